This design comes from an exercise in tuning for small area, a short achievable clock period and few clock cycles per item on the open sky130 flow, not from production work.
RTL that was checked went through simulation tests only; none was proved equivalent to the original.
Order is by start time. A run may have started before the one above it ended, and the first run may already hold edits.
The series may have gaps, and a smaller design here may also do less where the tests do not look.
For runs 2, 8, 10 and 11, only the layout was checked, not whether the RTL still works.

===== flow/design.v =====
`timescale 1ns/1ps
module linear_equation_solver_3x3 #(
    parameter DATA_WIDTH = 16,
    parameter MAX_ITER = 40,
    parameter FRAC_BITS = 8             
)(
    input wire clk,
    input wire rst,
    input wire start,
    input wire [DATA_WIDTH-1:0] a_data,
    input wire [3:0] a_addr,
    input wire a_wen,
    input wire [DATA_WIDTH-1:0] b_data,
    input wire [1:0] b_addr,
    input wire b_wen,
    output reg [DATA_WIDTH-1:0] x0, x1, x2,
    output reg done
);
    reg [DATA_WIDTH-1:0] A [0:8];
    reg [DATA_WIDTH-1:0] b [0:2];
    reg [DATA_WIDTH-1:0] x [0:2];
    reg [5:0] iter;  
    reg [1:0] state;
    localparam S_IDLE=0, S_UPDATE=1, S_OUTPUT=2;
    integer i, j;
    reg signed [2*DATA_WIDTH-1:0] prod;
    reg signed [2*DATA_WIDTH-1:0] sum;    
    reg signed [2*DATA_WIDTH-1:0] num;    
    reg signed [DATA_WIDTH-1:0] denom;    
    always @(posedge clk or posedge rst) begin
        if (rst) begin
            state <= S_IDLE;
            iter <= 0; done <= 0;
            x0 <= 0; x1 <= 0; x2 <= 0;
            x[0] <= 0; x[1] <= 0; x[2] <= 0;
        end else begin
            case (state)
                S_IDLE: begin
                    if (start) begin
                        done <= 0;
                        x[0] <= 0; x[1] <= 0; x[2] <= 0;
                        iter <= 0;
                        state <= S_UPDATE;
                    end
                end
                S_UPDATE: begin
                    for (i = 0; i < 3; i = i + 1) begin
                        sum = 0;
                        for (j = 0; j < 3; j = j + 1) begin
                            if (j != i) begin
                                prod = $signed(A[i*3 + j]) * $signed(x[j]);
                                sum = sum + (prod >>> FRAC_BITS);
                            end
                        end
                        num = $signed(b[i]) - sum;       
                        denom = $signed(A[i*3 + i]);     
                        if (denom != 0)
                            x[i] <= ($signed(num) * (1 << FRAC_BITS)) / $signed(denom);
                        else
                            x[i] <= 0;
                    end
                    iter <= iter + 1;
                    if (iter == MAX_ITER - 1)
                        state <= S_OUTPUT;
                end
                S_OUTPUT: begin
                    x0 <= x[0];
                    x1 <= x[1];
                    x2 <= x[2];
                    done <= 1;
                    state <= S_IDLE;
                end
                default: state <= S_IDLE;
            endcase
        end
    end
    always @(posedge clk) begin
        if (a_wen)
            A[a_addr] <= a_data;
        if (b_wen)
            b[b_addr] <= b_data;
    end
endmodule

===== flow/constraint.sdc =====
create_clock -name core_clock -period 110.0 [get_ports {clk}]
set_input_delay 22.0000 -clock core_clock [delete_from_list [all_inputs] [get_ports {clk}]]
set_output_delay 22.0000 -clock core_clock [all_outputs]
set_load 0.01 [all_outputs]

===== flow/config.mk =====
export PLATFORM = sky130hd
export DESIGN_NAME = linear_equation_solver_3x3
export DESIGN_NICKNAME = linear_equation_solver_3x3
export VERILOG_FILES = /design/flow/design.v
export SDC_FILE = /design/flow/constraint.sdc
export NUM_CORES = 4
export LEC_CHECK = 0
export CAP_MARGIN = 20
export CORE_MARGIN = 2
export CORE_UTILIZATION = 45
export PLACE_DENSITY = 0.6
export SETUP_SLACK_MARGIN = 5
export SLEW_MARGIN = 20

===== flow/run.sh =====
#!/bin/bash
# synth_recipe.tcl (not shown) runs the flow's synth.tcl, then flattens the netlist and writes it again
# the make line also repeats each setting of config.mk as NAME=value (left out here)
make -C /OpenROAD-flow-scripts/flow DESIGN_CONFIG=/design/flow/config.mk WORK_HOME=/design/flow/orfs CLKGATE_MAP_FILE= SYNTH_SCRIPT=/design/flow/synth_recipe.tcl finish

==> impl_metrics.sql, run 1 <==
INSERT INTO impl_metrics (metric_group, metric, value, unit) VALUES
('sta', 'max_freq', '0.0101', 'GHz'),
('global_routing', 'first_global_vias', '143000', ''),
('worst_setup_path', 'critical_path.slowest_cell', 'sky130_fd_sc_hd__dfrtp_1', ''),
('cts', 'clk_path_buf_depth', '3', ''),
('worst_setup_path', 'cp_common_cell', 'sky130_fd_sc_hd__o21a_1', ''),
('sta', 'worst-slew-pin-transition', '1240', 'ps'),
('worst_setup_path', 'worst_setup_path_startpoint', 'x[2][13]$_DFFE_PP0P_', ''),
('sta', 'timing.final.crit_period', '98950', 'ps'),
('placed_design', 'dpl.hpwl', '442000', 'um'),
('global_routing', 'grtUsageMet1', '41.7', '%'),
('sta', 'setup-violations-final', '0', ''),
('yosys', 'post_synth.cell_area_avg', '7.81', 'um^2'),
('floorplan', 'die-area', '357000', 'um^2'),
('global_routing', 'grt_first_pass_wirelength', '849000', 'um'),
('global_routing', 'grt.met2_usage', '49.0', '%'),
('final_layout', 'fin_nets', '24400', ''),
('yosys', 'synth-edff-count', '192', ''),
('routing', 'average_routed_wire_per_standard_cell', '21.8', 'um'),
('global_routing', 'grt_start_max_net_pins', '50', ''),
('worst_setup_path', 'setup.worst_path.end', 'x[0][1]$_DFFE_PP0P_', ''),
('worst_setup_path', 'timing.critical_path.depth', '411', ''),
('sta', 'finalCritPeriodShare', '90.0', '%'),
('yosys', 'portion_of_the_post_synthesis_area_used_by_sequential_elements', '5.29', '%'),
('global_routing', 'busiest_layer', 'met2', ''),
('worst_setup_path', 'critPathMaxFanout', '36', ''),
('routing', 'vias_per_cell', '5.81', ''),
('floorplan', 'pin_count', '92', ''),
('worst_setup_path', 'startpoint_type', 'register', ''),
('floorplan', 'standard_cell_row_count', '217', ''),
('yosys', 'yosys_warnings', '2', ''),
('cts', 'cts_buffers', '43', ''),
('cts', 'htree_num_levels', '2', ''),
('yosys', 'post_synth_num_cell_types', '115', ''),
('worst_setup_path', 'crit-reg2reg-launch', 'x[2][13]$_DFFE_PP0P_', ''),
('cts', 'tritoncts', 'yes', ''),
('sta', 'hold_viol_final', '0', ''),
('floorplan', 'die_w', '598', 'um'),
('routing', 'vias', '147000', ''),
('placed_design', 'io_buffers', '91', ''),
('placed_design', 'routabilityCongestion', '0.971', ''),
('yosys', 'synthArstFlopShare', '35.4', '%'),
('cts', 'clock-root-buffer', 'sky130_fd_sc_hd__clkbuf_16', ''),
('worst_setup_path', 'timing.rr.end', 'x[0][1]$_DFFE_PP0P_', ''),
('worst_setup_path', 'critical-path-max-stage-delay', '810', 'ps'),
('sta', 'final-max-slew-violation-count', '0', ''),
('worst_setup_path', 'category_of_cells_accounting_for_the_largest_share_of_critical_path_delay', 'compound AO/OA/AOI/OAI gates', ''),
('final_layout', 'mostFrequentLayoutCell', 'sky130_fd_sc_hd__inv_1', ''),
('worst_setup_path', 'critical_path_arrival', '99410', 'ps'),
('sta', 'timing.max_slew.rel_slack', '14.7', '%'),
('worst_setup_path', 'worst-setup-path-type', 'register to register', ''),
('final_layout', 'flow.area_growth_from_synthesis', '7.08', '%'),
('sta', 'setup_skew_after_layout', '77.9', 'ps'),
('global_routing', 'globalRouteMet3Util', '3.39', '%'),
('routing', 'drc_violations', '0', ''),
('sta', 'totalNegativeSetupSlack', '0', 'ps'),
('worst_setup_path', 'ff2ff_setup_slack', '11050', 'ps'),
('cts', 'clock_sinks', '297', ''),
('worst_setup_path', 'cp.buffers_inverters', '25', ''),
('routing', 'first_iter_violations', '11800', ''),
('outcome', 'outcome', 'finished clean', ''),
('global_routing', 'track_usage', '30.4', '%'),
('cts', 'clk_latency', '700', 'ps'),
('global_routing', 'grt_remaining_overflow', '0', ''),
('yosys', 'ys_dominant_reg_cell', 'sky130_fd_sc_hd__edfxtp_1', ''),
('routing', 'total_iterations_of_the_first_detailed_routing_run', '6', ''),
('routing', 'totalWireLength', '551000', 'um'),
('routing', 'ant_nets', '0', ''),
('worst_setup_path', 'required', '110460', 'ps'),
('final_layout', 'layout-drive-gt1-share', '5.87', '%'),
('cts', 'clk_transition_reported_paths', '90', 'ps'),
('yosys', 'post_synth_inst_count', '20300', '');
## how the worst min path moves through the flow
| stage | startpoint | slack [ps] | cells past startpoint | endpoint |
|---|---|---|---|---|
| 4_1_cts | x[0][10]$_DFFE_PP0P_ | 490 | 2 | x[0][10]$_DFFE_PP0P_ |
| 6_report | x[1][4]$_DFFE_PP0P_ | 500 | 2 | x[1][4]$_DFFE_PP0P_ |
| 3_3_place_gp | x[0][0]$_DFFE_PP0P_ | 460 | 2 | x[0][0]$_DFFE_PP0P_ |
| 5_1_grt | x1[13]$_DFFE_PP0P_ | 520 | 1 | x1[13]$_DFFE_PP0P_ |
| 2_1_floorplan | iter[5]$_DFFE_PP0P_ | 470 | 1 | iter[5]$_DFFE_PP0P_ |
| 3_5_place_dp | x[0][10]$_DFFE_PP0P_ | 480 | 2 | x[0][10]$_DFFE_PP0P_ |
## Yosys cell counts, types with 88 or more instances
cell	n	area, um^2
sky130_fd_sc_hd__a211oi_1	127	953
sky130_fd_sc_hd__a21boi_0	88	661
sky130_fd_sc_hd__a21o_1	608	4560
sky130_fd_sc_hd__a21oi_1	1251	6260
sky130_fd_sc_hd__a31oi_1	182	1140
sky130_fd_sc_hd__and2_1	783	4900
sky130_fd_sc_hd__and3_1	112	701
sky130_fd_sc_hd__clkbuf_1	552	2070
sky130_fd_sc_hd__dfrtp_1	105	2630
sky130_fd_sc_hd__edfxtp_1	192	5770
sky130_fd_sc_hd__fa_1	1575	31500
sky130_fd_sc_hd__ha_1	2191	27400
sky130_fd_sc_hd__inv_1	2382	8940
sky130_fd_sc_hd__mux2_2	350	3940
sky130_fd_sc_hd__mux2i_1	101	1010
sky130_fd_sc_hd__nand2_1	2100	7880
sky130_fd_sc_hd__nand2b_1	279	1750
sky130_fd_sc_hd__nand3_1	265	1330
sky130_fd_sc_hd__nand4_1	174	1090
sky130_fd_sc_hd__nor2_1	1484	5570
sky130_fd_sc_hd__nor2b_1	248	1550
sky130_fd_sc_hd__nor3_1	571	2860
sky130_fd_sc_hd__o211ai_1	99	743
sky130_fd_sc_hd__o21a_1	604	4530
sky130_fd_sc_hd__o21ai_0	1017	5090
sky130_fd_sc_hd__o21bai_1	139	1040
sky130_fd_sc_hd__o31ai_1	123	923
sky130_fd_sc_hd__or2_2	104	651
sky130_fd_sc_hd__or3_1	184	1150
sky130_fd_sc_hd__xnor2_1	857	7510
sky130_fd_sc_hd__xor2_1	436	3820
## state kept, by name, summed over array words and instances (netlist names)
name and flops:
iter 6, x1 16, x 48, b 48, done 1, x2 16
x0 16, state 2, A 144
## layer usage
| metal | wire length (um) | up-vias |
|---|---|---|
| met5 | 87 | - |
| met4 | 22600 | 12 |
| met3 | 37000 | 848 |
| met2 | 247000 | 4814 |
| met1 | 244000 | 70900 |
| li1 | - | 70100 |
## worst register-to-register path: cells and delay by family, from the launching register on
kind / cells / cell delay, ps
simple gates: 88 / 18180
buf+inv: 25 / 5150
fa+ha+maj: 42 / 14630
mux: 6 / 1990
flops: 1 / 810
compound gates: 246 / 56760
xor+xnor: 4 / 1250
## cells by family (layout without fill, tap and decap cells)
group                      after synthesis  after routing  synth area share, %
AOI/OAI and AO/OA                     4956           4957                 20.4
xor gates and xnor gates              1297           1297                 7.19
adders and majority gates             3766           3766                 37.2
buffers and inverters                 2997           2878                 7.11
DFF                                    297            297                 5.29
muxes                                  451            451                 3.12
other                                    1            454              0.00236
and+or+nand+nor                       6530           6530                 19.7
## through the flow
| step | setup WS, ps | std cells | area, um^2 | util [%] | hold slack, ps |
|---|---|---|---|---|---|
| 6_report | 11050 | 25200 | 170000 | 48.5 | 498 |
| 3_5_place_dp | 3780 | 25100 | 168000 | 47.9 | 479 |
| 5_1_grt | 4960 | 25200 | 170000 | 48.5 | 516 |
| 4_1_cts | 5030 | 25200 | 169000 | 48.3 | 492 |
| 2_1_floorplan | 22680 | 20700 | 160000 | - | 472 |
| 3_3_place_gp | 3270 | 25100 | 168000 | 47.9 | 465 |
## cell type report
cell class / count / area (um^2)
Timing Repair inverter: 2 / 10.0
Sequential cell: 297 / 8400
Tap cell: 4599 / 5750
Fill cell: 35000 / 180000
Inverter: 2385 / 8970
Multi-Input combinational cell: 17400 / 142000
Timing Repair Buffer: 413 / 3320
Antenna cell: 46 / 115
Clock inverter: 29 / 288
Clock buffer: 49 / 1140
## repair_timing
action,in CTS,in global routing
resized for setup,6,133
hold buffers,0,0
gates cloned,0,3
setup buffers,0,24
endpoints found under the setup margin,15,48
pin swaps,0,5
hold endpoints to repair,0,0
Testbench counts, summed over its fixed seeds: cycles 61,200, solves 1,200.
Power of run 1 is left out: the tool's default activity adds up to more than one toggle a clock period on the data nets, which glitch-free logic cannot reach.
==> run 2: changes to the inputs <==
==> flow/design.v (replaced) <==
`timescale 1ns/1ps
module linear_equation_solver_3x3 #(
    parameter DATA_WIDTH = 16,
    parameter MAX_ITER = 40,
    parameter FRAC_BITS = 8
)(
    input wire clk,
    input wire rst,
    input wire start,
    input wire [DATA_WIDTH-1:0] a_data,
    input wire [3:0] a_addr,
    input wire a_wen,
    input wire [DATA_WIDTH-1:0] b_data,
    input wire [1:0] b_addr,
    input wire b_wen,
    output reg [DATA_WIDTH-1:0] x0, x1, x2,
    output reg done
);
    reg [15:0] A [0:8];
    reg [15:0] b [0:2];
    reg [15:0] xo0, xo1, xo2;           
    always @(posedge clk) begin
        if (a_wen)
            A[a_addr] <= a_data;
        if (b_wen)
            b[b_addr] <= b_data;
    end
    function [15:0] abs16;
        input [15:0] v;
        abs16 = v[15] ? (~v + 16'd1) : v;
    endfunction
    function [3:0] lzc16;
        input [15:0] v;
        integer n;
        begin
            lzc16 = 4'd0;
            for (n = 0; n < 16; n = n + 1)
                if (v[n]) lzc16 = 4'd15 - n[3:0];
        end
    endfunction
    reg  [2:0]  rvalid;
    reg  [17:0] rr0, rr1, rr2;
    reg  [3:0]  sr0, sr1, sr2;
    reg         eng_busy;
    reg  [1:0]  eng_row;
    reg  [1:0]  eng_cnt;
    reg  [15:0] eng_dn;
    reg  [15:0] eng_r;
    reg  [17:0] eng_q;
    wire [1:0] pick = !rvalid[0] ? 2'd0 : !rvalid[1] ? 2'd1 : 2'd2;
    wire       need = ~&rvalid;
    wire [15:0] pick_d = abs16(pick == 2'd0 ? A[0] : pick == 2'd1 ? A[4] : A[8]);
    wire [3:0]  pick_s = lzc16(pick_d);
    wire diag_wr  = a_wen && (a_addr == 4'd0 || a_addr == 4'd4 || a_addr == 4'd8);
    wire [1:0] diag_row = (a_addr == 4'd0) ? 2'd0 : (a_addr == 4'd4) ? 2'd1 : 2'd2;
    wire hit_busy = diag_wr && diag_row == eng_row;
    wire hit_pick = diag_wr && diag_row == pick;
    reg [15:0] st_r;
    reg [17:0] st_q;
    reg [16:0] st_t;
    integer k;
    always @* begin
        st_r = eng_r;
        st_q = eng_q;
        for (k = 0; k < 6; k = k + 1) begin
            st_t = {st_r, 1'b1};
            if (st_t >= {1'b0, eng_dn}) begin
                st_r = st_t[15:0] - eng_dn;
                st_q = {st_q[16:0], 1'b1};
            end else begin
                st_r = st_t[15:0];
                st_q = {st_q[16:0], 1'b0};
            end
        end
    end
    wire eng_fin = eng_busy && eng_cnt == 2'd2;
    always @(posedge clk or posedge rst) begin
        if (rst) begin
            rvalid <= 3'b000;
            eng_busy <= 1'b0;
        end else begin
            if (eng_busy) begin
                eng_r <= st_r;
                eng_q <= st_q;
                eng_cnt <= eng_cnt + 2'd1;
                if (hit_busy) begin
                    eng_busy <= 1'b0;
                end else if (eng_fin) begin
                    eng_busy <= 1'b0;
                    rvalid[eng_row] <= 1'b1;
                    case (eng_row)
                        2'd0: rr0 <= st_q;
                        2'd1: rr1 <= st_q;
                        default: rr2 <= st_q;
                    endcase
                end
            end else if (need && !hit_pick) begin
                eng_busy <= 1'b1;
                eng_row <= pick;
                eng_cnt <= 2'd0;
                eng_dn <= pick_d << pick_s;
                eng_r <= 16'h7fff;
                eng_q <= 18'd0;
                case (pick)
                    2'd0: sr0 <= pick_s;
                    2'd1: sr1 <= pick_s;
                    default: sr2 <= pick_s;
                endcase
            end
            if (diag_wr)
                rvalid[diag_row] <= 1'b0;
        end
    end
    reg        running;
    reg [5:0]  it;         
    reg [1:0]  pos;        
    reg [1:0]  row1;       
    reg        replay;     
    reg        v2, slow2, sgn2, zero2, par2, end2, last2, first2;
    reg [1:0]  row2, pos2;
    reg [18:0] t2;
    reg [16:0] ylo2;
    reg [7:0]  mlo2;
    reg [15:0] rhi;
    reg        acc1, acc2;
    wire rd_even = it[0];    
    wire [15:0] xr0 = rd_even ? x0 : xo0;
    wire [15:0] xr1 = rd_even ? x1 : xo1;
    wire [15:0] xr2 = rd_even ? x2 : xo2;
    wire [1:0]  r1 = replay ? row2 : row1;
    wire [15:0] opa1 = (row1 == 2'd0) ? A[1] : (row1 == 2'd1) ? A[3] : A[6];
    wire [15:0] opx1 = (row1 == 2'd0) ? xr1 : xr0;
    wire [15:0] opa2 = (row1 == 2'd0) ? A[2] : (row1 == 2'd1) ? A[5] : A[7];
    wire [15:0] opx2 = (row1 == 2'd2) ? xr1 : xr2;
    wire [15:0] bi   = (row1 == 2'd0) ? b[0] : (row1 == 2'd1) ? b[1] : b[2];
    wire [15:0] di   = (row1 == 2'd0) ? A[0] : (row1 == 2'd1) ? A[4] : A[8];
    wire signed [31:0] p1 = $signed(opa1) * $signed(opx1);
    wire signed [31:0] p2 = $signed(opa2) * $signed(opx2);
    wire [23:0] num = {{8{bi[15]}}, bi} - p1[31:8] - p2[31:8];
    wire        sgn_n = num[23];
    wire [23:0] mag = sgn_n ? (~num + 24'd1) : num;
    wire [15:0] dabs1 = abs16(di);
    wire        zero1 = (di == 16'd0);
    wire        fast1 = zero1 || (mag[23:8] < dabs1);
    wire [3:0]  s1 = (r1 == 2'd0) ? sr0 : (r1 == 2'd1) ? sr1 : sr2;
    wire [31:0] y1 = replay ? {rhi, mlo2, 8'd0} :
                     fast1  ? {mag, 8'd0} : {16'd0, mag[23:8]};
    wire [31:0] ys1 = y1 << s1;
    wire [18:0] t1 = ys1[31:13];
    wire rready = (row1 == 2'd0 ? rvalid[0] : row1 == 2'd1 ? rvalid[1] : rvalid[2]) ||
                  (eng_fin && eng_row == row1);
    wire [17:0] rc2 = (row2 == 2'd0) ? rr0 : (row2 == 2'd1) ? rr1 : rr2;
    wire [15:0] d2  = abs16((row2 == 2'd0) ? A[0] : (row2 == 2'd1) ? A[4] : A[8]);
    wire [36:0] prod2 = t2 * rc2;
    wire [16:0] q0 = prod2[36:20];
    wire [33:0] qd_full = q0 * d2;
    wire [16:0] r0 = ylo2 - qd_full[16:0];
    wire        ge = (r0 >= {1'b0, d2});
    wire [15:0] q  = q0[15:0] + {15'd0, ge};
    wire [16:0] rem = ge ? (r0 - {1'b0, d2}) : r0;
    wire [15:0] xn = zero2 ? 16'd0 : sgn2 ? (~q + 16'd1) : q;
    wire [15:0] x_same  = (row2 == 2'd0) ? (par2 ? xo0 : x0) :
                          (row2 == 2'd1) ? (par2 ? xo1 : x1) : (par2 ? xo2 : x2);
    wire [15:0] x_other = (row2 == 2'd0) ? (par2 ? x0 : xo0) :
                          (row2 == 2'd1) ? (par2 ? x1 : xo1) : (par2 ? x2 : xo2);
    wire eq1 = (xn == x_other);
    wire eq2 = (xn == x_same) && !first2;
    wire wb  = v2 && !slow2;
    wire fin = wb && end2 && ((acc1 && eq1) || (acc2 && eq2) || last2);
    wire issue = running && !replay && !(v2 && slow2) && rready && !fin;
    always @(posedge clk or posedge rst) begin
        if (rst) begin
            running <= 1'b0;
            done <= 1'b0;
            v2 <= 1'b0;
            replay <= 1'b0;
            x0 <= 16'd0; x1 <= 16'd0; x2 <= 16'd0;
            it <= 6'd1; pos <= 2'd0; row1 <= 2'd0;
        end else begin
            if (wb) begin
                if (par2) begin
                    case (row2)
                        2'd0: xo0 <= xn;
                        2'd1: xo1 <= xn;
                        default: xo2 <= xn;
                    endcase
                end else begin
                    case (row2)
                        2'd0: x0 <= xn;
                        2'd1: x1 <= xn;
                        default: x2 <= xn;
                    endcase
                end
                if (pos2 == 2'd0) begin
                    acc1 <= eq1; acc2 <= eq2;
                end else begin
                    acc1 <= acc1 & eq1; acc2 <= acc2 & eq2;
                end
            end
            if (replay) begin
                replay <= 1'b0;
                v2 <= 1'b1;
                slow2 <= 1'b0;
                t2 <= t1;
                ylo2 <= y1[16:0];
            end else if (v2 && slow2) begin
                replay <= 1'b1;
                v2 <= 1'b0;
                rhi <= rem[15:0];
            end else if (issue) begin
                v2 <= 1'b1;
                slow2 <= !fast1;
                row2 <= row1;
                pos2 <= pos;
                par2 <= it[0];
                end2 <= (pos == 2'd2);
                last2 <= (it == MAX_ITER);
                first2 <= (it == 6'd1);
                sgn2 <= sgn_n ^ di[15];
                zero2 <= zero1;
                t2 <= t1;
                ylo2 <= y1[16:0];
                mlo2 <= mag[7:0];
                if (pos == 2'd2) begin
                    pos <= 2'd0;
                    it <= it + 6'd1;
                end else begin
                    pos <= pos + 2'd1;
                    row1 <= (row1 == 2'd2) ? 2'd0 : row1 + 2'd1;
                end
            end else begin
                v2 <= 1'b0;
            end
            if (fin) begin
                running <= 1'b0;
                done <= 1'b1;
                v2 <= 1'b0;
            end
            if (!running && start) begin
                running <= 1'b1;
                done <= 1'b0;
                v2 <= 1'b0;
                replay <= 1'b0;
                it <= 6'd1;
                pos <= 2'd0;
                row1 <= 2'd0;
                x0 <= 16'd0; x1 <= 16'd0; x2 <= 16'd0;
            end
        end
    end
endmodule
==> impl_metrics.sql, run 2 <==
INSERT INTO impl_metrics (metric_group, metric, value, unit) VALUES
('yosys', 'synthArstFlopShare', '13.4', '%'),
('final_layout', 'layout_common_cells', 'sky130_fd_sc_hd__inv_1 (1,226), sky130_fd_sc_hd__nand2_1 (1,047), sky130_fd_sc_hd__fa_1 (933)', ''),
('job', 'max_cap_viol_count', '0', ''),
('worst_setup_path', 'critPathMaxFanout', '26', ''),
('yosys', 'synth.largest_area_cell', 'sky130_fd_sc_hd__fa_1', ''),
('final_layout', 'nFillCells', '14400', ''),
('sta', 'setup_repair_after_global_routing_missed_its_margin', 'no', ''),
('yosys', 'synth_xor_xnor_area_share', '3.68', '%'),
('cts', 'post-cts-setup-buffers', '0', ''),
('cts', 'clk_latency', '730', 'ps'),
('yosys', 'synthDominantCellAreaShare', '27.1', '%'),
('routing', 'vias_per_cell', '5.71', ''),
('sta', 'totalNegativeSetupSlack', '0', 'ps'),
('floorplan', 'core-area', '152000', 'um^2'),
('sta', 'max_freq', '0.0411', 'GHz'),
('global_routing', 'number_of_antenna_violations_at_the_first_check_in_global_routing', '7', ''),
('routing', 'totalWireLength', '221000', 'um'),
('cts', 'cts_repair_resize_count', '0', ''),
('cts', 'cts_hold_repair.buffers', '0', ''),
('routing', 'average_routed_wire_per_standard_cell', '23.0', 'um'),
('floorplan', 'standard_cell_row_count', '143', ''),
('final_layout', 'flow.area_growth_from_synthesis', '8.20', '%'),
('sta', 'setup-violations-final', '0', ''),
('worst_setup_path', 'timing.critical_path.to_type', 'register', ''),
('final_layout', 'largest_reg_flops', '144', ''),
('yosys', 'most_frequent_cell_after_synthesis', 'sky130_fd_sc_hd__inv_1', ''),
('cts', 'clk_transition_reported_paths', '60', 'ps'),
('cts', 'htree_num_levels', '2', ''),
('placed_design', 'dpl.hpwl', '178000', 'um'),
('routing', 'drc_violations', '0', ''),
('yosys', 'synth_commonest_cells', 'sky130_fd_sc_hd__inv_1 (1,227), sky130_fd_sc_hd__nand2_1 (1,047), sky130_fd_sc_hd__fa_1 (933)', ''),
('global_routing', 'grt_start_max_net_pins', '77', ''),
('yosys', 'yosys.area_share.simple', '15.3', '%'),
('final_layout', 'biggest_registers_after_layout', 'A: 144 flops, b: 48 flops, t2: 19 flops', ''),
('yosys', 'ys_dominant_reg_cell', 'sky130_fd_sc_hd__edfxtp_1', ''),
('cts', 'clk_path_buf_depth', '3', ''),
('worst_setup_path', 'worst-setup-path-type', 'input pin to register', ''),
('yosys', 'post_synth_inst_count', '7518', ''),
('routing', 'first_iter_violations', '4988', ''),
('yosys', 'synth-edff-count', '427', ''),
('floorplan', 'pin_count', '92', ''),
('outcome', 'outcome', 'finished clean', ''),
('sta', 'final-max-slew-violation-count', '0', ''),
('floorplan', 'height_of_the_die', '396', 'um'),
('sta', 'setup_skew_after_layout', '94.9', 'ps'),
('routing', 'vias', '54800', ''),
('sta', 'hold_viol_final', '0', ''),
('cts', 'tritoncts', 'yes', ''),
('final_layout', 'fin_nets', '8982', ''),
('worst_setup_path', 'critical-path-max-stage-delay', '1080', 'ps'),
('yosys', 'synth_compound_area_share', '10.4', '%'),
('yosys', 'synth_fa_ha_area_share', '35.7', '%'),
('floorplan', 'start_util', '45.4', '%'),
('yosys', 'yosys_warnings', '1', ''),
('final_layout', 'largest_register', 'A', ''),
('yosys', 'post_synth.cell_area_avg', '9.18', 'um^2'),
('yosys', 'multiplexer_fraction_of_the_synthesized_cell_area', '5.75', '%'),
('global_routing', 'first_global_vias', '54700', ''),
('final_layout', 'mostFrequentLayoutCell', 'sky130_fd_sc_hd__inv_1', ''),
('worst_setup_path', 'startpoint_type', 'input pin', ''),
('sta', 'finalCritPeriodShare', '22.1', '%'),
('hold_path', 'min_path_type', 'register to register', ''),
('yosys', 'mappedNetlistArea', '69000', 'um^2'),
('placed_design', 'io_buffers', '91', ''),
('floorplan', 'die_w', '396', 'um'),
('sta', 'timing.max_slew.rel_slack', '22.7', '%'),
('floorplan', 'die-area', '157000', 'um^2'),
('worst_setup_path', 'critical_path.cell_chain', 'clkdlybuf4s50_1 -> clkinv_2 -> and3_1', ''),
('final_layout', 'layout-drive-gt1-share', '5.38', '%'),
('global_routing', 'grt_remaining_overflow', '0', ''),
('placed_design', 'placed_area', '72700', 'um^2'),
('yosys', 'post_synth_num_cell_types', '91', ''),
('global_routing', 'grt_first_pass_wirelength', '338000', 'um'),
('final_layout', 'postLayoutCellArea', '74700', 'um^2'),
('cts', 'clock_sinks', '493', ''),
('worst_setup_path', 'critical_path.slowest_cell', 'sky130_fd_sc_hd__clkdlybuf4s50_1', ''),
('worst_setup_path', 'required', '110270', 'ps'),
('sta', 'worst-slew-pin-transition', '1150', 'ps'),
('cts', 'clock-root-buffer', 'sky130_fd_sc_hd__clkbuf_16', ''),
('cts', 'cts_buffers', '57', ''),
('routing', 'total_iterations_of_the_first_detailed_routing_run', '8', ''),
('yosys', 'postSynthRegisterBits', '493', ''),
('worst_setup_path', 'category_of_cells_accounting_for_the_largest_share_of_critical_path_delay', 'buffers and inverters', ''),
('yosys', 'portion_of_the_post_synthesis_area_used_by_sequential_elements', '21.0', '%'),
('yosys', 'synth_top_family_by_area', 'adder cells', ''),
('placed_design', 'routabilityCongestion', '0.970', ''),
('routing', 'ant_nets', '0', ''),
('sta', 'timing.final.crit_period', '24320', 'ps'),
('global_routing', 'track_usage', '28.4', '%'),
('worst_setup_path', 'cp.buffers_inverters', '2', ''),
('yosys', 'synth_top_cells_by_area', 'sky130_fd_sc_hd__fa_1 (27%), sky130_fd_sc_hd__edfxtp_1 (19%), sky130_fd_sc_hd__ha_1 (8.6%)', ''),
('worst_setup_path', 'critical_path_arrival', '24590', 'ps');
==> run 2: cell types whose count changed after synthesis, sizes merged, moves of 481 or more <==
cell,before,now
a21oi,1252,274
and2,784,233
nand2,2100,1047
inv,2382,1227
o21ai,1056,320
o21a,605,82
nor2,1487,583
fa,1575,933
ha,2191,475
xnor2,858,192
a21o,608,78
nor3,571,90
==> run 2: metal layers <==
metal / wire (um) / up-vias / global-route usage (%)
li1: - / 24600 / -
met1: 94100 / 27600 / 40.1
met2: 96800 / 2299 / 43.3
met3: 22700 / 325 / 6.71
met4: 7620 / 4 / 8.28
met5: 62 / - / 0.216
==> run 2: metrics by stage <==
step	utilization, %	instances	setup WS, ps	hold slack, ps
2_1_floorplan	-	7518	84910	423
3_3_place_gp	47.8	9497	84990	449
3_5_place_dp	47.8	9498	84970	462
4_1_cts	49.1	9603	85660	480
5_1_grt	49.1	9608	85560	486
6_report	49.1	9608	85680	484
==> run 2: layout make-up <==
class                           instances  area (um^2)  share of cell area (%)
Inverter                             1231         4620                    6.19
Clock buffer                           71         1500                    2.01
Timing Repair Buffer                  241         2080                    2.79
Antenna cell                            1         2.50                 0.00335
Sequential cell                       493        14500                    19.4
Tap cell                             2030         2540                    3.40
Clock inverter                         34          440                   0.590
Multi-Input combinational cell       5507        49000                    65.6
==> run 2: kinds of logic (layout without fill, tap and decap cells) <==
kind of cell,Yosys count,count (layout)
AND/OR/NAND/NOR,2353,2353
buffers and inverters,1518,1577
XOR/XNOR,290,290
multiplexers,335,335
AO/OA/AOI/OAI,1120,1120
adder cells (fa/ha/maj),1408,1408
other,1,2
flip-flops,493,493
==> run 2: final timing paths <==
path	start	endpoint	slack, ps	cells past startpoint
max	rst	rr1[9]$_DFFE_PP_	85680	3
min	eng_q[6]$_SDFFCE_PN0P_	rr1[12]$_DFFE_PP_	480	0
max reg2reg	row2[1]$_DFFE_PP_	row2[0]$_DFFE_PP_	88530	61
min reg2reg	eng_q[6]$_SDFFCE_PN0P_	rr1[12]$_DFFE_PP_	480	0
max in group asynchronous	rst	row1[0]$_DFFE_PP0P_	86370	3
min in group asynchronous	rst	x1[11]$_DFFE_PP0P_	22440	2
Power of run 2 is left out for the same reason.
==> run 3: changes to the inputs <==
--- a/flow/design.v
+++ b/flow/design.v
@@ -48,12 +48,15 @@
     reg  [15:0] eng_r;
     reg  [17:0] eng_q;
-    wire [1:0] pick = !rvalid[0] ? 2'd0 : !rvalid[1] ? 2'd1 : 2'd2;
-    wire       need = ~&rvalid;
+    reg       dw_q;
+    reg [1:0] dw_row;
+    always @(posedge clk) begin
+        dw_q   <= a_wen && (a_addr == 4'd0 || a_addr == 4'd4 || a_addr == 4'd8);
+        dw_row <= (a_addr == 4'd0) ? 2'd0 : (a_addr == 4'd4) ? 2'd1 : 2'd2;
+    end
+    wire [1:0] pick = dw_q ? dw_row : !rvalid[0] ? 2'd0 : !rvalid[1] ? 2'd1 : 2'd2;
+    wire       need = dw_q || ~&rvalid;
     wire [15:0] pick_d = abs16(pick == 2'd0 ? A[0] : pick == 2'd1 ? A[4] : A[8]);
     wire [3:0]  pick_s = lzc16(pick_d);
-    wire diag_wr  = a_wen && (a_addr == 4'd0 || a_addr == 4'd4 || a_addr == 4'd8);
-    wire [1:0] diag_row = (a_addr == 4'd0) ? 2'd0 : (a_addr == 4'd4) ? 2'd1 : 2'd2;
-    wire hit_busy = diag_wr && diag_row == eng_row;
-    wire hit_pick = diag_wr && diag_row == pick;
+    wire dw_hit = dw_q && dw_row == eng_row;
     reg [15:0] st_r;
     reg [17:0] st_q;
@@ -74,5 +77,6 @@
         end
     end
-    wire eng_fin = eng_busy && eng_cnt == 2'd2;
+    wire eng_fin  = eng_busy && eng_cnt == 2'd2;
+    wire eng_load = !eng_busy && need;
     always @(posedge clk or posedge rst) begin
         if (rst) begin
@@ -81,25 +85,34 @@
         end else begin
             if (eng_busy) begin
-                eng_r <= st_r;
-                eng_q <= st_q;
-                eng_cnt <= eng_cnt + 2'd1;
-                if (hit_busy) begin
+                if (dw_hit || eng_fin)
                     eng_busy <= 1'b0;
-                end else if (eng_fin) begin
-                    eng_busy <= 1'b0;
+                if (eng_fin && !dw_hit)
                     rvalid[eng_row] <= 1'b1;
-                    case (eng_row)
-                        2'd0: rr0 <= st_q;
-                        2'd1: rr1 <= st_q;
-                        default: rr2 <= st_q;
-                    endcase
-                end
-            end else if (need && !hit_pick) begin
+            end else if (need) begin
                 eng_busy <= 1'b1;
-                eng_row <= pick;
-                eng_cnt <= 2'd0;
-                eng_dn <= pick_d << pick_s;
-                eng_r <= 16'h7fff;
-                eng_q <= 18'd0;
+            end
+            if (dw_q)
+                rvalid[dw_row] <= 1'b0;
+        end
+    end
+    always @(posedge clk) begin
+        if (eng_busy) begin
+            eng_r <= st_r;
+            eng_q <= st_q;
+            eng_cnt <= eng_cnt + 2'd1;
+            if (eng_fin) begin
+                case (eng_row)
+                    2'd0: rr0 <= st_q;
+                    2'd1: rr1 <= st_q;
+                    default: rr2 <= st_q;
+                endcase
+            end
+        end else begin
+            eng_row <= pick;
+            eng_cnt <= 2'd0;
+            eng_dn <= pick_d << pick_s;
+            eng_r <= 16'h7fff;
+            eng_q <= 18'd0;
+            if (need) begin
                 case (pick)
                     2'd0: sr0 <= pick_s;
@@ -108,6 +121,4 @@
                 endcase
             end
-            if (diag_wr)
-                rvalid[diag_row] <= 1'b0;
         end
     end
@@ -152,5 +163,11 @@
     wire [17:0] rc2 = (row2 == 2'd0) ? rr0 : (row2 == 2'd1) ? rr1 : rr2;
     wire [15:0] d2  = abs16((row2 == 2'd0) ? A[0] : (row2 == 2'd1) ? A[4] : A[8]);
-    wire [36:0] prod2 = t2 * rc2;
+    reg [36:0] prod2;
+    integer pi;
+    always @* begin
+        prod2 = 37'd0;
+        for (pi = 0; pi < 19; pi = pi + 1)
+            prod2 = prod2 + ((t2[pi] ? ({19'd0, rc2} << pi) : 37'd0) & ~37'h3fff);
+    end
     wire [16:0] q0 = prod2[36:20];
     wire [33:0] qd_full = q0 * d2;
@@ -168,5 +185,5 @@
     wire wb  = v2 && !slow2;
     wire fin = wb && end2 && ((acc1 && eq1) || (acc2 && eq2) || last2);
-    wire issue = running && !replay && !(v2 && slow2) && rready && !fin;
+    wire issue = running && !replay && !(v2 && slow2) && rready;
     always @(posedge clk or posedge rst) begin
         if (rst) begin
@@ -176,60 +193,22 @@
             replay <= 1'b0;
             x0 <= 16'd0; x1 <= 16'd0; x2 <= 16'd0;
-            it <= 6'd1; pos <= 2'd0; row1 <= 2'd0;
         end else begin
-            if (wb) begin
-                if (par2) begin
-                    case (row2)
-                        2'd0: xo0 <= xn;
-                        2'd1: xo1 <= xn;
-                        default: xo2 <= xn;
-                    endcase
-                end else begin
-                    case (row2)
-                        2'd0: x0 <= xn;
-                        2'd1: x1 <= xn;
-                        default: x2 <= xn;
-                    endcase
-                end
-                if (pos2 == 2'd0) begin
-                    acc1 <= eq1; acc2 <= eq2;
-                end else begin
-                    acc1 <= acc1 & eq1; acc2 <= acc2 & eq2;
-                end
-            end
-            if (replay) begin
+            if (wb && !par2) begin
+                case (row2)
+                    2'd0: x0 <= xn;
+                    2'd1: x1 <= xn;
+                    default: x2 <= xn;
+                endcase
+            end
+            if (replay)
                 replay <= 1'b0;
+            else if (v2 && slow2)
+                replay <= 1'b1;
+            if (replay)
                 v2 <= 1'b1;
-                slow2 <= 1'b0;
-                t2 <= t1;
-                ylo2 <= y1[16:0];
-            end else if (v2 && slow2) begin
-                replay <= 1'b1;
+            else if (v2 && slow2)
                 v2 <= 1'b0;
-                rhi <= rem[15:0];
-            end else if (issue) begin
-                v2 <= 1'b1;
-                slow2 <= !fast1;
-                row2 <= row1;
-                pos2 <= pos;
-                par2 <= it[0];
-                end2 <= (pos == 2'd2);
-                last2 <= (it == MAX_ITER);
-                first2 <= (it == 6'd1);
-                sgn2 <= sgn_n ^ di[15];
-                zero2 <= zero1;
-                t2 <= t1;
-                ylo2 <= y1[16:0];
-                mlo2 <= mag[7:0];
-                if (pos == 2'd2) begin
-                    pos <= 2'd0;
-                    it <= it + 6'd1;
-                end else begin
-                    pos <= pos + 2'd1;
-                    row1 <= (row1 == 2'd2) ? 2'd0 : row1 + 2'd1;
-                end
-            end else begin
-                v2 <= 1'b0;
-            end
+            else
+                v2 <= issue;
             if (fin) begin
                 running <= 1'b0;
@@ -242,9 +221,54 @@
                 v2 <= 1'b0;
                 replay <= 1'b0;
-                it <= 6'd1;
+                x0 <= 16'd0; x1 <= 16'd0; x2 <= 16'd0;
+            end
+        end
+    end
+    always @(posedge clk) begin
+        if (wb && par2) begin
+            case (row2)
+                2'd0: xo0 <= xn;
+                2'd1: xo1 <= xn;
+                default: xo2 <= xn;
+            endcase
+        end
+        if (wb) begin
+            if (pos2 == 2'd0) begin
+                acc1 <= eq1; acc2 <= eq2;
+            end else begin
+                acc1 <= acc1 & eq1; acc2 <= acc2 & eq2;
+            end
+        end
+        if (replay) begin
+            slow2 <= 1'b0;
+            t2 <= t1;
+            ylo2 <= y1[16:0];
+        end else if (v2 && slow2) begin
+            rhi <= rem[15:0];
+        end else if (issue) begin
+            slow2 <= !fast1;
+            row2 <= row1;
+            pos2 <= pos;
+            par2 <= it[0];
+            end2 <= (pos == 2'd2);
+            last2 <= (it == MAX_ITER);
+            first2 <= (it == 6'd1);
+            sgn2 <= sgn_n ^ di[15];
+            zero2 <= zero1;
+            t2 <= t1;
+            ylo2 <= y1[16:0];
+            mlo2 <= mag[7:0];
+            if (pos == 2'd2) begin
                 pos <= 2'd0;
-                row1 <= 2'd0;
-                x0 <= 16'd0; x1 <= 16'd0; x2 <= 16'd0;
-            end
+                it <= it + 6'd1;
+            end else begin
+                pos <= pos + 2'd1;
+                row1 <= (row1 == 2'd2) ? 2'd0 : row1 + 2'd1;
+            end
+        end
+        if (!running && start) begin
+            it <= 6'd1;
+            pos <= 2'd0;
+            row1 <= 2'd0;
         end
     end
==> impl_metrics.sql, run 3 <==
INSERT INTO impl_metrics (metric_group, metric, value, unit) VALUES
('final_layout', 'flow.area_growth_from_synthesis', '7.85', '%'),
('global_routing', 'first_global_vias', '51000', ''),
('global_routing', 'track_usage', '27.0', '%'),
('yosys', 'yosys_warnings', '1', ''),
('worst_setup_path', 'critical_path_arrival', '1770', 'ps'),
('final_layout', 'fin_nets', '8376', ''),
('worst_setup_path', 'worst-setup-path-type', 'register to output pin', ''),
('global_routing', 'grt_start_max_net_pins', '74', ''),
('yosys', 'post_synth_inst_count', '7044', ''),
('routing', 'average_routed_wire_per_standard_cell', '22.0', 'um'),
('cts', 'clk_path_buf_depth', '3', ''),
('yosys', 'portion_of_the_post_synthesis_area_used_by_sequential_elements', '21.7', '%'),
('sta', 'worst-slew-pin-transition', '1180', 'ps'),
('cts', 'htree_num_levels', '2', ''),
('final_layout', 'largest_reg_flops', '144', ''),
('sta', 'max_freq', '0.0421', 'GHz'),
('sta', 'setup-violations-final', '0', ''),
('global_routing', 'grt_first_pass_wirelength', '305000', 'um'),
('sta', 'timing.max_slew.rel_slack', '20.5', '%'),
('floorplan', 'pin_count', '92', ''),
('worst_setup_path', 'cp.buffers_inverters', '1', ''),
('cts', 'cts_buffers', '54', ''),
('floorplan', 'core-area', '144000', 'um^2'),
('worst_setup_path', 'ff2ff_setup_slack', '88260', 'ps'),
('floorplan', 'start_util', '45.4', '%'),
('cts', 'post-cts-setup-buffers', '0', ''),
('routing', 'total_iterations_of_the_first_detailed_routing_run', '8', ''),
('yosys', 'postSynthRegisterBits', '496', ''),
('yosys', 'synthArstFlopShare', '11.3', '%'),
('worst_setup_path', 'critical-path-max-stage-delay', '680', 'ps'),
('yosys', 'synth-edff-count', '396', ''),
('cts', 'cts_hold_repair.buffers', '0', ''),
('routing', 'drc_violations', '0', ''),
('global_routing', 'grt_remaining_overflow', '0', ''),
('placed_design', 'io_buffers', '91', ''),
('cts', 'clock_sinks', '496', ''),
('yosys', 'synth.largest_area_cell', 'sky130_fd_sc_hd__fa_1', ''),
('worst_setup_path', 'startpoint_type', 'register', ''),
('cts', 'clock-root-buffer', 'sky130_fd_sc_hd__clkbuf_16', ''),
('sta', 'timing.final.crit_period', '23770', 'ps'),
('floorplan', 'standard_cell_row_count', '139', ''),
('sta', 'setup_repair_after_global_routing_missed_its_margin', 'no', ''),
('placed_design', 'dpl.hpwl', '159000', 'um'),
('sta', 'totalNegativeSetupSlack', '0', 'ps'),
('routing', 'totalWireLength', '197000', 'um'),
('placed_design', 'routabilityCongestion', '0.949', ''),
('yosys', 'synth_top_cells_by_area', 'sky130_fd_sc_hd__fa_1 (26%), sky130_fd_sc_hd__edfxtp_1 (18%), sky130_fd_sc_hd__ha_1 (8.3%)', ''),
('worst_setup_path', 'critical_path.cell_chain', 'clkdlybuf4s50_1', ''),
('yosys', 'post_synth_num_cell_types', '114', ''),
('floorplan', 'die_w', '385', 'um'),
('worst_setup_path', 'critPathMaxFanout', '6', ''),
('job', 'max_cap_viol_count', '0', ''),
('worst_setup_path', 'required', '88000', 'ps'),
('final_layout', 'antenna-diode-count', '0', ''),
('cts', 'tritoncts', 'yes', ''),
('sta', 'setup_skew_after_layout', '39.7', 'ps'),
('sta', 'final-max-slew-violation-count', '0', ''),
('floorplan', 'height_of_the_die', '385', 'um'),
('routing', 'ant_nets', '0', ''),
('yosys', 'most_frequent_cell_after_synthesis', 'sky130_fd_sc_hd__inv_1', ''),
('sta', 'hold_viol_final', '0', ''),
('final_layout', 'largest_register', 'A', ''),
('worst_setup_path', 'category_of_cells_accounting_for_the_largest_share_of_critical_path_delay', 'buffers and inverters', ''),
('cts', 'clk_latency', '680', 'ps'),
('routing', 'vias_per_cell', '5.69', ''),
('hold_path', 'min_path_type', 'register to register', ''),
('yosys', 'post_synth.cell_area_avg', '9.26', 'um^2'),
('final_layout', 'layout_common_cells', 'sky130_fd_sc_hd__inv_1 (1,054), sky130_fd_sc_hd__nand2_1 (957), sky130_fd_sc_hd__fa_1 (854)', ''),
('worst_setup_path', 'timing.critical_path.to_type', 'output pin', ''),
('final_layout', 'multi_input_area', '46200', 'um^2'),
('global_routing', 'number_of_antenna_violations_at_the_first_check_in_global_routing', '2', ''),
('cts', 'clk_transition_reported_paths', '60', 'ps'),
('yosys', 'synthDominantCellAreaShare', '26.2', '%'),
('final_layout', 'mostFrequentLayoutCell', 'sky130_fd_sc_hd__inv_1', ''),
('outcome', 'outcome', 'finished clean', ''),
('cts', 'cts_repair_resize_count', '0', ''),
('yosys', 'mappedNetlistArea', '65200', 'um^2'),
('final_layout', 'layout-drive-gt1-share', '5.94', '%'),
('final_layout', 'ff_latch_area', '14200', 'um^2'),
('final_layout', 'biggest_registers_after_layout', 'A: 144 flops, b: 48 flops, t2: 19 flops', ''),
('yosys', 'synth_commonest_cells', 'sky130_fd_sc_hd__inv_1 (1,056), sky130_fd_sc_hd__nand2_1 (957), sky130_fd_sc_hd__fa_1 (854)', ''),
('routing', 'vias', '51200', ''),
('worst_setup_path', 'critical_path.slowest_cell', 'sky130_fd_sc_hd__clkdlybuf4s50_1', ''),
('final_layout', 'nFillCells', '13600', ''),
('yosys', 'ys_dominant_reg_cell', 'sky130_fd_sc_hd__edfxtp_1', ''),
('routing', 'first_iter_violations', '4440', ''),
('floorplan', 'die-area', '148000', 'um^2'),
('sta', 'finalCritPeriodShare', '21.6', '%');
-- run 3: cell count changes after synthesis, sizes merged, moves of 31 or more --
cell	previous run	this run
inv	1227	1060
dfxtp	0	44
a21oi	274	307
and2	233	166
clkbuf	241	203
o21ai	320	287
edfxtp	427	396
fa	933	854
ha	475	432
nand2	1047	959
-- run 3: routing by layer --
metal	track usage, %	part of all wire [%]	vias up
met5	0	0.0066	-
met4	8.04	3.3	2
met3	4.00	7.4	321
met2	42.5	45	1920
met1	38.4	44	25800
li1	-	-	23200
-- run 3: cells by family after synthesis --
group                      after synthesis  share of synthesized area (%)
and+or+nand+nor                       2241                           15.5
buffers and inverters                 1325                           7.74
adders and majority gates             1286                           34.5
AOI/OAI and AO/OA                     1069                           10.4
DFF                                    496                           21.7
xor gates and xnor gates               313                           4.35
muxes                                  313                           5.72
other                                    1                        0.00575
-- run 3: per-stage QoR --
| stage | hold slack (ps) | instances | util (%) | cell area, um^2 | worst slack (ps) |
|---|---|---|---|---|---|
| after floorplan | 393 | 7044 | - | 65200 | 86190 |
| after global placement | 401 | 8893 | 47.7 | 68500 | 86180 |
| after detailed placement | 403 | 8893 | 47.7 | 68500 | 86170 |
| after CTS | 411 | 8994 | 49.0 | 70300 | 86200 |
| after global routing | 434 | 8995 | 49.0 | 70300 | 86170 |
| final | 410 | 8995 | 49.0 | 70300 | 86230 |
-- run 3: layout make-up --
class / count / share of cell area [%]
timing repair buffer: 208 / 2.54
inverter: 1064 / 5.68
clock inverter: 28 / 0.448
clock buffer: 73 / 2.15
multi-input combinational: 5223 / 65.6
sequential: 496 / 20.2
tap: 1903 / 3.39
-- run 3: path summary, 6_finish.rpt --
| path | from | end | cells after the start |
|---|---|---|---|
| max | x1[3]$_DFFE_PP0P_ | x1[3] | 1 |
| min | eng_cnt[0]$_SDFF_PN0_ | eng_cnt[0]$_SDFF_PN0_ | 1 |
| max reg2reg | eng_dn[2]$_SDFFCE_PP0N_ | eng_r[1]$_SDFF_PN1_ | 84 |
| min reg2reg | eng_cnt[0]$_SDFF_PN0_ | eng_cnt[0]$_SDFF_PN0_ | 1 |
| max in group asynchronous | rst | x1[8]$_DFFE_PP0P_ | 3 |
| min in group asynchronous | rst | rvalid[0]$_DFF_PP0_ | 3 |
Testbench counts for the RTL of run 3, summed over its fixed seeds: cycles 35,813, solves 1,200.
Power of run 3 is left out for the same reason.
==> run 4: changes to the inputs <==
--- a/flow/config.mk
+++ b/flow/config.mk
@@ -6,4 +6,5 @@
 export NUM_CORES = 4
 export LEC_CHECK = 0
+export ABC_AREA = 1
 export CAP_MARGIN = 20
 export CORE_MARGIN = 2
==> impl_metrics.sql, run 4 <==
INSERT INTO impl_metrics (metric_group, metric, value, unit) VALUES
('worst_setup_path', 'timing.critical_path.to_type', 'register', ''),
('global_routing', 'number_of_antenna_violations_at_the_first_check_in_global_routing', '9', ''),
('cts', 'clk_latency', '670', 'ps'),
('yosys', 'post_synth.cell_area_avg', '8.24', 'um^2'),
('worst_setup_path', 'required', '110520', 'ps'),
('worst_setup_path', 'crit-reg2reg-launch', 'eng_dn[2]$_SDFFCE_PP0N_', ''),
('sta', 'setup_repair_after_global_routing_missed_its_margin', 'no', ''),
('sta', 'hold_viol_final', '0', ''),
('worst_setup_path', 'ff2ff_setup_slack', '91820', 'ps'),
('worst_setup_path', 'ff2ff_path_depth', '89', ''),
('routing', 'total_iterations_of_the_first_detailed_routing_run', '7', ''),
('sta', 'totalNegativeSetupSlack', '0', 'ps'),
('cts', 'clock_sinks', '496', ''),
('floorplan', 'height_of_the_die', '382', 'um'),
('routing', 'average_routed_wire_per_standard_cell', '20.8', 'um'),
('final_layout', 'layout_common_cells', 'sky130_fd_sc_hd__nand2_1 (1,583), sky130_fd_sc_hd__inv_1 (1,568), sky130_fd_sc_hd__fa_1 (854)', ''),
('worst_setup_path', 'critPathMaxFanout', '27', ''),
('final_layout', 'nFillCells', '13700', ''),
('floorplan', 'start_util', '45.4', '%'),
('yosys', 'post_synth_inst_count', '7802', ''),
('placed_design', 'io_buffers', '91', ''),
('floorplan', 'pin_count', '92', ''),
('yosys', 'yosys_warnings', '1', ''),
('cts', 'post-cts-setup-buffers', '0', ''),
('yosys', 'synth.largest_area_cell', 'sky130_fd_sc_hd__fa_1', ''),
('final_layout', 'largest_reg_flops', '144', ''),
('yosys', 'synthDominantCellAreaShare', '26.6', '%'),
('sta', 'worst-slew-pin-transition', '1140', 'ps'),
('outcome', 'outcome', 'finished clean', ''),
('worst_setup_path', 'worst-setup-path-type', 'input pin to register', ''),
('cts', 'cts_repair_resize_count', '0', ''),
('cts', 'clk_path_buf_depth', '3', ''),
('cts', 'tritoncts', 'yes', ''),
('hold_path', 'hold_path.startpoint', 'eng_cnt[0]$_SDFF_PN0_', ''),
('yosys', 'most_frequent_cell_after_synthesis', 'sky130_fd_sc_hd__nand2_1', ''),
('sta', 'final-max-slew-violation-count', '0', ''),
('global_routing', 'grt_first_pass_wirelength', '313000', 'um'),
('yosys', 'ys_dominant_reg_cell', 'sky130_fd_sc_hd__edfxtp_1', ''),
('yosys', 'synth_top_cells_by_area', 'sky130_fd_sc_hd__fa_1 (27%), sky130_fd_sc_hd__edfxtp_1 (18%), sky130_fd_sc_hd__nand2_1 (9.2%)', ''),
('final_layout', 'postLayoutCellArea', '69300', 'um^2'),
('routing', 'drc_violations', '0', ''),
('worst_setup_path', 'critical_path_arrival', '24600', 'ps'),
('placed_design', 'placed_area', '67500', 'um^2'),
('final_layout', 'biggest_registers_after_layout', 'A: 144 flops, b: 48 flops, t2: 19 flops', ''),
('placed_design', 'routabilityCongestion', '0.957', ''),
('worst_setup_path', 'timing.rr.end', 'eng_r[5]$_SDFF_PN1_', ''),
('global_routing', 'track_usage', '28.0', '%'),
('floorplan', 'die_w', '382', 'um'),
('sta', 'setup-violations-final', '0', ''),
('hold_path', 'whs_endpoint', 'eng_cnt[0]$_SDFF_PN0_', ''),
('cts', 'clock-root-buffer', 'sky130_fd_sc_hd__clkbuf_16', ''),
('sta', 'timing.max_slew.rel_slack', '24.2', '%'),
('cts', 'cts_buffers', '54', ''),
('yosys', 'portion_of_the_post_synthesis_area_used_by_sequential_elements', '22.0', '%'),
('floorplan', 'die-area', '146000', 'um^2'),
('routing', 'ant_nets', '0', ''),
('global_routing', 'first_global_vias', '53000', ''),
('sta', 'max_freq', '0.0415', 'GHz'),
('yosys', 'postSynthRegisterBits', '496', ''),
('worst_setup_path', 'startpoint_type', 'input pin', ''),
('yosys', 'mappedNetlistArea', '64300', 'um^2'),
('sta', 'setup_skew_after_layout', '38.4', 'ps'),
('global_routing', 'grt_remaining_overflow', '0', ''),
('routing', 'totalWireLength', '203000', 'um'),
('routing', 'first_iter_violations', '4937', ''),
('cts', 'cts_hold_repair.buffers', '0', ''),
('final_layout', 'fin_nets', '9159', ''),
('cts', 'clk_transition_reported_paths', '60', 'ps'),
('hold_path', 'timing.hold.worst_path_depth', '1', ''),
('sta', 'timing.final.crit_period', '24080', 'ps'),
('placed_design', 'dpl.hpwl', '163000', 'um'),
('final_layout', 'flow.area_growth_from_synthesis', '7.80', '%'),
('yosys', 'post_synth_num_cell_types', '80', ''),
('global_routing', 'grt_start_max_net_pins', '68', ''),
('floorplan', 'core-area', '142000', 'um^2'),
('job', 'max_cap_viol_count', '0', ''),
('yosys', 'synth_commonest_cells', 'sky130_fd_sc_hd__nand2_1 (1,584), sky130_fd_sc_hd__inv_1 (1,569), sky130_fd_sc_hd__fa_1 (854)', ''),
('yosys', 'synthArstFlopShare', '11.3', '%'),
('final_layout', 'mostFrequentLayoutCell', 'sky130_fd_sc_hd__nand2_1', ''),
('final_layout', 'layout-drive-gt1-share', '5.01', '%'),
('yosys', 'synth-edff-count', '396', ''),
('sta', 'finalCritPeriodShare', '21.9', '%'),
('final_layout', 'largest_register', 'A', ''),
('floorplan', 'standard_cell_row_count', '138', ''),
('routing', 'vias', '52900', ''),
('hold_path', 'min_path_type', 'register to register', ''),
('cts', 'htree_num_levels', '2', ''),
('routing', 'vias_per_cell', '5.41', '');
## run 4: logic make-up (layout without fill, tap and decap cells)
family,after synthesis,after routing,synth area share (%)
and+or+nand+nor,2913,2913,19.0
buffers and inverters,1839,1908,10.9
adders and majority gates,1286,1286,35.0
AOI/OAI and AO/OA,983,983,9.08
DFF,496,496,22.0
xor gates and xnor gates,281,281,3.92
muxes,3,3,0.0506
other,1,8,0.00583
## run 4: metrics by stage
stage	cells	worst slack [ps]	util, %	hold WS (ps)
floorplan	7802	85800	-	393
global placement	9663	85310	47.6	405
detailed placement	9663	85360	47.6	406
CTS	9760	86020	48.9	414
global route	9767	85790	48.9	431
finish	9768	85920	48.9	417
## run 4: cell type report
| type | count | area [um^2] | area share [%] |
|---|---|---|---|
| Inverter | 1606 | 6030 | 8.70 |
| Multi-Input combinational cell | 5467 | 43200 | 62.3 |
| Tap cell | 1890 | 2360 | 3.41 |
| Timing Repair Buffer | 205 | 1770 | 2.56 |
| Antenna cell | 7 | 17.5 | 0.0253 |
| Clock buffer | 70 | 1440 | 2.08 |
| Clock inverter | 27 | 325 | 0.469 |
| Sequential cell | 496 | 14200 | 20.4 |
## run 4: routing by layer
metal  routed length [um]  vias to the layer above  track usage (%)
li1                     -                    24600                -
met1                82900                    25700             36.9
met2                95400                     2165             46.4
met3                14400                      446             3.56
met4                10600                        6             12.4
met5                   40                        -                0
## run 4: worst max-delay path by stage
stage / from / end / slack (ps) / depth (start not counted)
global placement: start / x1[2]$_DFFE_PP0P_ / 85310 / 9
detailed placement: start / x1[1]$_DFFE_PP0P_ / 85360 / 9
CTS: start / x1[1]$_DFFE_PP0P_ / 86020 / 9
global route: start / x1[1]$_DFFE_PP0P_ / 85790 / 9
finish: start / x1[1]$_DFFE_PP0P_ / 85920 / 9
floorplan: a_addr[1] / A[8][0]$_DFFE_PP_ / 85800 / 3
## run 4: critical path: stages
cell	delay, ps
sky130_fd_sc_hd__clkdlybuf4s50_1	460
sky130_fd_sc_hd__inv_1	40
sky130_fd_sc_hd__nor2_1	70
sky130_fd_sc_hd__buf_4	320
sky130_fd_sc_hd__inv_1	290
sky130_fd_sc_hd__nand2_1	790
sky130_fd_sc_hd__inv_1	370
sky130_fd_sc_hd__nand2_1	150
sky130_fd_sc_hd__nand2_1	70
Power of run 4 is left out for the same reason.
==> run 5: changes to the inputs <==
--- a/flow/design.v
+++ b/flow/design.v
@@ -47,5 +47,4 @@
     reg  [15:0] eng_dn;
     reg  [15:0] eng_r;
-    reg  [17:0] eng_q;
     reg       dw_q;
     reg [1:0] dw_row;
@@ -59,4 +58,5 @@
     wire [3:0]  pick_s = lzc16(pick_d);
     wire dw_hit = dw_q && dw_row == eng_row;
+    wire [17:0] eng_q = (eng_row == 2'd0) ? rr0 : (eng_row == 2'd1) ? rr1 : rr2;
     reg [15:0] st_r;
     reg [17:0] st_q;
@@ -99,13 +99,10 @@
         if (eng_busy) begin
             eng_r <= st_r;
-            eng_q <= st_q;
             eng_cnt <= eng_cnt + 2'd1;
-            if (eng_fin) begin
-                case (eng_row)
-                    2'd0: rr0 <= st_q;
-                    2'd1: rr1 <= st_q;
-                    default: rr2 <= st_q;
-                endcase
-            end
+            case (eng_row)
+                2'd0: rr0 <= st_q;
+                2'd1: rr1 <= st_q;
+                default: rr2 <= st_q;
+            endcase
         end else begin
             eng_row <= pick;
@@ -113,5 +110,4 @@
             eng_dn <= pick_d << pick_s;
             eng_r <= 16'h7fff;
-            eng_q <= 18'd0;
             if (need) begin
                 case (pick)
@@ -128,4 +124,6 @@
     reg [1:0]  row1;       
     reg        replay;     
+    reg        first1;     
+    reg        zero_x;     
     reg        v2, slow2, sgn2, zero2, par2, end2, last2, first2;
     reg [1:0]  row2, pos2;
@@ -141,7 +139,7 @@
     wire [1:0]  r1 = replay ? row2 : row1;
     wire [15:0] opa1 = (row1 == 2'd0) ? A[1] : (row1 == 2'd1) ? A[3] : A[6];
-    wire [15:0] opx1 = (row1 == 2'd0) ? xr1 : xr0;
+    wire [15:0] opx1 = first1 ? 16'd0 : (row1 == 2'd0) ? xr1 : xr0;
     wire [15:0] opa2 = (row1 == 2'd0) ? A[2] : (row1 == 2'd1) ? A[5] : A[7];
-    wire [15:0] opx2 = (row1 == 2'd2) ? xr1 : xr2;
+    wire [15:0] opx2 = first1 ? 16'd0 : (row1 == 2'd2) ? xr1 : xr2;
     wire [15:0] bi   = (row1 == 2'd0) ? b[0] : (row1 == 2'd1) ? b[1] : b[2];
     wire [15:0] di   = (row1 == 2'd0) ? A[0] : (row1 == 2'd1) ? A[4] : A[8];
@@ -216,4 +214,7 @@
                 v2 <= 1'b0;
             end
+            if (zero_x) begin
+                x0 <= 16'd0; x1 <= 16'd0; x2 <= 16'd0;
+            end
             if (!running && start) begin
                 running <= 1'b1;
@@ -221,5 +222,4 @@
                 v2 <= 1'b0;
                 replay <= 1'b0;
-                x0 <= 16'd0; x1 <= 16'd0; x2 <= 16'd0;
             end
         end
@@ -267,8 +267,12 @@
             end
         end
+        zero_x <= !running && start;
+        if (issue && pos == 2'd2)
+            first1 <= 1'b0;
         if (!running && start) begin
             it <= 6'd1;
             pos <= 2'd0;
             row1 <= 2'd0;
+            first1 <= 1'b1;
         end
     end
--- a/flow/config.mk
+++ b/flow/config.mk
@@ -6,5 +6,4 @@
 export NUM_CORES = 4
 export LEC_CHECK = 0
-export ABC_AREA = 1
 export CAP_MARGIN = 20
 export CORE_MARGIN = 2
==> impl_metrics.sql, run 5 <==
INSERT INTO impl_metrics (metric_group, metric, value, unit) VALUES
('worst_setup_path', 'critical_path.cell_chain', 'clkdlybuf4s50_1', ''),
('final_layout', 'final_core_util', '49.2', '%'),
('yosys', 'synth_commonest_cells', 'sky130_fd_sc_hd__inv_1 (1,073), sky130_fd_sc_hd__nand2_1 (908), sky130_fd_sc_hd__fa_1 (856)', ''),
('yosys', 'post_synth.cell_area_avg', '9.28', 'um^2'),
('cts', 'clk_latency', '690', 'ps'),
('placed_design', 'io_buffers', '91', ''),
('sta', 'setup_skew_after_layout', '41.7', 'ps'),
('yosys', 'ys_dominant_reg_cell', 'sky130_fd_sc_hd__edfxtp_1', ''),
('sta', 'timing.final.crit_period', '23850', 'ps'),
('routing', 'total_iterations_of_the_first_detailed_routing_run', '6', ''),
('final_layout', 'layout-drive-gt1-share', '6.45', '%'),
('cts', 'clk_path_buf_depth', '3', ''),
('sta', 'finalCritPeriodShare', '21.7', '%'),
('yosys', 'mappedNetlistArea', '65400', 'um^2'),
('yosys', 'synth_top_family_by_area', 'adder cells', ''),
('final_layout', 'layout_common_cells', 'sky130_fd_sc_hd__inv_1 (1,072), sky130_fd_sc_hd__nand2_1 (908), sky130_fd_sc_hd__fa_1 (856)', ''),
('cts', 'tritoncts', 'yes', ''),
('routing', 'totalWireLength', '212000', 'um'),
('worst_setup_path', 'critPathMaxFanout', '5', ''),
('cts', 'clock-root-buffer', 'sky130_fd_sc_hd__clkbuf_16', ''),
('yosys', 'synthDominantCellAreaShare', '26.2', '%'),
('worst_setup_path', 'startpoint_type', 'register', ''),
('routing', 'average_routed_wire_per_standard_cell', '23.5', 'um'),
('yosys', 'synth.largest_area_cell', 'sky130_fd_sc_hd__fa_1', ''),
('global_routing', 'first_global_vias', '51500', ''),
('yosys', 'synth_compound_area_share', '10.6', '%'),
('final_layout', 'mostFrequentLayoutCell', 'sky130_fd_sc_hd__inv_1', ''),
('floorplan', 'die_w', '385', 'um'),
('yosys', 'post_synth_inst_count', '7046', ''),
('placed_design', 'dpl.hpwl', '171000', 'um'),
('global_routing', 'grt_remaining_overflow', '0', ''),
('global_routing', 'grt_first_pass_wirelength', '318000', 'um'),
('routing', 'drc_violations', '0', ''),
('worst_setup_path', 'worst-setup-path-type', 'register to output pin', ''),
('floorplan', 'start_util', '45.4', '%'),
('floorplan', 'core-area', '144000', 'um^2'),
('worst_setup_path', 'critical-path-max-stage-delay', '750', 'ps'),
('yosys', 'post_synth_num_cell_types', '110', ''),
('worst_setup_path', 'required', '88000', 'ps'),
('final_layout', 'biggest_registers_after_layout', 'A: 144 flops, b: 48 flops, t2: 19 flops', ''),
('cts', 'htree_num_levels', '2', ''),
('job', 'max_cap_viol_count', '0', ''),
('routing', 'ant_nets', '0', ''),
('cts', 'clock_sinks', '486', ''),
('routing', 'first_iter_violations', '4779', ''),
('yosys', 'synthArstFlopShare', '11.5', '%'),
('floorplan', 'die-area', '148000', 'um^2'),
('yosys', 'yosys.area_share.simple', '14.7', '%'),
('yosys', 'yosys_warnings', '1', ''),
('sta', 'totalNegativeSetupSlack', '0', 'ps'),
('outcome', 'outcome', 'finished clean', ''),
('sta', 'timing.max_slew.rel_slack', '18.3', '%'),
('final_layout', 'largest_reg_flops', '144', ''),
('routing', 'vias_per_cell', '5.72', ''),
('final_layout', 'largest_register', 'A', ''),
('worst_setup_path', 'critical_path.slowest_cell', 'sky130_fd_sc_hd__clkdlybuf4s50_1', ''),
('global_routing', 'number_of_antenna_violations_at_the_first_check_in_global_routing', '20', ''),
('yosys', 'synth_fa_ha_area_share', '34.4', '%'),
('yosys', 'postSynthRegisterBits', '486', ''),
('sta', 'final-max-slew-violation-count', '0', ''),
('sta', 'hold_viol_final', '0', ''),
('global_routing', 'track_usage', '28.6', '%'),
('worst_setup_path', 'timing.critical_path.to_type', 'output pin', ''),
('hold_path', 'min_path_type', 'register to register', ''),
('cts', 'cts_buffers', '59', ''),
('floorplan', 'standard_cell_row_count', '139', ''),
('placed_design', 'routabilityCongestion', '0.988', ''),
('worst_setup_path', 'category_of_cells_accounting_for_the_largest_share_of_critical_path_delay', 'buffers and inverters', ''),
('cts', 'cts_hold_repair.buffers', '0', ''),
('cts', 'clk_transition_reported_paths', '60', 'ps'),
('final_layout', 'fin_nets', '8405', ''),
('sta', 'setup_repair_after_global_routing_missed_its_margin', 'no', ''),
('sta', 'setup-violations-final', '0', ''),
('floorplan', 'pin_count', '92', ''),
('worst_setup_path', 'critical_path_arrival', '1850', 'ps'),
('worst_setup_path', 'cp.buffers_inverters', '1', ''),
('global_routing', 'grt_start_max_net_pins', '94', ''),
('sta', 'max_freq', '0.0419', 'GHz'),
('cts', 'cts_repair_resize_count', '0', ''),
('yosys', 'portion_of_the_post_synthesis_area_used_by_sequential_elements', '21.4', '%'),
('yosys', 'most_frequent_cell_after_synthesis', 'sky130_fd_sc_hd__inv_1', ''),
('routing', 'vias', '51700', ''),
('sta', 'worst-slew-pin-transition', '1220', 'ps'),
('yosys', 'synth_xor_xnor_area_share', '4.38', '%'),
('cts', 'post-cts-setup-buffers', '0', ''),
('sta', 'whs', '412', 'ps'),
('floorplan', 'height_of_the_die', '385', 'um'),
('yosys', 'synth_top_cells_by_area', 'sky130_fd_sc_hd__fa_1 (26%), sky130_fd_sc_hd__edfxtp_1 (18%), sky130_fd_sc_hd__ha_1 (8.2%)', ''),
('yosys', 'synth-edff-count', '396', ''),
('yosys', 'multiplexer_fraction_of_the_synthesized_cell_area', '6.73', '%'),
('final_layout', 'flow.area_growth_from_synthesis', '8.46', '%');
[run 5: cell types whose count changed after synthesis, moves of 63 or more]
cell                       before   now
sky130_fd_sc_hd__xnor2_1       82   206
sky130_fd_sc_hd__nand2b_1       0    63
sky130_fd_sc_hd__nor2_1       682   617
sky130_fd_sc_hd__inv_1       1569  1073
sky130_fd_sc_hd__mux2i_1        1   260
sky130_fd_sc_hd__mux2_2         2    76
sky130_fd_sc_hd__and2_1         5   154
sky130_fd_sc_hd__nand2_1     1584   908
sky130_fd_sc_hd__o21a_1         4    87
sky130_fd_sc_hd__xor2_1       191   105
sky130_fd_sc_hd__nand3_1      373    64
sky130_fd_sc_hd__o21ai_0      319   238
[run 5: final cells by class]
type	instances	area (um^2)
Clock inverter	38	358
Clock buffer	74	1600
Timing Repair Buffer	234	2010
Sequential cell	486	14000
Fill cell	13500	73100
Multi-Input combinational cell	5214	46500
Antenna cell	3	7.51
Inverter	1081	4060
Tap cell	1903	2380
[run 5: routing by layer]
layer	global-route usage, %	share of wire (%)	vias up
li1	-	-	23300
met1	38.9	42	26000
met2	43.9	44	1968
met3	7.09	9.4	419
met4	11.0	4.4	14
met5	0	0.15	-
[run 5: metrics by stage]
step           setup slack, ps  cells  area (um^2)
2_1_floorplan            86190   7046        65400
3_3_place_gp             86380   8918        68900
3_5_place_dp             86360   8918        68900
4_1_cts                  85970   9030        70900
5_1_grt                  85960   9030        70900
6_report                 86150   9033        70900
[run 5: cells by family (layout without fill, tap and decap cells)]
family,after synthesis,count (layout)
fa+ha+maj,1286,1286
compound gates,1070,1070
flops,486,486
mux,383,383
simple gates,2156,2156
other cells,1,4
xor+xnor,318,318
buf+inv,1346,1427
[run 5: final timing paths]
kind	start	to	slack (ps)	cells after the start
max in group asynchronous	rst	replay$_DFF_PP0_	87270	3
setup / recovery	x1[4]$_DFFE_PP0P_	x1[4]	86150	1
setup reg to reg	eng_dn[2]$_SDFFCE_PP0N_	eng_r[13]$_SDFF_PN1_	89000	79
min in group asynchronous	rst	eng_busy$_DFF_PP0_	22000	3
hold / removal	eng_cnt[0]$_SDFF_PN0_	eng_cnt[0]$_SDFF_PN0_	410	1
hold reg to reg	eng_cnt[0]$_SDFF_PN0_	eng_cnt[0]$_SDFF_PN0_	410	1
Testbench counts for the RTL of run 5, summed over its fixed seeds: cycles 35,813, solves 1,200.
Power of run 5 is left out for the same reason.
==> run 6: changes to the inputs <==
--- a/flow/config.mk
+++ b/flow/config.mk
@@ -6,8 +6,9 @@
 export NUM_CORES = 4
 export LEC_CHECK = 0
+export ABC_AREA = 1
 export CAP_MARGIN = 20
 export CORE_MARGIN = 2
-export CORE_UTILIZATION = 45
-export PLACE_DENSITY = 0.6
+export CORE_UTILIZATION = 60
+export PLACE_DENSITY = 0.7
 export SETUP_SLACK_MARGIN = 5
 export SLEW_MARGIN = 20
==> impl_metrics.sql, run 6 <==
INSERT INTO impl_metrics (metric_group, metric, value, unit) VALUES
('outcome', 'outcome', 'finished clean', ''),
('routing', 'totalWireLength', '199000', 'um'),
('yosys', 'synth_commonest_cells', 'sky130_fd_sc_hd__inv_1 (1,568), sky130_fd_sc_hd__nand2_1 (1,550), sky130_fd_sc_hd__fa_1 (856)', ''),
('routing', 'topmost_layer_with_routed_signal_wires', 'met5', ''),
('job', 'max_cap_viol_count', '0', ''),
('placed_design', 'dpl_worst_slack', '85990', 'ps'),
('routing', 'route.met3.wl', '20100', 'um'),
('sta', 'fin_ws', '86310', 'ps'),
('floorplan', 'die_w', '332', 'um'),
('hold_path', 'min_path_type', 'register to register', ''),
('routing', 'total_iterations_of_the_first_detailed_routing_run', '7', ''),
('sta', 'finalCritPeriodShare', '21.5', '%'),
('worst_setup_path', 'worst-setup-path-type', 'register to output pin', ''),
('global_routing', 'grt_first_pass_wirelength', '307000', 'um'),
('global_routing', 'number_of_antenna_violations_at_the_first_check_in_global_routing', '2', ''),
('sta', 'timing.max_slew.rel_slack', '15.9', '%'),
('yosys', 'synth-edff-count', '396', ''),
('sta', 'hold_viol_final', '0', ''),
('worst_setup_path', 'cp.buffers_inverters', '1', ''),
('routing', 'vias', '53900', ''),
('final_layout', 'biggest_registers_after_layout', 'A: 144 flops, b: 48 flops, t2: 19 flops', ''),
('final_layout', 'layout-drive-gt1-share', '4.66', '%'),
('yosys', 'post_synth_num_cell_types', '81', ''),
('worst_setup_path', 'ff2ff_path_depth', '92', ''),
('worst_setup_path', 'category_of_cells_accounting_for_the_largest_share_of_critical_path_delay', 'buffers and inverters', ''),
('cts', 'cts_hold_repair.buffers', '0', ''),
('final_layout', 'nFillCells', '9287', ''),
('floorplan', 'pin_count', '92', ''),
('cts', 'clock-root-buffer', 'sky130_fd_sc_hd__clkbuf_16', ''),
('worst_setup_path', 'critical_path_arrival', '1690', 'ps'),
('yosys', 'synth.largest_area_cell', 'sky130_fd_sc_hd__fa_1', ''),
('yosys', 'ys_dominant_reg_cell', 'sky130_fd_sc_hd__edfxtp_1', ''),
('yosys', 'post_synth.cell_area_avg', '8.21', 'um^2'),
('hold_path', 'timing.hold.worst_path_depth', '1', ''),
('worst_setup_path', 'critPathMaxFanout', '5', ''),
('cts', 'post-cts-setup-buffers', '0', ''),
('floorplan', 'core-area', '107000', 'um^2'),
('routing', 'drc_violations', '0', ''),
('routing', 'ant_nets', '0', ''),
('placed_design', 'dpl.hpwl', '160000', 'um'),
('cts', 'clk_transition_reported_paths', '70', 'ps'),
('routing', 'wl_met2', '89900', 'um'),
('cts', 'tritoncts', 'yes', ''),
('routing', 'first_iter_violations', '5947', ''),
('worst_setup_path', 'required', '88000', 'ps'),
('hold_path', 'hold_path.startpoint', 'eng_cnt[0]$_SDFF_PN0_', ''),
('cts', 'htree_num_levels', '2', ''),
('cts', 'clock_sinks', '486', ''),
('sta', 'final-max-slew-violation-count', '0', ''),
('floorplan', 'die-area', '110000', 'um^2'),
('sta', 'totalNegativeSetupSlack', '0', 'ps'),
('routing', 'average_routed_wire_per_standard_cell', '21.5', 'um'),
('sta', 'setup_repair_after_global_routing_missed_its_margin', 'no', ''),
('sta', 'worst-slew-pin-transition', '1250', 'ps'),
('cts', 'clk_latency', '650', 'ps'),
('yosys', 'synthArstFlopShare', '11.5', '%'),
('yosys', 'synthDominantCellAreaShare', '26.6', '%'),
('sta', 'setup-violations-final', '0', ''),
('floorplan', 'start_util', '60.3', '%'),
('worst_setup_path', 'timing.rr.end', 'eng_r[14]$_SDFF_PN1_', ''),
('yosys', 'mappedNetlistArea', '64400', 'um^2'),
('yosys', 'synth_top_cells_by_area', 'sky130_fd_sc_hd__fa_1 (27%), sky130_fd_sc_hd__edfxtp_1 (18%), sky130_fd_sc_hd__inv_1 (9.1%)', ''),
('worst_setup_path', 'ff2ff_setup_slack', '90370', 'ps'),
('global_routing', 'track_usage', '36.4', '%'),
('placed_design', 'io_buffers', '91', ''),
('sta', 'max_freq', '0.0422', 'GHz'),
('global_routing', 'first_global_vias', '52900', ''),
('yosys', 'postSynthRegisterBits', '486', ''),
('worst_setup_path', 'startpoint_type', 'register', ''),
('routing', 'vias_per_cell', '5.81', ''),
('final_layout', 'largest_reg_flops', '144', ''),
('final_layout', 'largest_register', 'A', ''),
('final_layout', 'flow.area_growth_from_synthesis', '6.37', '%'),
('final_layout', 'mostFrequentLayoutCell', 'sky130_fd_sc_hd__inv_1', ''),
('hold_path', 'whs_endpoint', 'eng_cnt[0]$_SDFF_PN0_', ''),
('final_layout', 'layout_common_cells', 'sky130_fd_sc_hd__inv_1 (1,566), sky130_fd_sc_hd__nand2_1 (1,550), sky130_fd_sc_hd__fa_1 (856)', ''),
('cts', 'cts_repair_resize_count', '0', ''),
('final_layout', 'fin_nets', '9157', ''),
('global_routing', 'grt_remaining_overflow', '0', ''),
('cts', 'clk_path_buf_depth', '3', ''),
('yosys', 'yosys_warnings', '1', ''),
('sta', 'setup_skew_after_layout', '40.7', 'ps'),
('placed_design', 'routabilityCongestion', '1.01', ''),
('cts', 'cts_buffers', '53', ''),
('sta', 'timing.final.crit_period', '23690', 'ps'),
('worst_setup_path', 'critical-path-max-stage-delay', '630', 'ps'),
('worst_setup_path', 'critical_path.cell_chain', 'clkdlybuf4s50_1', ''),
('yosys', 'post_synth_inst_count', '7836', ''),
('floorplan', 'standard_cell_row_count', '120', ''),
('global_routing', 'grt_start_max_net_pins', '83', ''),
('floorplan', 'height_of_the_die', '332', 'um'),
('worst_setup_path', 'timing.critical_path.to_type', 'output pin', ''),
('routing', 'wirelength_met1', '78200', 'um'),
('yosys', 'most_frequent_cell_after_synthesis', 'sky130_fd_sc_hd__inv_1', ''),
('yosys', 'portion_of_the_post_synthesis_area_used_by_sequential_elements', '21.7', '%'),
('worst_setup_path', 'critical_path.slowest_cell', 'sky130_fd_sc_hd__clkdlybuf4s50_1', ''),
('worst_setup_path', 'crit-reg2reg-launch', 'eng_dn[2]$_SDFFCE_PP0N_', '');
[run 6: changes by cell type in the layout (fill, tap and decap cells not counted), moves of 116 or more]
cell / before / now
sky130_fd_sc_hd__mux2i_1: 258 / 1
sky130_fd_sc_hd__inv_1: 1072 / 1566
sky130_fd_sc_hd__nand3_1: 64 / 399
sky130_fd_sc_hd__xnor2_1: 206 / 90
sky130_fd_sc_hd__nand2_1: 908 / 1550
sky130_fd_sc_hd__and2_1: 154 / 4
[run 6: kinds of logic (layout without fill, tap and decap cells)]
logic type	Yosys count	in the layout	share of synthesized area [%]
mux	3	3	0.0505
compound gates	1014	1014	9.56
simple gates	2924	2924	19.0
other cells	1	2	0.00583
fa+ha+maj	1286	1286	35.0
xor+xnor	273	273	3.76
flops	486	486	21.7
buf+inv	1849	1886	11.0
[run 6: how the worst max path moves through the flow]
stage                  startpoint                 end  slack, ps  cells past startpoint
6_report        x1[0]$_DFFE_PP0P_               x1[0]      86310                      1
5_1_grt        x1[14]$_DFFE_PP0P_              x1[14]      86290                      1
4_1_cts        x1[14]$_DFFE_PP0P_              x1[14]      86310                      1
3_5_place_dp            a_addr[2]   A[2][6]$_DFFE_PP_      85990                      4
3_3_place_gp            a_addr[2]  A[5][11]$_DFFE_PP_      85770                      3
2_1_floorplan           a_addr[1]   A[8][0]$_DFFE_PP_      85800                      3
[run 6: cell type report]
cell class	instances	area [um^2]	share of cell area (%)
diodes	1	2.50	0.00365
clock buffers	68	1490	2.17
clock inverters	32	256	0.375
inverters	1614	6060	8.86
multi-input cells	5501	43400	63.4
flip-flops and latches	486	14000	20.4
well taps	1403	1760	2.56
repair buffers	172	1520	2.22
[run 6: per-layer routing]
metal	track usage (%)	vias to the layer above
met5	0	-
met4	16.3	4
met3	7.00	522
met2	57.7	2681
met1	48.6	26100
li1	-	24600
[run 6: worst register-to-register path, delay by kind of cell (launching register included)]
family | cells | cell delay [ps]
AO/OA/AOI/OAI | 46 | 9820
buffers and inverters | 11 | 3160
flip-flops | 1 | 520
AND/OR/NAND/NOR | 28 | 3760
adder cells (fa/ha/maj) | 7 | 2350
[run 6: per-stage QoR]
stage | cells | util [%] | hold WS [ps] | area [um^2]
after detailed placement | 9176 | 62.5 | 408 | 66700
final | 9277 | 64.1 | 416 | 68500
after CTS | 9276 | 64.1 | 414 | 68500
after global routing | 9276 | 64.1 | 422 | 68500
after floorplan | 7836 | - | 393 | 64400
after global placement | 9175 | 62.5 | 402 | 66700
Power of run 6 is left out for the same reason.
==> run 7: changes to the inputs <==
--- a/flow/config.mk
+++ b/flow/config.mk
@@ -9,6 +9,6 @@
 export CAP_MARGIN = 20
 export CORE_MARGIN = 2
-export CORE_UTILIZATION = 60
-export PLACE_DENSITY = 0.7
+export CORE_UTILIZATION = 75
+export PLACE_DENSITY = 0.85
 export SETUP_SLACK_MARGIN = 5
 export SLEW_MARGIN = 20
==> impl_metrics.sql, run 7 <==
INSERT INTO impl_metrics (metric_group, metric, value, unit) VALUES
('global_routing', 'grt_first_pass_wirelength', '318000', 'um'),
('sta', 'finalCritPeriodShare', '21.5', '%'),
('routing', 'drc_violations', '0', ''),
('final_layout', 'layout_common_cells', 'sky130_fd_sc_hd__inv_1 (1,566), sky130_fd_sc_hd__nand2_1 (1,550), sky130_fd_sc_hd__fa_1 (856)', ''),
('yosys', 'post_synth_inst_count', '7836', ''),
('cts', 'clock_sinks', '486', ''),
('yosys', 'postSynthRegisterBits', '486', ''),
('worst_setup_path', 'worst-setup-path-type', 'register to output pin', ''),
('floorplan', 'standard_cell_row_count', '107', ''),
('yosys', 'synth.largest_area_cell', 'sky130_fd_sc_hd__fa_1', ''),
('cts', 'clk_latency', '640', 'ps'),
('floorplan', 'die_w', '297', 'um'),
('routing', 'vias', '56900', ''),
('hold_path', 'min_path_type', 'register to register', ''),
('yosys', 'post_synth.cell_area_avg', '8.21', 'um^2'),
('job', 'max_cap_viol_count', '0', ''),
('yosys', 'ys_dominant_reg_cell', 'sky130_fd_sc_hd__edfxtp_1', ''),
('sta', 'max_freq', '0.0423', 'GHz'),
('worst_setup_path', 'category_of_cells_accounting_for_the_largest_share_of_critical_path_delay', 'buffers and inverters', ''),
('sta', 'whs', '424', 'ps'),
('cts', 'clk_path_buf_depth', '3', ''),
('yosys', 'synth_commonest_cells', 'sky130_fd_sc_hd__inv_1 (1,568), sky130_fd_sc_hd__nand2_1 (1,550), sky130_fd_sc_hd__fa_1 (856)', ''),
('routing', 'first_iter_violations', '6937', ''),
('cts', 'clock-root-buffer', 'sky130_fd_sc_hd__clkbuf_16', ''),
('worst_setup_path', 'timing.critical_path.to_type', 'output pin', ''),
('placed_design', 'dpl.hpwl', '161000', 'um'),
('worst_setup_path', 'required', '88000', 'ps'),
('global_routing', 'number_of_antenna_violations_at_the_first_check_in_global_routing', '4', ''),
('routing', 'vias_per_cell', '6.31', ''),
('cts', 'cts_repair_resize_count', '0', ''),
('placed_design', 'io_buffers', '91', ''),
('placed_design', 'post-place-cells', '8918', ''),
('routing', 'total_iterations_of_the_first_detailed_routing_run', '8', ''),
('sta', 'final-max-slew-violation-count', '0', ''),
('placed_design', 'routabilityCongestion', '1.04', ''),
('yosys', 'portion_of_the_post_synthesis_area_used_by_sequential_elements', '21.7', '%'),
('worst_setup_path', 'critical_path.slowest_cell', 'sky130_fd_sc_hd__clkdlybuf4s50_1', ''),
('final_layout', 'biggest_registers_after_layout', 'A: 144 flops, b: 48 flops, t2: 19 flops', ''),
('sta', 'setup-violations-final', '0', ''),
('global_routing', 'track_usage', '47.0', '%'),
('yosys', 'synthDominantCellAreaShare', '26.6', '%'),
('global_routing', 'grt_start_max_net_pins', '83', ''),
('cts', 'cts_buffers', '51', ''),
('yosys', 'synthArstFlopShare', '11.5', '%'),
('cts', 'post-cts-setup-buffers', '0', ''),
('yosys', 'yosys_warnings', '1', ''),
('worst_setup_path', 'cp.buffers_inverters', '1', ''),
('yosys', 'synth_top_cells_by_area', 'sky130_fd_sc_hd__fa_1 (27%), sky130_fd_sc_hd__edfxtp_1 (18%), sky130_fd_sc_hd__inv_1 (9.1%)', ''),
('final_layout', 'fin_nets', '9157', ''),
('worst_setup_path', 'critical_path_arrival', '1660', 'ps'),
('sta', 'setup_skew_after_layout', '46.9', 'ps'),
('final_layout', 'final_core_util', '79.9', '%'),
('sta', 'totalNegativeSetupSlack', '0', 'ps'),
('sta', 'setup_repair_after_global_routing_missed_its_margin', 'no', ''),
('sta', 'worst-slew-pin-transition', '1330', 'ps'),
('worst_setup_path', 'critical_path.cell_chain', 'clkdlybuf4s50_1', ''),
('sta', 'hold_viol_final', '0', ''),
('yosys', 'mappedNetlistArea', '64400', 'um^2'),
('routing', 'average_routed_wire_per_standard_cell', '23.0', 'um'),
('yosys', 'post_synth_num_cell_types', '81', ''),
('sta', 'timing.max_slew.rel_slack', '10.6', '%'),
('floorplan', 'core-area', '85100', 'um^2'),
('cts', 'tritoncts', 'yes', ''),
('floorplan', 'die-area', '88200', 'um^2'),
('outcome', 'outcome', 'finished clean', ''),
('yosys', 'most_frequent_cell_after_synthesis', 'sky130_fd_sc_hd__inv_1', ''),
('yosys', 'synth-edff-count', '396', ''),
('final_layout', 'flow.area_growth_from_synthesis', '5.72', '%'),
('final_layout', 'largest_register', 'A', ''),
('routing', 'ant_nets', '0', ''),
('cts', 'cts_hold_repair.buffers', '0', ''),
('cts', 'clk_transition_reported_paths', '60', 'ps'),
('worst_setup_path', 'critPathMaxFanout', '5', ''),
('floorplan', 'start_util', '75.6', '%'),
('cts', 'htree_num_levels', '2', ''),
('final_layout', 'layout-drive-gt1-share', '4.45', '%'),
('global_routing', 'first_global_vias', '57900', ''),
('floorplan', 'height_of_the_die', '297', 'um'),
('final_layout', 'largest_reg_flops', '144', ''),
('final_layout', 'layout.cells.non_filler', '9012', ''),
('worst_setup_path', 'ff2ff_setup_slack', '90010', 'ps'),
('global_routing', 'grt_remaining_overflow', '0', ''),
('final_layout', 'mostFrequentLayoutCell', 'sky130_fd_sc_hd__inv_1', ''),
('final_layout', 'nFillCells', '5604', ''),
('sta', 'timing.final.crit_period', '23660', 'ps'),
('worst_setup_path', 'startpoint_type', 'register', ''),
('routing', 'totalWireLength', '207000', 'um'),
('worst_setup_path', 'critical-path-max-stage-delay', '630', 'ps'),
('floorplan', 'pin_count', '92', '');
## run 7: cell counts after synthesis
Identical to the previous run, type by type.
## run 7: path summary, 6_finish.rpt
check                                   startpoint               endpoint  depth (start not counted)
max                              x2[9]$_DFFE_PP0P_                  x2[9]                          1
min                          eng_cnt[0]$_SDFF_PN0_  eng_cnt[0]$_SDFF_PN0_                          1
max reg2reg                eng_dn[2]$_SDFFCE_PP0N_    eng_r[4]$_SDFF_PN1_                         87
min reg2reg                  eng_cnt[0]$_SDFF_PN0_  eng_cnt[0]$_SDFF_PN0_                          1
max in group asynchronous                      rst      x1[2]$_DFFE_PP0P_                          3
min in group asynchronous                      rst    rvalid[1]$_DFF_PP0_                          3
## run 7: per-layer routing
metal | share of wire (%) | wire (um) | GRT usage [%] | vias up
li1 | - | - | - | 24600
met1 | 33 | 69300 | 56.8 | 27000
met2 | 44 | 91700 | 72.7 | 4156
met3 | 14 | 28500 | 14.0 | 1152
met4 | 8.5 | 17700 | 32.9 | 4
met5 | 0.013 | 26 | 0.216 | -
## run 7: cells by family (layout without fill, tap and decap cells)
logic type | count (synthesis) | after routing | share of synthesized area (%)
AND/OR/NAND/NOR | 2924 | 2924 | 19.0
adder cells (fa/ha/maj) | 1286 | 1286 | 35.0
XOR/XNOR | 273 | 273 | 3.76
AO/OA/AOI/OAI | 1014 | 1014 | 9.56
multiplexers | 3 | 3 | 0.0505
flip-flops | 486 | 486 | 21.7
buffers and inverters | 1849 | 1879 | 11.0
other | 1 | 3 | 0.00583
## run 7: final cells by class
type / count / area (um^2) / share of cell area (%)
diodes: 2 / 5.00 / 0.00736
clock buffers: 59 / 1330 / 1.95
clock inverters: 32 / 292 / 0.428
inverters: 1614 / 6060 / 8.91
multi-input cells: 5501 / 43400 / 63.8
flip-flops and latches: 486 / 14000 / 20.5
well taps: 1144 / 1430 / 2.10
repair buffers: 174 / 1550 / 2.28
## run 7: per-stage QoR
stage	instance area [um^2]	worst slack, ps
floorplan	64400	85800
global placement	66400	86000
detailed placement	66400	85950
CTS	68000	86350
global route	68000	86340
finish	68000	86340
Power of run 7 is left out for the same reason.
==> run 8: changes to the inputs <==
--- a/flow/design.v
+++ b/flow/design.v
@@ -61,5 +61,5 @@
     reg [15:0] st_r;
     reg [17:0] st_q;
-    reg [16:0] st_t;
+    reg [17:0] st_d;
     integer k;
     always @* begin
@@ -67,12 +67,7 @@
         st_q = eng_q;
         for (k = 0; k < 6; k = k + 1) begin
-            st_t = {st_r, 1'b1};
-            if (st_t >= {1'b0, eng_dn}) begin
-                st_r = st_t[15:0] - eng_dn;
-                st_q = {st_q[16:0], 1'b1};
-            end else begin
-                st_r = st_t[15:0];
-                st_q = {st_q[16:0], 1'b0};
-            end
+            st_d = {1'b0, st_r, 1'b1} - {2'b00, eng_dn};
+            st_q = {st_q[16:0], !st_d[17]};
+            st_r = st_d[17] ? {st_r[14:0], 1'b1} : st_d[15:0];
         end
     end
--- a/flow/config.mk
+++ b/flow/config.mk
@@ -9,6 +9,6 @@
 export CAP_MARGIN = 20
 export CORE_MARGIN = 2
-export CORE_UTILIZATION = 75
-export PLACE_DENSITY = 0.85
+export CORE_UTILIZATION = 60
+export PLACE_DENSITY = 0.7
 export SETUP_SLACK_MARGIN = 5
 export SLEW_MARGIN = 20
==> impl_metrics.sql, run 8 <==
INSERT INTO impl_metrics (metric_group, metric, value, unit) VALUES
('outcome', 'outcome', 'finished clean', ''),
('final_layout', 'fin_nets', '9153', ''),
('worst_setup_path', 'critical-path-max-stage-delay', '640', 'ps'),
('floorplan', 'start_util', '60.3', '%'),
('sta', 'worst-slew-pin-transition', '1330', 'ps'),
('cts', 'tritoncts', 'yes', ''),
('routing', 'totalWireLength', '195000', 'um'),
('worst_setup_path', 'critPathMaxFanout', '5', ''),
('yosys', 'synth.largest_area_cell', 'sky130_fd_sc_hd__fa_1', ''),
('global_routing', 'first_global_vias', '53300', ''),
('routing', 'first_iter_violations', '5235', ''),
('cts', 'clk_latency', '650', 'ps'),
('worst_setup_path', 'timing.critical_path.to_type', 'output pin', ''),
('floorplan', 'pin_count', '92', ''),
('placed_design', 'dpl.hpwl', '157000', 'um'),
('yosys', 'synth_commonest_cells', 'sky130_fd_sc_hd__inv_1 (1,601), sky130_fd_sc_hd__nand2_1 (1,554), sky130_fd_sc_hd__fa_1 (856)', ''),
('global_routing', 'track_usage', '36.0', '%'),
('routing', 'vias', '53500', ''),
('yosys', 'post_synth_num_cell_types', '84', ''),
('placed_design', 'io_buffers', '91', ''),
('global_routing', 'grt_remaining_overflow', '0', ''),
('cts', 'clk_transition_reported_paths', '60', 'ps'),
('yosys', 'portion_of_the_post_synthesis_area_used_by_sequential_elements', '21.7', '%'),
('cts', 'clock_sinks', '486', ''),
('global_routing', 'grt_start_max_net_pins', '103', ''),
('sta', 'timing.final.crit_period', '23690', 'ps'),
('worst_setup_path', 'worst-setup-path-type', 'register to output pin', ''),
('yosys', 'post_synth.cell_area_avg', '8.22', 'um^2'),
('global_routing', 'number_of_antenna_violations_at_the_first_check_in_global_routing', '1', ''),
('sta', 'fin_ws', '86310', 'ps'),
('cts', 'clk_path_buf_depth', '3', ''),
('final_layout', 'antenna-diode-count', '0', ''),
('worst_setup_path', 'critical_path_arrival', '1690', 'ps'),
('cts', 'htree_num_levels', '2', ''),
('final_layout', 'biggest_registers_after_layout', 'A: 144 flops, b: 48 flops, t2: 19 flops', ''),
('final_layout', 'layout_common_cells', 'sky130_fd_sc_hd__inv_1 (1,598), sky130_fd_sc_hd__nand2_1 (1,554), sky130_fd_sc_hd__fa_1 (856)', ''),
('placed_design', 'dpl_worst_slack', '86040', 'ps'),
('routing', 'total_iterations_of_the_first_detailed_routing_run', '6', ''),
('routing', 'average_routed_wire_per_standard_cell', '21.0', 'um'),
('yosys', 'synth-edff-count', '396', ''),
('cts', 'clock-root-buffer', 'sky130_fd_sc_hd__clkbuf_16', ''),
('worst_setup_path', 'critical_path.cell_chain', 'clkdlybuf4s50_1', ''),
('sta', 'final-max-slew-violation-count', '0', ''),
('floorplan', 'die_w', '331', 'um'),
('yosys', 'ys_dominant_reg_cell', 'sky130_fd_sc_hd__edfxtp_1', ''),
('sta', 'timing.max_slew.rel_slack', '11.1', '%'),
('global_routing', 'grt_first_pass_wirelength', '304000', 'um'),
('cts', 'cts_hold_repair.buffers', '0', ''),
('final_layout', 'largest_register', 'A', ''),
('worst_setup_path', 'startpoint_type', 'register', ''),
('yosys', 'synthDominantCellAreaShare', '26.7', '%'),
('hold_path', 'min_path_type', 'register to register', ''),
('yosys', 'post_synth_inst_count', '7820', ''),
('floorplan', 'height_of_the_die', '331', 'um'),
('sta', 'max_freq', '0.0422', 'GHz'),
('routing', 'drc_violations', '0', ''),
('final_layout', 'mostFrequentLayoutCell', 'sky130_fd_sc_hd__inv_1', ''),
('floorplan', 'standard_cell_row_count', '120', ''),
('final_layout', 'flow.area_growth_from_synthesis', '6.58', '%'),
('sta', 'setup_repair_after_global_routing_missed_its_margin', 'no', ''),
('yosys', 'postSynthRegisterBits', '486', ''),
('sta', 'totalNegativeSetupSlack', '0', 'ps'),
('sta', 'setup_skew_after_layout', '47.3', 'ps'),
('final_layout', 'largest_reg_flops', '144', ''),
('cts', 'post-cts-setup-buffers', '0', ''),
('final_layout', 'layout-drive-gt1-share', '4.78', '%'),
('worst_setup_path', 'critical_path.slowest_cell', 'sky130_fd_sc_hd__clkdlybuf4s50_1', ''),
('yosys', 'most_frequent_cell_after_synthesis', 'sky130_fd_sc_hd__inv_1', ''),
('floorplan', 'core-area', '107000', 'um^2'),
('cts', 'cts_repair_resize_count', '0', ''),
('sta', 'setup-violations-final', '0', ''),
('worst_setup_path', 'ff2ff_setup_slack', '90750', 'ps'),
('yosys', 'mappedNetlistArea', '64300', 'um^2'),
('cts', 'cts_buffers', '54', ''),
('sta', 'hold_viol_final', '0', ''),
('placed_design', 'routabilityCongestion', '0.999', ''),
('yosys', 'synth_top_cells_by_area', 'sky130_fd_sc_hd__fa_1 (27%), sky130_fd_sc_hd__edfxtp_1 (18%), sky130_fd_sc_hd__inv_1 (9.3%)', ''),
('floorplan', 'die-area', '110000', 'um^2'),
('sta', 'finalCritPeriodShare', '21.5', '%'),
('worst_setup_path', 'cp.buffers_inverters', '1', ''),
('yosys', 'yosys_warnings', '1', ''),
('routing', 'vias_per_cell', '5.77', ''),
('worst_setup_path', 'required', '88000', 'ps'),
('yosys', 'synthArstFlopShare', '11.5', '%'),
('worst_setup_path', 'category_of_cells_accounting_for_the_largest_share_of_critical_path_delay', 'buffers and inverters', ''),
('routing', 'ant_nets', '0', ''),
('job', 'max_cap_viol_count', '0', '');
run 8: worst paths after layout:
path | start | to | cells after the start
max in group asynchronous | rst | rvalid[0]$_DFF_PP0_ | 3
max | x1[14]$_DFFE_PP0P_ | x1[14] | 1
min in group asynchronous | rst | x1[6]$_DFFE_PP0P_ | 3
min | eng_cnt[0]$_SDFF_PN0_ | eng_cnt[0]$_SDFF_PN0_ | 1
min reg2reg | eng_cnt[0]$_SDFF_PN0_ | eng_cnt[0]$_SDFF_PN0_ | 1
max reg2reg | eng_dn[2]$_SDFFCE_PP0N_ | eng_r[6]$_SDFF_PN1_ | 106
run 8: final cells by class:
| class | instances | area (um^2) |
|---|---|---|
| clock buffer | 60 | 1400 |
| clock inverter | 41 | 460 |
| fill | 9323 | 38100 |
| inverter | 1652 | 6200 |
| multi-input combinational | 5449 | 43200 |
| sequential | 486 | 14000 |
| tap | 1403 | 1760 |
| timing repair buffer | 181 | 1590 |
run 8: cell families after synthesis:
logic type | count (synthesis) | synth area share, %
other | 1 | 0.00583
and+or+nand+nor | 2920 | 19.1
buffers and inverters | 1885 | 11.3
DFF | 486 | 21.7
muxes | 2 | 0.0311
xor gates and xnor gates | 273 | 3.79
adders and majority gates | 1286 | 35.0
AOI/OAI and AO/OA | 967 | 9.05
run 8: metrics by stage:
step	hold slack, ps	utilization, %	instance area [um^2]	std cells
floorplan	393	-	64300	7820
global route	442	64.3	68500	9272
finish	422	64.3	68500	9272
CTS	420	64.3	68500	9272
global placement	401	62.5	66700	9171
detailed placement	413	62.5	66700	9171
run 8: routing by layer:
layer | part of all wire [%] | global-route usage (%) | vias to the layer above | wire (um)
met5 | 0 | 0 | - | 0
met4 | 5.0 | 15.5 | 0 | 9800
met2 | 45 | 57.0 | 2557 | 88100
li1 | - | - | 24500 | -
met1 | 40 | 48.7 | 25900 | 78000
met3 | 9.7 | 6.71 | 469 | 18800
Power of run 8 is left out for the same reason.
==> run 9: changes to the inputs <==
--- a/flow/design.v
+++ b/flow/design.v
@@ -61,5 +61,5 @@
     reg [15:0] st_r;
     reg [17:0] st_q;
-    reg [17:0] st_d;
+    reg [16:0] st_t;
     integer k;
     always @* begin
@@ -67,7 +67,12 @@
         st_q = eng_q;
         for (k = 0; k < 6; k = k + 1) begin
-            st_d = {1'b0, st_r, 1'b1} - {2'b00, eng_dn};
-            st_q = {st_q[16:0], !st_d[17]};
-            st_r = st_d[17] ? {st_r[14:0], 1'b1} : st_d[15:0];
+            st_t = {st_r, 1'b1};
+            if (st_t >= {1'b0, eng_dn}) begin
+                st_r = st_t[15:0] - eng_dn;
+                st_q = {st_q[16:0], 1'b1};
+            end else begin
+                st_r = st_t[15:0];
+                st_q = {st_q[16:0], 1'b0};
+            end
         end
     end
==> flow/flow/run.sh (new file) <==
#!/bin/bash
# Standard layout, with two changes:
#  - after global placement, the port buffers inserted by buffer_ports are
#    re-mastered from the slow default cell to a plain buffer;
#  - the later timing repairs aim for more setup slack than the default
#    5 ns margin (same clock and constraints).
set -euo pipefail
RES=$PWD/orfs/results/$FLOW_PLATFORM/linear_equation_solver_3x3/base
bash standard.sh $RES/3_3_place_gp.odb > flow_to_gp.log 2>&1
cat > port_buffers.tcl <<EOS
read_db $RES/3_3_place_gp.odb
set n 0
set buf [[ord::get_db] findMaster sky130_fd_sc_hd__buf_4]
foreach inst [[ord::get_db_block] getInsts] {
  set name [\$inst getName]
  set master [[\$inst getMaster] getName]
  if {[regexp {^(input|output)[0-9]+\$} \$name] && [string match sky130_fd_sc_hd__clkdlybuf* \$master]} {
    \$inst swapMaster \$buf
    incr n
  }
}
puts "re-mastered \$n port buffers"
write_db $RES/3_3_place_gp.odb
EOS
openroad -no_splash -exit port_buffers.tcl > port_buffers.log 2>&1
bash standard.sh SETUP_SLACK_MARGIN=${SLACK_MARGIN:-86} finish > flow_finish.log 2>&1
==> flow/standard.sh (new file) <==
#!/bin/bash
# synth_recipe.tcl (not shown) runs the flow's synth.tcl, then flattens the netlist and writes it again
# the make line also repeats each setting of config.mk as NAME=value (left out here)
make -C /OpenROAD-flow-scripts/flow DESIGN_CONFIG=/design/flow/config.mk WORK_HOME=/design/flow/orfs CLKGATE_MAP_FILE= SYNTH_SCRIPT=/design/flow/synth_recipe.tcl "${@:-finish}"
removed: flow/run.sh
==> impl_metrics.sql, run 9 <==
INSERT INTO impl_metrics (metric_group, metric, value, unit) VALUES
('worst_setup_path', 'ff2ff_setup_slack', '90530', 'ps'),
('yosys', 'synth.largest_area_cell', 'sky130_fd_sc_hd__fa_1', ''),
('yosys', 'synthArstFlopShare', '11.5', '%'),
('global_routing', 'first_global_vias', '52700', ''),
('floorplan', 'standard_cell_row_count', '120', ''),
('routing', 'vias', '54000', ''),
('floorplan', 'height_of_the_die', '332', 'um'),
('final_layout', 'layout-drive-gt1-share', '5.74', '%'),
('global_routing', 'track_usage', '36.3', '%'),
('final_layout', 'largest_reg_flops', '144', ''),
('sta', 'final-max-slew-violation-count', '0', ''),
('yosys', 'synth_top_cells_by_area', 'sky130_fd_sc_hd__fa_1 (27%), sky130_fd_sc_hd__edfxtp_1 (18%), sky130_fd_sc_hd__inv_1 (9.1%)', ''),
('job', 'max_cap_viol_count', '0', ''),
('worst_setup_path', 'critPathMaxFanout', '2', ''),
('floorplan', 'die_w', '332', 'um'),
('yosys', 'ys_dominant_reg_cell', 'sky130_fd_sc_hd__edfxtp_1', ''),
('final_layout', 'fin_nets', '9157', ''),
('routing', 'ant_nets', '0', ''),
('cts', 'cts_hold_repair.buffers', '0', ''),
('sta', 'setup-violations-final', '0', ''),
('worst_setup_path', 'category_of_cells_accounting_for_the_largest_share_of_critical_path_delay', 'flip-flops', ''),
('sta', 'setup_repair_after_global_routing_missed_its_margin', 'no', ''),
('yosys', 'yosys_warnings', '1', ''),
('worst_setup_path', 'critical_path.cell_chain', 'buf_4', ''),
('yosys', 'postSynthRegisterBits', '486', ''),
('sta', 'setup_skew_after_layout', '31.8', 'ps'),
('cts', 'tritoncts', 'yes', ''),
('cts', 'clock-root-buffer', 'sky130_fd_sc_hd__clkbuf_16', ''),
('worst_setup_path', 'startpoint_type', 'register', ''),
('floorplan', 'die-area', '110000', 'um^2'),
('cts', 'cts_buffers', '53', ''),
('routing', 'average_routed_wire_per_standard_cell', '21.4', 'um'),
('cts', 'clk_transition_reported_paths', '70', 'ps'),
('yosys', 'synthDominantCellAreaShare', '26.6', '%'),
('floorplan', 'start_util', '60.3', '%'),
('yosys', 'portion_of_the_post_synthesis_area_used_by_sequential_elements', '21.7', '%'),
('yosys', 'synth_commonest_cells', 'sky130_fd_sc_hd__inv_1 (1,568), sky130_fd_sc_hd__nand2_1 (1,550), sky130_fd_sc_hd__fa_1 (856)', ''),
('final_layout', 'flow.area_growth_from_synthesis', '5.97', '%'),
('sta', 'hold_viol_final', '0', ''),
('routing', 'totalWireLength', '199000', 'um'),
('yosys', 'mappedNetlistArea', '64400', 'um^2'),
('yosys', 'post_synth.cell_area_avg', '8.21', 'um^2'),
('worst_setup_path', 'worst-setup-path-type', 'register to output pin', ''),
('global_routing', 'number_of_antenna_violations_at_the_first_check_in_global_routing', '1', ''),
('final_layout', 'largest_register', 'A', ''),
('final_layout', 'biggest_registers_after_layout', 'A: 144 flops, b: 48 flops, t2: 19 flops', ''),
('routing', 'total_iterations_of_the_first_detailed_routing_run', '7', ''),
('global_routing', 'grt_start_max_net_pins', '83', ''),
('global_routing', 'grt_remaining_overflow', '0', ''),
('yosys', 'most_frequent_cell_after_synthesis', 'sky130_fd_sc_hd__inv_1', ''),
('worst_setup_path', 'critical_path_arrival', '1250', 'ps'),
('yosys', 'synth-edff-count', '396', ''),
('global_routing', 'grt_first_pass_wirelength', '306000', 'um'),
('sta', 'timing.max_slew.rel_slack', '20.7', '%'),
('outcome', 'outcome', 'finished clean', ''),
('worst_setup_path', 'critical_path.slowest_cell', 'sky130_fd_sc_hd__dfrtp_1', ''),
('routing', 'vias_per_cell', '5.82', ''),
('floorplan', 'pin_count', '92', ''),
('cts', 'cts_repair_resize_count', '0', ''),
('worst_setup_path', 'timing.critical_path.to_type', 'output pin', ''),
('sta', 'timing.final.crit_period', '23250', 'ps'),
('cts', 'clk_latency', '640', 'ps'),
('worst_setup_path', 'critical-path-max-stage-delay', '440', 'ps'),
('final_layout', 'mostFrequentLayoutCell', 'sky130_fd_sc_hd__inv_1', ''),
('yosys', 'post_synth_num_cell_types', '81', ''),
('yosys', 'post_synth_inst_count', '7836', ''),
('cts', 'post-cts-setup-buffers', '0', ''),
('routing', 'drc_violations', '0', ''),
('worst_setup_path', 'required', '88000', 'ps'),
('cts', 'htree_num_levels', '2', ''),
('placed_design', 'io_buffers', '91', ''),
('cts', 'clk_path_buf_depth', '3', ''),
('sta', 'worst-slew-pin-transition', '1180', 'ps'),
('sta', 'finalCritPeriodShare', '21.1', '%'),
('cts', 'clock_sinks', '486', ''),
('routing', 'first_iter_violations', '5685', ''),
('placed_design', 'dpl.hpwl', '160000', 'um'),
('sta', 'max_freq', '0.0430', 'GHz'),
('worst_setup_path', 'cp.buffers_inverters', '1', ''),
('floorplan', 'core-area', '107000', 'um^2'),
('hold_path', 'min_path_type', 'register to register', ''),
('sta', 'totalNegativeSetupSlack', '0', 'ps'),
('final_layout', 'layout_common_cells', 'sky130_fd_sc_hd__inv_1 (1,566), sky130_fd_sc_hd__nand2_1 (1,550), sky130_fd_sc_hd__fa_1 (856)', ''),
('placed_design', 'routabilityCongestion', '1.01', '');
-- run 9: area by class of cell --
type,count,area [um^2]
multi-input cells,5501,43400
diodes,3,7.51
inverters,1614,6060
well taps,1403,1760
flip-flops and latches,486,14000
clock buffers,66,1430
clock inverters,34,273
fillers,9339,38500
repair buffers,172,1290
-- run 9: kinds of logic after synthesis --
kind of cell    share of synthesized area [%]
compound gates                           9.56
xor+xnor                                 3.76
fa+ha+maj                                35.0
buf+inv                                  11.0
flops                                    21.7
mux                                    0.0505
other cells                           0.00583
simple gates                             19.0
-- run 9: path summary, 6_finish.rpt --
check	from	endpoint	cells after the start
setup / recovery	done$_DFFE_PP0P_	done	1
hold / removal	eng_cnt[0]$_SDFF_PN0_	eng_cnt[0]$_SDFF_PN0_	1
setup reg to reg	eng_dn[2]$_SDFFCE_PP0N_	eng_r[3]$_SDFF_PN1_	92
hold reg to reg	eng_cnt[0]$_SDFF_PN0_	eng_cnt[0]$_SDFF_PN0_	1
max in group asynchronous	rst	x0[2]$_DFFE_PP0P_	3
min in group asynchronous	rst	rvalid[0]$_DFF_PP0_	3
-- run 9: metrics by stage --
step           cell area [um^2]  setup slack, ps  util [%]  std cells  hold slack [ps]
2_1_floorplan             64400            85800         -       7836              393
3_3_place_gp              66700            85770      62.5       9175              402
3_5_place_dp              66500            86370      62.3       9176              405
4_1_cts                   68200            86740      63.9       9276              414
5_1_grt                   68200            86730      63.9       9276              424
6_report                  68200            86750      63.9       9279              415
-- run 9: routing by layer --
metal	vias to the layer above	routed length, um	track usage, %
li1	24600	-	-
met1	26200	78200	48.5
met2	2737	89300	57.0
met3	518	20200	7.45
met4	0	11100	17.2
met5	-	0	0
Testbench counts for the RTL of run 9, summed over its fixed seeds: cycles 35,813, solves 1,200.
Power of run 9 is left out for the same reason.
==> run 10: changes to the inputs <==
--- a/flow/design.v
+++ b/flow/design.v
@@ -57,9 +57,13 @@
     wire [15:0] pick_d = abs16(pick == 2'd0 ? A[0] : pick == 2'd1 ? A[4] : A[8]);
     wire [3:0]  pick_s = lzc16(pick_d);
+    wire [15:0] pick_m = pick_d | (pick_d >> 1) | (pick_d >> 2) | (pick_d >> 3) |
+                         (pick_d >> 4) | (pick_d >> 5) | (pick_d >> 6) | (pick_d >> 7) |
+                         (pick_d >> 8) | (pick_d >> 9) | (pick_d >> 10) | (pick_d >> 11) |
+                         (pick_d >> 12) | (pick_d >> 13) | (pick_d >> 14) | (pick_d >> 15);
     wire dw_hit = dw_q && dw_row == eng_row;
     wire [17:0] eng_q = (eng_row == 2'd0) ? rr0 : (eng_row == 2'd1) ? rr1 : rr2;
     reg [15:0] st_r;
     reg [17:0] st_q;
-    reg [16:0] st_t;
+    reg [17:0] st_d;
     integer k;
     always @* begin
@@ -67,12 +71,7 @@
         st_q = eng_q;
         for (k = 0; k < 6; k = k + 1) begin
-            st_t = {st_r, 1'b1};
-            if (st_t >= {1'b0, eng_dn}) begin
-                st_r = st_t[15:0] - eng_dn;
-                st_q = {st_q[16:0], 1'b1};
-            end else begin
-                st_r = st_t[15:0];
-                st_q = {st_q[16:0], 1'b0};
-            end
+            st_d = {1'b0, st_r, 1'b1} - {2'b00, eng_dn};
+            st_q = {st_q[16:0], !st_d[17]};
+            st_r = st_d[17] ? {st_r[14:0], 1'b1} : st_d[15:0];
         end
     end
@@ -108,6 +107,6 @@
             eng_row <= pick;
             eng_cnt <= 2'd0;
-            eng_dn <= pick_d << pick_s;
-            eng_r <= 16'h7fff;
+            eng_dn <= pick_d;
+            eng_r <= pick_m >> 1;
             if (need) begin
                 case (pick)
@@ -131,5 +130,4 @@
     reg [16:0] ylo2;
     reg [7:0]  mlo2;
-    reg [15:0] rhi;
     reg        acc1, acc2;
     wire rd_even = it[0];    
@@ -153,5 +151,5 @@
     wire        fast1 = zero1 || (mag[23:8] < dabs1);
     wire [3:0]  s1 = (r1 == 2'd0) ? sr0 : (r1 == 2'd1) ? sr1 : sr2;
-    wire [31:0] y1 = replay ? {rhi, mlo2, 8'd0} :
+    wire [31:0] y1 = replay ? {ylo2[15:0], mlo2, 8'd0} :
                      fast1  ? {mag, 8'd0} : {16'd0, mag[23:8]};
     wire [31:0] ys1 = y1 << s1;
@@ -245,5 +243,5 @@
             ylo2 <= y1[16:0];
         end else if (v2 && slow2) begin
-            rhi <= rem[15:0];
+            ylo2 <= rem;        
         end else if (issue) begin
             slow2 <= !fast1;
==> impl_metrics.sql, run 10 <==
INSERT INTO impl_metrics (metric_group, metric, value, unit) VALUES
('outcome', 'outcome', 'finished clean', ''),
('yosys', 'synth_commonest_cells', 'sky130_fd_sc_hd__nand2_1 (1,612), sky130_fd_sc_hd__inv_1 (1,601), sky130_fd_sc_hd__fa_1 (856)', ''),
('floorplan', 'die_w', '329', 'um'),
('cts', 'clock-root-buffer', 'sky130_fd_sc_hd__clkbuf_16', ''),
('floorplan', 'start_util', '60.4', '%'),
('worst_setup_path', 'startpoint_type', 'register', ''),
('worst_setup_path', 'required', '88000', 'ps'),
('routing', 'drc_violations', '0', ''),
('global_routing', 'grt_remaining_overflow', '0', ''),
('sta', 'timing.final.crit_period', '23370', 'ps'),
('final_layout', 'biggest_registers_after_layout', 'A: 144 flops, b: 48 flops, t2: 19 flops', ''),
('worst_setup_path', 'timing.critical_path.to_type', 'output pin', ''),
('sta', 'final-max-slew-violation-count', '0', ''),
('cts', 'cts_buffers', '53', ''),
('cts', 'cts_repair_resize_count', '0', ''),
('yosys', 'portion_of_the_post_synthesis_area_used_by_sequential_elements', '21.2', '%'),
('worst_setup_path', 'critical_path.cell_chain', 'buf_4', ''),
('worst_setup_path', 'worst-setup-path-type', 'register to output pin', ''),
('global_routing', 'first_global_vias', '54500', ''),
('yosys', 'post_synth_num_cell_types', '72', ''),
('final_layout', 'layout.cells.non_filler', '9286', ''),
('routing', 'first_iter_violations', '5354', ''),
('global_routing', 'number_of_antenna_violations_at_the_first_check_in_global_routing', '3', ''),
('floorplan', 'standard_cell_row_count', '119', ''),
('worst_setup_path', 'setup.worst_path.end', 'x1[3]', ''),
('yosys', 'most_frequent_cell_after_synthesis', 'sky130_fd_sc_hd__nand2_1', ''),
('worst_setup_path', 'worst_setup_path_startpoint', 'x1[3]$_DFFE_PP0P_', ''),
('sta', 'setup_skew_after_layout', '34.9', 'ps'),
('final_layout', 'flow.area_growth_from_synthesis', '6.73', '%'),
('sta', 'setup-violations-final', '0', ''),
('final_layout', 'nFillCells', '9206', ''),
('worst_setup_path', 'critPathMaxFanout', '5', ''),
('final_layout', 'fin_nets', '9178', ''),
('hold_path', 'min_path_type', 'register to register', ''),
('floorplan', 'die-area', '108000', 'um^2'),
('final_layout', 'ff_latch_area', '13500', 'um^2'),
('placed_design', 'post-place-cells', '9185', ''),
('yosys', 'synthDominantCellAreaShare', '27.0', '%'),
('yosys', 'mappedNetlistArea', '63500', 'um^2'),
('yosys', 'synth-edff-count', '380', ''),
('sta', 'totalNegativeSetupSlack', '0', 'ps'),
('yosys', 'yosys_warnings', '1', ''),
('cts', 'clk_transition_reported_paths', '60', 'ps'),
('global_routing', 'grt_start_max_net_pins', '60', ''),
('worst_setup_path', 'cp.buffers_inverters', '1', ''),
('placed_design', 'routabilityCongestion', '1.01', ''),
('yosys', 'post_synth.cell_area_avg', '8.12', 'um^2'),
('worst_setup_path', 'crit-reg2reg-launch', 'row2[1]$_DFFE_PP_', ''),
('yosys', 'synth.largest_area_cell', 'sky130_fd_sc_hd__fa_1', ''),
('sta', 'finalCritPeriodShare', '21.2', '%'),
('cts', 'clock_sinks', '470', ''),
('floorplan', 'height_of_the_die', '329', 'um'),
('placed_design', 'dpl.hpwl', '163000', 'um'),
('worst_setup_path', 'timing.critical_path.depth', '1', ''),
('sta', 'max_freq', '0.0428', 'GHz'),
('routing', 'average_routed_wire_per_standard_cell', '21.7', 'um'),
('yosys', 'postSynthRegisterBits', '470', ''),
('sta', 'worst-slew-pin-transition', '1160', 'ps'),
('worst_setup_path', 'ff2ff_path_depth', '73', ''),
('hold_path', 'timing.hold.worst_path_depth', '1', ''),
('routing', 'ant_nets', '0', ''),
('cts', 'clk_latency', '680', 'ps'),
('final_layout', 'layout_common_cells', 'sky130_fd_sc_hd__nand2_1 (1,612), sky130_fd_sc_hd__inv_1 (1,598), sky130_fd_sc_hd__fa_1 (856)', ''),
('routing', 'vias_per_cell', '5.81', ''),
('floorplan', 'core-area', '105000', 'um^2'),
('worst_setup_path', 'critical_path.slowest_cell', 'sky130_fd_sc_hd__dfrtp_1', ''),
('worst_setup_path', 'timing.rr.end', 'v2$_DFF_PP0_', ''),
('final_layout', 'largest_register', 'A', ''),
('cts', 'tritoncts', 'yes', ''),
('yosys', 'synth_top_cells_by_area', 'sky130_fd_sc_hd__fa_1 (27%), sky130_fd_sc_hd__edfxtp_1 (18%), sky130_fd_sc_hd__nand2_1 (9.5%)', ''),
('sta', 'hold_viol_final', '0', ''),
('routing', 'total_iterations_of_the_first_detailed_routing_run', '7', ''),
('routing', 'vias', '54000', ''),
('final_layout', 'largest_reg_flops', '144', ''),
('sta', 'setup_repair_after_global_routing_missed_its_margin', 'no', ''),
('final_layout', 'layout-drive-gt1-share', '5.55', '%'),
('final_layout', 'multi_input_area', '43000', 'um^2'),
('cts', 'clk_path_buf_depth', '3', ''),
('cts', 'post-cts-setup-buffers', '0', ''),
('worst_setup_path', 'critical_path_arrival', '1370', 'ps'),
('cts', 'cts_hold_repair.buffers', '0', ''),
('routing', 'totalWireLength', '202000', 'um'),
('floorplan', 'pin_count', '92', ''),
('final_layout', 'mostFrequentLayoutCell', 'sky130_fd_sc_hd__nand2_1', ''),
('sta', 'timing.max_slew.rel_slack', '22.6', '%'),
('global_routing', 'track_usage', '38.2', '%'),
('worst_setup_path', 'category_of_cells_accounting_for_the_largest_share_of_critical_path_delay', 'flip-flops', ''),
('yosys', 'post_synth_inst_count', '7825', ''),
('placed_design', 'io_buffers', '91', ''),
('yosys', 'ys_dominant_reg_cell', 'sky130_fd_sc_hd__edfxtp_1', ''),
('global_routing', 'grt_first_pass_wirelength', '313000', 'um'),
('worst_setup_path', 'critical-path-max-stage-delay', '500', 'ps'),
('yosys', 'synthArstFlopShare', '11.9', '%'),
('cts', 'htree_num_levels', '2', ''),
('worst_setup_path', 'ff2ff_setup_slack', '90950', 'ps'),
('job', 'max_cap_viol_count', '0', '');
[run 10: worst reg2reg max path, delay by kind of cell (launching register included)]
| family | cells | cell delay [ps] |
|---|---|---|
| XOR/XNOR | 2 | 690 |
| buffers and inverters | 17 | 2730 |
| AO/OA/AOI/OAI | 13 | 2820 |
| adder cells (fa/ha/maj) | 17 | 7030 |
| AND/OR/NAND/NOR | 24 | 5220 |
| flip-flops | 1 | 400 |
[run 10: how the worst min path moves through the flow]
stage                                      from                    end
after floorplan           eng_cnt[0]$_SDFF_PN0_  eng_cnt[0]$_SDFF_PN0_
after global placement    eng_cnt[0]$_SDFF_PN0_  eng_cnt[0]$_SDFF_PN0_
after detailed placement  eng_cnt[0]$_SDFF_PN0_  eng_cnt[0]$_SDFF_PN0_
after CTS                 eng_cnt[0]$_SDFF_PN0_  eng_cnt[0]$_SDFF_PN0_
after global routing      eng_cnt[0]$_SDFF_PN0_  eng_cnt[0]$_SDFF_PN0_
final                     eng_cnt[0]$_SDFF_PN0_  eng_cnt[0]$_SDFF_PN0_
[run 10: through the flow]
stage / utilization [%] / instance area [um^2] / hold slack [ps] / worst slack (ps)
5_1_grt: 64.5 / 67800 / 429 / 86610
3_5_place_dp: 62.7 / 65900 / 405 / 86670
3_3_place_gp: 62.9 / 66100 / 403 / 86370
6_report: 64.5 / 67800 / 412 / 86630
4_1_cts: 64.5 / 67800 / 414 / 86610
2_1_floorplan: - / 63500 / 393 / 85790
[run 10: final cells by class]
type / instances / area share (%)
Clock inverter: 34 / 0.642
Inverter: 1637 / 9.06
Multi-Input combinational cell: 5486 / 63.4
Timing Repair Buffer: 201 / 2.23
Clock buffer: 66 / 2.15
Tap cell: 1391 / 2.57
Antenna cell: 1 / 0.00369
Sequential cell: 470 / 19.9
[run 10: logic make-up (layout without fill, tap and decap cells)]
| family | after synthesis | in the layout | synth area share [%] |
|---|---|---|---|
| simple gates | 2970 | 2970 | 19.3 |
| buf+inv | 1869 | 1938 | 11.2 |
| fa+ha+maj | 1286 | 1286 | 35.4 |
| compound gates | 956 | 956 | 9.08 |
| flops | 470 | 470 | 21.2 |
| xor+xnor | 274 | 274 | 3.81 |
| other cells | 0 | 1 | 0 |
[run 10: metal layers]
metal	part of all wire [%]	global-route usage, %
met1	38	47.7
met2	46	61.2
met3	8.9	7.36
met4	7.7	24.0
met5	0	0
Power of run 10 is left out for the same reason.
==> run 11: changes to the inputs <==
--- a/flow/flow/run.sh
+++ b/flow/flow/run.sh
@@ -24,3 +24,3 @@
 EOS
 openroad -no_splash -exit port_buffers.tcl > port_buffers.log 2>&1
-bash standard.sh SETUP_SLACK_MARGIN=${SLACK_MARGIN:-86} finish > flow_finish.log 2>&1
+bash standard.sh SETUP_SLACK_MARGIN=${SLACK_MARGIN:-88} finish > flow_finish.log 2>&1
==> impl_metrics.sql, run 11 <==
INSERT INTO impl_metrics (metric_group, metric, value, unit) VALUES
('sta', 'setup-violations-final', '0', ''),
('worst_setup_path', 'critPathMaxFanout', '2', ''),
('worst_setup_path', 'required', '88000', 'ps'),
('worst_setup_path', 'ff2ff_setup_slack', '90860', 'ps'),
('hold_path', 'hold_path.startpoint', 'eng_cnt[0]$_SDFF_PN0_', ''),
('worst_setup_path', 'cp.buffers_inverters', '1', ''),
('cts', 'clk_transition_reported_paths', '70', 'ps'),
('yosys', 'post_synth.cell_area_avg', '8.12', 'um^2'),
('global_routing', 'grt_start_max_net_pins', '60', ''),
('job', 'max_cap_viol_count', '0', ''),
('sta', 'finalCritPeriodShare', '21.2', '%'),
('global_routing', 'number_of_antenna_violations_at_the_first_check_in_global_routing', '3', ''),
('floorplan', 'pin_count', '92', ''),
('worst_setup_path', 'worst-setup-path-type', 'register to output pin', ''),
('final_layout', 'nFillCells', '9026', ''),
('worst_setup_path', 'timing.rr.end', 'v2$_DFF_PP0_', ''),
('final_layout', 'multi_input_area', '43200', 'um^2'),
('sta', 'worst-slew-pin-transition', '1150', 'ps'),
('global_routing', 'grt_remaining_overflow', '0', ''),
('hold_path', 'whs_endpoint', 'eng_cnt[0]$_SDFF_PN0_', ''),
('floorplan', 'standard_cell_row_count', '119', ''),
('yosys', 'post_synth_num_cell_types', '72', ''),
('final_layout', 'largest_register', 'A', ''),
('worst_setup_path', 'ff2ff_path_depth', '73', ''),
('cts', 'cts_hold_repair.buffers', '0', ''),
('placed_design', 'dpl.hpwl', '163000', 'um'),
('final_layout', 'biggest_registers_after_layout', 'A: 144 flops, b: 48 flops, t2: 19 flops', ''),
('sta', 'timing.final.crit_period', '23270', 'ps'),
('yosys', 'yosys_warnings', '1', ''),
('worst_setup_path', 'category_of_cells_accounting_for_the_largest_share_of_critical_path_delay', 'flip-flops', ''),
('sta', 'timing.max_slew.rel_slack', '23.2', '%'),
('routing', 'first_iter_violations', '5524', ''),
('sta', 'totalNegativeSetupSlack', '0', 'ps'),
('yosys', 'synth_commonest_cells', 'sky130_fd_sc_hd__nand2_1 (1,612), sky130_fd_sc_hd__inv_1 (1,601), sky130_fd_sc_hd__fa_1 (856)', ''),
('routing', 'total_iterations_of_the_first_detailed_routing_run', '9', ''),
('global_routing', 'first_global_vias', '54900', ''),
('yosys', 'synth_top_cells_by_area', 'sky130_fd_sc_hd__fa_1 (27%), sky130_fd_sc_hd__edfxtp_1 (18%), sky130_fd_sc_hd__nand2_1 (9.5%)', ''),
('worst_setup_path', 'critical_path.cell_chain', 'buf_6', ''),
('hold_path', 'min_path_type', 'register to register', ''),
('yosys', 'synthDominantCellAreaShare', '27.0', '%'),
('cts', 'clk_path_buf_depth', '3', ''),
('sta', 'hold_viol_final', '0', ''),
('floorplan', 'die_w', '329', 'um'),
('yosys', 'most_frequent_cell_after_synthesis', 'sky130_fd_sc_hd__nand2_1', ''),
('final_layout', 'layout-drive-gt1-share', '6.79', '%'),
('worst_setup_path', 'startpoint_type', 'register', ''),
('yosys', 'synthArstFlopShare', '11.9', '%'),
('routing', 'totalWireLength', '204000', 'um'),
('worst_setup_path', 'crit-reg2reg-launch', 'row2[1]$_DFFE_PP_', ''),
('floorplan', 'height_of_the_die', '329', 'um'),
('cts', 'clk_latency', '690', 'ps'),
('yosys', 'mappedNetlistArea', '63500', 'um^2'),
('final_layout', 'flow.area_growth_from_synthesis', '8.51', '%'),
('sta', 'setup_repair_after_global_routing_missed_its_margin', 'yes', ''),
('cts', 'htree_num_levels', '2', ''),
('routing', 'average_routed_wire_per_standard_cell', '21.8', 'um'),
('sta', 'final-max-slew-violation-count', '0', ''),
('sta', 'max_freq', '0.0430', 'GHz'),
('placed_design', 'routabilityCongestion', '1.01', ''),
('cts', 'clock-root-buffer', 'sky130_fd_sc_hd__clkbuf_16', ''),
('worst_setup_path', 'critical_path_arrival', '1270', 'ps'),
('cts', 'tritoncts', 'yes', ''),
('routing', 'vias', '54400', ''),
('outcome', 'outcome', 'finished clean', ''),
('routing', 'vias_per_cell', '5.82', ''),
('yosys', 'synth-edff-count', '380', ''),
('yosys', 'ys_dominant_reg_cell', 'sky130_fd_sc_hd__edfxtp_1', ''),
('floorplan', 'core-area', '105000', 'um^2'),
('worst_setup_path', 'timing.critical_path.to_type', 'output pin', ''),
('global_routing', 'grt_first_pass_wirelength', '316000', 'um'),
('routing', 'ant_nets', '0', ''),
('worst_setup_path', 'critical-path-max-stage-delay', '450', 'ps'),
('hold_path', 'timing.hold.worst_path_depth', '1', ''),
('worst_setup_path', 'critical_path.slowest_cell', 'sky130_fd_sc_hd__dfrtp_2', ''),
('cts', 'cts_buffers', '53', ''),
('routing', 'drc_violations', '0', ''),
('final_layout', 'fin_nets', '9249', ''),
('placed_design', 'io_buffers', '91', ''),
('floorplan', 'die-area', '108000', 'um^2'),
('cts', 'clock_sinks', '470', ''),
('final_layout', 'layout_common_cells', 'sky130_fd_sc_hd__nand2_1 (1,608), sky130_fd_sc_hd__inv_1 (1,593), sky130_fd_sc_hd__fa_1 (856)', ''),
('final_layout', 'largest_reg_flops', '144', ''),
('sta', 'setup_skew_after_layout', '39.4', 'ps'),
('yosys', 'portion_of_the_post_synthesis_area_used_by_sequential_elements', '21.2', '%'),
('yosys', 'synth.largest_area_cell', 'sky130_fd_sc_hd__fa_1', ''),
('global_routing', 'track_usage', '38.6', '%'),
('floorplan', 'start_util', '60.4', '%'),
('yosys', 'postSynthRegisterBits', '470', ''),
('final_layout', 'mostFrequentLayoutCell', 'sky130_fd_sc_hd__nand2_1', ''),
('yosys', 'post_synth_inst_count', '7825', ''),
('final_layout', 'ff_latch_area', '13500', 'um^2');
[run 11: area by class of cell]
| class | instances | area share (%) |
|---|---|---|
| Timing Repair Buffer | 271 | 3.51 |
| Antenna cell | 1 | 0.00363 |
| Tap cell | 1391 | 2.53 |
| Multi-Input combinational cell | 5486 | 62.7 |
| Timing Repair inverter | 1 | 0.0127 |
| Clock inverter | 34 | 0.632 |
| Inverter | 1637 | 8.96 |
| Sequential cell | 470 | 19.6 |
| Clock buffer | 66 | 2.11 |
[run 11: repair_timing]
item	4_1_cts	5_1_grt
cloned	13	0
setup buffers	46	12
resized for setup	161	21
pin swaps	11	11
setup endpoints to repair	307	268
[run 11: kinds of logic after synthesis]
kind of cell    synth area share (%)
compound gates                  9.08
xor+xnor                        3.81
fa+ha+maj                       35.4
buf+inv                         11.2
flops                           21.2
simple gates                    19.3
[run 11: metrics by stage]
stage          cell area (um^2)  setup slack (ps)  util, %  hold WS, ps  cells
2_1_floorplan             63500             85790        -          393   7825
3_3_place_gp              66100             86370     62.9          403   9185
3_5_place_dp              65900             86670     62.7          405   9185
4_1_cts                   68800             86710     65.4          414   9344
5_1_grt                   68900             86720     65.6          429   9356
6_report                  68900             86730     65.6          412   9357
[run 11: worst max-delay path by stage]
stage                      startpoint  depth (start not counted)  slack [ps]                 end
floorplan                   a_addr[1]                          3       85790   A[8][0]$_DFFE_PP_
global placement                  rst                          3       86370  x0[11]$_DFFE_PP0P_
detailed placement                rst                          3       86670  x0[12]$_DFFE_PP0P_
CTS                 x1[3]$_DFFE_PP0P_                          1       86710               x1[3]
global route        x1[3]$_DFFE_PP0P_                          1       86720               x1[3]
finish              x1[3]$_DFFE_PP0P_                          1       86730               x1[3]
[run 11: metal layers]
metal	GRT usage, %	share of wire (%)
met1	48.1	37
met2	62.0	46
met3	7.44	9.4
met4	24.3	7.5
met5	0	0
Power of run 11 is left out for the same reason.
==> run 12: changes to the inputs <==
--- a/flow/design.v
+++ b/flow/design.v
@@ -122,12 +122,9 @@
     reg [1:0]  pos;        
     reg [1:0]  row1;       
-    reg        replay;     
     reg        first1;     
     reg        zero_x;     
     reg        v2, slow2, sgn2, zero2, par2, end2, last2, first2;
     reg [1:0]  row2, pos2;
-    reg [18:0] t2;
-    reg [16:0] ylo2;
-    reg [7:0]  mlo2;
+    reg [23:0] mag2;
     reg        acc1, acc2;
     wire rd_even = it[0];    
@@ -135,5 +132,4 @@
     wire [15:0] xr1 = rd_even ? x1 : xo1;
     wire [15:0] xr2 = rd_even ? x2 : xo2;
-    wire [1:0]  r1 = replay ? row2 : row1;
     wire [15:0] opa1 = (row1 == 2'd0) ? A[1] : (row1 == 2'd1) ? A[3] : A[6];
     wire [15:0] opx1 = first1 ? 16'd0 : (row1 == 2'd0) ? xr1 : xr0;
@@ -149,12 +145,11 @@
     wire [15:0] dabs1 = abs16(di);
     wire        zero1 = (di == 16'd0);
-    wire        fast1 = zero1 || (mag[23:8] < dabs1);
-    wire [3:0]  s1 = (r1 == 2'd0) ? sr0 : (r1 == 2'd1) ? sr1 : sr2;
-    wire [31:0] y1 = replay ? {ylo2[15:0], mlo2, 8'd0} :
-                     fast1  ? {mag, 8'd0} : {16'd0, mag[23:8]};
-    wire [31:0] ys1 = y1 << s1;
-    wire [18:0] t1 = ys1[31:13];
+    wire        slow1 = !zero1 && !(mag[23:8] < dabs1);
     wire rready = (row1 == 2'd0 ? rvalid[0] : row1 == 2'd1 ? rvalid[1] : rvalid[2]) ||
                   (eng_fin && eng_row == row1);
+    wire [3:0]  s2  = (row2 == 2'd0) ? sr0 : (row2 == 2'd1) ? sr1 : sr2;
+    wire [31:0] y2  = slow2 ? {16'd0, mag2[23:8]} : {mag2, 8'd0};
+    wire [31:0] ys2 = y2 << s2;
+    wire [18:0] t2  = ys2[31:13];
     wire [17:0] rc2 = (row2 == 2'd0) ? rr0 : (row2 == 2'd1) ? rr1 : rr2;
     wire [15:0] d2  = abs16((row2 == 2'd0) ? A[0] : (row2 == 2'd1) ? A[4] : A[8]);
@@ -168,5 +163,5 @@
     wire [16:0] q0 = prod2[36:20];
     wire [33:0] qd_full = q0 * d2;
-    wire [16:0] r0 = ylo2 - qd_full[16:0];
+    wire [16:0] r0 = y2[16:0] - qd_full[16:0];
     wire        ge = (r0 >= {1'b0, d2});
     wire [15:0] q  = q0[15:0] + {15'd0, ge};
@@ -181,5 +176,5 @@
     wire wb  = v2 && !slow2;
     wire fin = wb && end2 && ((acc1 && eq1) || (acc2 && eq2) || last2);
-    wire issue = running && !replay && !(v2 && slow2) && rready;
+    wire issue = running && !(v2 && slow2) && rready;
     always @(posedge clk or posedge rst) begin
         if (rst) begin
@@ -187,5 +182,4 @@
             done <= 1'b0;
             v2 <= 1'b0;
-            replay <= 1'b0;
             x0 <= 16'd0; x1 <= 16'd0; x2 <= 16'd0;
         end else begin
@@ -197,13 +191,5 @@
                 endcase
             end
-            if (replay)
-                replay <= 1'b0;
-            else if (v2 && slow2)
-                replay <= 1'b1;
-            if (replay)
-                v2 <= 1'b1;
-            else if (v2 && slow2)
-                v2 <= 1'b0;
-            else
+            if (!(v2 && slow2))
                 v2 <= issue;
             if (fin) begin
@@ -219,5 +205,4 @@
                 done <= 1'b0;
                 v2 <= 1'b0;
-                replay <= 1'b0;
             end
         end
@@ -238,12 +223,9 @@
             end
         end
-        if (replay) begin
+        if (v2 && slow2) begin
             slow2 <= 1'b0;
-            t2 <= t1;
-            ylo2 <= y1[16:0];
-        end else if (v2 && slow2) begin
-            ylo2 <= rem;        
+            mag2[23:8] <= rem[15:0];
         end else if (issue) begin
-            slow2 <= !fast1;
+            slow2 <= slow1;
             row2 <= row1;
             pos2 <= pos;
@@ -254,7 +236,5 @@
             sgn2 <= sgn_n ^ di[15];
             zero2 <= zero1;
-            t2 <= t1;
-            ylo2 <= y1[16:0];
-            mlo2 <= mag[7:0];
+            mag2 <= mag;
             if (pos == 2'd2) begin
                 pos <= 2'd0;
--- a/flow/flow/run.sh
+++ b/flow/flow/run.sh
@@ -24,3 +24,3 @@
 EOS
 openroad -no_splash -exit port_buffers.tcl > port_buffers.log 2>&1
-bash standard.sh SETUP_SLACK_MARGIN=${SLACK_MARGIN:-88} finish > flow_finish.log 2>&1
+bash standard.sh SETUP_SLACK_MARGIN=${SLACK_MARGIN:-86} finish > flow_finish.log 2>&1
==> impl_metrics.sql, run 12 <==
INSERT INTO impl_metrics (metric_group, metric, value, unit) VALUES
('outcome', 'outcome', 'finished clean', ''),
('sta', 'timing.max_slew.rel_slack', '15.9', '%'),
('final_layout', 'nFillCells', '9254', ''),
('final_layout', 'layout-drive-gt1-share', '5.48', '%'),
('yosys', 'synthDominantCellAreaShare', '26.9', '%'),
('final_layout', 'ff_latch_area', '12900', 'um^2'),
('routing', 'totalWireLength', '188000', 'um'),
('worst_setup_path', 'critPathMaxFanout', '5', ''),
('worst_setup_path', 'timing.critical_path.to_type', 'output pin', ''),
('yosys', 'yosys_warnings', '1', ''),
('cts', 'htree_num_levels', '2', ''),
('sta', 'setup_repair_after_global_routing_missed_its_margin', 'no', ''),
('floorplan', 'pin_count', '92', ''),
('placed_design', 'post-place-cells', '9256', ''),
('floorplan', 'standard_cell_row_count', '119', ''),
('placed_design', 'placed_area', '65800', 'um^2'),
('sta', 'max_freq', '0.0431', 'GHz'),
('sta', 'hold_viol_final', '0', ''),
('placed_design', 'routabilityCongestion', '0.972', ''),
('hold_path', 'hold_path.startpoint', 'eng_cnt[0]$_SDFF_PN0_', ''),
('sta', 'final-max-slew-violation-count', '0', ''),
('yosys', 'ys_dominant_reg_cell', 'sky130_fd_sc_hd__edfxtp_1', ''),
('cts', 'cts_repair_resize_count', '0', ''),
('routing', 'average_routed_wire_per_standard_cell', '20.1', 'um'),
('final_layout', 'fin_nets', '9244', ''),
('routing', 'ant_nets', '0', ''),
('worst_setup_path', 'worst-setup-path-type', 'register to output pin', ''),
('cts', 'post-cts-setup-buffers', '0', ''),
('cts', 'clock-root-buffer', 'sky130_fd_sc_hd__clkbuf_16', ''),
('yosys', 'synth-edff-count', '360', ''),
('yosys', 'synthArstFlopShare', '12.2', '%'),
('yosys', 'portion_of_the_post_synthesis_area_used_by_sequential_elements', '20.2', '%'),
('cts', 'clk_latency', '620', 'ps'),
('sta', 'setup_skew_after_layout', '33.7', 'ps'),
('yosys', 'most_frequent_cell_after_synthesis', 'sky130_fd_sc_hd__nand2_1', ''),
('yosys', 'post_synth.cell_area_avg', '8.04', 'um^2'),
('worst_setup_path', 'cp.buffers_inverters', '1', ''),
('sta', 'timing.final.crit_period', '23220', 'ps'),
('floorplan', 'die-area', '109000', 'um^2'),
('yosys', 'synth_top_cells_by_area', 'sky130_fd_sc_hd__fa_1 (27%), sky130_fd_sc_hd__edfxtp_1 (17%), sky130_fd_sc_hd__nand2_1 (10%)', ''),
('cts', 'cts_hold_repair.buffers', '0', ''),
('final_layout', 'biggest_registers_after_layout', 'A: 144 flops, b: 48 flops, mag2: 24 flops', ''),
('sta', 'finalCritPeriodShare', '21.1', '%'),
('worst_setup_path', 'required', '88000', 'ps'),
('yosys', 'post_synth_num_cell_types', '84', ''),
('yosys', 'synth.largest_area_cell', 'sky130_fd_sc_hd__fa_1', ''),
('placed_design', 'dpl.hpwl', '152000', 'um'),
('routing', 'total_iterations_of_the_first_detailed_routing_run', '6', ''),
('floorplan', 'core-area', '105000', 'um^2'),
('yosys', 'synth_commonest_cells', 'sky130_fd_sc_hd__nand2_1 (1,734), sky130_fd_sc_hd__inv_1 (1,652), sky130_fd_sc_hd__fa_1 (856)', ''),
('sta', 'totalNegativeSetupSlack', '0', 'ps'),
('sta', 'worst-slew-pin-transition', '1260', 'ps'),
('cts', 'cts_buffers', '49', ''),
('global_routing', 'first_global_vias', '53100', ''),
('sta', 'setup-violations-final', '0', ''),
('placed_design', 'io_buffers', '91', ''),
('worst_setup_path', 'critical_path_arrival', '1220', 'ps'),
('routing', 'vias', '53200', ''),
('cts', 'clock_sinks', '449', ''),
('worst_setup_path', 'critical_path.slowest_cell', 'sky130_fd_sc_hd__dfrtp_1', ''),
('floorplan', 'die_w', '330', 'um'),
('global_routing', 'number_of_antenna_violations_at_the_first_check_in_global_routing', '8', ''),
('final_layout', 'mostFrequentLayoutCell', 'sky130_fd_sc_hd__nand2_1', ''),
('worst_setup_path', 'crit-reg2reg-launch', 'row2[1]$_DFFE_PP_', ''),
('yosys', 'postSynthRegisterBits', '449', ''),
('worst_setup_path', 'worst_setup_path_startpoint', 'x1[4]$_DFFE_PP0P_', ''),
('final_layout', 'largest_register', 'A', ''),
('hold_path', 'min_path_type', 'register to register', ''),
('yosys', 'mappedNetlistArea', '63700', 'um^2'),
('final_layout', 'layout_common_cells', 'sky130_fd_sc_hd__nand2_1 (1,733), sky130_fd_sc_hd__inv_1 (1,651), sky130_fd_sc_hd__fa_1 (856)', ''),
('global_routing', 'grt_remaining_overflow', '0', ''),
('routing', 'vias_per_cell', '5.69', ''),
('cts', 'tritoncts', 'yes', ''),
('floorplan', 'height_of_the_die', '330', 'um'),
('routing', 'drc_violations', '0', ''),
('cts', 'clk_transition_reported_paths', '60', 'ps'),
('final_layout', 'postLayoutCellArea', '67500', 'um^2'),
('final_layout', 'largest_reg_flops', '144', ''),
('final_layout', 'multi_input_area', '43500', 'um^2'),
('job', 'max_cap_viol_count', '0', ''),
('final_layout', 'flow.area_growth_from_synthesis', '5.97', '%'),
('worst_setup_path', 'critical_path.cell_chain', 'buf_4', ''),
('global_routing', 'grt_start_max_net_pins', '90', ''),
('final_layout', 'layout.cells.non_filler', '9355', ''),
('global_routing', 'grt_first_pass_wirelength', '296000', 'um'),
('worst_setup_path', 'startpoint_type', 'register', ''),
('worst_setup_path', 'category_of_cells_accounting_for_the_largest_share_of_critical_path_delay', 'flip-flops', ''),
('floorplan', 'start_util', '60.5', '%'),
('cts', 'clk_path_buf_depth', '3', ''),
('worst_setup_path', 'critical-path-max-stage-delay', '430', 'ps'),
('sta', 'whs', '425', 'ps'),
('yosys', 'post_synth_inst_count', '7921', ''),
('routing', 'first_iter_violations', '4615', ''),
('global_routing', 'track_usage', '35.3', '%');
==> run 12: cell types whose count changed after synthesis, sizes merged, moves of 15 or more <==
cell and change:
nand3 -106, nand2 +135, or2 -37, inv +59
o221ai +19, nand4 +15, edfxtp -20, o22ai -16
o21ai +66
==> run 12: layout make-up <==
type | instances | share of cell area, %
clock inverter | 28 | 0.467
sequential | 449 | 19.1
antenna | 7 | 0.0260
clock buffer | 63 | 1.97
tap | 1391 | 2.58
multi-input combinational | 5546 | 64.5
inverter | 1696 | 9.46
timing repair buffer | 175 | 1.94
==> run 12: path summary, 6_finish.rpt <==
kind,endpoint,slack [ps],depth (start not counted)
setup / recovery,x1[4],86780,1
hold / removal,eng_cnt[0]$_SDFF_PN0_,430,1
setup reg to reg,running$_DFFE_PP0P_,89310,78
hold reg to reg,eng_cnt[0]$_SDFF_PN0_,430,1
max in group asynchronous,x0[9]$_DFFE_PP0P_,87780,3
min in group asynchronous,eng_busy$_DFF_PP0_,21650,3
==> run 12: worst register-to-register path: cells and delay by family, from the launching register on <==
family / cells / cell delay [ps]
AOI/OAI and AO/OA: 15 / 4620
xor gates and xnor gates: 2 / 610
adders and majority gates: 16 / 6650
buffers and inverters: 14 / 3430
DFF: 1 / 420
and+or+nand+nor: 31 / 4800
==> run 12: cell families (layout without fill, tap and decap cells) <==
logic type / Yosys count / count (layout) / share of synthesized area, %
other: 0 / 7 / 0
XOR/XNOR: 265 / 265 / 3.68
adder cells (fa/ha/maj): 1284 / 1284 / 35.3
buffers and inverters: 1926 / 1962 / 11.6
flip-flops: 449 / 449 / 20.2
AO/OA/AOI/OAI: 1028 / 1028 / 9.87
multiplexers: 6 / 6 / 0.0983
AND/OR/NAND/NOR: 2963 / 2963 / 19.2
==> run 12: layer usage <==
layer  part of all wire [%]  up-vias  global-route usage, %
met5                  0.013        -                      0
met4                    4.9        4                   15.1
met3                    8.0      452                   5.61
met2                     46     2152                   57.3
met1                     41    25900                   47.1
li1                       -    24700                      -
==> run 12: through the flow <==
stage                     setup slack [ps]  util (%)
after floorplan                      85800         -
after global placement               86480      62.7
after detailed placement             86860      62.5
after CTS                            86760      64.1
after global routing                 86750      64.1
final                                86780      64.1
Testbench counts for the RTL of run 12, summed over its fixed seeds: cycles 35,813, solves 1,200.
Power of run 12 is left out for the same reason.
==> run 13: changes to the inputs <==
--- a/flow/config.mk
+++ b/flow/config.mk
@@ -10,4 +10,6 @@
 export CORE_MARGIN = 2
 export CORE_UTILIZATION = 60
+export CTS_CLUSTER_DIAMETER = 100
+export CTS_CLUSTER_SIZE = 25
 export PLACE_DENSITY = 0.7
 export SETUP_SLACK_MARGIN = 5
==> impl_metrics.sql, run 13 <==
INSERT INTO impl_metrics (metric_group, metric, value, unit) VALUES
('yosys', 'mappedNetlistArea', '63700', 'um^2'),
('cts', 'cts_hold_repair.buffers', '0', ''),
('worst_setup_path', 'critical_path_arrival', '1230', 'ps'),
('hold_path', 'whs_endpoint', 'eng_cnt[0]$_SDFF_PN0_', ''),
('global_routing', 'number_of_antenna_violations_at_the_first_check_in_global_routing', '9', ''),
('worst_setup_path', 'critical_path.cell_chain', 'buf_4', ''),
('cts', 'tritoncts', 'yes', ''),
('floorplan', 'pin_count', '92', ''),
('routing', 'average_routed_wire_per_standard_cell', '20.2', 'um'),
('worst_setup_path', 'timing.critical_path.depth', '1', ''),
('worst_setup_path', 'worst-setup-path-type', 'register to output pin', ''),
('yosys', 'synth_compound_area_share', '9.87', '%'),
('routing', 'vias', '53100', ''),
('yosys', 'portion_of_the_post_synthesis_area_used_by_sequential_elements', '20.2', '%'),
('hold_path', 'min_path_type', 'register to register', ''),
('sta', 'final-max-slew-violation-count', '0', ''),
('routing', 'total_iterations_of_the_first_detailed_routing_run', '8', ''),
('yosys', 'yosys.area_share.simple', '19.2', '%'),
('yosys', 'post_synth_num_cell_types', '84', ''),
('yosys', 'most_frequent_cell_after_synthesis', 'sky130_fd_sc_hd__nand2_1', ''),
('cts', 'cts_buffers', '23', ''),
('sta', 'totalNegativeSetupSlack', '0', 'ps'),
('routing', 'ant_nets', '0', ''),
('yosys', 'post_synth.cell_area_avg', '8.04', 'um^2'),
('final_layout', 'fin_nets', '9218', ''),
('sta', 'fin_ws', '86770', 'ps'),
('sta', 'max_freq', '0.0431', 'GHz'),
('yosys', 'synthArstFlopShare', '12.2', '%'),
('worst_setup_path', 'critPathMaxFanout', '5', ''),
('floorplan', 'standard_cell_row_count', '119', ''),
('placed_design', 'routabilityCongestion', '0.972', ''),
('placed_design', 'io_buffers', '91', ''),
('final_layout', 'layout.cells.non_filler', '9304', ''),
('cts', 'clock-root-buffer', 'sky130_fd_sc_hd__clkbuf_16', ''),
('final_layout', 'largest_reg_flops', '144', ''),
('sta', 'timing.final.crit_period', '23230', 'ps'),
('sta', 'timing.max_slew.rel_slack', '18.3', '%'),
('cts', 'cts_repair_resize_count', '0', ''),
('hold_path', 'timing.hold.worst_path_depth', '1', ''),
('floorplan', 'die_w', '330', 'um'),
('routing', 'totalWireLength', '188000', 'um'),
('cts', 'clk_path_buf_depth', '3', ''),
('sta', 'setup_repair_after_global_routing_missed_its_margin', 'no', ''),
('sta', 'hold_viol_final', '0', ''),
('cts', 'clock_sinks', '449', ''),
('job', 'max_cap_viol_count', '0', ''),
('final_layout', 'largest_register', 'A', ''),
('placed_design', 'dpl.hpwl', '152000', 'um'),
('hold_path', 'hold_path.startpoint', 'eng_cnt[0]$_SDFF_PN0_', ''),
('floorplan', 'start_util', '60.5', '%'),
('yosys', 'post_synth_inst_count', '7921', ''),
('placed_design', 'dpl_worst_slack', '86860', 'ps'),
('global_routing', 'first_global_vias', '52800', ''),
('worst_setup_path', 'crit-reg2reg-launch', 'row2[1]$_DFFE_PP_', ''),
('yosys', 'synth_top_family_by_area', 'adder cells', ''),
('outcome', 'outcome', 'finished clean', ''),
('worst_setup_path', 'cp.buffers_inverters', '1', ''),
('yosys', 'ys_dominant_reg_cell', 'sky130_fd_sc_hd__edfxtp_1', ''),
('floorplan', 'core-area', '105000', 'um^2'),
('yosys', 'postSynthRegisterBits', '449', ''),
('sta', 'worst-slew-pin-transition', '1210', 'ps'),
('yosys', 'synth_xor_xnor_area_share', '3.68', '%'),
('yosys', 'synth.largest_area_cell', 'sky130_fd_sc_hd__fa_1', ''),
('global_routing', 'grt_first_pass_wirelength', '294000', 'um'),
('routing', 'first_iter_violations', '4444', ''),
('worst_setup_path', 'timing.critical_path.to_type', 'output pin', ''),
('yosys', 'synthDominantCellAreaShare', '26.9', '%'),
('final_layout', 'biggest_registers_after_layout', 'A: 144 flops, b: 48 flops, mag2: 24 flops', ''),
('routing', 'drc_violations', '0', ''),
('worst_setup_path', 'timing.rr.end', 'running$_DFFE_PP0P_', ''),
('worst_setup_path', 'critical-path-max-stage-delay', '440', 'ps'),
('worst_setup_path', 'worst_setup_path_startpoint', 'x1[14]$_DFFE_PP0P_', ''),
('worst_setup_path', 'startpoint_type', 'register', ''),
('sta', 'setup_skew_after_layout', '43.9', 'ps'),
('yosys', 'synth_commonest_cells', 'sky130_fd_sc_hd__nand2_1 (1,734), sky130_fd_sc_hd__inv_1 (1,652), sky130_fd_sc_hd__fa_1 (856)', ''),
('yosys', 'multiplexer_fraction_of_the_synthesized_cell_area', '0.0983', '%'),
('worst_setup_path', 'required', '88000', 'ps'),
('cts', 'clk_transition_reported_paths', '120', 'ps'),
('yosys', 'yosys_warnings', '1', ''),
('routing', 'vias_per_cell', '5.71', ''),
('cts', 'post-cts-setup-buffers', '0', ''),
('worst_setup_path', 'ff2ff_setup_slack', '89310', 'ps'),
('final_layout', 'mostFrequentLayoutCell', 'sky130_fd_sc_hd__nand2_1', ''),
('placed_design', 'post-place-cells', '9256', ''),
('floorplan', 'height_of_the_die', '330', 'um'),
('global_routing', 'grt_remaining_overflow', '0', ''),
('yosys', 'synth_top_cells_by_area', 'sky130_fd_sc_hd__fa_1 (27%), sky130_fd_sc_hd__edfxtp_1 (17%), sky130_fd_sc_hd__nand2_1 (10%)', ''),
('yosys', 'synth-edff-count', '360', ''),
('floorplan', 'die-area', '109000', 'um^2'),
('worst_setup_path', 'critical_path.slowest_cell', 'sky130_fd_sc_hd__dfrtp_1', ''),
('final_layout', 'layout_common_cells', 'sky130_fd_sc_hd__nand2_1 (1,733), sky130_fd_sc_hd__inv_1 (1,651), sky130_fd_sc_hd__fa_1 (856)', ''),
('worst_setup_path', 'ff2ff_path_depth', '80', ''),
('cts', 'htree_num_levels', '1', ''),
('cts', 'clk_latency', '620', 'ps'),
('sta', 'finalCritPeriodShare', '21.1', '%'),
('global_routing', 'track_usage', '35.1', '%'),
('final_layout', 'flow.area_growth_from_synthesis', '4.50', '%'),
('worst_setup_path', 'category_of_cells_accounting_for_the_largest_share_of_critical_path_delay', 'flip-flops', ''),
('final_layout', 'layout-drive-gt1-share', '4.87', '%'),
('yosys', 'synth_fa_ha_area_share', '35.3', '%'),
('global_routing', 'grt_start_max_net_pins', '90', ''),
('sta', 'setup-violations-final', '0', '');
==> run 13: metal layers <==
layer / global-route usage [%] / part of all wire, %
met2: 57.3 / 47
met4: 14.3 / 4.6
met1: 47.0 / 41
met5: 0 / 0.018
met3: 5.47 / 8.1
==> run 13: per-stage QoR <==
step	utilization, %	instance area, um^2	hold slack [ps]
after floorplan	-	63700	393
after global placement	62.7	66000	403
after detailed placement	62.5	65800	410
after CTS	63.2	66500	431
after global routing	63.2	66500	447
final	63.2	66500	434
==> run 13: worst max-delay path by stage <==
stage / endpoint / slack, ps
2_1_floorplan: A[8][0]$_DFFE_PP_ / 85800
3_3_place_gp: A[4][0]$_DFFE_PP_ / 86480
3_5_place_dp: A[4][3]$_DFFE_PP_ / 86860
4_1_cts: x1[14] / 86750
5_1_grt: x2[12] / 86740
6_report: x1[14] / 86770
==> run 13: area by class of cell <==
class | count | area [um^2]
Tap cell | 1391 | 1740
Sequential cell | 449 | 12900
Clock buffer | 37 | 638
Multi-Input combinational cell | 5546 | 43500
Fill cell | 9342 | 38700
Timing Repair Buffer | 175 | 1310
Inverter | 1696 | 6380
Clock inverter | 5 | 72.6
Antenna cell | 5 | 12.5
==> run 13: cell families (layout without fill, tap and decap cells) <==
kind of cell | Yosys count | count (layout)
adders and majority gates | 1284 | 1284
and+or+nand+nor | 2963 | 2963
xor gates and xnor gates | 265 | 265
DFF | 449 | 449
buffers and inverters | 1926 | 1913
AOI/OAI and AO/OA | 1028 | 1028
muxes | 6 | 6
other | 0 | 5
Power of run 13 is left out for the same reason.
==> run 14: changes to the inputs <==
--- a/flow/config.mk
+++ b/flow/config.mk
@@ -9,8 +9,6 @@
 export CAP_MARGIN = 20
 export CORE_MARGIN = 2
-export CORE_UTILIZATION = 60
-export CTS_CLUSTER_DIAMETER = 100
-export CTS_CLUSTER_SIZE = 25
-export PLACE_DENSITY = 0.7
+export CORE_UTILIZATION = 80
+export PLACE_DENSITY = 0.88
 export SETUP_SLACK_MARGIN = 5
 export SLEW_MARGIN = 20
==> impl_metrics.sql, run 14 <==
INSERT INTO impl_metrics (metric_group, metric, value, unit) VALUES
('worst_setup_path', 'worst_setup_path_startpoint', 'x1[4]$_DFFE_PP0P_', ''),
('final_layout', 'layout-drive-gt1-share', '5.33', '%'),
('routing', 'total_iterations_of_the_first_detailed_routing_run', '11', ''),
('sta', 'timing.max_slew.rel_slack', '20.2', '%'),
('sta', 'setup-violations-final', '0', ''),
('worst_setup_path', 'startpoint_type', 'register', ''),
('sta', 'hold_viol_final', '0', ''),
('floorplan', 'standard_cell_row_count', '103', ''),
('global_routing', 'grt_first_pass_wirelength', '323000', 'um'),
('worst_setup_path', 'critical_path.slowest_cell', 'sky130_fd_sc_hd__dfrtp_1', ''),
('floorplan', 'start_util', '80.7', '%'),
('yosys', 'postSynthRegisterBits', '449', ''),
('routing', 'drc_violations', '0', ''),
('sta', 'max_freq', '0.0430', 'GHz'),
('worst_setup_path', 'critical_path.cell_chain', 'buf_4', ''),
('cts', 'cts_hold_repair.buffers', '0', ''),
('placed_design', 'routabilityCongestion', '1.01', ''),
('outcome', 'outcome', 'finished clean', ''),
('yosys', 'synthArstFlopShare', '12.2', '%'),
('global_routing', 'track_usage', '51.8', '%'),
('floorplan', 'die_w', '286', 'um'),
('global_routing', 'grt_remaining_overflow', '0', ''),
('worst_setup_path', 'cp.buffers_inverters', '1', ''),
('routing', 'vias', '58600', ''),
('hold_path', 'hold_path.startpoint', 'pos[1]$_SDFFE_PP0P_', ''),
('yosys', 'ys_dominant_reg_cell', 'sky130_fd_sc_hd__edfxtp_1', ''),
('sta', 'final-max-slew-violation-count', '0', ''),
('worst_setup_path', 'required', '88000', 'ps'),
('global_routing', 'first_global_vias', '59500', ''),
('placed_design', 'io_buffers', '91', ''),
('worst_setup_path', 'critical_path_arrival', '1240', 'ps'),
('worst_setup_path', 'ff2ff_path_depth', '78', ''),
('worst_setup_path', 'category_of_cells_accounting_for_the_largest_share_of_critical_path_delay', 'flip-flops', ''),
('worst_setup_path', 'crit-reg2reg-launch', 'row2[1]$_DFFE_PP_', ''),
('yosys', 'post_synth_num_cell_types', '84', ''),
('job', 'max_cap_viol_count', '0', ''),
('yosys', 'synth-edff-count', '360', ''),
('worst_setup_path', 'critical-path-max-stage-delay', '450', 'ps'),
('yosys', 'post_synth.cell_area_avg', '8.04', 'um^2'),
('floorplan', 'pin_count', '92', ''),
('cts', 'htree_num_levels', '2', ''),
('sta', 'timing.final.crit_period', '23240', 'ps'),
('cts', 'cts_repair_resize_count', '0', ''),
('cts', 'clock_sinks', '449', ''),
('sta', 'worst-slew-pin-transition', '1180', 'ps'),
('cts', 'post-cts-setup-buffers', '0', ''),
('cts', 'clk_latency', '650', 'ps'),
('floorplan', 'die-area', '81900', 'um^2'),
('global_routing', 'number_of_antenna_violations_at_the_first_check_in_global_routing', '17', ''),
('floorplan', 'core-area', '78900', 'um^2'),
('cts', 'clock-root-buffer', 'sky130_fd_sc_hd__clkbuf_16', ''),
('hold_path', 'min_path_type', 'register to register', ''),
('worst_setup_path', 'worst-setup-path-type', 'register to output pin', ''),
('placed_design', 'dpl.hpwl', '156000', 'um'),
('final_layout', 'layout_common_cells', 'sky130_fd_sc_hd__nand2_1 (1,733), sky130_fd_sc_hd__inv_1 (1,650), sky130_fd_sc_hd__fa_1 (856)', ''),
('cts', 'cts_buffers', '48', ''),
('yosys', 'synth.largest_area_cell', 'sky130_fd_sc_hd__fa_1', ''),
('final_layout', 'largest_reg_flops', '144', ''),
('yosys', 'synth_top_cells_by_area', 'sky130_fd_sc_hd__fa_1 (27%), sky130_fd_sc_hd__edfxtp_1 (17%), sky130_fd_sc_hd__nand2_1 (10%)', ''),
('worst_setup_path', 'timing.critical_path.depth', '1', ''),
('sta', 'totalNegativeSetupSlack', '0', 'ps'),
('final_layout', 'biggest_registers_after_layout', 'A: 144 flops, b: 48 flops, mag2: 24 flops', ''),
('yosys', 'synth_commonest_cells', 'sky130_fd_sc_hd__nand2_1 (1,734), sky130_fd_sc_hd__inv_1 (1,652), sky130_fd_sc_hd__fa_1 (856)', ''),
('global_routing', 'grt_start_max_net_pins', '95', ''),
('routing', 'ant_nets', '0', ''),
('final_layout', 'flow.area_growth_from_synthesis', '5.10', '%'),
('cts', 'clk_path_buf_depth', '3', ''),
('cts', 'tritoncts', 'yes', ''),
('floorplan', 'height_of_the_die', '286', 'um'),
('yosys', 'mappedNetlistArea', '63700', 'um^2'),
('yosys', 'yosys_warnings', '1', ''),
('yosys', 'portion_of_the_post_synthesis_area_used_by_sequential_elements', '20.2', '%'),
('worst_setup_path', 'timing.critical_path.to_type', 'output pin', ''),
('yosys', 'most_frequent_cell_after_synthesis', 'sky130_fd_sc_hd__nand2_1', ''),
('routing', 'first_iter_violations', '8563', ''),
('final_layout', 'largest_register', 'A', ''),
('sta', 'setup_repair_after_global_routing_missed_its_margin', 'no', ''),
('routing', 'totalWireLength', '209000', 'um'),
('cts', 'clk_transition_reported_paths', '60', 'ps'),
('final_layout', 'mostFrequentLayoutCell', 'sky130_fd_sc_hd__nand2_1', ''),
('yosys', 'post_synth_inst_count', '7921', ''),
('worst_setup_path', 'critPathMaxFanout', '5', ''),
('sta', 'setup_skew_after_layout', '41.6', 'ps'),
('yosys', 'synthDominantCellAreaShare', '26.9', '%'),
('routing', 'average_routed_wire_per_standard_cell', '23.2', 'um'),
('sta', 'finalCritPeriodShare', '21.1', '%'),
('routing', 'vias_per_cell', '6.50', ''),
('final_layout', 'fin_nets', '9241', ''),
('hold_path', 'timing.hold.worst_path_depth', '0', '');
## run 14: routing by layer
layer  global-route usage, %  vias to the layer above  wire length, um
met2                    78.2                     5073            90700
met4                    41.2                        6            21800
met1                    59.4                    27100            65900
met5                       0                        -               40
li1                        -                    24700                -
met3                    19.5                     1670            30700
## run 14: area by class of cell
type / instances / area, um^2
multi-input cells: 5546 / 43500
fillers: 4535 / 12000
repair buffers: 173 / 1290
inverters: 1696 / 6380
diodes: 10 / 25.0
clock inverters: 21 / 214
flip-flops and latches: 449 / 12900
clock buffers: 65 / 1310
well taps: 1050 / 1310
## run 14: final timing paths
kind                                  endpoint  slack, ps
max                                      x1[4]      86760
min                          pos2[1]$_DFFE_PP_        460
max reg2reg                running$_DFFE_PP0P_      88920
min reg2reg                  pos2[1]$_DFFE_PP_        460
max in group asynchronous    x1[2]$_DFFE_PP0P_      87810
min in group asynchronous  rvalid[0]$_DFF_PP0_      21640
## run 14: kinds of logic (layout without fill, tap and decap cells)
logic type	after synthesis	in the layout	synth area share, %
buffers and inverters	1926	1955	11.6
DFF	449	449	20.2
AOI/OAI and AO/OA	1028	1028	9.87
and+or+nand+nor	2963	2963	19.2
adders and majority gates	1284	1284	35.3
muxes	6	6	0.0983
xor gates and xnor gates	265	265	3.68
other	0	10	0
## run 14: through the flow
step | cells | hold slack [ps] | area [um^2] | utilization [%] | worst slack, ps
final | 9010 | 462 | 66900 | 84.8 | 86760
after global routing | 9005 | 476 | 66900 | 84.8 | 86760
after CTS | 8998 | 457 | 66900 | 84.8 | 86770
after detailed placement | 8912 | 428 | 65300 | 82.9 | 86510
after global placement | 8911 | 401 | 65600 | 83.1 | 85970
after floorplan | 7921 | 393 | 63700 | - | 85800
Power of run 14 is left out for the same reason.
==> run 15: changes to the inputs <==
--- a/flow/config.mk
+++ b/flow/config.mk
@@ -7,8 +7,10 @@
 export LEC_CHECK = 0
 export ABC_AREA = 1
-export CAP_MARGIN = 20
+export CAP_MARGIN = 5
 export CORE_MARGIN = 2
-export CORE_UTILIZATION = 80
-export PLACE_DENSITY = 0.88
+export CORE_UTILIZATION = 60
+export CTS_CLUSTER_DIAMETER = 90
+export CTS_CLUSTER_SIZE = 20
+export PLACE_DENSITY = 0.7
 export SETUP_SLACK_MARGIN = 5
-export SLEW_MARGIN = 20
+export SLEW_MARGIN = 5
==> impl_metrics.sql, run 15 <==
INSERT INTO impl_metrics (metric_group, metric, value, unit) VALUES
('outcome', 'outcome', 'finished clean', ''),
('cts', 'clk_transition_reported_paths', '90', 'ps'),
('final_layout', 'fin_nets', '9222', ''),
('yosys', 'mappedNetlistArea', '63700', 'um^2'),
('cts', 'tritoncts', 'yes', ''),
('worst_setup_path', 'ff2ff_setup_slack', '89420', 'ps'),
('cts', 'cts_buffers', '28', ''),
('routing', 'first_iter_violations', '4551', ''),
('routing', 'totalWireLength', '187000', 'um'),
('floorplan', 'height_of_the_die', '330', 'um'),
('cts', 'post-cts-setup-buffers', '0', ''),
('worst_setup_path', 'timing.rr.end', 'running$_DFFE_PP0P_', ''),
('worst_setup_path', 'required', '88000', 'ps'),
('floorplan', 'start_util', '60.5', '%'),
('final_layout', 'layout_common_cells', 'sky130_fd_sc_hd__nand2_1 (1,733), sky130_fd_sc_hd__inv_1 (1,651), sky130_fd_sc_hd__fa_1 (856)', ''),
('yosys', 'multiplexer_fraction_of_the_synthesized_cell_area', '0.0983', '%'),
('cts', 'clk_latency', '640', 'ps'),
('yosys', 'synthDominantCellAreaShare', '26.9', '%'),
('hold_path', 'min_path_type', 'register to register', ''),
('floorplan', 'standard_cell_row_count', '119', ''),
('floorplan', 'die-area', '109000', 'um^2'),
('placed_design', 'routabilityCongestion', '0.972', ''),
('placed_design', 'io_buffers', '91', ''),
('floorplan', 'core-area', '105000', 'um^2'),
('worst_setup_path', 'ff2ff_path_depth', '80', ''),
('worst_setup_path', 'critPathMaxFanout', '5', ''),
('yosys', 'synth.largest_area_cell', 'sky130_fd_sc_hd__fa_1', ''),
('job', 'max_cap_viol_count', '0', ''),
('yosys', 'synth_top_family_by_area', 'adder cells', ''),
('worst_setup_path', 'cp.buffers_inverters', '1', ''),
('global_routing', 'track_usage', '35.1', '%'),
('yosys', 'post_synth_num_cell_types', '84', ''),
('yosys', 'synth_commonest_cells', 'sky130_fd_sc_hd__nand2_1 (1,734), sky130_fd_sc_hd__inv_1 (1,652), sky130_fd_sc_hd__fa_1 (856)', ''),
('final_layout', 'largest_reg_flops', '144', ''),
('floorplan', 'die_w', '330', 'um'),
('worst_setup_path', 'worst-setup-path-type', 'register to output pin', ''),
('yosys', 'ys_dominant_reg_cell', 'sky130_fd_sc_hd__edfxtp_1', ''),
('yosys', 'synth_xor_xnor_area_share', '3.68', '%'),
('worst_setup_path', 'critical_path.cell_chain', 'buf_4', ''),
('sta', 'setup_skew_after_layout', '47.5', 'ps'),
('yosys', 'synth-edff-count', '360', ''),
('sta', 'totalNegativeSetupSlack', '0', 'ps'),
('cts', 'clock-root-buffer', 'sky130_fd_sc_hd__clkbuf_16', ''),
('hold_path', 'hold_path.startpoint', 'eng_cnt[0]$_SDFF_PN0_', ''),
('sta', 'final-max-slew-violation-count', '0', ''),
('final_layout', 'mostFrequentLayoutCell', 'sky130_fd_sc_hd__nand2_1', ''),
('global_routing', 'grt_first_pass_wirelength', '295000', 'um'),
('routing', 'ant_nets', '0', ''),
('sta', 'worst-slew-pin-transition', '1220', 'ps'),
('worst_setup_path', 'crit-reg2reg-launch', 'row2[1]$_DFFE_PP_', ''),
('hold_path', 'whs_endpoint', 'eng_cnt[0]$_SDFF_PN0_', ''),
('worst_setup_path', 'critical-path-max-stage-delay', '440', 'ps'),
('final_layout', 'nFillCells', '9334', ''),
('yosys', 'yosys.area_share.simple', '19.2', '%'),
('cts', 'cts_repair_resize_count', '0', ''),
('global_routing', 'grt_start_max_net_pins', '90', ''),
('worst_setup_path', 'critical_path.slowest_cell', 'sky130_fd_sc_hd__dfrtp_1', ''),
('cts', 'clock_sinks', '449', ''),
('placed_design', 'dpl.hpwl', '152000', 'um'),
('yosys', 'yosys_warnings', '1', ''),
('yosys', 'post_synth_inst_count', '7921', ''),
('yosys', 'synth_fa_ha_area_share', '35.3', '%'),
('yosys', 'post_synth.cell_area_avg', '8.04', 'um^2'),
('global_routing', 'number_of_antenna_violations_at_the_first_check_in_global_routing', '9', ''),
('sta', 'timing.max_slew.rel_slack', '18.8', '%'),
('global_routing', 'grt_remaining_overflow', '0', ''),
('sta', 'finalCritPeriodShare', '21.1', '%'),
('hold_path', 'timing.hold.worst_path_depth', '1', ''),
('routing', 'vias_per_cell', '5.70', ''),
('final_layout', 'largest_register', 'A', ''),
('global_routing', 'first_global_vias', '52900', ''),
('cts', 'cts_hold_repair.buffers', '0', ''),
('sta', 'hold_viol_final', '0', ''),
('yosys', 'postSynthRegisterBits', '449', ''),
('routing', 'total_iterations_of_the_first_detailed_routing_run', '8', ''),
('worst_setup_path', 'category_of_cells_accounting_for_the_largest_share_of_critical_path_delay', 'flip-flops', ''),
('final_layout', 'layout-drive-gt1-share', '4.93', '%'),
('floorplan', 'pin_count', '92', ''),
('worst_setup_path', 'critical_path_arrival', '1210', 'ps'),
('sta', 'timing.final.crit_period', '23210', 'ps'),
('worst_setup_path', 'startpoint_type', 'register', ''),
('sta', 'max_freq', '0.0431', 'GHz'),
('cts', 'clk_path_buf_depth', '3', ''),
('yosys', 'synth_compound_area_share', '9.87', '%'),
('sta', 'setup_repair_after_global_routing_missed_its_margin', 'no', ''),
('worst_setup_path', 'timing.critical_path.to_type', 'output pin', ''),
('cts', 'htree_num_levels', '1', ''),
('routing', 'drc_violations', '0', ''),
('routing', 'vias', '53100', ''),
('yosys', 'most_frequent_cell_after_synthesis', 'sky130_fd_sc_hd__nand2_1', ''),
('yosys', 'portion_of_the_post_synthesis_area_used_by_sequential_elements', '20.2', '%'),
('yosys', 'synthArstFlopShare', '12.2', '%'),
('routing', 'average_routed_wire_per_standard_cell', '20.1', 'um'),
('final_layout', 'flow.area_growth_from_synthesis', '4.70', '%'),
('yosys', 'synth_top_cells_by_area', 'sky130_fd_sc_hd__fa_1 (27%), sky130_fd_sc_hd__edfxtp_1 (17%), sky130_fd_sc_hd__nand2_1 (10%)', ''),
('final_layout', 'biggest_registers_after_layout', 'A: 144 flops, b: 48 flops, mag2: 24 flops', ''),
('sta', 'setup-violations-final', '0', '');
==> run 15: cell counts after synthesis <==
No cell type changed its count.
==> run 15: logic make-up after synthesis <==
family / Yosys count
mux: 6
simple gates: 2963
flops: 449
fa+ha+maj: 1284
compound gates: 1028
buf+inv: 1926
xor+xnor: 265
==> run 15: worst max path at each step <==
stage | from | end | cells after the start
3_5_place_dp | a_addr[3] | A[4][3]$_DFFE_PP_ | 5
3_3_place_gp | a_addr[2] | A[4][0]$_DFFE_PP_ | 4
2_1_floorplan | a_addr[1] | A[8][0]$_DFFE_PP_ | 3
5_1_grt | x2[0]$_DFFE_PP0P_ | x2[0] | 1
4_1_cts | x1[14]$_DFFE_PP0P_ | x1[14] | 1
6_report | x0[10]$_DFFE_PP0P_ | x0[10] | 1
==> run 15: stage by stage <==
stage	hold slack, ps	area [um^2]	std cells	setup slack (ps)	util [%]
final	428	66700	9313	86790	63.3
after global placement	403	66000	9256	86480	62.7
after detailed placement	410	65800	9256	86860	62.5
after CTS	427	66600	9307	86770	63.3
after floorplan	393	63700	7921	85800	-
after global routing	443	66700	9312	86750	63.3
==> run 15: metal layers <==
metal  global-route usage [%]  vias up  wire length (um)
li1                         -    24700                 -
met4                     14.5        6              8770
met1                     46.8    25900             76200
met3                     5.74      412             15300
met2                     57.2     2109             87200
met5                        0        -                34
==> run 15: final cells by class <==
type / instances / area (um^2) / area share, %
sequential: 449 / 12900 / 19.3
timing repair buffer: 174 / 1310 / 1.96
antenna: 6 / 15.0 / 0.0225
tap: 1391 / 1740 / 2.61
multi-input combinational: 5546 / 43500 / 65.3
inverter: 1696 / 6380 / 9.57
clock buffer: 44 / 761 / 1.14
clock inverter: 7 / 91.3 / 0.137
Power of run 15 is left out for the same reason.
==> run 16: changes to the inputs <==
--- a/flow/config.mk
+++ b/flow/config.mk
@@ -7,5 +7,5 @@
 export LEC_CHECK = 0
 export ABC_AREA = 1
-export CAP_MARGIN = 5
+export CAP_MARGIN = 20
 export CORE_MARGIN = 2
 export CORE_UTILIZATION = 60
@@ -14,3 +14,3 @@
 export PLACE_DENSITY = 0.7
 export SETUP_SLACK_MARGIN = 5
-export SLEW_MARGIN = 5
+export SLEW_MARGIN = 20
==> impl_metrics.sql, run 16 <==
INSERT INTO impl_metrics (metric_group, metric, value, unit) VALUES
('outcome', 'outcome', 'finished clean', ''),
('yosys', 'synth.largest_area_cell', 'sky130_fd_sc_hd__fa_1', ''),
('sta', 'worst-slew-pin-transition', '1160', 'ps'),
('yosys', 'synth_xor_xnor_area_share', '3.68', '%'),
('sta', 'timing.final.crit_period', '23220', 'ps'),
('global_routing', 'grt_remaining_overflow', '0', ''),
('yosys', 'multiplexer_fraction_of_the_synthesized_cell_area', '0.0983', '%'),
('yosys', 'most_frequent_cell_after_synthesis', 'sky130_fd_sc_hd__nand2_1', ''),
('floorplan', 'die_w', '330', 'um'),
('cts', 'clk_path_buf_depth', '3', ''),
('worst_setup_path', 'critPathMaxFanout', '5', ''),
('worst_setup_path', 'category_of_cells_accounting_for_the_largest_share_of_critical_path_delay', 'flip-flops', ''),
('sta', 'setup-violations-final', '0', ''),
('yosys', 'synth_top_family_by_area', 'adder cells', ''),
('yosys', 'synth_compound_area_share', '9.87', '%'),
('worst_setup_path', 'cp.buffers_inverters', '1', ''),
('global_routing', 'track_usage', '35.1', '%'),
('routing', 'average_routed_wire_per_standard_cell', '20.1', 'um'),
('routing', 'drc_violations', '0', ''),
('placed_design', 'routabilityCongestion', '0.972', ''),
('sta', 'max_freq', '0.0431', 'GHz'),
('cts', 'clk_transition_reported_paths', '90', 'ps'),
('routing', 'vias', '53000', ''),
('final_layout', 'mostFrequentLayoutCell', 'sky130_fd_sc_hd__nand2_1', ''),
('yosys', 'synthDominantCellAreaShare', '26.9', '%'),
('worst_setup_path', 'crit-reg2reg-launch', 'row2[1]$_DFFE_PP_', ''),
('worst_setup_path', 'startpoint_type', 'register', ''),
('yosys', 'synth_top_cells_by_area', 'sky130_fd_sc_hd__fa_1 (27%), sky130_fd_sc_hd__edfxtp_1 (17%), sky130_fd_sc_hd__nand2_1 (10%)', ''),
('cts', 'clk_latency', '630', 'ps'),
('final_layout', 'fin_nets', '9223', ''),
('global_routing', 'first_global_vias', '52900', ''),
('cts', 'htree_num_levels', '1', ''),
('job', 'max_cap_viol_count', '0', ''),
('final_layout', 'biggest_registers_after_layout', 'A: 144 flops, b: 48 flops, mag2: 24 flops', ''),
('yosys', 'synth_fa_ha_area_share', '35.3', '%'),
('cts', 'clock_sinks', '449', ''),
('sta', 'finalCritPeriodShare', '21.1', '%'),
('yosys', 'post_synth_inst_count', '7921', ''),
('worst_setup_path', 'critical_path.cell_chain', 'buf_4', ''),
('sta', 'final-max-slew-violation-count', '0', ''),
('floorplan', 'height_of_the_die', '330', 'um'),
('routing', 'totalWireLength', '188000', 'um'),
('global_routing', 'grt_first_pass_wirelength', '295000', 'um'),
('worst_setup_path', 'critical_path_arrival', '1220', 'ps'),
('yosys', 'synthArstFlopShare', '12.2', '%'),
('final_layout', 'largest_register', 'A', ''),
('final_layout', 'layout_common_cells', 'sky130_fd_sc_hd__nand2_1 (1,733), sky130_fd_sc_hd__inv_1 (1,651), sky130_fd_sc_hd__fa_1 (856)', ''),
('routing', 'vias_per_cell', '5.69', ''),
('final_layout', 'layout-drive-gt1-share', '4.94', '%'),
('yosys', 'synth-edff-count', '360', ''),
('worst_setup_path', 'worst-setup-path-type', 'register to output pin', ''),
('worst_setup_path', 'critical_path.slowest_cell', 'sky130_fd_sc_hd__dfrtp_1', ''),
('yosys', 'yosys_warnings', '1', ''),
('placed_design', 'io_buffers', '91', ''),
('worst_setup_path', 'timing.critical_path.to_type', 'output pin', ''),
('floorplan', 'standard_cell_row_count', '119', ''),
('sta', 'hold_viol_final', '0', ''),
('final_layout', 'flow.area_growth_from_synthesis', '4.72', '%'),
('yosys', 'mappedNetlistArea', '63700', 'um^2'),
('placed_design', 'dpl.hpwl', '152000', 'um'),
('routing', 'first_iter_violations', '4515', ''),
('sta', 'timing.max_slew.rel_slack', '22.0', '%'),
('yosys', 'post_synth_num_cell_types', '84', ''),
('yosys', 'ys_dominant_reg_cell', 'sky130_fd_sc_hd__edfxtp_1', ''),
('cts', 'cts_repair_resize_count', '0', ''),
('cts', 'tritoncts', 'yes', ''),
('sta', 'totalNegativeSetupSlack', '0', 'ps'),
('yosys', 'portion_of_the_post_synthesis_area_used_by_sequential_elements', '20.2', '%'),
('sta', 'setup_skew_after_layout', '39.2', 'ps'),
('hold_path', 'min_path_type', 'register to register', ''),
('yosys', 'postSynthRegisterBits', '449', ''),
('floorplan', 'start_util', '60.5', '%'),
('cts', 'cts_hold_repair.buffers', '0', ''),
('yosys', 'post_synth.cell_area_avg', '8.04', 'um^2'),
('cts', 'clock-root-buffer', 'sky130_fd_sc_hd__clkbuf_16', ''),
('floorplan', 'pin_count', '92', ''),
('final_layout', 'largest_reg_flops', '144', ''),
('final_layout', 'postLayoutCellArea', '66700', 'um^2'),
('global_routing', 'number_of_antenna_violations_at_the_first_check_in_global_routing', '9', ''),
('hold_path', 'hold_path.startpoint', 'eng_cnt[0]$_SDFF_PN0_', ''),
('cts', 'post-cts-setup-buffers', '0', ''),
('sta', 'setup_repair_after_global_routing_missed_its_margin', 'no', ''),
('routing', 'total_iterations_of_the_first_detailed_routing_run', '6', ''),
('cts', 'cts_buffers', '28', ''),
('floorplan', 'core-area', '105000', 'um^2'),
('global_routing', 'grt_start_max_net_pins', '90', ''),
('yosys', 'synth_commonest_cells', 'sky130_fd_sc_hd__nand2_1 (1,734), sky130_fd_sc_hd__inv_1 (1,652), sky130_fd_sc_hd__fa_1 (856)', ''),
('placed_design', 'placed_area', '65800', 'um^2'),
('floorplan', 'die-area', '109000', 'um^2'),
('worst_setup_path', 'critical-path-max-stage-delay', '440', 'ps'),
('worst_setup_path', 'required', '88000', 'ps'),
('yosys', 'yosys.area_share.simple', '19.2', '%'),
('routing', 'ant_nets', '0', ''),
('worst_setup_path', 'worst_setup_path_startpoint', 'x2[0]$_DFFE_PP0P_', '');
run 16: cell counts after synthesis:
Identical to the previous run, type by type.
run 16: routing by layer:
layer	GRT usage, %	share of wire [%]	vias to the layer above
li1	-	-	24700
met1	46.8	40	25700
met2	57.2	47	2158
met3	5.74	8.3	416
met4	14.5	4.7	6
met5	0	0.018	-
run 16: stage by stage:
step                      hold slack (ps)  worst slack, ps  utilization [%]  instances
final                                 423            86780             63.3       9313
after global routing                  443            86750             63.3       9313
after CTS                             427            86770             63.3       9307
after global placement                403            86480             62.7       9256
after floorplan                       393            85800                -       7921
after detailed placement              410            86860             62.5       9256
run 16: layout make-up:
cell class,instances,area (um^2)
clock inverters,7,91.3
multi-input cells,5546,43500
well taps,1391,1740
fillers,9332,38600
diodes,5,12.5
repair buffers,175,1310
clock buffers,44,761
flip-flops and latches,449,12900
inverters,1696,6380
run 16: path summary, 6_finish.rpt:
kind                                         end  slack (ps)  cells after the start
hold / removal             eng_cnt[0]$_SDFF_PN0_         420                      1
hold reg to reg            eng_cnt[0]$_SDFF_PN0_         420                      1
setup / recovery                           x2[0]       86780                      1
max in group asynchronous      x1[7]$_DFFE_PP0P_       87770                      3
min in group asynchronous    rvalid[0]$_DFF_PP0_       21610                      3
setup reg to reg             running$_DFFE_PP0P_       89330                     78
run 16: cell families (layout without fill, tap and decap cells):
logic type	after synthesis	after routing
other	0	5
and+or+nand+nor	2963	2963
muxes	6	6
AOI/OAI and AO/OA	1028	1028
buffers and inverters	1926	1922
adders and majority gates	1284	1284
xor gates and xnor gates	265	265
DFF	449	449
Power of run 16 is left out for the same reason.
==> run 17: changes to the inputs <==
--- a/flow/config.mk
+++ b/flow/config.mk
@@ -10,4 +10,5 @@
 export CORE_MARGIN = 2
 export CORE_UTILIZATION = 60
+export CTS_BUF_LIST = sky130_fd_sc_hd__clkbuf_4 sky130_fd_sc_hd__clkbuf_8 sky130_fd_sc_hd__clkbuf_16
 export CTS_CLUSTER_DIAMETER = 90
 export CTS_CLUSTER_SIZE = 20
==> impl_metrics.sql, run 17 <==
INSERT INTO impl_metrics (metric_group, metric, value, unit) VALUES
('outcome', 'outcome', 'finished clean', ''),
('yosys', 'mappedNetlistArea', '63700', 'um^2'),
('cts', 'post-cts-setup-buffers', '0', ''),
('placed_design', 'dpl_worst_slack', '86860', 'ps'),
('worst_setup_path', 'critical_path.cell_chain', 'buf_4', ''),
('sta', 'setup_repair_after_global_routing_missed_its_margin', 'no', ''),
('yosys', 'post_synth_inst_count', '7921', ''),
('global_routing', 'first_global_vias', '52900', ''),
('cts', 'clk_latency', '630', 'ps'),
('worst_setup_path', 'worst-setup-path-type', 'register to output pin', ''),
('sta', 'final-max-slew-violation-count', '0', ''),
('cts', 'htree_num_levels', '1', ''),
('sta', 'worst-slew-pin-transition', '1220', 'ps'),
('yosys', 'synth_commonest_cells', 'sky130_fd_sc_hd__nand2_1 (1,734), sky130_fd_sc_hd__inv_1 (1,652), sky130_fd_sc_hd__fa_1 (856)', ''),
('placed_design', 'io_buffers', '91', ''),
('final_layout', 'mostFrequentLayoutCell', 'sky130_fd_sc_hd__nand2_1', ''),
('yosys', 'most_frequent_cell_after_synthesis', 'sky130_fd_sc_hd__nand2_1', ''),
('global_routing', 'grt_remaining_overflow', '0', ''),
('routing', 'average_routed_wire_per_standard_cell', '20.1', 'um'),
('placed_design', 'dpl.hpwl', '152000', 'um'),
('placed_design', 'routabilityCongestion', '0.972', ''),
('cts', 'tritoncts', 'yes', ''),
('cts', 'clock-root-buffer', 'sky130_fd_sc_hd__clkbuf_16', ''),
('sta', 'totalNegativeSetupSlack', '0', 'ps'),
('final_layout', 'biggest_registers_after_layout', 'A: 144 flops, b: 48 flops, mag2: 24 flops', ''),
('floorplan', 'standard_cell_row_count', '119', ''),
('routing', 'total_iterations_of_the_first_detailed_routing_run', '8', ''),
('floorplan', 'height_of_the_die', '330', 'um'),
('yosys', 'ys_dominant_reg_cell', 'sky130_fd_sc_hd__edfxtp_1', ''),
('sta', 'fin_ws', '86780', 'ps'),
('final_layout', 'layout-drive-gt1-share', '5.14', '%'),
('routing', 'vias_per_cell', '5.71', ''),
('worst_setup_path', 'required', '88000', 'ps'),
('worst_setup_path', 'critical_path_arrival', '1220', 'ps'),
('sta', 'timing.max_slew.rel_slack', '18.0', '%'),
('yosys', 'synthArstFlopShare', '12.2', '%'),
('yosys', 'synth-edff-count', '360', ''),
('floorplan', 'pin_count', '92', ''),
('cts', 'cts_repair_resize_count', '0', ''),
('yosys', 'portion_of_the_post_synthesis_area_used_by_sequential_elements', '20.2', '%'),
('sta', 'setup_skew_after_layout', '36.9', 'ps'),
('final_layout', 'flow.area_growth_from_synthesis', '4.81', '%'),
('routing', 'drc_violations', '0', ''),
('sta', 'finalCritPeriodShare', '21.1', '%'),
('cts', 'clock_sinks', '449', ''),
('yosys', 'yosys_warnings', '1', ''),
('cts', 'clk_path_buf_depth', '3', ''),
('routing', 'ant_nets', '0', ''),
('routing', 'wl_met2', '87700', 'um'),
('global_routing', 'grt_start_max_net_pins', '90', ''),
('yosys', 'post_synth_num_cell_types', '84', ''),
('floorplan', 'core-area', '105000', 'um^2'),
('yosys', 'synth.largest_area_cell', 'sky130_fd_sc_hd__fa_1', ''),
('routing', 'vias', '53100', ''),
('hold_path', 'min_path_type', 'register to register', ''),
('worst_setup_path', 'cp.buffers_inverters', '1', ''),
('yosys', 'postSynthRegisterBits', '449', ''),
('cts', 'clk_transition_reported_paths', '90', 'ps'),
('final_layout', 'largest_register', 'A', ''),
('cts', 'cts_buffers', '28', ''),
('global_routing', 'number_of_antenna_violations_at_the_first_check_in_global_routing', '9', ''),
('final_layout', 'fin_nets', '9223', ''),
('yosys', 'synth_top_cells_by_area', 'sky130_fd_sc_hd__fa_1 (27%), sky130_fd_sc_hd__edfxtp_1 (17%), sky130_fd_sc_hd__nand2_1 (10%)', ''),
('floorplan', 'die_w', '330', 'um'),
('sta', 'timing.final.crit_period', '23220', 'ps'),
('worst_setup_path', 'critical-path-max-stage-delay', '430', 'ps'),
('global_routing', 'track_usage', '35.1', '%'),
('yosys', 'synthDominantCellAreaShare', '26.9', '%'),
('worst_setup_path', 'critPathMaxFanout', '4', ''),
('global_routing', 'grt_first_pass_wirelength', '295000', 'um'),
('job', 'max_cap_viol_count', '0', ''),
('worst_setup_path', 'critical_path.slowest_cell', 'sky130_fd_sc_hd__dfrtp_1', ''),
('cts', 'cts_hold_repair.buffers', '0', ''),
('routing', 'totalWireLength', '188000', 'um'),
('routing', 'wirelength_met1', '75900', 'um'),
('worst_setup_path', 'category_of_cells_accounting_for_the_largest_share_of_critical_path_delay', 'flip-flops', ''),
('final_layout', 'largest_reg_flops', '144', ''),
('sta', 'max_freq', '0.0431', 'GHz'),
('worst_setup_path', 'startpoint_type', 'register', ''),
('floorplan', 'start_util', '60.5', '%'),
('sta', 'hold_viol_final', '0', ''),
('routing', 'route.met3.wl', '15600', 'um'),
('yosys', 'post_synth.cell_area_avg', '8.04', 'um^2'),
('routing', 'topmost_layer_with_routed_signal_wires', 'met5', ''),
('sta', 'setup-violations-final', '0', ''),
('routing', 'first_iter_violations', '4553', ''),
('floorplan', 'die-area', '109000', 'um^2'),
('final_layout', 'final_core_util', '63.4', '%'),
('final_layout', 'layout_common_cells', 'sky130_fd_sc_hd__nand2_1 (1,733), sky130_fd_sc_hd__inv_1 (1,651), sky130_fd_sc_hd__fa_1 (856)', ''),
('worst_setup_path', 'timing.critical_path.to_type', 'output pin', '');
==> run 17: cell counts after synthesis <==
Identical to the previous run, type by type.
==> run 17: logic make-up after synthesis <==
| group | share of synthesized area, % |
|---|---|
| AND/OR/NAND/NOR | 19.2 |
| buffers and inverters | 11.6 |
| adder cells (fa/ha/maj) | 35.3 |
| AO/OA/AOI/OAI | 9.87 |
| flip-flops | 20.2 |
| XOR/XNOR | 3.68 |
| multiplexers | 0.0983 |
==> run 17: routing by layer <==
metal  track usage [%]  vias up
met5                 0        -
met2              57.5     2188
met1              47.0    25900
li1                  -    24700
met4              14.0        6
met3              5.46      394
==> run 17: path summary, 6_finish.rpt <==
path	slack [ps]	endpoint	startpoint	cells after the start
min in group asynchronous	21590	rvalid[0]$_DFF_PP0_	rst	3
max reg2reg	89310	running$_DFFE_PP0P_	row2[1]$_DFFE_PP_	80
min	430	eng_cnt[0]$_SDFF_PN0_	eng_cnt[0]$_SDFF_PN0_	1
min reg2reg	430	eng_cnt[0]$_SDFF_PN0_	eng_cnt[0]$_SDFF_PN0_	1
max in group asynchronous	87770	x1[3]$_DFFE_PP0P_	rst	3
max	86780	x0[12]	x0[12]$_DFFE_PP0P_	1
==> run 17: per-stage QoR <==
step | hold slack (ps) | std cells | area, um^2
after floorplan | 393 | 7921 | 63700
after global placement | 403 | 9256 | 66000
after detailed placement | 410 | 9256 | 65800
after CTS | 427 | 9307 | 66700
after global routing | 443 | 9313 | 66700
final | 433 | 9313 | 66700
==> run 17: cell type report <==
class,instances,area [um^2]
diodes,5,12.5
multi-input cells,5546,43500
fillers,9322,38500
well taps,1391,1740
repair buffers,175,1310
flip-flops and latches,449,12900
inverters,1696,6380
clock inverters,7,91.3
clock buffers,44,821
Power of run 17 is left out for the same reason.

-- separate check: timing with driven ports --
In the flow no input, the clock included, has a driving cell. The finished layouts below were timed again as built, in two steps. Step 1, drivers: a clkbuf_16 drives clk and a buf_2 each remaining input, both assumed. Step 2 moves the port delays by t, midway between the first and last clock arrival at a register: inputs arrive t later, outputs are due t later. That takes back most of the time a late clock gives input paths. Slacks: no drivers / after step 1 / after step 2; pairs: no drivers / after step 1.
run	t, ns	setup slack, ns	hold slack, ns	slew at the worst register clock pin (ns)
run 1	0.744	11.046 / 11.046 / 11.046	0.498 / 0.498 / 0.498	0.09 / 0.09
run 2	0.762	85.680 / 85.640 / 84.878	0.484 / 0.484 / 0.484	0.08 / 0.08
run 3	0.740	86.227 / 86.145 / 86.171	0.410 / 0.410 / 0.410	0.07 / 0.07
run 4	0.738	85.924 / 85.977 / 85.240	0.417 / 0.417 / 0.417	0.08 / 0.08
run 5	0.735	86.148 / 86.079 / 86.351	0.412 / 0.412 / 0.412	0.07 / 0.07
run 6	0.703	86.308 / 86.231 / 86.078	0.416 / 0.416 / 0.416	0.07 / 0.07
run 7	0.691	86.335 / 86.262 / 85.796	0.424 / 0.424 / 0.424	0.07 / 0.07
run 8	0.708	86.312 / 86.230 / 86.036	0.422 / 0.422 / 0.422	0.07 / 0.07
run 9	0.701	86.748 / 86.670 / 86.488	0.415 / 0.415 / 0.415	0.07 / 0.07
run 10	0.744	86.628 / 86.550 / 86.719	0.412 / 0.412 / 0.412	0.07 / 0.07
run 11	0.745	86.729 / 86.651 / 86.922	0.412 / 0.412 / 0.412	0.07 / 0.07
run 12	0.675	86.783 / 86.712 / 86.789	0.425 / 0.425 / 0.425	0.07 / 0.07
run 13	0.659	86.773 / 86.707 / 86.803	0.434 / 0.434 / 0.434	0.12 / 0.12
run 14	0.695	86.755 / 86.688 / 86.349	0.462 / 0.462 / 0.462	0.08 / 0.08
run 15	0.682	86.789 / 86.718 / 86.802	0.428 / 0.428 / 0.428	0.09 / 0.09
run 16	0.681	86.785 / 86.714 / 86.799	0.423 / 0.423 / 0.423	0.09 / 0.09
run 17	0.677	86.785 / 86.716 / 86.805	0.433 / 0.433 / 0.433	0.09 / 0.09
After both steps every run listed still meets setup and hold. For run 2, which loses most, drivers alone change the setup slack by -0.040 ns; drivers and shift together by -0.802 ns. The worst setup slack also covers recovery checks on asynchronous resets.
